Context: an optimization exercise on an open-source flow, tuned for small area, a short achievable clock period and few clock cycles per item. The choices shown serve that exercise and are no tape-out recipe.
At most, simulation tests tie the RTL to the original design; equivalence was not proved.
The runs stand in the order in which they began. Some may have run side by side, so a run need not build on the results above it, and the first need not be the original design.
The series may have gaps, and a smaller design here may also do less where the tests do not look.
The RTL of run 16 was laid out without a check of its function.
Power figures rest on the tool's default switching activity, not on a simulated workload.

`flow/run.sh`:
```
#!/bin/bash
# synth_recipe.tcl (not shown) runs the flow's synth.tcl, then flattens the netlist and writes it again
# the make line also repeats each setting of config.mk as NAME=value (left out here)
make -C /OpenROAD-flow-scripts/flow DESIGN_CONFIG=/design/flow/config.mk WORK_HOME=/design/flow/orfs CLKGATE_MAP_FILE= SYNTH_SCRIPT=/design/flow/synth_recipe.tcl finish
```
`flow/config.mk`:
```
export PLATFORM = sky130hd
export DESIGN_NAME = fir_wrapper
export DESIGN_NICKNAME = fir_wrapper
export VERILOG_FILES = /design/flow/design.v
export SDC_FILE = /design/flow/constraint.sdc
export NUM_CORES = 4
export LEC_CHECK = 0
export CAP_MARGIN = 20
export CORE_MARGIN = 2
export CORE_UTILIZATION = 40
export SLEW_MARGIN = 20
```
`flow/constraint.sdc`:
```
create_clock -name core_clock -period 10.0 [get_ports {wb_clk_i}]
set_input_delay 2.0000 -clock core_clock [delete_from_list [all_inputs] [get_ports {wb_clk_i}]]
set_output_delay 2.0000 -clock core_clock [all_outputs]
set_load 0.01 [all_outputs]
```
`flow/design.v`:
```
module bram11 (clk, we, re, waddr, raddr, wdi, rdo);
    parameter ADDR_WIDTH = 12;
    parameter SIZE = 11;
    parameter BIT_WIDTH = 32;
    input                          clk;
    input                          we, re;
    input [ADDR_WIDTH-1:0]         waddr, raddr;
    input [BIT_WIDTH-1:0]          wdi;
    output reg [BIT_WIDTH-1:0]     rdo;
    reg [BIT_WIDTH-1:0] RAM [SIZE-1:0];
    always @(posedge clk)begin
        if(re) rdo <= RAM[raddr >> 2];
    end
    always @(posedge clk)begin
        if(we) RAM[waddr >> 2] <= wdi;
    end
endmodule
module fir 
#(  parameter pADDR_WIDTH = 12,
    parameter pDATA_WIDTH = 32,
    parameter Tape_Num    = 10  
)
(
    output  wire                     awready,  
    output  wire                      wready,   
    input   wire                     awvalid,  
    input   wire [(pADDR_WIDTH-1):0] awaddr,   
    input   wire                     wvalid,  
    input   wire [(pDATA_WIDTH-1):0] wdata,   
    output  wire                     arready,  
    input   wire                     rready,  
    input   wire                     arvalid,  
    input   wire [(pADDR_WIDTH-1):0] araddr,  
    output  reg                      rvalid,  
    output  reg  [(pDATA_WIDTH-1):0] rdata,   
    input   wire                     ss_tvalid,  
    input   wire [(pDATA_WIDTH-1):0] ss_tdata,  
    input   wire                     ss_tlast,  
    output  reg                      ss_tready,  
    input   wire                     sm_tready,  
    output  reg                      sm_tvalid,  
    output  reg  [(pDATA_WIDTH-1):0] sm_tdata,  
    output  reg                      sm_tlast,  
    output  reg  [3:0]               tap_WE,
    output  wire                     tap_EN,
    output  reg  [(pDATA_WIDTH-1):0] tap_Di,
    output  wire   [(pADDR_WIDTH-1):0] tap_A,
    input   wire [(pDATA_WIDTH-1):0] tap_Do,
    output  reg  [3:0]               data_WE,
    output  wire                     data_EN,
    output  reg  [(pDATA_WIDTH-1):0] data_Di,
    output  wire [(pADDR_WIDTH-1):0] data_A,
    input   wire [(pDATA_WIDTH-1):0] data_Do,
    input   wire                     axis_clk,
    input   wire                     axis_rst_n
);
localparam S_RESET_RAM = 0;
localparam S_COMPUTE = 1;
localparam S_READY = 2;
localparam S_DONE = 3;
localparam S_FIN = 4;
localparam S_WAIT_START = 5;
reg ap_done_w, ap_done_r;
reg ap_idle_w, ap_idle_r;
reg ap_start_w, ap_start_r;
reg rvalid_w;
reg [(pDATA_WIDTH-1):0] rdata_w;
reg read_axil_wait_w, read_axil_wait_r;
reg tap_A_read, tap_A_write;
reg [(pDATA_WIDTH-1):0] data_len_w,data_len_r;
wire [31:0] addr_map_0_data;
reg [3:0] data_A_byte;
reg [3:0] state_w, state_r;
reg [3:0] data_addr_cnt_w, data_addr_cnt_r;
reg [3:0] data_addr_base_w, data_addr_base_r;
reg [(pDATA_WIDTH-1):0] res_w,res_r;
reg last_one_w, last_one_r;
wire [31:0] mac_result;
assign addr_map_0_data = {{29{1'b0}},ap_idle_r,ap_done_r,ap_start_r};
assign tap_EN = 1'b1;
assign data_EN = 1'b1;
assign tap_A =  tap_A_write ? awaddr-64 : 
                tap_A_read ? araddr-64 : data_addr_cnt_r<<2;
assign wready = awvalid && wvalid;
assign awready = awvalid && wvalid;
assign data_A = data_A_byte << 2;
assign arready = 1;
assign mac_result = $signed(res_r) + $signed($signed(data_Do) * $signed(tap_Do));
always @(*) begin
    state_w = state_r;
    case (state_r)
        S_RESET_RAM:begin
            if(data_addr_cnt_r == Tape_Num)begin
                state_w = S_WAIT_START;
            end
        end
        S_WAIT_START:begin
            if(ap_start_r)begin
                state_w = S_READY;
            end
        end
        S_READY:begin
            if(ss_tvalid)begin
                state_w = S_COMPUTE;
            end
        end
        S_COMPUTE:begin
            if(data_addr_cnt_r == Tape_Num + 1)begin
                state_w = S_DONE;
            end
        end
        S_DONE:begin
            if(sm_tready)begin
                if(last_one_r) 
                    state_w = S_FIN;
                else
                    state_w = S_READY;
            end
        end
    endcase
end
always @(*) begin
    data_addr_cnt_w = data_addr_cnt_r;
    data_WE = 4'b0000;
    data_Di = 0;
    data_A_byte = 0;
    ap_done_w = ap_done_r;
    ap_idle_w = ap_idle_r;
    data_addr_base_w = data_addr_base_r;
    last_one_w = last_one_r;
    ss_tready = 0;
    sm_tvalid = 0;
    sm_tdata = 0;
    res_w = res_r;
    case (state_r)
        S_RESET_RAM:begin
            data_WE = 4'b1111;
            data_Di = 0;
            data_A_byte = data_addr_cnt_r;
            if (data_addr_cnt_r == Tape_Num)begin
                data_addr_cnt_w = data_addr_cnt_r;
                ap_idle_w = 0;
            end
            else begin
                data_addr_cnt_w = data_addr_cnt_r + 1;
            end
        end
        S_WAIT_START:begin
            data_addr_cnt_w = 0;
        end
        S_READY:begin
            ss_tready = 1;
            res_w = 0;
            if(ss_tvalid)begin
                data_Di = ss_tdata;
                data_WE = 4'b1111;
                data_A_byte = data_addr_base_r;
            end
        end
        S_COMPUTE:begin
            if(data_addr_cnt_r != 0)begin
                res_w = mac_result;
            end
            data_A_byte = (data_addr_base_r + data_addr_cnt_r > Tape_Num) ? 
                        data_addr_base_r + data_addr_cnt_r - Tape_Num - 1 : 
                        data_addr_base_r + data_addr_cnt_r;
            if(data_addr_cnt_r == Tape_Num + 1)begin
                data_addr_cnt_w = 0;
                if(data_addr_base_r == 0)begin
                    data_addr_base_w = Tape_Num;
                end
                else begin
                    data_addr_base_w = data_addr_base_r - 1;
                end
                if(ss_tlast)begin
                    ap_done_w = 1;
                    ap_idle_w = 1;
                end
            end
            else begin
                data_addr_cnt_w = data_addr_cnt_r + 1;
            end
        end
        S_DONE:begin
            sm_tvalid = 1;
            sm_tdata = res_r;
            if(sm_tready)begin
                res_w = 0;
                last_one_w = ss_tlast;
            end
        end
        S_FIN:begin
        end
    endcase
end
always @(*) begin
    tap_A_write = 0;
    tap_Di = 0;
    tap_WE = 0;
    ap_start_w = 0;
    data_len_w = data_len_r;
    if(awvalid && wvalid)begin
        if(awaddr >= 64)begin
            tap_A_write = 1;
            tap_Di = wdata;
            tap_WE = 4'b1111;
        end
        else begin
            if (awaddr == 0)begin
                ap_start_w = 1;
            end
            else begin  
                data_len_w = wdata;
            end
        end
    end
end
always @(*) begin
    rvalid_w = 0;
    rdata_w = 0;
    read_axil_wait_w = 0;
    tap_A_read = 0;
    if(arvalid)begin
        if(araddr == 0)begin
            rdata_w = addr_map_0_data;
            rvalid_w = 1;
        end
        else begin
            if(read_axil_wait_r == 0) begin
                read_axil_wait_w = 1;
                tap_A_read = 1;
            end
            else begin
                rdata_w = tap_Do;
                rvalid_w = 1;
            end
        end
    end
end
always @(posedge axis_clk or negedge axis_rst_n) begin
    if(!axis_rst_n) begin
        ap_done_r <= 1'b0;
        ap_idle_r <= 1'b1;  
        ap_start_r <= 1'b0;
        rdata <= 0;
        rvalid <= 0;
        read_axil_wait_r <= 0;
        data_len_r <= 0;
        data_addr_cnt_r <= 0;
        state_r <= S_RESET_RAM;
        data_addr_base_r <= Tape_Num;
        res_r <= 0;
        last_one_r <= 0;
    end 
    else begin
        ap_done_r <= ap_done_w;
        ap_idle_r <= ap_idle_w;
        ap_start_r <= ap_start_w;
        rdata <= rdata_w;
        rvalid <= rvalid_w;
        read_axil_wait_r <= read_axil_wait_w;
        data_len_r <= data_len_w;
        data_addr_cnt_r <= data_addr_cnt_w;
        state_r <= state_w;
        data_addr_base_r <= data_addr_base_w;
        res_r <= res_w;
        last_one_r <= last_one_w;
    end
end
endmodule
`timescale 1ns / 1ps
module fir_wrapper (  
    input           wb_clk_i,
    input           wb_rst_i,
    input           wbs_stb_i,
    input           wbs_cyc_i,
    input           wbs_we_i,
    input   [3:0]   wbs_sel_i,
    input  [31:0]   wbs_dat_i,
    input  [31:0]   wbs_adr_i,
    output reg          wbs_ack_o,
    output reg [31:0]   wbs_dat_o
);
wire awready, wready;
reg awvalid, wvalid, awvalid_w, wvalid_w;
reg [11:0] awaddr,   awaddr_w;
reg [31:0] wdata,   wdata_w;
reg  rready, arvalid , rready_w, arvalid_w;
wire  arready, rvalid;
reg  [11:0] araddr,araddr_w;
wire [31:0] rdata;
wire  ss_tready;
reg ss_tvalid ,ss_tvalid_w;
reg [31:0] ss_tdata, ss_tdata_w;
reg sm_tready,sm_tready_w;
wire        sm_tvalid;
wire [31:0] sm_tdata;
wire [3:0]  tap_WE;
wire        tap_EN;
wire [11:0] tap_A;
wire [31:0] tap_Di, tap_Do;
wire axil_valid,axis_valid;
wire read;  
wire wb_valid;
reg wbs_ack_o_w;
reg [31:0] wbs_dat_o_w;
assign axil_valid = (wbs_adr_i[31:24] == 8'h30) && (wbs_adr_i[7:4] < 4'h8);
assign axis_valid = (wbs_adr_i[31:24] == 8'h30) && (wbs_adr_i[7:4] == 4'h8);
bram11 tap_ram(
    .clk(wb_clk_i),
    .we(|tap_WE),
    .re(tap_EN),
    .waddr(tap_A),
    .raddr(tap_A),
    .wdi(tap_Di),
    .rdo(tap_Do)
);
wire [3:0]  data_WE;
wire        data_EN;
wire [11:0] data_A;
wire [31:0] data_Di, data_Do;
bram11 data_ram(
    .clk(wb_clk_i),
    .we(|data_WE),
    .re(data_EN),
    .waddr(data_A),
    .raddr(data_A),
    .wdi(data_Di),
    .rdo(data_Do)
);
fir inst_fir(
    .awready(awready),
    .wready(wready),
    .awvalid(awvalid),
    .awaddr(awaddr),
    .wvalid(wvalid),
    .wdata(wdata),
    .arready(arready),
    .rready(rready),
    .arvalid(arvalid),
    .araddr(araddr),
    .rvalid(rvalid),
    .rdata(rdata),    
    .ss_tvalid(ss_tvalid), 
    .ss_tdata(ss_tdata), 
    .ss_tlast(1'b0), 
    .ss_tready(ss_tready), 
    .sm_tready(sm_tready), 
    .sm_tvalid(sm_tvalid), 
    .sm_tdata(sm_tdata), 
    .sm_tlast(), 
    .tap_WE(tap_WE),
    .tap_EN(tap_EN),
    .tap_Di(tap_Di),
    .tap_A(tap_A),
    .tap_Do(tap_Do),
    .data_WE(data_WE),
    .data_EN(data_EN),
    .data_Di(data_Di),
    .data_A(data_A),
    .data_Do(data_Do),
    .axis_clk(wb_clk_i),
    .axis_rst_n(~wb_rst_i)
);
reg [2:0] wb_state_w, wb_state_r;
reg [31:0] axilr_data_w, axilr_data_r;
reg [31:0] sm_data_buf_w, sm_data_buf_r;
localparam S_IDLE = 0;
localparam S_ACK = 1;
localparam S_AXILW = 2;
localparam S_AXILR_WAITREADY = 3;
localparam S_AXILR = 4;
localparam S_AXISW = 5;
localparam S_AXISR = 6;
always @(*) begin
    awvalid_w = 0;
    wvalid_w = 0;
    awaddr_w = awaddr;
    wdata_w = wdata;
    arvalid_w = 0;
    rready_w = 0;
    araddr_w = araddr;
    axilr_data_w = axilr_data_r;
    ss_tvalid_w = 0;
    ss_tdata_w = ss_tdata;
    sm_tready_w = 0;
    sm_data_buf_w = sm_data_buf_r;
    wb_state_w = wb_state_r;
    wbs_ack_o = 0;
    case (wb_state_r)
        S_IDLE:begin
            if (wbs_stb_i && wbs_cyc_i && (wbs_we_i) && axil_valid) begin
                awvalid_w = 1;
                wvalid_w = 1;
                awaddr_w = wbs_adr_i[11:0];
                wdata_w = wbs_dat_i[31:0];
                wb_state_w = S_AXILW;
            end
            if (wbs_stb_i && wbs_cyc_i && (~wbs_we_i) && axil_valid) begin
                arvalid_w = 1;
                araddr_w = wbs_adr_i[11:0];
                wb_state_w = S_AXILR_WAITREADY;
            end
            if (wbs_stb_i && wbs_cyc_i && (wbs_we_i) && axis_valid) begin
                ss_tvalid_w = 1;
                ss_tdata_w = wbs_dat_i[31:0];
                wb_state_w = S_AXISW;
            end
            if (wbs_stb_i && wbs_cyc_i && (~wbs_we_i) && axis_valid) begin
                sm_tready_w = 1;
                wb_state_w = S_AXISR;
            end
        end 
        S_AXILW:begin
            if (awready && wready) begin
                awvalid_w = 0;
                wvalid_w = 0;
                wb_state_w = S_ACK;
            end
        end
        S_AXILR_WAITREADY:begin
            arvalid_w = 1;
            if (arready) begin
                arvalid_w = 0;
                wb_state_w = S_AXILR;
                rready_w = 1;
            end
        end
        S_AXILR:begin
            if (rvalid) begin
                axilr_data_w = rdata;
                wb_state_w = S_ACK;
            end
        end
        S_AXISW:begin
            if (ss_tready) begin
                ss_tvalid_w = 0;
                wb_state_w = S_ACK;
            end
        end
        S_AXISR:begin
            sm_tready_w = 1;
            if (sm_tvalid) begin
                sm_data_buf_w = sm_tdata;
                wb_state_w = S_ACK;
            end
        end
        S_ACK:begin
            wb_state_w = S_IDLE;
            wbs_ack_o = 1;
        end
    endcase
end
always @(posedge wb_clk_i or posedge wb_rst_i) begin
    if (wb_rst_i)begin
        wbs_dat_o <= 0;
        awvalid <= 0;
        wvalid <= 0;
        awaddr <= 0;
        wdata <= 0;
        arvalid <= 0;
        rready <= 0;
        araddr <= 0;
        ss_tvalid <= 0;
        ss_tdata <= 0;
        sm_tready <= 0;
        sm_data_buf_r <= 0;
        wb_state_r <= 0;
    end
    else begin
        wbs_dat_o <= axis_valid ? sm_data_buf_w : axilr_data_w;
        awvalid <= awvalid_w;
        wvalid <= wvalid_w;
        awaddr <= awaddr_w;
        wdata <= wdata_w;
        arvalid <= arvalid_w;
        rready <= rready_w;
        araddr <= araddr_w;
        ss_tvalid <= ss_tvalid_w;
        ss_tdata <= ss_tdata_w;
        sm_tready <= sm_tready_w;
        axilr_data_r <= axilr_data_w;
        sm_data_buf_r <= sm_data_buf_w;
        wb_state_r <= wb_state_w;
    end
end
endmodule
```
==> summary.txt, run 1 <==
Outcome
  • Status: no timing/DRC/antenna violations

Drt
  • DR WL/cell: approximately 22 um
  • Drt first pass iters: 5
  • ANT nets after route: 0
  • Post-detailed-routing wire length: approximately 140000 um
  • Via count: between 30k and 40k
  • DRT iter0 DRCs: 2386
  • Drt via density: slightly above 5
  • # DRC: 0

Clock network
  • H-Tree Depth: 3
  • Clock transition at path regs: around 0.06 ns
  • Hold_buf cts: 0
  • Clock Sinks: between 1k and 1.5k
  • Clock Path Buffers: 3
  • Clk latency of the worst-skew pair: 0.74 ns
  • CTS tree: built
  • Setup bufs post-CTS: 0
  • Post-CTS Resized: 0
  • Number of buffers created by CTS: 110
  • CTS Root Cell: clkbuf_16

Global routing
  • Grt total ovfl: 0
  • Largest net degree at the start of global routing: approximately 120
  • First-pass GRT wire length: roughly 220000 um
  • Vias in the first global route: between 30k and 40k
  • Initial antenna violation count: 12
  • Global Route Usage Sum: 0.199

Timing
  • Fin crit period: around 8.1 ns
  • Slew HR: 0.265
  • Worst-margin pin slew: between 1 and 1.5 ns
  • Hold WS: 0.453 ns
  • Tcrit/Tclk final: 0.808
  • Setup total negative slack: 0 ns
  • Max Fclk: between 0.1 and 0.15 GHz
  • Final Max Slew Viols: 0
  • Clk_skew: roughly 0.093 ns
  • Setup violators final: 0
  • Fin. Hold Viols: 0
  • Unrepaired setup endpoints after global routing: false

Synth
  • Main synth FF type: edfxtp_1
  • FFs w/ async S/R, synth: 0.229
  • Area leader, netlist: edfxtp_1
  • Sequential fraction of the synthesis area: 0.516
  • Netlist Area Pre-Place: roughly 57000 um^2
  • Yosys cell types: 60
  • Synth top area cells: edfxtp_1, fa_1, dfrtp_1
  • Post-Synthesis Cells: ~4.4k
  • Post-synth EDFFs: 736
  • Syn_nets: 5044
  • Yosys reg bits: around 1.0k
  • Syn_area_per_cell: about 13 um^2
  • Synth Warn #: 3
  • Synth top area share: 0.388

Layout
  • Final net count: between 5k and 6k
  • Most frequent cells in the layout: edfxtp_1, inv_1, fa_1
  • Area grow syn2layout: 12.2%
  • Most common cell after layout, fill and taps aside: edfxtp_1
  • Design area: between 60000 and 70000 um^2
  • Non-filler cells, final: about 6.4k
  • Layout cells sized above 1: 0.114

Critical path
  • Element type at the critical path start: flop
  • Critical path launch point: tap_ram.rdo[1]$_DFF_P_
  • CP max-delay cell: dfxtp_1
  • Delay of the slowest critical-path stage: around 0.93 ns
  • Crit path DAT: a little under 9 ns
  • Critical Path Most Common Cell: fa_1
  • CP Class: reg -> reg
  • CP required: 10.59 ns
  • RR Startpoint: tap_ram.rdo[1]$_DFF_P_
  • Worst-path fanout max: 17
  • CP Capture Type: flop
  • Reg2reg setup slack: just under 2 ns

Placed design
  • Placed cell count: 6217
  • GPL Wtd Cong: 0.845
  • DPL Wire Length: ~93000 um
  • # port buffers: 89
  • Placed cell area: 60200 um^2

Die
  • Starting Density: 0.402
  • DIE WIDTH: 381 um
  • Die Footprint: about 150000 um^2
  • I/O pin cnt: roughly 110
  • Core area: ~140000 um^2
  • Row Count: 138
  • Die Y: between 300 and 400 um

Min path
  • HP Class: reg -> reg
  • Hold Path Origin: inst_fir.ap_idle_r$_DFFE_PP1P_

Job
  • Max-cap violations: 0
-- per-layer routing --
layer	global-route usage	wire length (um)	vias up	part of all wire
met5	0	0	-	0
met4	0.0541	3680	0	0.026
met3	0.0328	8370	210	0.059
met2	0.326	68200	867	0.48
met1	0.273	62100	17300	0.44
li1	-	-	14800	-
-- final timing paths --
check                                                     endpoint  cells after the start
hold / removal                      inst_fir.ap_idle_r$_DFFE_PP1P_                      2
setup reg to reg                    inst_fir.res_r[31]$_DFFE_PP0P_                     25
setup / recovery                    inst_fir.res_r[31]$_DFFE_PP0P_                     25
max in group asynchronous  inst_fir.data_addr_cnt_r[2]$_DFFE_PP0P_                      3
hold reg to reg                     inst_fir.ap_idle_r$_DFFE_PP1P_                      2
min in group asynchronous                   wbs_dat_o[5]$_DFF_PP0_                      2
-- sequential cells by signal (all words and copies together) (netlist names), 3 cells and up --
signal / flops
data_ram.RAM: 352
tap_ram.RAM: 352
axilr_data_r: 32
data_ram.rdo: 32
inst_fir.rdata: 32
inst_fir.res_r: 32
sm_data_buf_r: 32
ss_tdata: 32
tap_ram.rdo: 32
wbs_dat_o: 32
wdata: 32
araddr: 12
awaddr: 12
inst_fir.data_addr_base_r: 4
inst_fir.data_addr_cnt_r: 4
inst_fir.state_r: 3
wb_state_r: 3
-- cell type report --
type / count / area (um^2)
fillers: 12700 / 77600
flip-flops and latches: 1038 / 29300
multi-input cells: 2567 / 24800
clock buffers: 151 / 3040
well taps: 1890 / 2360
inverters: 538 / 2030
repair buffers: 184 / 1630
clock inverters: 57 / 601
diodes: 2 / 5.00
-- cells in the mapped netlist, types with 12 or more instances --
cell,instances
dfxtp_1,64
buf_2,36
a22o_1,21
a211o_1,31
xnor2_1,75
dfrtp_1,235
ha_1,161
inv_1,537
nor2b_1,73
mux4_2,64
xor2_1,17
mux2i_1,170
o21ai_0,35
and3_1,38
edfxtp_1,736
nor2_1,149
clkbuf_1,162
mux2_2,139
nand2_1,390
fa_1,439
buf_4,12
a21oi_1,134
nor3_1,15
and2_1,381
a211oi_1,128
buf_1,12
-- kinds of logic (layout without fill, tap and decap cells) --
kind of cell,Yosys count,in the layout,synth area share
XOR/XNOR,92,92,0.0142
other,0,2,0
adder cells (fa/ha/maj),600,600,0.190
AND/OR/NAND/NOR,1094,1094,0.0965
multiplexers,373,373,0.0827
AO/OA/AOI/OAI,408,408,0.0482
buffers and inverters,766,930,0.0529
flip-flops,1038,1038,0.516
-- worst max-delay path, delay by kind of cell, from the launching register on --
family / cells / cell delay, ns
AO/OA/AOI/OAI: 7 / 2.02
XOR/XNOR: 1 / 0.17
adder cells (fa/ha/maj): 9 / 3.86
buffers and inverters: 5 / 0.38
flip-flops: 1 / 0.93
AND/OR/NAND/NOR: 3 / 0.54
-- through the flow --
step	util	setup WS (ns)
final	0.451	1.92
after global routing	0.451	1.50
after CTS	0.451	1.88
after detailed placement	0.426	1.87
after global placement	0.425	1.95
after floorplan	-	0.622
Testbench counts, summed over its fixed seeds: cycles 20,480, items 1,280.
Power of run 1 is not shown: the default activity estimate is doubtful for this run.
--- run 2: outline of the changes from run 1 ---
flow/design.v: 487 -> 2497 lines; modules unchanged: 0
  fir_wrapper: edited, 216 -> 2496 lines, shown in part
  removed: bram11, fir
==> module fir_wrapper as of run 2, first 56 of 2496 lines <==
module fir_wrapper (
    input           wb_clk_i,
    input           wb_rst_i,
    input           wbs_stb_i,
    input           wbs_cyc_i,
    input           wbs_we_i,
    input   [3:0]   wbs_sel_i,
    input  [31:0]   wbs_dat_i,
    input  [31:0]   wbs_adr_i,
    output          wbs_ack_o,
    output [31:0]   wbs_dat_o
);
  wire req = wbs_stb_i & wbs_cyc_i;
  reg ack_r, init_r, ik_r;
  reg sl0, sl1, sl2, sl3, sl4;
  assign wbs_ack_o = ack_r;
  always @(posedge wb_clk_i or posedge wb_rst_i) begin
    if (wb_rst_i) begin
      ack_r <= 1'b0; init_r <= 1'b1; ik_r <= 1'b1;
      sl0 <= 1'b0; sl1 <= 1'b0; sl2 <= 1'b0; sl3 <= 1'b0; sl4 <= 1'b0;
    end else begin
      ack_r <= req & ~ack_r & ~init_r;
      ik_r <= 1'b0;
      sl0 <= ik_r | (req & wbs_we_i & wbs_adr_i[7] & ~ack_r & ~init_r);
      sl1 <= sl0; sl2 <= sl1; sl3 <= sl2; sl4 <= sl3;
      if (sl4) init_r <= 1'b0;
    end
  end
  reg mask_r;
  always @(posedge wb_clk_i) mask_r <= wbs_adr_i[7];
  reg [10:0] cwe;
  reg [31:0] h [0:10];
  integer i;
  always @(posedge wb_clk_i) begin
    for (i = 0; i < 11; i = i + 1)
      cwe[i] <= req & wbs_we_i & ~wbs_adr_i[7] & wbs_adr_i[6] & (wbs_adr_i[5:2] == i) & ~ack_r;
  end
  always @(posedge wb_clk_i) begin
    for (i = 0; i < 11; i = i + 1)
      if (cwe[i]) h[i] <= wbs_dat_i;
  end
  wire hold = sl0 | sl1 | sl2;
  wire [32:0] xe = {wbs_dat_i, 1'b0};
  reg [15:0] bone, btwo, bneg;
  integer d;
  always @(posedge wb_clk_i) begin
    if (!hold) begin
      for (d = 0; d < 16; d = d + 1) begin
        bone[d] <= ~init_r & (xe[2*d+1] ^ xe[2*d]);
        btwo[d] <= ~init_r & ((xe[2*d+2] & ~xe[2*d+1] & ~xe[2*d]) | (~xe[2*d+2] & xe[2*d+1] & xe[2*d]));
        bneg[d] <= ~init_r & xe[2*d+2];
      end
    end
  end
  reg [31:0] s [0:10];
  wire [31:0] s11 = 32'd0;
==> run 2 against run 1 <==
Effect of this change: global-route usage is 5.0 points higher; critical path depth fell by 7; clock skew fell by 0.017 ns; utilization fell by 0.98 points; synthesized cell count is 36% higher; sequential share of layout area fell by 9.0 points; critical endpoint is now pr0[90]$_DFF_P_; maximum frequency grew 25%; worst hold slack improved by 0.16 ns; count of clock-buffer cells in the layout is 6 lower.
==> summary.txt, run 2 <==
Synth
  • Post-synth EDFFs: about 750
  • Synth Area in Compound Gates: 0.148
  • Syn_area_per_cell: 11.8 um^2
  • Commonest cells in the netlist: edfxtp_1, a22oi_1, fa_1
  • Post-synthesis xor/xnor area fraction: 0.122
  • Yosys cell types: approximately 70
  • Largest family of logic cells by synthesized area: adder cells
  • Sequential fraction of the synthesis area: 0.406
  • Top-count cell post-synth: edfxtp_1
  • Yosys reg bits: 1042
  • Post-Synthesis Cells: around 5.9k
  • Syn_nets: 6852
  • Main synth FF type: edfxtp_1
  • Synth top area share: 0.322
  • Multiplexer share of the synthesized area: 0.00402
  • FFs w/ async S/R, synth: 0.00768
  • Simple-Gate Fraction of Synth Area: 0.0401
  • Netlist Area Pre-Place: 70100 um^2
  • Synth Warn #: 3
  • Synth top area cells: edfxtp_1, fa_1, dfxtp_1
  • Area leader, netlist: edfxtp_1
  • Adder-cell share of the synthesized area: 0.219

Clock network
  • Setup bufs post-CTS: 0
  • Clock Path Buffers: 3
  • Number of buffers created by CTS: 114
  • CTS tree: built
  • Hold_buf cts: 0
  • CTS Root Cell: clkbuf_16
  • Clk latency of the worst-skew pair: roughly 0.79 ns
  • H-Tree Depth: 3
  • Clock transition at path regs: 0.06 ns
  • Post-CTS Resized: 0
  • Clock Sinks: 1042

Layout
  • Most frequent cells in the layout: edfxtp_1, a22oi_1, fa_1
  • Biggest regs: h: 352 flops, s: 352 flops, pr0: 92 flops
  • Layout cells sized above 1: 0.0722
  • Fillers: 15.9k
  • Area grow syn2layout: 9.60%
  • Non-filler cells, final: approximately 8.2k
  • Final net count: roughly 6.7k
  • Most common cell after layout, fill and taps aside: edfxtp_1

Die
  • DIE WIDTH: 423 um
  • Die Footprint: around 180000 um^2
  • Die Y: 423 um
  • I/O pin cnt: 106
  • Starting Density: 0.403
  • Row Count: between 150 and 200
  • Core area: approximately 170000 um^2

Global routing
  • Grt total ovfl: 0
  • First-pass GRT wire length: roughly 330000 um
  • Vias in the first global route: around 50k
  • Largest net degree at the start of global routing: 96
  • Global Route Usage Sum: 0.248
  • Initial antenna violation count: 4

Drt
  • Via count: ~48k
  • DR WL/cell: between 20 and 30 um
  • Post-detailed-routing wire length: about 220000 um
  • DRT iter0 DRCs: 4917
  • Drt via density: about 5.8
  • ANT nets after route: 0
  • Top layer in use: met5
  • # DRC: 0
  • WL met1: between 90000 and 100000 um
  • DR WL met2: approximately 100000 um
  • Drt first pass iters: 6
  • Met3 WL: 22500 um

Critical path
  • Worst-path fanout max: between 50 and 60
  • CP required: between 10 and 15 ns
  • Element type at the critical path start: flop
  • CP Capture Type: flop
  • CP Class: reg -> reg
  • Reg2reg setup slack: between 3 and 4 ns
  • Crit path DAT: 7.09 ns

Timing
  • Setup total negative slack: 0 ns
  • Fin. Hold Viols: 0
  • Final Max Slew Viols: 0
  • Tcrit/Tclk final: 0.646
  • Setup violators final: 0
  • Worst-margin pin slew: 1.19 ns
  • Clk_skew: about 0.077 ns
  • Fin crit period: 6.46 ns
  • Max Fclk: approximately 0.15 GHz
  • Unrepaired setup endpoints after global routing: false
  • Slew HR: 0.207

Placed design
  • # port buffers: 75
  • Placed cell count: 8007
  • DPL Wire Length: ~140000 um
  • GPL Wtd Cong: about 0.9

Outcome
  • Status: no timing/DRC/antenna violations

Job
  • Max-cap violations: 0

Min path
  • HP Class: reg -> reg
-- run 2: cell types whose count changed after synthesis, sizes merged, moves of 169 or more --
cell | previous run | this run
and2 | 381 | 37
a22oi | 4 | 773
dfxtp | 64 | 282
dfrtp | 235 | 6
fa | 439 | 651
clkbuf | 162 | 331
xnor2 | 75 | 608
xor2 | 17 | 364
a22o | 21 | 279
-- run 2: final cells by class --
class | instances | area, um^2 | area share
Sequential cell | 1042 | 28400 | 0.370
Multi-Input combinational cell | 3811 | 37400 | 0.487
Timing Repair Buffer | 208 | 1820 | 0.0237
Clock inverter | 70 | 785 | 0.0102
Tap cell | 2325 | 2910 | 0.0379
Antenna cell | 2 | 5.00 | 0.0000651
Clock buffer | 145 | 3100 | 0.0404
Inverter | 622 | 2330 | 0.0304
-- run 2: metal layers --
layer  vias to the layer above  track usage
li1                      20200            -
met1                     24400        0.335
met2                      2664        0.381
met3                       571       0.0575
met4                         4        0.110
met5                         -            0
-- run 2: path summary, 6_finish.rpt --
| path | from | to | cells past startpoint |
|---|---|---|---|
| worst max-delay path | sl1$_DFF_PP0_ | pr0[90]$_DFF_P_ | 18 |
| worst min-delay path | ik_r$_DFF_PP1_ | sl0$_DFF_PP0_ | 1 |
| worst max register to register | sl1$_DFF_PP0_ | pr0[90]$_DFF_P_ | 18 |
| worst min register to register | ik_r$_DFF_PP1_ | sl0$_DFF_PP0_ | 1 |
| max in group asynchronous | wb_rst_i | sl1$_DFF_PP0_ | 2 |
| min in group asynchronous | wb_rst_i | sl2$_DFF_PP0_ | 2 |
-- run 2: logic make-up after synthesis --
kind of cell,count (synthesis)
adders and majority gates,837
and+or+nand+nor,618
muxes,27
other,1
xor gates and xnor gates,972
buffers and inverters,1089
AOI/OAI and AO/OA,1356
DFF,1042
-- run 2: worst max-delay path: stages, from the launching register on --
cell and delay, ns:
dfrtp_4 0.82, buf_4 0.75, a22oi_1 0.15, nand2_1 0.85, a22oi_1 0.24, xnor2_1 0.21
fa_1 0.52, inv_1 0.06, fa_1 0.54, inv_1 0.05, fa_1 0.45, fa_1 0.44
xor2_1 0.17, xnor2_1 0.18, xnor2_1 0.16, xnor2_1 0.15, xnor2_1 0.10, xnor2_1 0.16
xnor2_1 0.27
-- run 2: stage by stage --
step	area (um^2)	utilization	setup slack, ns	hold WS (ns)
after CTS	76800	0.441	3.64	0.618
after detailed placement	72900	0.419	3.65	0.610
after global placement	72900	0.419	3.73	0.607
after floorplan	70100	-	3.16	0.343
after global routing	76800	0.441	3.42	0.620
final	76800	0.442	3.54	0.615
Testbench counts for the RTL of run 2, summed over its fixed seeds: cycles 5,120, items 1,280.
Power of run 2 is not shown: the default activity estimate is doubtful for this run.
--- run 3: outline of the changes from run 2 ---
flow/design.v: 2497 -> 3220 lines; modules unchanged: 0
  fir_wrapper: edited, 2496 -> 3219 lines, shown in part
==> module fir_wrapper as of run 3, first 56 of 3219 lines <==
module fir_wrapper (
    input           wb_clk_i,
    input           wb_rst_i,
    input           wbs_stb_i,
    input           wbs_cyc_i,
    input           wbs_we_i,
    input   [3:0]   wbs_sel_i,
    input  [31:0]   wbs_dat_i,
    input  [31:0]   wbs_adr_i,
    output          wbs_ack_o,
    output [31:0]   wbs_dat_o
);
  wire req = wbs_stb_i & wbs_cyc_i;
  reg ack_r, init_r, ik_r;
  reg sl0, sl1, sl2, sl3, sl4;
  assign wbs_ack_o = ack_r;
  always @(posedge wb_clk_i or posedge wb_rst_i) begin
    if (wb_rst_i) begin
      ack_r <= 1'b0; init_r <= 1'b1; ik_r <= 1'b1;
      sl0 <= 1'b0; sl1 <= 1'b0; sl2 <= 1'b0; sl3 <= 1'b0; sl4 <= 1'b0;
    end else begin
      ack_r <= req & ~ack_r & ~init_r;
      ik_r <= 1'b0;
      sl0 <= ik_r | (req & wbs_we_i & wbs_adr_i[7] & ~ack_r & ~init_r);
      sl1 <= sl0; sl2 <= sl1; sl3 <= sl2; sl4 <= sl3;
      if (sl4) init_r <= 1'b0;
    end
  end
  reg mask_r;
  always @(posedge wb_clk_i) mask_r <= wbs_adr_i[7];
  reg [10:0] cwe;
  reg [31:0] h [0:10];
  integer i;
  always @(posedge wb_clk_i) begin
    for (i = 0; i < 11; i = i + 1)
      cwe[i] <= req & wbs_we_i & ~wbs_adr_i[7] & wbs_adr_i[6] & (wbs_adr_i[5:2] == i) & ~ack_r;
  end
  always @(posedge wb_clk_i) begin
    for (i = 0; i < 11; i = i + 1)
      if (cwe[i]) h[i] <= wbs_dat_i;
  end
  wire hold = sl0 | sl1 | sl2;
  wire [32:0] xe = {wbs_dat_i, 1'b0};
  reg [15:0] bone, btwo, bneg;
  integer d;
  always @(posedge wb_clk_i) begin
    if (!hold) begin
      for (d = 0; d < 16; d = d + 1) begin
        bone[d] <= ~init_r & (xe[2*d+1] ^ xe[2*d]);
        btwo[d] <= ~init_r & ((xe[2*d+2] & ~xe[2*d+1] & ~xe[2*d]) | (~xe[2*d+2] & xe[2*d+1] & xe[2*d]));
        bneg[d] <= ~init_r & xe[2*d+2];
      end
    end
  end
  reg [31:0] s [0:10];
  wire [31:0] s11 = 32'd0;
--- a/flow/config.mk
+++ b/flow/config.mk
@@ -9,3 +9,4 @@
 export CORE_MARGIN = 2
-export CORE_UTILIZATION = 40
+export CORE_UTILIZATION = 50
+export SETUP_SLACK_MARGIN = 5
 export SLEW_MARGIN = 20
==> run 3 against run 2 <==
Effect of this change: global-route usage increased by 6.0 points; count of clock-buffer cells in the layout increased by 41; final cell count increased by 0.11%; utilization increased by 11 points; wire length increased by 3.4%; register-to-register slack improved by 1.6 ns; first-iteration DRC count increased by 17%; setup slack improved by 1.6 ns; critical path depth decreased by 7; highest routed layer unchanged.
==> summary.txt, run 3 <==
Synth
  • Syn_area_per_cell: around 12 um^2
  • Top-count cell post-synth: a22oi_1
  • Commonest cells in the netlist: a22oi_1, inv_1, edfxtp_1
  • Post-Synthesis Cells: 6331
  • Netlist Area Pre-Place: between 70000 and 80000 um^2
  • Synth Warn #: 3
  • Syn_nets: about 7.2k
  • Yosys cell types: 73
  • Main synth FF type: edfxtp_1
  • Sequential fraction of the synthesis area: 0.437
  • FFs w/ async S/R, synth: 0.00648
  • Yosys reg bits: 1234
  • Post-synth EDFFs: roughly 750
  • Synth top area share: 0.306
  • Area leader, netlist: edfxtp_1
  • Synth top area cells: edfxtp_1, fa_1, dfxtp_1

Timing
  • Max Fclk: roughly 0.21 GHz
  • Slew HR: 0.179
  • Clk_skew: 0.0509 ns
  • Tcrit/Tclk final: 0.484
  • Setup violators final: 0
  • Fin. Hold Viols: 0
  • Hold WS: ~0.43 ns
  • Setup total negative slack: 0 ns
  • Fin crit period: approximately 4.8 ns
  • Worst-margin pin slew: ~1.2 ns
  • Unrepaired setup endpoints after global routing: false
  • Final Max Slew Viols: 0

Critical path
  • Worst-path fanout max: 64
  • CP Cell Sequence: nor2b_4 > buf_4 > buf_4 > a22o_1 > a21oi_1 > fa_1 > inv_1 > fa_1 > inv_1 > fa_1 > inv_1
  • CP Capture Type: flop
  • RR Startpoint: sl1$_DFF_PP0_
  • CP Class: reg -> reg
  • R2r endpoint: pr1[112]$_DFF_P_
  • Crit path DAT: between 5 and 6 ns
  • Cells on worst reg2reg path: 11
  • CP required: around 11 ns
  • Element type at the critical path start: flop
  • Reg2reg setup slack: ~5.2 ns
  • Delay of the slowest critical-path stage: 1.00 ns
  • CP max-delay cell: dfrtp_4

Min path
  • HP Class: reg -> reg
  • Hold Path Origin: s[3][1]$_DFFE_PP_
  • Hold Crit Depth: 2
  • Min-Delay Endpoint: pr2[4]$_DFF_P_

Layout
  • Final net count: roughly 7.1k
  • Util after Layout: 0.550
  • Biggest regs: h: 352 flops, s: 352 flops, pr0: 124 flops
  • Layout cells sized above 1: 0.0663
  • Most frequent cells in the layout: a22oi_1, inv_1, edfxtp_1
  • Fillers: 12.5k
  • Most common cell after layout, fill and taps aside: a22oi_1
  • Footprint of the multi-input gates: approximately 37000 um^2
  • Seq. cell area: 32300 um^2
  • Area grow syn2layout: 9.65%

Drt
  • Post-detailed-routing wire length: between 200000 and 250000 um
  • Via count: approximately 50k
  • DR WL/cell: 28.1 um
  • ANT nets after route: 0
  • Drt via density: just over 6
  • Drt first pass iters: 6
  • DRT iter0 DRCs: ~5.7k
  • # DRC: 0

Die
  • Starting Density: 0.502
  • Row Count: 141
  • DIE WIDTH: 388 um
  • Core area: between 100000 and 150000 um^2
  • Die Y: a little under 400 um
  • Die Footprint: 151000 um^2
  • I/O pin cnt: 106

Placed design
  • DPL Wire Length: roughly 140000 um
  • GPL Wtd Cong: about 0.9
  • # port buffers: 75

Clock network
  • H-Tree Depth: 4
  • Number of buffers created by CTS: about 140
  • Post-CTS Resized: 0
  • Setup bufs post-CTS: 0
  • Clk latency of the worst-skew pair: 0.79 ns
  • Clock transition at path regs: around 0.06 ns
  • CTS Root Cell: clkbuf_16
  • Hold_buf cts: 0
  • Clock Sinks: 1234
  • Clock Path Buffers: 3
  • CTS tree: built

Global routing
  • Largest net degree at the start of global routing: between 80 and 90
  • Vias in the first global route: approximately 52k
  • Initial antenna violation count: 3
  • Global Route Usage Sum: 0.308
  • Grt total ovfl: 0
  • First-pass GRT wire length: between 300000 and 400000 um

Outcome
  • Status: no timing/DRC/antenna violations

Job
  • Max-cap violations: 0
==> run 3: cell types whose count changed after synthesis, moves of 63 or more <==
| cell | previous run | this run |
|---|---|---|
| a22o_1 | 279 | 35 |
| inv_1 | 621 | 828 |
| dfxtp_1 | 282 | 474 |
| xor2_1 | 364 | 556 |
| xnor2_1 | 607 | 418 |
| a22oi_1 | 719 | 883 |
| nand2_1 | 299 | 363 |
| a222oi_1 | 1 | 64 |
==> run 3: kinds of logic (layout without fill, tap and decap cells) <==
kind of cell / Yosys count / after routing / share of synthesized area
buffers and inverters: 1328 / 1297 / 0.0675
XOR/XNOR: 974 / 974 / 0.116
other: 1 / 5 / 0.0000508
adder cells (fa/ha/maj): 839 / 839 / 0.209
AND/OR/NAND/NOR: 618 / 618 / 0.0359
AO/OA/AOI/OAI: 1317 / 1317 / 0.132
multiplexers: 20 / 20 / 0.00297
flip-flops: 1234 / 1234 / 0.437
==> run 3: worst max path at each step <==
stage                         start                  to  slack (ns)  cells past startpoint
finish                sl1$_DFF_PP0_    pr1[112]$_DFF_P_        5.16                     11
global route        pr0[13]$_DFF_P_  s[9][25]$_DFFE_PP_        5.02                     15
CTS                 pr0[13]$_DFF_P_  s[0][31]$_DFFE_PP_        5.05                     15
detailed placement  pr0[13]$_DFF_P_  s[0][31]$_DFFE_PP_        5.09                     15
global placement    pr0[13]$_DFF_P_  s[0][31]$_DFFE_PP_        5.10                     15
floorplan             sl3$_DFF_PP0_    pr0[112]$_DFF_P_        5.09                     10
==> run 3: per-stage QoR <==
stage | cells | setup WS (ns) | instance area (um^2)
floorplan | 6331 | 5.09 | 73800
global placement | 7971 | 5.10 | 76300
detailed placement | 7972 | 5.09 | 76300
CTS | 8229 | 5.05 | 80900
global route | 8231 | 5.02 | 81000
finish | 8234 | 5.16 | 81000
==> run 3: layout make-up <==
cell class                      count  share of cell area
Tap cell                         1930              0.0298
Sequential cell                  1234               0.399
Clock inverter                     71              0.0101
Timing Repair Buffer              212              0.0225
Clock buffer                      186              0.0477
Multi-Input combinational cell   3769               0.452
Inverter                          828              0.0384
Antenna cell                        4            0.000124
==> run 3: worst max-delay path: cells and delay by family (launching register included) <==
kind	cells	cell delay, ns
buffers and inverters	5	1.45
AO/OA/AOI/OAI	2	0.32
flip-flops	1	1.00
AND/OR/NAND/NOR	1	0.27
adder cells (fa/ha/maj)	3	1.61
==> run 3: per-layer routing <==
| layer | routed length, um | vias up | track usage | part of all wire |
|---|---|---|---|---|
| met2 | 106000 | 2781 | 0.489 | 0.46 |
| met5 | 27 | - | 0 | 0.00012 |
| met3 | 22200 | 624 | 0.0715 | 0.096 |
| li1 | - | 21100 | - | - |
| met4 | 12700 | 4 | 0.151 | 0.055 |
| met1 | 90500 | 25200 | 0.400 | 0.39 |
Testbench counts for the RTL of run 3, summed over its fixed seeds: cycles 5,120, items 1,280.
Power of run 3 is not shown: the default activity estimate is doubtful for this run.
==> run 4: changes to the inputs <==
==> flow/flow/run.sh (new file) <==
#!/bin/bash
set -e
cp standard.sh standard.sh.log
cp config.mk config.mk.orig.log
echo "export SETUP_SLACK_MARGIN = 6.5" >> config.mk
bash standard.sh > standard.log 2>&1
==> flow/standard.sh (new file) <==
#!/bin/bash
# synth_recipe.tcl (not shown) runs the flow's synth.tcl, then flattens the netlist and writes it again
# the make line also repeats each setting of config.mk as NAME=value (left out here)
make -C /OpenROAD-flow-scripts/flow DESIGN_CONFIG=/design/flow/config.mk WORK_HOME=/design/flow/orfs CLKGATE_MAP_FILE= SYNTH_SCRIPT=/design/flow/synth_recipe.tcl "${@:-finish}"
--- a/flow/config.mk
+++ b/flow/config.mk
@@ -10,3 +10,3 @@
 export CORE_UTILIZATION = 50
-export SETUP_SLACK_MARGIN = 5
 export SLEW_MARGIN = 20
+export SETUP_SLACK_MARGIN = 6.5
removed: flow/run.sh
==> run 4 against run 3 <==
Effect of this change: critical path type unchanged; synthesized area stayed put; non-clock buffer count grew 220; worst hold slack got worse by 0.0054 ns; first-iteration DRC count is 16% higher; final cell count increased by 2.6%.
==> summary.txt, run 4 <==
Global routing
  • Initial antenna violation count: 6
  • Vias in the first global route: 52.3k
  • Grt total ovfl: 0
  • First-pass GRT wire length: approximately 360000 um
  • Global Route Usage Sum: 0.325
  • Largest net degree at the start of global routing: 106

Layout
  • Biggest regs: h: 352 flops, s: 352 flops, pr0: 124 flops
  • Non-filler cells, final: ~8.5k
  • Design area: slightly below 90000 um^2
  • Most common cell after layout, fill and taps aside: a22oi_1
  • Area grow syn2layout: 17.1%
  • Layout cells sized above 1: 0.158
  • Final net count: 7315
  • Most frequent cells in the layout: a22oi_1, inv_1, edfxtp_1

Critical path
  • R2r endpoint: s[8][30]$_DFFE_PP_
  • CP Class: reg -> reg
  • Worst Path Buf+Inv: 4
  • Critical path launch point: pr2[16]$_DFF_P_
  • Crit path DAT: 4.68 ns
  • CP max-delay cell: fa_1
  • CP Cell Sequence: fa_1 > inv_1 > fa_1 > inv_2 > ha_4 > nand4_1 > a211o_1 > a31oi_4 > a31oi_4 > nor3b_4 > a211oi_4 > a41oi_4 > buf_12 > a21oi_4 > xor2_2 > buf_6
  • Worst-path fanout max: 3
  • Delay of the slowest critical-path stage: about 0.54 ns
  • Reg2reg setup slack: approximately 5.9 ns
  • Top Family by Delay on Critical Path: compound AO/OA/AOI/OAI gates
  • CP Capture Point: s[8][30]$_DFFE_PP_
  • Cells on worst reg2reg path: 16
  • CP Capture Type: flop
  • RR Startpoint: pr2[16]$_DFF_P_
  • Crit path depth: 16
  • CP required: roughly 11 ns
  • Element type at the critical path start: flop

Synth
  • Simple-Gate Fraction of Synth Area: 0.0359
  • Yosys reg bits: ~1.2k
  • Area leader, netlist: edfxtp_1
  • Post-synthesis xor/xnor area fraction: 0.116
  • Netlist Area Pre-Place: roughly 74000 um^2
  • Synth top area cells: edfxtp_1, fa_1, dfxtp_1
  • Synth Area in Compound Gates: 0.132
  • Main synth FF type: edfxtp_1
  • Yosys cell types: 73
  • Synth Warn #: 3
  • Post-Synthesis Cells: between 6k and 7k
  • Top-count cell post-synth: a22oi_1
  • Commonest cells in the netlist: a22oi_1, inv_1, edfxtp_1
  • Syn_nets: between 7k and 8k
  • FFs w/ async S/R, synth: 0.00648
  • Adder-cell share of the synthesized area: 0.209
  • Sequential fraction of the synthesis area: 0.437
  • Multiplexer share of the synthesized area: 0.00297
  • Post-synth EDFFs: approximately 750
  • Synth top area share: 0.306
  • Largest family of logic cells by synthesized area: adder cells
  • Syn_area_per_cell: roughly 12 um^2

Drt
  • Post-detailed-routing wire length: between 200000 and 300000 um
  • DR WL/cell: a little under 30 um
  • ANT nets after route: 0
  • # DRC: 0
  • Via count: around 50k
  • Drt first pass iters: 9
  • Drt via density: slightly above 6
  • DRT iter0 DRCs: 6652

Die
  • Core area: around 150000 um^2
  • Die Y: slightly below 400 um
  • Starting Density: 0.502
  • Row Count: about 140
  • Die Footprint: around 150000 um^2
  • DIE WIDTH: slightly below 400 um
  • I/O pin cnt: around 110

Timing
  • Fin. Hold Viols: 0
  • Clk_skew: around 0.048 ns
  • Setup violators final: 0
  • Fin crit period: 4.12 ns
  • Worst-margin pin slew: roughly 1.0 ns
  • Unrepaired setup endpoints after global routing: true
  • Slew HR: 0.304
  • Tcrit/Tclk final: 0.412
  • Final Max Slew Viols: 0
  • Setup total negative slack: 0 ns
  • Max Fclk: ~0.24 GHz

Placed design
  • DPL Wire Length: 147000 um
  • Placed cell count: ~8k
  • GPL Wtd Cong: a little under 0.9
  • # port buffers: 75
  • Placed cell area: approximately 77000 um^2

Clock network
  • CTS tree: built
  • Clock Sinks: between 1k and 1.5k
  • Hold_buf cts: 0
  • Number of buffers created by CTS: between 100 and 150
  • CTS Root Cell: clkbuf_16
  • Clock transition at path regs: ~0.06 ns
  • Clk latency of the worst-skew pair: 0.82 ns
  • H-Tree Depth: 4
  • Clock Path Buffers: 3

Job
  • Max-cap violations: 0

Min path
  • HP Class: reg -> reg

Outcome
  • Status: no timing/DRC/antenna violations
-- run 4: cell counts after synthesis --
No cell type changed its count.
-- run 4: worst min path at each step --
stage	start	endpoint	slack (ns)	cells past startpoint
after floorplan	bneg[2]$_DFFE_PN_	pr0[13]$_DFF_P_	0.35	0
after global placement	s[2][5]$_DFFE_PP_	pr1[17]$_DFF_P_	0.41	2
after detailed placement	s[2][5]$_DFFE_PP_	pr1[17]$_DFF_P_	0.42	2
after CTS	h[1][8]$_DFFE_PP_	hs1[8]$_DFF_P_	0.42	2
after global routing	s[3][2]$_DFFE_PP_	pr2[8]$_DFF_P_	0.44	2
final	s[3][3]$_DFFE_PP_	pr2[11]$_DFF_P_	0.43	2
-- run 4: per-stage QoR --
step           utilization  worst slack [ns]  hold slack [ns]
2_1_floorplan            -              6.23            0.346
3_3_place_gp         0.520              5.03            0.409
3_5_place_dp         0.520              5.03            0.419
4_1_cts              0.573              5.92            0.422
5_1_grt              0.587              5.72            0.443
6_report             0.588              5.88            0.427
-- run 4: cell type report --
cell class | instances | area, um^2
Inverter | 828 | 3110
Clock inverter | 71 | 1010
Sequential cell | 1234 | 32400
Antenna cell | 4 | 10.0
Clock buffer | 183 | 3720
Fill cell | 11900 | 60700
Tap cell | 1930 | 2410
Multi-Input combinational cell | 3770 | 39000
Timing Repair Buffer | 432 | 4830
-- run 4: kinds of logic (layout without fill, tap and decap cells) --
kind of cell               count (synthesis)  count (layout)
muxes                                     20              20
buffers and inverters                   1328            1514
and+or+nand+nor                          618             619
xor gates and xnor gates                 974             974
adders and majority gates                839             839
other                                      1               5
AOI/OAI and AO/OA                       1317            1317
DFF                                     1234            1234
-- run 4: per-layer routing --
layer  global-route usage  wire, um  up-vias
li1                     -         -    21500
met1                0.442     99300    26100
met2                0.485    110000     3142
met3               0.0914     28100      666
met4                0.145     13600        0
met5                    0         0        -
-- run 4: worst register-to-register path, cell delays in order (launching register included) --
cell	delay, ns
dfxtp_2	0.32
fa_1	0.54
inv_1	0.05
fa_1	0.50
inv_2	0.06
ha_4	0.27
nand4_1	0.11
a211o_1	0.37
a31oi_4	0.30
a31oi_4	0.14
nor3b_4	0.18
a211oi_4	0.27
a41oi_4	0.16
buf_12	0.19
a21oi_4	0.16
xor2_2	0.09
buf_6	0.14
-- run 4: repair_timing --
item	4_1_cts	5_1_grt
resized for setup	556	276
buffers inserted	103	74
endpoints found under the setup margin	414	291
pin swaps	110	139
cloned	10	11
Power of run 4 is not shown: the default activity estimate is doubtful for this run.
==> run 5: too many edits to list; what changed since run 4 <==
flow/design.v: 3220 -> 2540 lines; modules unchanged: 0
  fir_wrapper: edited, 3219 -> 2539 lines, shown in part
==> module fir_wrapper, changes in run 5, first 49 of 5670 lines <==
@@ -13,15 +13,26 @@
   wire req = wbs_stb_i & wbs_cyc_i;
-  reg ack_r, init_r, ik_r;
-  reg sl0, sl1, sl2, sl3, sl4;
+  reg        ack_r, init_r, act;
+  reg  [1:0] ph;
+  reg  [3:0] icnt;
   assign wbs_ack_o = ack_r;
+  wire p0 = (ph == 2'd0);
+  wire p1 = (ph == 2'd1);
+  wire p3 = (ph == 2'd3);
+  wire a_x   =  wbs_we_i &  wbs_adr_i[7];                   
+  wire a_y   = ~wbs_we_i &  wbs_adr_i[7];                   
+  wire a_ctl =  wbs_we_i & ~wbs_adr_i[7] & ~wbs_adr_i[6];   
+  wire a_any = ~wbs_adr_i[7] & (wbs_adr_i[6] | ~wbs_we_i);  
+  wire a_go  = (a_x & p3) | ((a_y | a_ctl) & p1) | a_any;
   always @(posedge wb_clk_i or posedge wb_rst_i) begin
     if (wb_rst_i) begin
-      ack_r <= 1'b0; init_r <= 1'b1; ik_r <= 1'b1;
-      sl0 <= 1'b0; sl1 <= 1'b0; sl2 <= 1'b0; sl3 <= 1'b0; sl4 <= 1'b0;
+      ack_r <= 1'b0; init_r <= 1'b1; act <= 1'b0;
+      ph <= 2'd0; icnt <= 4'd0;
     end else begin
-      ack_r <= req & ~ack_r & ~init_r;
-      ik_r <= 1'b0;
-      sl0 <= ik_r | (req & wbs_we_i & wbs_adr_i[7] & ~ack_r & ~init_r);
-      sl1 <= sl0; sl2 <= sl1; sl3 <= sl2; sl4 <= sl3;
-      if (sl4) init_r <= 1'b0;
+      ph <= ph + 2'd1;
+      ack_r <= req & ~ack_r & ~init_r & a_go;
+      if (p3) begin
+        act  <= init_r | (req & ~ack_r & a_x);
+        if (init_r) icnt <= icnt + 4'd1;
+        if (icnt == 4'd12) init_r <= 1'b0;
+      end
     end
@@ -31,13 +42,8 @@
   reg [10:0] cwe;
-  reg [31:0] h [0:10];
   integer i;
-  always @(posedge wb_clk_i) begin
+  always @(posedge wb_clk_i)
     for (i = 0; i < 11; i = i + 1)
       cwe[i] <= req & wbs_we_i & ~wbs_adr_i[7] & wbs_adr_i[6] & (wbs_adr_i[5:2] == i) & ~ack_r;
-  end
-  always @(posedge wb_clk_i) begin
-    for (i = 0; i < 11; i = i + 1)
-      if (cwe[i]) h[i] <= wbs_dat_i;
-  end
removed: flow/flow/run.sh
removed: flow/standard.sh
==> flow/run.sh (new file) <==
#!/bin/bash
# synth_recipe.tcl (not shown) runs the flow's synth.tcl, then flattens the netlist and writes it again
# the make line also repeats each setting of config.mk as NAME=value (left out here)
make -C /OpenROAD-flow-scripts/flow DESIGN_CONFIG=/design/flow/config.mk WORK_HOME=/design/flow/orfs CLKGATE_MAP_FILE= SYNTH_SCRIPT=/design/flow/synth_recipe.tcl finish
--- a/flow/config.mk
+++ b/flow/config.mk
@@ -10,3 +10,3 @@
 export CORE_UTILIZATION = 50
+export SETUP_SLACK_MARGIN = 5
 export SLEW_MARGIN = 20
-export SETUP_SLACK_MARGIN = 6.5
==> run 5 against run 4 <==
Effect of this change: worst hold slack lost 0.12 ns; count of clock-buffer cells in the layout shrank 8; maximum frequency shrank 15%; setup slack lost 0.73 ns; critical path depth shrank 2; wire length shrank 13%; synthesized area shrank 9.5%; still clean; via count shrank 8.6%; global-route usage shrank 0.36 points; non-clock buffer count shrank 235; utilization shrank 4.0 points; critical path type unchanged.
==> summary.txt, run 5 <==
Critical path
  • RR Startpoint: pr0[13]$_DFF_P_
  • CP Cell Sequence: inv_1 > fa_1 > inv_1 > fa_1 > ha_1 > nor3_1 > nor2_1 > a31oi_1 > a31oi_1 > a221oi_2 > o21ai_1 > nand3_1 > a21o_1 > a211oi_1
  • Element type at the critical path start: flop
  • Reg2reg setup slack: approximately 5.1 ns
  • CP required: roughly 11 ns
  • CP Class: reg -> reg
  • Cells on worst reg2reg path: 14
  • Worst-path fanout max: 5
  • CP Capture Type: flop
  • CP max-delay cell: a31oi_1
  • Crit path DAT: ~5.5 ns
  • R2r endpoint: S0_0[31]$_DFF_P_
  • Worst Path Buf+Inv: 2
  • Critical path launch point: pr0[13]$_DFF_P_
  • Delay of the slowest critical-path stage: about 0.81 ns
  • Top Family by Delay on Critical Path: compound AO/OA/AOI/OAI gates

Drt
  • Drt first pass iters: 6
  • Post-detailed-routing wire length: ~220000 um
  • DR WL/cell: roughly 28 um
  • ANT nets after route: 0
  • DRT iter0 DRCs: between 4k and 5k
  • # DRC: 0
  • Via count: ~47k
  • Drt via density: approximately 5.9

Clock network
  • CTS Root Cell: clkbuf_16
  • Clock Sinks: 1107
  • Number of buffers created by CTS: roughly 120
  • CTS tree: built
  • Clock Path Buffers: 3
  • Clk latency of the worst-skew pair: between 0.7 and 0.8 ns
  • H-Tree Depth: 3
  • Hold_buf cts: 0
  • Setup bufs post-CTS: 0
  • Post-CTS Resized: 0
  • Clock transition at path regs: around 0.07 ns

Pwr
  • Flop pwr share: 0.363
  • Pwr dens: ~230 nW/um^2
  • LEAKAGE: roughly 30 nW
  • Clock network power share: 0.267
  • Overall power: between 15 and 20 mW
  • Switching Share: 0.357
  • Combinational Power Share: 0.370
  • Int Pwr: between 10 and 15 mW
  • Maximum vdd drop: roughly 0.18 mV
  • Sw power: around 6.1 mW

Timing
  • Fin. Hold Viols: 0
  • Tcrit/Tclk final: 0.486
  • Worst-margin pin slew: 1.27 ns
  • Max Fclk: a little over 0.2 GHz
  • Final Max Slew Viols: 0
  • Setup violators final: 0
  • Clk_skew: approximately 0.048 ns
  • Fin crit period: roughly 4.9 ns
  • Slew HR: 0.151
  • Unrepaired setup endpoints after global routing: false
  • Setup total negative slack: 0 ns

Synth
  • FFs w/ async S/R, synth: 0.00813
  • Post-synth EDFFs: between 40 and 50
  • Multiplexer share of the synthesized area: 0.0766
  • Netlist Area Pre-Place: approximately 67000 um^2
  • Synth Area in Compound Gates: 0.117
  • Post-synthesis xor/xnor area fraction: 0.128
  • Sequential fraction of the synthesis area: 0.340
  • Simple-Gate Fraction of Synth Area: 0.0300
  • Post-Synthesis Cells: approximately 6.3k
  • Commonest cells in the netlist: dfxtp_1, inv_1, a22oi_1
  • Synth top area share: 0.315
  • Yosys reg bits: around 1.1k
  • Synth top area cells: dfxtp_1, fa_1, a22oi_1
  • Syn_area_per_cell: between 10 and 15 um^2
  • Yosys cell types: 70
  • Area leader, netlist: dfxtp_1
  • Top-count cell post-synth: dfxtp_1
  • Synth Warn #: 1
  • Syn_nets: 7184
  • Adder-cell share of the synthesized area: 0.232
  • Main synth FF type: dfxtp_1
  • Largest family of logic cells by synthesized area: adder cells

Die
  • Starting Density: 0.502
  • DIE WIDTH: roughly 370 um
  • Die Footprint: 137000 um^2
  • Core area: roughly 130000 um^2
  • Row Count: around 130
  • I/O pin cnt: ~110
  • Die Y: 370 um

Layout
  • Most common cell after layout, fill and taps aside: dfxtp_1
  • Most frequent cells in the layout: dfxtp_1, inv_1, a22oi_1
  • Final net count: roughly 7k
  • Largest register FFs: between 100 and 150
  • Layout cells sized above 1: 0.128
  • Biggest regs: pr0: 124 flops, pr1: 121 flops, pr2: 121 flops
  • Area grow syn2layout: 9.02%
  • Design area: roughly 73000 um^2
  • Util after Layout: 0.547
  • Biggest register: pr0

Min path
  • Hold Crit Depth: 0
  • HP Class: reg -> reg
  • Min-Delay Endpoint: S1_1[27]$_DFF_P_
  • Hold Path Origin: S1_0[27]$_DFF_P_

Global routing
  • Initial antenna violation count: 6
  • Global Route Usage Sum: 0.321
  • Largest net degree at the start of global routing: 90
  • First-pass GRT wire length: 321000 um
  • Vias in the first global route: 48.8k
  • Grt total ovfl: 0

Placed design
  • DPL Wire Length: ~140000 um
  • Placed cell area: 68800 um^2
  • # port buffers: 75
  • GPL Wtd Cong: between 0.9 and 1

Outcome
  • Status: no timing/DRC/antenna violations

Job
  • Max-cap violations: 0
## run 5: cell types whose count changed in the layout (fill, tap and decap cells not counted), sizes merged, moves of 163 or more
cell / change
edfxtp: -704
xnor2: +163
nand2: -242
buf: -248
dfxtp: +576
mux2: +413
## run 5: how the worst max path moves through the flow
stage	to	slack, ns	cells after the start
2_1_floorplan	pr1[96]$_DFF_P_	5.80	10
3_3_place_gp	S2_0[31]$_DFF_P_	5.21	14
3_5_place_dp	S2_0[31]$_DFF_P_	5.21	14
4_1_cts	S2_0[31]$_DFF_P_	5.16	14
5_1_grt	S2_0[31]$_DFF_P_	5.00	14
6_report	S0_0[31]$_DFF_P_	5.14	14
## run 5: through the flow
step / setup slack (ns) / hold slack [ns] / instances
2_1_floorplan: 5.80 / 0.310 / 6268
5_1_grt: 5.00 / 0.311 / 7924
4_1_cts: 5.16 / 0.311 / 7922
3_3_place_gp: 5.21 / 0.310 / 7700
3_5_place_dp: 5.21 / 0.312 / 7700
6_report: 5.14 / 0.307 / 7926
## run 5: per-layer routing
metal  wire length (um)  vias to the layer above  share of wire  global-route usage
met5                 13                        -       0.000059             0.00142
met4              13100                        2          0.060               0.169
met3              23700                      647           0.11              0.0926
met2              95400                     2789           0.44               0.488
met1              86600                    23600           0.40               0.414
li1                   -                    20000              -                   -
## run 5: cell type report
class	instances	area [um^2]
Clock inverter	47	547
Multi-Input combinational cell	3782	39000
Inverter	846	3180
Sequential cell	1107	22700
Tap cell	1768	2210
Clock buffer	175	3510
Fill cell	11600	60300
Antenna cell	4	10.0
Timing Repair Buffer	197	1690
## run 5: power groups by stage
stage,logic (mW),clock network [mW],registers (mW)
detailed placement,6.23,0,6.24
global placement,6.12,0,6.23
CTS,6.28,4.60,6.16
floorplan,4.63,0,5.88
global route,7.13,4.78,6.25
finish,6.28,4.52,6.17
## run 5: cells by family after synthesis
group           count (synthesis)
buf+inv                      1379
flops                        1107
compound gates               1086
xor+xnor                      975
fa+ha+maj                     843
mux                           458
simple gates                  420
Testbench counts for the RTL of run 5, summed over its fixed seeds: cycles 5,120, items 1,280.
==> run 6: changes to the inputs <==
==> flow/flow/run.sh (new file) <==
#!/bin/bash
set -e
cp standard.sh standard.sh.log
cp config.mk config.mk.orig.log
echo "export SETUP_SLACK_MARGIN = 6.3" >> config.mk
bash standard.sh > standard.log 2>&1
==> flow/standard.sh (new file) <==
#!/bin/bash
# synth_recipe.tcl (not shown) runs the flow's synth.tcl, then flattens the netlist and writes it again
# the make line also repeats each setting of config.mk as NAME=value (left out here)
make -C /OpenROAD-flow-scripts/flow DESIGN_CONFIG=/design/flow/config.mk WORK_HOME=/design/flow/orfs CLKGATE_MAP_FILE= SYNTH_SCRIPT=/design/flow/synth_recipe.tcl "${@:-finish}"
--- a/flow/config.mk
+++ b/flow/config.mk
@@ -10,3 +10,3 @@
 export CORE_UTILIZATION = 50
-export SETUP_SLACK_MARGIN = 5
 export SLEW_MARGIN = 20
+export SETUP_SLACK_MARGIN = 6.3
removed: flow/run.sh
==> run 6 against run 5 <==
Effect of this change: still clean; sequential cell count unchanged; setup slack gained 0.88 ns; synthesized cell count stayed put; via count increased by 1.7%; final cell count rose by 1.1%; sequential power about the same; design area rose by 3.9%; utilization up 2.1 points; first-iteration DRC count rose by 11%; count of clock-buffer cells in the layout is 8 lower; maximum frequency is 22% higher; clock skew grew 0.015 ns; critical path type unchanged; critical endpoint is now S2_0[29]$_DFF_P_; largest cell class unchanged; highest routed layer unchanged.
==> summary.txt, run 6 <==
Clock network
  • Number of buffers created by CTS: 118
  • Clock Sinks: 1107
  • Clock transition at path regs: 0.07 ns
  • CTS Root Cell: clkbuf_16
  • Clk latency of the worst-skew pair: ~0.8 ns
  • Clock Path Buffers: 3
  • Hold_buf cts: 0
  • H-Tree Depth: 3
  • CTS tree: built

Critical path
  • Top Family by Delay on Critical Path: adder cells
  • CP Class: reg -> reg
  • CP Cell Sequence: inv_2 > fa_1 > fa_1 > inv_2 > ha_4 > nand2_4 > o21ai_2 > o211ai_1 > buf_4 > o221a_4 > nor3_4 > buf_12 > o211ai_1 > buf_4 > buf_6 > o211a_4 > o211ai_1 > nand4b_1
  • Delay of the slowest critical-path stage: approximately 0.58 ns
  • Critical Path Most Common Cell: o211ai_1
  • Element type at the critical path start: flop
  • Worst-path fanout max: 4
  • Crit path DAT: approximately 4.6 ns
  • CP Capture Type: flop
  • CP max-delay cell: fa_1
  • CP required: approximately 11 ns
  • Worst Path Buf+Inv: 6

Global routing
  • Initial antenna violation count: 6
  • Vias in the first global route: 49.9k
  • First-pass GRT wire length: about 330000 um
  • Global Route Usage Sum: 0.327
  • Grt total ovfl: 0
  • Largest net degree at the start of global routing: 77

Die
  • Core area: about 130000 um^2
  • DIE WIDTH: approximately 370 um
  • Die Y: between 300 and 400 um
  • Starting Density: 0.502
  • Die Footprint: between 100000 and 150000 um^2
  • I/O pin cnt: between 100 and 150
  • Row Count: between 100 and 150

Synth
  • Synth Warn #: 1
  • FFs w/ async S/R, synth: 0.00813
  • Synth top area cells: dfxtp_1, fa_1, a22oi_1
  • Syn_area_per_cell: between 10 and 15 um^2
  • Netlist Area Pre-Place: 66800 um^2
  • Top-count cell post-synth: dfxtp_1
  • Sequential fraction of the synthesis area: 0.340
  • Yosys cell types: 70
  • Post-Synthesis Cells: between 6k and 7k
  • Syn_nets: 7184
  • Area leader, netlist: dfxtp_1
  • Synth top area share: 0.315
  • Main synth FF type: dfxtp_1
  • Post-synth EDFFs: 48
  • Commonest cells in the netlist: dfxtp_1, inv_1, a22oi_1
  • Yosys reg bits: 1107

Timing
  • Clk_skew: 0.0629 ns
  • Setup violators final: 0
  • Crit path setup slack, layout: approximately 6 ns
  • Worst-margin pin slew: between 1 and 1.5 ns
  • Fin crit period: approximately 4 ns
  • Fin. Hold Viols: 0
  • Slew HR: 0.252
  • Max Fclk: 0.252 GHz
  • Final Max Slew Viols: 0
  • Tcrit/Tclk final: 0.397
  • Setup total negative slack: 0 ns
  • Unrepaired setup endpoints after global routing: true

Drt
  • Via count: around 48k
  • DR WL/cell: 28.3 um
  • Drt first pass iters: 8
  • Drt via density: 5.97
  • # DRC: 0
  • Post-detailed-routing wire length: 227000 um
  • DRT iter0 DRCs: approximately 5.3k
  • ANT nets after route: 0

Pwr
  • Flop pwr share: 0.349
  • Sw power: 6.35 mW
  • Combinational Power Share: 0.387
  • Switching Share: 0.360
  • Int Pwr: ~11 mW
  • Clock network power share: 0.263
  • Pwr dens: between 200 and 250 nW/um^2
  • Maximum vdd drop: 0.183 mV
  • LEAKAGE: 30.7 nW

Placed design
  • GPL Wtd Cong: ~0.89
  • # port buffers: between 70 and 80
  • DPL Wire Length: roughly 140000 um
  • Worst slack at placement: just over 5 ns

Layout
  • Biggest register: pr0
  • Layout cells sized above 1: 0.174
  • Final net count: 7057
  • Most common cell after layout, fill and taps aside: dfxtp_1
  • Most frequent cells in the layout: dfxtp_1, inv_1, a22oi_1
  • Fillers: ~11k
  • Largest register FFs: roughly 120
  • Biggest regs: pr0: 124 flops, pr1: 121 flops, pr2: 121 flops
  • Area grow syn2layout: 13.3%

Min path
  • HP Class: reg -> reg

Outcome
  • Status: no timing/DRC/antenna violations

Job
  • Max-cap violations: 0
-- run 6: metrics by stage --
step,cell area [um^2],hold WS (ns),cells,utilization,power [mW]
3_3_place_gp,68800,0.310,7709,0.517,12.3
3_5_place_dp,68800,0.312,7709,0.517,12.4
4_1_cts,74800,0.321,7978,0.562,17.5
6_report,75700,0.320,8014,0.569,17.6
2_1_floorplan,66800,0.310,6268,-,10.5
5_1_grt,75700,0.327,8012,0.569,18.8
-- run 6: what timing repair did --
| item | in CTS | in global routing |
|---|---|---|
| pin swaps | 51 | 49 |
| buffers inserted | 42 | 24 |
| cloned | 5 | 9 |
| setup endpoints to repair | 258 | 111 |
| resized for setup | 446 | 111 |
-- run 6: power by group through the flow --
stage	Clock [mW]	Sequential (mW)	Combinational [mW]
floorplan	0	5.88	4.63
detailed placement	0	6.23	6.21
global placement	0	6.22	6.12
global route	4.90	6.24	7.67
finish	4.65	6.17	6.83
CTS	4.71	6.15	6.62
-- run 6: area by class of cell --
type	instances	area, um^2	share of cell area
clock buffers	167	3500	0.0463
multi-input cells	3782	40000	0.528
well taps	1768	2210	0.0292
repair buffers	286	3380	0.0446
clock inverters	55	691	0.00912
inverters	846	3190	0.0422
diodes	3	7.51	0.0000992
flip-flops and latches	1107	22700	0.300
-- run 6: path summary, 6_finish.rpt --
path / endpoint / cells past startpoint / slack, ns / start
setup / recovery: S2_0[29]$_DFF_P_ / 18 / 6.03 / pr2[20]$_DFF_P_
min in group asynchronous: act$_DFFE_PP0P_ / 2 / 1.50 / wb_rst_i
max in group asynchronous: init_r$_DFFE_PP1P_ / 2 / 8.19 / wb_rst_i
setup reg to reg: S2_0[29]$_DFF_P_ / 18 / 6.03 / pr2[20]$_DFF_P_
hold / removal: S2_1[26]$_DFF_P_ / 0 / 0.32 / S2_0[26]$_DFF_P_
hold reg to reg: S2_1[26]$_DFF_P_ / 0 / 0.32 / S2_0[26]$_DFF_P_
-- run 6: cell families after synthesis --
kind of cell	Yosys count	synth area share
muxes	458	0.0766
adders and majority gates	843	0.232
and+or+nand+nor	420	0.0300
xor gates and xnor gates	975	0.128
AOI/OAI and AO/OA	1086	0.117
DFF	1107	0.340
buffers and inverters	1379	0.0775
-- run 6: per-layer routing --
metal  GRT usage  vias up  part of all wire
met3      0.0972      723              0.11
met2       0.484     2967              0.42
met1       0.422    24000              0.39
met4       0.198        4             0.074
met5           0        -           0.00012
li1            -    20200                 -
## Run 7: large edit since run 6, in outline
flow/design.v: 2540 -> 2599 lines; modules unchanged: 0
  fir_wrapper: edited, 2539 -> 2598 lines, shown in part
==> module fir_wrapper, changes in run 7, first 32 of 3337 lines <==
@@ -23,4 +23,11 @@
   wire a_ctl =  wbs_we_i & ~wbs_adr_i[7] & ~wbs_adr_i[6];   
-  wire a_any = ~wbs_adr_i[7] & (wbs_adr_i[6] | ~wbs_we_i);  
-  wire a_go  = (a_x & p3) | ((a_y | a_ctl) & p1) | a_any;
+  wire a_st  = ~wbs_we_i & ~wbs_adr_i[7];                   
+  wire a_h   =  wbs_we_i & ~wbs_adr_i[7] &  wbs_adr_i[6];   
+  wire [3:0] kt;    
+  assign kt[0] = (wbs_adr_i[5:2] <= 4'd2);
+  assign kt[1] = (wbs_adr_i[5:2] >= 4'd3) & (wbs_adr_i[5:2] <= 4'd5);
+  assign kt[2] = (wbs_adr_i[5:2] >= 4'd6) & (wbs_adr_i[5:2] <= 4'd8);
+  assign kt[3] = (wbs_adr_i[5:2] >= 4'd9);
+  wire h_ok  = (kt[0] & p3) | (kt[1] & p0) | (kt[2] & p1) | (kt[3] & (ph == 2'd2));
+  wire a_go  = (a_x & p3) | ((a_y | a_ctl) & p1) | a_st | (a_h & h_ok);
   always @(posedge wb_clk_i or posedge wb_rst_i) begin
@@ -41,7 +48,9 @@
   always @(posedge wb_clk_i) mask_r <= wbs_adr_i[7];
-  reg [10:0] cwe;
-  integer i;
+  wire [2:0] kj;    
+  assign kj[0] = (wbs_adr_i[5:2] == 4'd0) | (wbs_adr_i[5:2] == 4'd3) | (wbs_adr_i[5:2] == 4'd6) | (wbs_adr_i[5:2] == 4'd9);
+  assign kj[1] = (wbs_adr_i[5:2] == 4'd1) | (wbs_adr_i[5:2] == 4'd4) | (wbs_adr_i[5:2] == 4'd7) | (wbs_adr_i[5:2] == 4'd10);
+  assign kj[2] = (wbs_adr_i[5:2] == 4'd2) | (wbs_adr_i[5:2] == 4'd5) | (wbs_adr_i[5:2] == 4'd8);
+  reg [2:0] hw;
   always @(posedge wb_clk_i)
-    for (i = 0; i < 11; i = i + 1)
-      cwe[i] <= req & wbs_we_i & ~wbs_adr_i[7] & wbs_adr_i[6] & (wbs_adr_i[5:2] == i) & ~ack_r;
+    hw <= {3{req & ~ack_r & ~init_r & a_h & h_ok}} & kj;
   wire take = p3 & ~init_r & req & ~ack_r & a_x;
@@ -71,32 +80,19 @@
   assign wbs_dat_o = S0_0 & {32{mask_r}};
-  wire [3:0] phv = {p3, ph == 2'd2, p1, p0};
-  wire hw0_0 = (cwe[0] & phv[3]) | (cwe[3] & phv[0]) | (cwe[6] & phv[1]) | (cwe[9] & phv[2]);
==> run 7 against run 6 <==
Effect of this change: sequential power is 13% lower; count of clock-buffer cells in the layout is 26 lower; synthesized cell count is 11% lower; worst hold slack worse by 0.0024 ns; clock power is 15% lower; non-clock buffer count is 41 lower; utilization is 0.62 points lower; critical path type is now reg -> out; setup slack better by 0.10 ns; wire length is 12% lower; combinational power is 43% lower; critical endpoint is now wbs_dat_o[31]; design area is 12% lower; global-route usage is 0.87 points lower.
==> summary.txt, run 7 <==
Die
  • DIE WIDTH: about 350 um
  • Core area: about 120000 um^2
  • Row Count: around 130
  • I/O pin cnt: ~110
  • Die Y: about 350 um
  • Die Footprint: 122000 um^2
  • Starting Density: 0.505

Critical path
  • Crit path DAT: 1.87 ns
  • CP Capture Type: primary output
  • Element type at the critical path start: flop
  • Top Family by Delay on Critical Path: buffers and inverters
  • CP Cell Sequence: buf_6 > buf_16 > buf_12 > and2_4 > buf_6
  • CP max-delay cell: dfxtp_4
  • Delay of the slowest critical-path stage: between 0.4 and 0.5 ns
  • CP required: 8.00 ns
  • Worst Path Buf+Inv: 4
  • Critical Path Most Common Cell: buf_6
  • Worst-path fanout max: 7
  • CP Class: reg -> out

Timing
  • Max Fclk: ~0.26 GHz
  • Unrepaired setup endpoints after global routing: true
  • Fin. Hold Viols: 0
  • Worst-margin pin slew: roughly 1.1 ns
  • Slew HR: 0.261
  • Setup violators final: 0
  • Clk_skew: roughly 0.045 ns
  • Setup total negative slack: 0 ns
  • Tcrit/Tclk final: 0.387
  • Fin crit period: 3.87 ns
  • Final Max Slew Viols: 0

Drt
  • Drt via density: ~5.9
  • Via count: 42.1k
  • DRT iter0 DRCs: roughly 5.3k
  • Top layer in use: met5
  • DR WL met2: 84500 um
  • Post-detailed-routing wire length: 200000 um
  • DR WL/cell: about 28 um
  • WL met1: just over 80000 um
  • Met3 WL: 23600 um
  • # DRC: 0
  • Drt first pass iters: 9
  • ANT nets after route: 0

Job
  • Max-cap violations: 0

Min path
  • HP Class: reg -> reg

Layout
  • Final net count: between 6k and 7k
  • Most common cell after layout, fill and taps aside: dfxtp_1
  • Util after Layout: 0.562
  • Biggest regs: pr0: 80 flops, pr1: 80 flops, pr2: 80 flops
  • Non-filler cells, final: about 7.1k
  • Most frequent cells in the layout: dfxtp_1, a22oi_1, inv_1
  • Layout cells sized above 1: 0.107
  • Area grow syn2layout: 11.4%

Clock network
  • Clock Path Buffers: 3
  • CTS Root Cell: clkbuf_16
  • Hold_buf cts: 0
  • Clock Sinks: 973
  • Number of buffers created by CTS: a little over 100
  • CTS tree: built
  • H-Tree Depth: 3
  • Clock transition at path regs: approximately 0.070 ns
  • Clk latency of the worst-skew pair: 0.76 ns

Synth
  • Adder-cell share of the synthesized area: 0.260
  • Syn_area_per_cell: 10.7 um^2
  • Syn_nets: 6486
  • Synth Area in Compound Gates: 0.126
  • Synth top area cells: dfxtp_1, fa_1, a22oi_1
  • Multiplexer share of the synthesized area: 0.0331
  • Synth top area share: 0.307
  • Largest family of logic cells by synthesized area: adder cells
  • Post-synth EDFFs: between 40 and 50
  • Top-count cell post-synth: dfxtp_1
  • Main synth FF type: dfxtp_1
  • Yosys cell types: 72
  • Simple-Gate Fraction of Synth Area: 0.0317
  • Netlist Area Pre-Place: roughly 60000 um^2
  • Post-Synthesis Cells: about 5.6k
  • Commonest cells in the netlist: dfxtp_1, a22oi_1, inv_1
  • Synth Warn #: 1
  • Area leader, netlist: dfxtp_1
  • Sequential fraction of the synthesis area: 0.335
  • Post-synthesis xor/xnor area fraction: 0.143
  • Yosys reg bits: 973
  • FFs w/ async S/R, synth: 0.00925

Pwr
  • Pwr dens: a little under 200 nW/um^2
  • LEAKAGE: 26.2 nW
  • Maximum vdd drop: roughly 0.16 mV

Global routing
  • Initial antenna violation count: 3
  • First-pass GRT wire length: roughly 290000 um
  • Vias in the first global route: between 40k and 50k
  • Global Route Usage Sum: 0.319
  • Grt total ovfl: 0
  • Largest net degree at the start of global routing: between 90 and 100

Outcome
  • Status: no timing/DRC/antenna violations

Placed design
  • DPL Wire Length: ~120000 um
  • Placed cell count: 6882
  • # port buffers: 75
  • GPL Wtd Cong: around 0.90
-- run 7: worst paths after layout --
path | end | start | slack, ns | cells past startpoint
min in group asynchronous | ph[0]$_DFF_PP0_ | wb_rst_i | 1.54 | 2
max | wbs_dat_o[31] | mask_r$_DFF_P_ | 6.13 | 5
max in group asynchronous | init_r$_DFFE_PP1P_ | wb_rst_i | 8.14 | 2
min reg2reg | S1_1[28]$_DFF_P_ | S1_0[28]$_DFF_P_ | 0.32 | 0
min | S1_1[28]$_DFF_P_ | S1_0[28]$_DFF_P_ | 0.32 | 0
max reg2reg | pr1[67]$_DFF_P_ | bone[9]$_DFFE_PP_ | 6.32 | 9
-- run 7: layout make-up --
type	instances	area, um^2
Fill cell	10100	51800
Multi-Input combinational cell	3449	35600
Sequential cell	973	20000
Timing Repair Buffer	245	2950
Clock buffer	141	2900
Inverter	662	2480
Tap cell	1600	2000
Clock inverter	50	626
Antenna cell	1	2.50
-- run 7: per-layer routing --
metal  vias up  track usage
met5         -      0.00118
met4         2        0.152
met3       562       0.0877
met2      2743        0.473
met1     20900        0.431
li1      17900            -
-- run 7: kinds of logic (layout without fill, tap and decap cells) --
kind of cell,Yosys count,after routing
AO/OA/AOI/OAI,1047,1047
XOR/XNOR,973,973
adder cells (fa/ha/maj),846,846
buffers and inverters,1145,1098
AND/OR/NAND/NOR,403,403
multiplexers,180,180
flip-flops,973,973
other,0,1
-- run 7: metrics by stage --
stage / total power, mW / hold WS, ns / area (um^2) / worst slack, ns
after CTS: 13.3 / 0.321 / 65900 / 6.10
after global placement: 9.18 / 0.310 / 61700 / 5.64
after global routing: 14.1 / 0.325 / 66600 / 6.11
after floorplan: 7.93 / 0.310 / 59800 / 6.31
after detailed placement: 9.26 / 0.312 / 61700 / 5.61
final: 13.2 / 0.318 / 66600 / 6.13
-- run 7: timing repair --
| item | CTS | global route |
|---|---|---|
| endpoints found under the setup margin | 228 | 86 |
| setup buffers | 16 | 15 |
| endpoints found under the hold margin | 0 | 0 |
| resized for setup | 278 | 75 |
| gates cloned | 3 | 13 |
| pin swaps | 10 | 1 |
-- run 7: where the power goes --
group	internal, mW	leakage [nW]	switching [mW]
clock	2.25	1.72	1.70
sequential	4.86	8.10	0.504
combinational	1.70	16.4	2.22
Testbench counts for the RTL of run 7, summed over its fixed seeds: cycles 5,120, items 1,280.
==> run 8: changes to the inputs <==
==> flow/flow/run.sh (replaced) <==
#!/bin/bash
set -e
cp standard.sh standard.sh.log
cp config.mk config.mk.orig.log
echo "export SETUP_SLACK_MARGIN = 6.7" >> config.mk
bash standard.sh > standard.log 2>&1
--- a/flow/config.mk
+++ b/flow/config.mk
@@ -11,2 +11,2 @@
 export SLEW_MARGIN = 20
-export SETUP_SLACK_MARGIN = 6.3
+export SETUP_SLACK_MARGIN = 6.7
==> run 8 against run 7 <==
Effect of this change: worst hold slack worse by 0.0080 ns; setup slack better by 0.054 ns; non-clock buffer count up 241; clock power about the same; via count up 8.9%; synthesized area unchanged; clock skew about the same; critical path depth unchanged.
==> summary.txt, run 8 <==
Layout
  • Most frequent cells in the layout: dfxtp_1, inv_1, a22oi_1
  • Non-filler cells, final: 7357
  • Fillers: approximately 9.1k
  • Most common cell after layout, fill and taps aside: dfxtp_1
  • Design area: approximately 74000 um^2
  • Final net count: between 6k and 7k
  • Biggest regs: pr0: 80 flops, pr1: 80 flops, pr2: 80 flops
  • Area grow syn2layout: 24.4%
  • Layout cells sized above 1: 0.283

Critical path
  • CP Cell Sequence: buf_6 > buf_12 > buf_16 > and2_4 > buf_6
  • Crit path DAT: about 1.8 ns
  • CP Class: reg -> out
  • Reg2reg setup slack: between 6 and 7 ns
  • Critical Path Most Common Cell: buf_6
  • Element type at the critical path start: flop
  • Delay of the slowest critical-path stage: between 0.4 and 0.5 ns
  • CP max-delay cell: dfxtp_4
  • Worst-path fanout max: 8
  • CP required: 8.00 ns
  • CP Capture Type: primary output

Clock network
  • Clk latency of the worst-skew pair: slightly above 0.7 ns
  • Clock transition at path regs: approximately 0.06 ns
  • CTS Root Cell: clkbuf_16
  • Number of buffers created by CTS: 102
  • Clock Path Buffers: 3
  • Hold_buf cts: 0
  • H-Tree Depth: 3
  • Clock Sinks: a little under 1k
  • CTS tree: built

Synth
  • Syn_nets: between 6k and 7k
  • Sequential fraction of the synthesis area: 0.335
  • Main synth FF type: dfxtp_1
  • Yosys reg bits: just under 1k
  • Area leader, netlist: dfxtp_1
  • Commonest cells in the netlist: dfxtp_1, a22oi_1, inv_1
  • Netlist Area Pre-Place: around 60000 um^2
  • FFs w/ async S/R, synth: 0.00925
  • Post-synth EDFFs: 48
  • Syn_area_per_cell: approximately 11 um^2
  • Synth top area share: 0.307
  • Synth Warn #: 1
  • Post-Synthesis Cells: 5567
  • Yosys cell types: 72
  • Synth top area cells: dfxtp_1, fa_1, a22oi_1
  • Top-count cell post-synth: dfxtp_1

Timing
  • Worst-margin pin slew: about 1 ns
  • Crit path setup slack, layout: just over 6 ns
  • Unrepaired setup endpoints after global routing: true
  • Clk_skew: around 0.046 ns
  • Slew HR: 0.344
  • Final Max Slew Viols: 0
  • Setup total negative slack: 0 ns
  • Fin crit period: between 3 and 4 ns
  • Max Fclk: 0.262 GHz
  • Fin. Hold Viols: 0
  • Tcrit/Tclk final: 0.382
  • Setup violators final: 0

Job
  • Max-cap violations: 0

Global routing
  • Largest net degree at the start of global routing: 52
  • Grt total ovfl: 0
  • Initial antenna violation count: 4
  • Vias in the first global route: between 40k and 50k
  • First-pass GRT wire length: approximately 330000 um
  • Global Route Usage Sum: 0.385

Outcome
  • Status: no timing/DRC/antenna violations

Placed design
  • Placed cell area: a little over 60000 um^2
  • Worst slack at placement: 5.52 ns
  • Placed cell count: 6870
  • # port buffers: 75
  • GPL Wtd Cong: 0.884
  • DPL Wire Length: ~120000 um

Drt
  • DR WL/cell: 32.5 um
  • Via count: around 46k
  • Drt via density: between 6 and 7
  • Drt first pass iters: 10
  • DRT iter0 DRCs: 6456
  • ANT nets after route: 0
  • Post-detailed-routing wire length: approximately 240000 um
  • # DRC: 0

Die
  • Core area: between 100000 and 150000 um^2
  • Row Count: 126
  • Die Y: approximately 350 um
  • DIE WIDTH: 350 um
  • Die Footprint: between 100000 and 150000 um^2
  • I/O pin cnt: 106
  • Starting Density: 0.505

Pwr
  • LEAKAGE: approximately 29 nW
  • Maximum vdd drop: roughly 0.16 mV
  • Pwr dens: 183 nW/um^2

Min path
  • HP Class: reg -> reg
-- run 8: cells by family (layout without fill, tap and decap cells) --
group / count (synthesis) / count (layout) / synth area share
buf+inv: 1145 / 1333 / 0.0721
compound gates: 1047 / 1047 / 0.126
xor+xnor: 973 / 973 / 0.143
flops: 973 / 973 / 0.335
fa+ha+maj: 846 / 846 / 0.260
simple gates: 403 / 403 / 0.0317
mux: 180 / 180 / 0.0331
other cells: 0 / 2 / 0
-- run 8: cell type report --
| class | instances | area [um^2] | area share |
|---|---|---|---|
| diodes | 2 | 5.00 | 0.0000673 |
| clock buffers | 134 | 2860 | 0.0384 |
| clock inverters | 51 | 627 | 0.00843 |
| inverters | 662 | 2490 | 0.0335 |
| multi-input cells | 3449 | 38500 | 0.518 |
| flip-flops and latches | 973 | 20100 | 0.270 |
| well taps | 1600 | 2000 | 0.0269 |
| repair buffers | 486 | 7750 | 0.104 |
-- run 8: where the power goes --
part,switching (mW),internal [mW]
sequential,0.503,4.86
clock,1.65,2.30
combinational,2.42,1.88
total,4.58,9.04
-- run 8: critical path: cells and delay by family, from the launching register on --
family,cells,cell delay (ns)
AND/OR/NAND/NOR,1,0.16
flip-flops,1,0.41
buffers and inverters,4,0.53
-- run 8: timing repair --
item | 4_1_cts | 5_1_grt
setup buffers | 159 | 53
resized for setup | 883 | 495
endpoints found under the setup margin | 266 | 203
pin swaps | 314 | 335
cloned | 78 | 10
-- run 8: layer usage --
layer / track usage / wire, um
met4: 0.271 / 22000
met2: 0.543 / 95100
met5: 0.00667 / 319
met1: 0.484 / 86400
met3: 0.147 / 35000
-- run 8: per-stage QoR --
step           hold slack [ns]  utilization  power, mW
3_3_place_gp             0.310        0.521       9.22
3_5_place_dp             0.312        0.521       9.27
5_1_grt                  0.320        0.628       14.4
2_1_floorplan            0.310            -       7.95
4_1_cts                  0.319        0.607       13.4
6_report                 0.310        0.628       13.6
-- run 8: final timing paths --
path | cells past startpoint | start | to
max | 5 | mask_r$_DFF_P_ | wbs_dat_o[9]
min | 0 | H0_2[25]$_DFF_P_ | H0_1[25]$_DFF_P_
max reg2reg | 13 | btwo[0]$_DFFE_PP_ | pr2[67]$_DFF_P_
min reg2reg | 0 | H0_2[25]$_DFF_P_ | H0_1[25]$_DFF_P_
max in group asynchronous | 2 | wb_rst_i | init_r$_DFFE_PP1P_
min in group asynchronous | 2 | wb_rst_i | icnt[3]$_DFFE_PP0P_
==> run 9: too many edits to list; what changed since run 8 <==
flow/design.v: 2599 -> 2607 lines; modules unchanged: 0
  fir_fa: new, 4 lines
  fir_ha: new, 4 lines
  fir_wrapper: edited, 2598 -> 2598 lines, shown in part
==> module fir_fa as of run 9 <==
module fir_fa (input a, input b, input c, output s, output co);
  assign s  = a ^ b ^ c;
  assign co = (a & b) | (a & c) | (b & c);
endmodule
==> module fir_ha as of run 9 <==
module fir_ha (input a, input b, output s, output co);
  assign s  = a ^ b;
  assign co = a & b;
endmodule
==> module fir_wrapper as of run 9, first 49 of 2598 lines <==
module fir_wrapper (
    input           wb_clk_i,
    input           wb_rst_i,
    input           wbs_stb_i,
    input           wbs_cyc_i,
    input           wbs_we_i,
    input   [3:0]   wbs_sel_i,
    input  [31:0]   wbs_dat_i,
    input  [31:0]   wbs_adr_i,
    output          wbs_ack_o,
    output [31:0]   wbs_dat_o
);
  wire req = wbs_stb_i & wbs_cyc_i;
  reg        ack_r, init_r, act;
  reg  [1:0] ph;
  reg  [3:0] icnt;
  assign wbs_ack_o = ack_r;
  wire p0 = (ph == 2'd0);
  wire p1 = (ph == 2'd1);
  wire p3 = (ph == 2'd3);
  wire a_x   =  wbs_we_i &  wbs_adr_i[7];                   
  wire a_y   = ~wbs_we_i &  wbs_adr_i[7];                   
  wire a_ctl =  wbs_we_i & ~wbs_adr_i[7] & ~wbs_adr_i[6];   
  wire a_st  = ~wbs_we_i & ~wbs_adr_i[7];                   
  wire a_h   =  wbs_we_i & ~wbs_adr_i[7] &  wbs_adr_i[6];   
  wire [3:0] kt;    
  assign kt[0] = (wbs_adr_i[5:2] <= 4'd2);
  assign kt[1] = (wbs_adr_i[5:2] >= 4'd3) & (wbs_adr_i[5:2] <= 4'd5);
  assign kt[2] = (wbs_adr_i[5:2] >= 4'd6) & (wbs_adr_i[5:2] <= 4'd8);
  assign kt[3] = (wbs_adr_i[5:2] >= 4'd9);
  wire h_ok  = (kt[0] & p3) | (kt[1] & p0) | (kt[2] & p1) | (kt[3] & (ph == 2'd2));
  wire a_go  = (a_x & p3) | ((a_y | a_ctl) & p1) | a_st | (a_h & h_ok);
  always @(posedge wb_clk_i or posedge wb_rst_i) begin
    if (wb_rst_i) begin
      ack_r <= 1'b0; init_r <= 1'b1; act <= 1'b0;
      ph <= 2'd0; icnt <= 4'd0;
    end else begin
      ph <= ph + 2'd1;
      ack_r <= req & ~ack_r & ~init_r & a_go;
      if (p3) begin
        act  <= init_r | (req & ~ack_r & a_x);
        if (init_r) icnt <= icnt + 4'd1;
        if (icnt == 4'd12) init_r <= 1'b0;
      end
    end
  end
  reg mask_r;
  always @(posedge wb_clk_i) mask_r <= wbs_adr_i[7];
  wire [2:0] kj;    
==> flow/flow/run.sh (replaced) <==
#!/bin/bash
set -e
cp standard.sh standard.sh.log
cp config.mk config.mk.orig.log
echo "export SETUP_SLACK_MARGIN = 6.3" >> config.mk
bash standard.sh > standard.log 2>&1
--- a/flow/config.mk
+++ b/flow/config.mk
@@ -11,2 +11,4 @@
 export SLEW_MARGIN = 20
-export SETUP_SLACK_MARGIN = 6.7
+export SYNTH_HIERARCHICAL = 1
+export SYNTH_MINIMUM_KEEP_SIZE = 0
+export SETUP_SLACK_MARGIN = 6.3
==> run 9 against run 8 <==
Effect of this change: sequential share of layout area rose by 4.6 points; final cell count fell by 14%; setup slack got worse by 0.10 ns; maximum frequency fell by 2.6%; non-clock buffer count fell by 297; first-iteration DRC count fell by 28%; utilization fell by 7.3 points.
==> summary.txt, run 9 <==
Outcome
  • Status: no timing/DRC/antenna violations

Pwr
  • Flop pwr share: 0.415
  • Overall power: approximately 13 mW
  • Sw power: between 4 and 5 mW
  • Int Pwr: 8.99 mW
  • Switching Share: 0.324
  • Pwr dens: roughly 210 nW/um^2
  • Maximum vdd drop: 0.183 mV
  • Combinational Power Share: 0.289
  • LEAKAGE: approximately 21 nW
  • Clock network power share: 0.296

Drt
  • DR WL/cell: 29.5 um
  • # DRC: 0
  • DRT iter0 DRCs: approximately 4.7k
  • Drt via density: roughly 6.2
  • Post-detailed-routing wire length: between 150000 and 200000 um
  • Via count: about 40k
  • Drt first pass iters: 7
  • ANT nets after route: 0

Timing
  • Max Fclk: ~0.26 GHz
  • Tcrit/Tclk final: 0.392
  • Fin crit period: 3.92 ns
  • Slew HR: 0.257
  • Clk_skew: around 0.062 ns
  • Unrepaired setup endpoints after global routing: true
  • Setup total negative slack: 0 ns
  • Final Max Slew Viols: 0
  • Crit path setup slack, layout: just over 6 ns
  • Worst-margin pin slew: approximately 1.1 ns
  • Setup violators final: 0
  • Fin. Hold Viols: 0

Synth
  • Synth Warn #: 7
  • Yosys reg bits: slightly below 1k
  • Area leader, netlist: dfxtp_1
  • Syn_area_per_cell: about 12 um^2
  • Commonest cells in the netlist: xnor2_1, dfxtp_1, a22oi_1
  • Synth top area share: 0.319
  • Post-synth EDFFs: 48
  • Top-count cell post-synth: xnor2_1
  • Synth top area cells: dfxtp_1, fa_1, xnor2_1
  • Main synth FF type: dfxtp_1
  • Sequential fraction of the synthesis area: 0.348
  • Post-Synthesis Cells: between 4k and 5k
  • FFs w/ async S/R, synth: 0.00925
  • Yosys cell types: 60
  • Syn_nets: 5839
  • Netlist Area Pre-Place: 57500 um^2

Critical path
  • CP max-delay cell: dfxtp_4
  • Worst-path fanout max: 8
  • RR Startpoint: H2_0[2]$_DFF_P_
  • Delay of the slowest critical-path stage: around 0.36 ns
  • CP Class: reg -> out
  • R2r endpoint: pr2[12]$_DFF_P_
  • Worst Path Buf+Inv: 5
  • Element type at the critical path start: flop
  • Crit path DAT: 1.92 ns
  • CP required: ~8.0 ns
  • CP Capture Type: primary output
  • Reg2reg setup slack: roughly 6.3 ns
  • Top Family by Delay on Critical Path: buffers and inverters
  • CP Cell Sequence: buf_12 > buf_16 > buf_12 > buf_6 > and2_4 > buf_6
  • Cells on worst reg2reg path: 6

Layout
  • Layout cells sized above 1: 0.112
  • Final net count: roughly 5.7k
  • Most common cell after layout, fill and taps aside: xnor2_1
  • Most frequent cells in the layout: xnor2_1, dfxtp_1, a22oi_1
  • Area grow syn2layout: 10.3%
  • Util after Layout: 0.555
  • Biggest regs: pr0: 80 flops, pr1: 80 flops, pr2: 80 flops
  • Fillers: about 9.7k
  • Design area: between 60000 and 70000 um^2

Job
  • Max-cap violations: 0

Placed design
  • Worst slack at placement: between 5 and 6 ns
  • GPL Wtd Cong: 0.870
  • DPL Wire Length: roughly 110000 um
  • # port buffers: between 70 and 80
  • Placed cell area: between 50000 and 60000 um^2

Clock network
  • Clk latency of the worst-skew pair: between 0.7 and 0.8 ns
  • H-Tree Depth: 3
  • CTS Root Cell: clkbuf_16
  • Hold_buf cts: 0
  • Number of buffers created by CTS: slightly above 100
  • Clock Path Buffers: 3
  • Clock Sinks: between 900 and 1k
  • Clock transition at path regs: 0.06 ns
  • CTS tree: built

Min path
  • HP Class: reg -> reg
  • Hold Path Origin: S1_1[13]$_DFF_P_
  • Hold Crit Depth: 0
  • Min-Delay Endpoint: S1_2[13]$_DFF_P_

Die
  • Die Footprint: 118000 um^2
  • DIE WIDTH: around 340 um
  • I/O pin cnt: roughly 110
  • Starting Density: 0.503
  • Core area: 114000 um^2
  • Row Count: 124
  • Die Y: between 300 and 400 um

Global routing
  • Initial antenna violation count: 5
  • Global Route Usage Sum: 0.315
  • Vias in the first global route: ~42k
  • Largest net degree at the start of global routing: 98
  • Grt total ovfl: 0
  • First-pass GRT wire length: around 270000 um
==> run 9: how the worst max path moves through the flow <==
stage,startpoint,endpoint,slack (ns),cells past startpoint
finish,mask_r$_DFF_P_,wbs_dat_o[0],6.08,6
global placement,bone[3]$_DFFE_PN_,pr2[75]$_DFF_P_,5.43,7
detailed placement,bone[3]$_DFFE_PN_,pr2[75]$_DFF_P_,5.38,7
floorplan,bneg[9]$_DFFE_PN_,pr1[67]$_DFF_P_,6.28,8
global route,mask_r$_DFF_P_,wbs_dat_o[0],6.04,6
CTS,mask_r$_DFF_P_,wbs_dat_o[0],6.01,6
==> run 9: area by class of cell <==
type,count,area [um^2],area share
clock buffers,135,2830,0.0446
multi-input cells,3378,35500,0.561
diodes,2,5.00,0.0000790
repair buffers,189,2130,0.0337
clock inverters,54,712,0.0112
well taps,1512,1890,0.0299
inverters,57,214,0.00338
flip-flops and latches,973,20000,0.316
==> run 9: kinds of logic (layout without fill, tap and decap cells) <==
| kind of cell | Yosys count | after routing | share of synthesized area |
|---|---|---|---|
| other | 0 | 2 | 0 |
| flip-flops | 973 | 973 | 0.348 |
| XOR/XNOR | 979 | 979 | 0.149 |
| AO/OA/AOI/OAI | 998 | 998 | 0.125 |
| AND/OR/NAND/NOR | 361 | 361 | 0.0290 |
| buffers and inverters | 536 | 435 | 0.0351 |
| multiplexers | 161 | 161 | 0.0315 |
| adder cells (fa/ha/maj) | 879 | 879 | 0.282 |
==> run 9: stage by stage <==
stage | hold WS, ns | cells
finish | 0.292 | 6300
global route | 0.306 | 6298
CTS | 0.290 | 6289
detailed placement | 0.312 | 6078
global placement | 0.310 | 6078
floorplan | 0.310 | 4887
==> run 9: Yosys stat by module, one instance, submodules excluded <==
module	copies in the design	flops+latches
fir_wrapper	1	973
fir_fa	693	0
fir_ha	105	0
==> run 9: timing repair <==
action / 4_1_cts / 5_1_grt
gates resized for setup: 226 / 37
setup buffers: 20 / 7
gates cloned: 2 / 2
pin swaps: 1 / 0
endpoints found under the setup margin: 246 / 143
==> run 9: power by group through the flow <==
stage	combinational [mW]	sequential [mW]	clock, mW
after global placement	3.74	5.59	0
after floorplan	2.77	5.21	0
final	3.84	5.52	3.94
after detailed placement	3.78	5.59	0
after global routing	4.35	5.58	4.17
after CTS	3.85	5.53	4.01
==> run 9: layer usage <==
metal	track usage	up-vias	wire, um
li1	-	16200	-
met1	0.395	19900	70800
met2	0.493	2535	83000
met3	0.0752	652	18200
met4	0.198	2	13800
met5	0	-	13
==> run 9: worst reg2reg max path: stages (launching register included) <==
cell	delay (ns)
dfxtp_2	0.97
a22oi_1	0.35
xnor2_1	0.21
fa_1	0.45
fa_1	0.50
fa_1	0.53
fa_1	0.49
Testbench counts for the RTL of run 9, summed over its fixed seeds: cycles 5,120, items 1,280.
==> run 10: changes to the inputs <==
--- a/flow/design.v
+++ b/flow/design.v
@@ -55,4 +55,9 @@
   end
-  reg mask_r;
-  always @(posedge wb_clk_i) mask_r <= wbs_adr_i[7];
+  reg [3:0] mask_r;
+  always @(posedge wb_clk_i) begin
+    mask_r[0] <= wbs_adr_i[7];
+    mask_r[1] <= wbs_adr_i[2];
+    mask_r[2] <= wbs_adr_i[7] & wbs_adr_i[2];
+    mask_r[3] <= wbs_adr_i[7] | wbs_adr_i[2];
+  end
   wire [2:0] kj;    
@@ -88,3 +93,3 @@
   reg [31:0] H2_3, S2_3;
-  assign wbs_dat_o = S0_0 & {32{mask_r}};
+  assign wbs_dat_o = S0_0 & {{8{mask_r[3]}}, {8{mask_r[2]}}, {8{mask_r[1]}}, {8{mask_r[0]}}};
   always @(posedge wb_clk_i) begin
==> flow/flow/run.sh (replaced) <==
#!/bin/bash
set -e
cp standard.sh standard.sh.log
cp config.mk config.mk.orig.log
echo "export SETUP_SLACK_MARGIN = 6.0" >> config.mk
bash standard.sh > standard.log 2>&1
--- a/flow/config.mk
+++ b/flow/config.mk
@@ -13,2 +13,2 @@
 export SYNTH_MINIMUM_KEEP_SIZE = 0
-export SETUP_SLACK_MARGIN = 6.3
+export SETUP_SLACK_MARGIN = 6.0
==> run 10 against run 9 <==
Effect of this change: first-iteration DRC count decreased by 3.6%; critical path type is now reg -> reg; count of clock-buffer cells in the layout fell by 1; maximum frequency down 0.95%; power up 2.2%; combinational power up 4%; via count decreased by 0.31%; utilization fell by 0.19 points; sequential share of layout area increased by 0.10 points; still clean on timing, DRC and antenna.
==> summary.txt, run 10 <==
Synth
  • Syn_nets: between 5k and 6k
  • Main synth FF type: dfxtp_1
  • Synth Warn #: 7
  • Yosys cell types: roughly 70
  • Top-count cell post-synth: xnor2_1
  • Yosys reg bits: between 900 and 1k
  • Sequential fraction of the synthesis area: 0.347
  • Syn_area_per_cell: roughly 12 um^2
  • Synth top area share: 0.318
  • Post-Synthesis Cells: between 4k and 5k
  • Commonest cells in the netlist: xnor2_1, dfxtp_1, a22oi_1
  • Area leader, netlist: dfxtp_1
  • Synth top area cells: dfxtp_1, fa_1, xnor2_1
  • Post-synth EDFFs: 48
  • FFs w/ async S/R, synth: 0.00922
  • Netlist Area Pre-Place: 57800 um^2

Clock network
  • Number of buffers created by CTS: around 100
  • Clock Sinks: between 900 and 1k
  • Clock Path Buffers: 3
  • Hold_buf cts: 0
  • Clock transition at path regs: approximately 0.070 ns
  • CTS tree: built
  • Clk latency of the worst-skew pair: roughly 0.7 ns
  • CTS Root Cell: clkbuf_16
  • H-Tree Depth: 3

Layout
  • Layout cells sized above 1: 0.0961
  • Biggest regs: pr0: 80 flops, pr1: 80 flops, pr2: 80 flops
  • Non-filler cells, final: 6333
  • Final net count: between 5k and 6k
  • Fillers: 9726
  • Most common cell after layout, fill and taps aside: xnor2_1
  • Design area: about 63000 um^2
  • Area grow syn2layout: 9.51%
  • Most frequent cells in the layout: xnor2_1, dfxtp_1, a22oi_1

Die
  • DIE WIDTH: about 340 um
  • Starting Density: 0.505
  • Row Count: 124
  • Core area: ~110000 um^2
  • Die Y: around 340 um
  • Die Footprint: ~120000 um^2
  • I/O pin cnt: 106

Critical path
  • Worst-path fanout max: between 40 and 50
  • CP Cell Sequence: buf_6 > clkbuf_8 > xnor2_1 > fa_1 > fa_1 > fa_1 > fa_1
  • CP required: between 10 and 15 ns
  • CP max-delay cell: clkbuf_8
  • Delay of the slowest critical-path stage: 0.68 ns
  • Element type at the critical path start: flop
  • RR Startpoint: bneg[2]$_DFFE_PN_
  • Reg2reg setup slack: 6.05 ns
  • CP Class: reg -> reg
  • CP Capture Type: flop
  • R2r endpoint: pr0[30]$_DFF_P_
  • Crit path DAT: 4.52 ns
  • Cells on worst reg2reg path: 7
  • Critical Path Most Common Cell: fa_1

Timing
  • Fin crit period: between 3 and 4 ns
  • Hold WS: just over 0.3 ns
  • Slew HR: 0.172
  • Setup total negative slack: 0 ns
  • Setup violators final: 0
  • Final Max Slew Viols: 0
  • Unrepaired setup endpoints after global routing: true
  • Fin. Hold Viols: 0
  • Max Fclk: 0.253 GHz
  • Clk_skew: 0.0394 ns
  • Tcrit/Tclk final: 0.395
  • Worst-margin pin slew: 1.24 ns

Min path
  • Min-Delay Endpoint: H1_1[7]$_DFF_P_
  • Hold Crit Depth: 0
  • Hold Path Origin: H1_2[7]$_DFF_P_
  • HP Class: reg -> reg

Global routing
  • Vias in the first global route: approximately 42k
  • Largest net degree at the start of global routing: slightly above 90
  • Global Route Usage Sum: 0.313
  • First-pass GRT wire length: 273000 um
  • Initial antenna violation count: 8
  • Grt total ovfl: 0

Placed design
  • # port buffers: 75
  • DPL Wire Length: 118000 um
  • Placed cell area: slightly below 60000 um^2
  • GPL Wtd Cong: between 0.9 and 1
  • Placed cell count: around 6k

Pwr
  • Overall power: between 10 and 15 mW
  • Pwr dens: approximately 210 nW/um^2
  • LEAKAGE: 20.7 nW
  • Maximum vdd drop: about 0.19 mV

Drt
  • Drt via density: slightly above 6
  • DRT iter0 DRCs: ~4.5k
  • # DRC: 0
  • Drt first pass iters: 7
  • Via count: approximately 40k
  • DR WL/cell: roughly 29 um
  • Post-detailed-routing wire length: about 180000 um
  • ANT nets after route: 0

Outcome
  • Status: no timing/DRC/antenna violations

Job
  • Max-cap violations: 0
run 10: cell types whose count changed after synthesis, sizes merged, moves of 7 or more:
| cell | before | now |
|---|---|---|
| nor2 | 107 | 115 |
| clkbuf | 356 | 371 |
| o21ai | 60 | 69 |
| xor2 | 44 | 37 |
| buf | 123 | 110 |
| nor3 | 7 | 14 |
run 10: worst max-delay path: cells and delay by family (launching register included):
family	cells	cell delay [ns]
xor gates and xnor gates	1	0.20
adders and majority gates	4	1.95
buffers and inverters	2	1.21
DFF	1	0.34
run 10: cell type report:
class | instances | area, um^2 | area share
Multi-Input combinational cell | 3424 | 35700 | 0.565
Sequential cell | 976 | 20100 | 0.317
Clock buffer | 134 | 2850 | 0.0451
Tap cell | 1512 | 1890 | 0.0299
Timing Repair Buffer | 172 | 1680 | 0.0266
Clock inverter | 57 | 833 | 0.0132
Inverter | 55 | 206 | 0.00326
Antenna cell | 3 | 7.51 | 0.000119
run 10: metrics by stage:
stage | setup WS, ns | utilization
global placement | 5.40 | 0.519
CTS | 5.98 | 0.552
global route | 5.89 | 0.553
floorplan | 6.12 | -
finish | 6.05 | 0.553
detailed placement | 5.38 | 0.519
run 10: what timing repair did:
| action | CTS | global route |
|---|---|---|
| resized for setup | 28 | 23 |
| endpoints found under the setup margin | 215 | 75 |
| buffers inserted | 4 | 1 |
run 10: logic make-up (layout without fill, tap and decap cells):
family / after synthesis / count (layout) / share of synthesized area
AO/OA/AOI/OAI: 1029 / 1029 / 0.128
other: 0 / 3 / 0
multiplexers: 162 / 162 / 0.0315
buffers and inverters: 536 / 418 / 0.0349
flip-flops: 976 / 976 / 0.347
adder cells (fa/ha/maj): 879 / 879 / 0.280
AND/OR/NAND/NOR: 381 / 381 / 0.0306
XOR/XNOR: 973 / 973 / 0.147
run 10: how the worst max path moves through the flow:
stage,startpoint,to,cells after the start
finish,bneg[2]$_DFFE_PN_,pr0[30]$_DFF_P_,7
global route,bone[2]$_DFFE_PN_,pr2[79]$_DFF_P_,12
CTS,bneg[0]$_DFFE_PN_,pr2[79]$_DFF_P_,11
detailed placement,btwo[3]$_DFFE_PN_,pr2[79]$_DFF_P_,11
global placement,bneg[0]$_DFFE_PN_,pr2[79]$_DFF_P_,11
floorplan,ph[0]$_DFF_PP0_,pr1[67]$_DFF_P_,11
run 10: where the power goes:
group / leakage, nW / switching, mW / internal, mW
clock network: 1.81 / 1.68 / 2.43
registers: 8.12 / 0.574 / 4.92
logic: 10.7 / 2.14 / 1.86
run 10: metal layers:
layer  track usage  part of all wire  vias to the layer above  wire length (um)
li1              -                 -                    16400                 -
met1         0.397              0.39                    19600             71700
met2         0.497              0.45                     2514             83500
met3        0.0786             0.099                      579             18300
met4         0.163             0.060                        8             11200
met5             0           0.00027                        -                50
run 10: per-module statistics from Yosys, one instance, submodules excluded:
module,area [um^2],cells inside,flops+latches
fir_wrapper,42600,4138,976
fir_ha,12.5,1,0
fir_fa,20.0,1,0
Testbench counts for the RTL of run 10, summed over its fixed seeds: cycles 5,120, items 1,280.
==> run 11: changes to the inputs <==
==> flow/flow/run.sh (replaced) <==
#!/bin/bash
set -e
cp standard.sh standard.sh.log
cp config.mk config.mk.orig.log
echo "export SETUP_SLACK_MARGIN = 6.5" >> config.mk
bash standard.sh > standard.log 2>&1
--- a/flow/config.mk
+++ b/flow/config.mk
@@ -13,2 +13,2 @@
 export SYNTH_MINIMUM_KEEP_SIZE = 0
-export SETUP_SLACK_MARGIN = 6.0
+export SETUP_SLACK_MARGIN = 6.5
==> run 11 against run 10 <==
Effect of this change: sequential cell count unchanged; synthesized area unchanged; clock power decreased by 1%; die area unchanged; register-to-register slack improved by 0.34 ns; utilization increased by 1.6 points; design area increased by 2.9%; synthesized cell count unchanged; largest cell class unchanged; largest power group unchanged; highest routed layer unchanged.
==> summary.txt, run 11 <==
Outcome
  • Status: no timing/DRC/antenna violations

Synth
  • Main synth FF type: dfxtp_1
  • Post-synth EDFFs: 48
  • Sequential fraction of the synthesis area: 0.347
  • Synth top area cells: dfxtp_1, fa_1, xnor2_1
  • Area leader, netlist: dfxtp_1
  • Commonest cells in the netlist: xnor2_1, dfxtp_1, a22oi_1
  • Syn_nets: 5888
  • Yosys reg bits: slightly below 1k
  • Post-Synthesis Cells: approximately 5k
  • Synth Warn #: 7
  • FFs w/ async S/R, synth: 0.00922
  • Synth top area share: 0.318
  • Top-count cell post-synth: xnor2_1
  • Netlist Area Pre-Place: approximately 58000 um^2
  • Yosys cell types: between 60 and 70
  • Syn_area_per_cell: 11.7 um^2

Pwr
  • Pwr dens: between 200 and 250 nW/um^2
  • Overall power: between 10 and 15 mW
  • Maximum vdd drop: approximately 0.18 mV
  • LEAKAGE: approximately 22 nW

Die
  • Row Count: 124
  • Core area: ~110000 um^2
  • Starting Density: 0.505
  • DIE WIDTH: approximately 340 um
  • Die Footprint: about 120000 um^2
  • I/O pin cnt: roughly 110
  • Die Y: approximately 340 um

Timing
  • Final Max Slew Viols: 0
  • Tcrit/Tclk final: 0.362
  • Max Fclk: roughly 0.28 GHz
  • Setup violators final: 0
  • Worst-margin pin slew: 1.14 ns
  • Unrepaired setup endpoints after global routing: true
  • Fin. Hold Viols: 0
  • Clk_skew: 0.0568 ns
  • Setup total negative slack: 0 ns
  • Fin crit period: ~3.6 ns
  • Slew HR: 0.241
  • Crit path setup slack, layout: 6.38 ns

Critical path
  • Critical Path Most Common Cell: fa_1
  • Element type at the critical path start: flop
  • CP Capture Type: flop
  • CP required: 10.56 ns
  • CP Class: reg -> reg
  • Worst-path fanout max: 91
  • Delay of the slowest critical-path stage: 0.57 ns
  • Crit path DAT: between 4 and 5 ns
  • CP Cell Sequence: clkbuf_16 > xnor2_1 > fa_1 > fa_1 > fa_1 > fa_1
  • CP max-delay cell: fa_1

Placed design
  • # port buffers: 75
  • Worst slack at placement: between 5 and 6 ns
  • DPL Wire Length: around 120000 um
  • Placed cell count: between 6k and 7k
  • GPL Wtd Cong: between 0.8 and 0.9

Drt
  • DRT iter0 DRCs: approximately 5.3k
  • # DRC: 0
  • DR WL/cell: 32.2 um
  • Post-detailed-routing wire length: a little over 200000 um
  • Via count: about 41k
  • Drt first pass iters: 9
  • ANT nets after route: 0
  • Drt via density: roughly 6.4

Global routing
  • Global Route Usage Sum: 0.332
  • First-pass GRT wire length: around 280000 um
  • Initial antenna violation count: 4
  • Vias in the first global route: about 43k
  • Largest net degree at the start of global routing: 92
  • Grt total ovfl: 0

Layout
  • Util after Layout: 0.569
  • Area grow syn2layout: 12.7%
  • Most frequent cells in the layout: xnor2_1, dfxtp_1, a22oi_1
  • Non-filler cells, final: roughly 6.4k
  • Biggest regs: pr0: 80 flops, pr1: 80 flops, pr2: 80 flops
  • Layout cells sized above 1: 0.129
  • Most common cell after layout, fill and taps aside: xnor2_1
  • Final net count: about 5.7k

Clock network
  • CTS Root Cell: clkbuf_16
  • CTS tree: built
  • Number of buffers created by CTS: 102
  • Clock Sinks: about 980
  • Clock Path Buffers: 3
  • Clk latency of the worst-skew pair: between 0.7 and 0.8 ns
  • H-Tree Depth: 3
  • Clock transition at path regs: ~0.060 ns

Min path
  • HP Class: reg -> reg

Job
  • Max-cap violations: 0
## run 11: cells by family after synthesis
| kind of cell | count (synthesis) | synth area share |
|---|---|---|
| simple gates | 381 | 0.0306 |
| buf+inv | 536 | 0.0349 |
| compound gates | 1029 | 0.128 |
| xor+xnor | 973 | 0.147 |
| mux | 162 | 0.0315 |
| flops | 976 | 0.347 |
| fa+ha+maj | 879 | 0.280 |
## run 11: worst paths after layout
kind	startpoint	endpoint	slack [ns]	cells after the start
worst max-delay path	bneg[1]$_DFFE_PN_	pr2[16]$_DFF_P_	6.38	6
worst min-delay path	S1_0[14]$_DFF_P_	S1_1[14]$_DFF_P_	0.29	0
worst max register to register	bneg[1]$_DFFE_PN_	pr2[16]$_DFF_P_	6.38	6
worst min register to register	S1_0[14]$_DFF_P_	S1_1[14]$_DFF_P_	0.29	0
max in group asynchronous	wb_rst_i	init_r$_DFFE_PP1P_	8.17	2
min in group asynchronous	wb_rst_i	ph[0]$_DFF_PP0_	1.52	2
## run 11: cell type report
type / instances / area (um^2)
fill: 9495 / 49400
inverter: 55 / 206
antenna: 2 / 5.00
clock inverter: 49 / 657
multi-input combinational: 3424 / 35900
sequential: 976 / 20200
tap: 1512 / 1890
clock buffer: 143 / 3010
timing repair buffer: 235 / 3240
## run 11: critical path, delay by kind of cell, from the launching register on
kind / cells / cell delay (ns)
xor+xnor: 1 / 0.48
fa+ha+maj: 4 / 1.91
flops: 1 / 0.41
buf+inv: 1 / 0.34
## run 11: report_power, final
part           internal, mW  switching [mW]
Combinational          1.87            2.20
Clock                  2.36            1.68
Sequential             4.94           0.569
## run 11: stage by stage
stage               cell area [um^2]  hold WS, ns
floorplan                      57900        0.310
global placement               59400        0.310
detailed placement             59400        0.312
CTS                            64200        0.294
global route                   65100        0.305
finish                         65100        0.293
## run 11: per-layer routing
layer	global-route usage	share of wire
met1	0.411	0.37
met2	0.511	0.43
met5	0.00160	0.00043
met4	0.206	0.082
met3	0.0955	0.12
## run 11: timing repair
| item | 4_1_cts | 5_1_grt |
|---|---|---|
| setup buffers | 19 | 15 |
| setup endpoints to repair | 268 | 129 |
| hold buffers | 0 | 0 |
| pin swaps | 2 | 8 |
| cloned | 10 | 19 |
| gates resized for setup | 292 | 101 |
## run 11: per-module statistics from Yosys (local to each module, per instance)
module,cells,flops+latches,times used
fir_fa,1,0,693
fir_ha,1,0,105
fir_wrapper,4138,976,1
==> run 12: changes to the inputs <==
--- a/flow/config.mk
+++ b/flow/config.mk
@@ -9,3 +9,4 @@
 export CORE_MARGIN = 2
-export CORE_UTILIZATION = 50
+export CORE_UTILIZATION = 60
+export CTS_CLUSTER_SIZE = 30
 export SLEW_MARGIN = 20
==> run 12 against run 11 <==
Effect of this change: still clean on timing, DRC and antenna; largest cell class unchanged; critical endpoint is now pr1[52]$_DFF_P_; clock skew shrank 0.028 ns; clock power shrank 2%; wire length grew 1.1%.
==> summary.txt, run 12 <==
Drt
  • # DRC: 0
  • DRT iter0 DRCs: around 5.5k
  • DR WL/cell: roughly 34 um
  • Drt via density: about 6.7
  • Via count: between 40k and 50k
  • Drt first pass iters: 11
  • Post-detailed-routing wire length: approximately 210000 um
  • ANT nets after route: 0

Timing
  • Unrepaired setup endpoints after global routing: true
  • Slew HR: 0.335
  • Clk_skew: approximately 0.029 ns
  • Worst-margin pin slew: 0.994 ns
  • Setup violators final: 0
  • Tcrit/Tclk final: 0.354
  • Final Max Slew Viols: 0
  • Setup total negative slack: 0 ns
  • Max Fclk: between 0.2 and 0.3 GHz
  • Fin. Hold Viols: 0
  • Fin crit period: 3.54 ns

Synth
  • Yosys cell types: between 60 and 70
  • Yosys reg bits: 976
  • Main synth FF type: dfxtp_1
  • Post-synth EDFFs: between 40 and 50
  • Syn_area_per_cell: around 12 um^2
  • Post-Synthesis Cells: a little under 5k
  • Top-count cell post-synth: xnor2_1
  • Syn_nets: a little under 6k
  • Commonest cells in the netlist: xnor2_1, dfxtp_1, a22oi_1
  • FFs w/ async S/R, synth: 0.00922
  • Synth top area cells: dfxtp_1, fa_1, xnor2_1
  • Sequential fraction of the synthesis area: 0.347
  • Synth top area share: 0.318
  • Netlist Area Pre-Place: slightly below 60000 um^2
  • Synth Warn #: 7
  • Area leader, netlist: dfxtp_1

Clock network
  • Clock Path Buffers: 3
  • CTS Root Cell: clkbuf_16
  • Clk latency of the worst-skew pair: between 0.7 and 0.8 ns
  • H-Tree Depth: 3
  • Clock Sinks: about 1000
  • Number of buffers created by CTS: 100
  • Clock transition at path regs: ~0.07 ns
  • CTS tree: built

Layout
  • Most common cell after layout, fill and taps aside: xnor2_1
  • Design area: ~65000 um^2
  • Most frequent cells in the layout: xnor2_1, dfxtp_1, a22oi_1
  • Layout cells sized above 1: 0.134
  • Final net count: about 5.8k
  • Biggest regs: pr0: 80 flops, pr1: 80 flops, pr2: 80 flops
  • Area grow syn2layout: 12.2%

Pwr
  • Sw power: 4.54 mW
  • LEAKAGE: around 22 nW
  • Maximum vdd drop: about 0.22 mV
  • Pwr dens: between 200 and 250 nW/um^2
  • Clock network power share: 0.292
  • Switching Share: 0.333
  • Flop pwr share: 0.405
  • Int Pwr: 9.10 mW
  • Combinational Power Share: 0.303

Global routing
  • Largest net degree at the start of global routing: 70
  • Initial antenna violation count: 3
  • GR Util met2: 0.594
  • GRT Max-Usage Layer: met2
  • Grt total ovfl: 0
  • Vias in the first global route: 42.9k
  • Met1 usage: 0.491
  • Global Route Usage Sum: 0.395
  • First-pass GRT wire length: 284000 um
  • GRT met3 Usage: 0.121

Placed design
  • GPL Wtd Cong: roughly 0.95
  • DPL Wire Length: between 100000 and 150000 um
  • # port buffers: 75
  • Placed cell area: a little under 60000 um^2

Critical path
  • Cells on worst reg2reg path: 8
  • Crit path DAT: between 4 and 5 ns
  • CP required: around 11 ns
  • Worst-path fanout max: 20
  • Element type at the critical path start: flop
  • CP Class: reg -> reg
  • CP Capture Type: flop
  • Reg2reg setup slack: 6.46 ns

Die
  • Core area: ~95000 um^2
  • Starting Density: 0.607
  • I/O pin cnt: 106
  • DIE WIDTH: around 310 um
  • Die Footprint: about 100000 um^2
  • Row Count: about 110
  • Die Y: approximately 310 um

Outcome
  • Status: no timing/DRC/antenna violations

Min path
  • HP Class: reg -> reg
  • Hold Crit Depth: 0

Job
  • Max-cap violations: 0
==> run 12: changes by cell type in the layout (fill, tap and decap cells not counted), sizes merged, moves of 4 or more <==
| cell | previous run | this run |
|---|---|---|
| clkdlybuf4s15 | 11 | 7 |
| buf | 152 | 168 |
| diode | 2 | 7 |
| clkbuf | 169 | 162 |
| clkinvlp | 4 | 12 |
| clkinv | 28 | 32 |
==> run 12: logic make-up after synthesis <==
| logic type | share of synthesized area |
|---|---|
| compound gates | 0.128 |
| xor+xnor | 0.147 |
| simple gates | 0.0306 |
| mux | 0.0315 |
| buf+inv | 0.0349 |
| flops | 0.347 |
| fa+ha+maj | 0.280 |
==> run 12: worst paths after layout <==
check,from,endpoint
min in group asynchronous,wb_rst_i,ph[1]$_DFF_PP0_
worst max register to register,bone[1]$_DFFE_PN_,pr1[52]$_DFF_P_
worst min register to register,H1_1[5]$_DFF_P_,H1_0[5]$_DFF_P_
worst max-delay path,bone[1]$_DFFE_PN_,pr1[52]$_DFF_P_
worst min-delay path,H1_1[5]$_DFF_P_,H1_0[5]$_DFF_P_
max in group asynchronous,wb_rst_i,init_r$_DFFE_PP1P_
==> run 12: layout make-up <==
class	count	area (um^2)
Multi-Input combinational cell	3424	35900
Antenna cell	7	17.5
Clock inverter	67	815
Fill cell	7198	30400
Timing Repair Buffer	262	3410
Clock buffer	122	2750
Tap cell	1265	1580
Sequential cell	976	20200
Inverter	55	206
==> run 12: critical path: stages, from the launching register on <==
cell	delay [ns]
edfxtp_1	0.44
buf_12	0.30
buf_16	0.23
a22oi_1	0.12
xnor2_1	0.31
fa_1	0.51
fa_1	0.50
fa_1	0.53
fa_1	0.42
==> run 12: power groups by stage <==
stage               Combinational (mW)  Clock [mW]  Sequential, mW
global placement                  3.98           0            5.57
finish                            4.13        3.98            5.53
CTS                               4.07        4.03            5.52
global route                      4.59        4.20            5.58
detailed placement                4.03           0            5.58
floorplan                         2.91           0            5.23
==> run 12: through the flow <==
step,utilization,std cells,hold WS [ns],setup slack [ns],power [mW]
floorplan,-,4936,0.310,6.46,8.14
global placement,0.621,5898,0.310,5.49,9.55
detailed placement,0.621,5898,0.312,5.45,9.61
CTS,0.669,6115,0.318,6.37,13.6
global route,0.681,6172,0.319,6.42,14.4
finish,0.681,6178,0.317,6.46,13.6
==> run 12: per-module statistics from Yosys (local to each module, per instance) <==
module | cell area (um^2) | cells inside | flip-flops and latches
fir_fa | 20.0 | 1 | 0
fir_wrapper | 42600 | 4138 | 976
fir_ha | 12.5 | 1 | 0
==> run 12: timing repair <==
item                                    in CTS  in global routing
resized for setup                          248                143
setup buffers                               18                 31
endpoints found under the setup margin     271                129
pin swaps                                    1                 15
cloned                                      10                 24
hold buffers                                 0                  0
==> run 12: layer usage <==
| metal | vias up | wire [um] |
|---|---|---|
| met1 | 20700 | 74100 |
| met3 | 943 | 26500 |
| li1 | 16600 | - |
| met2 | 3252 | 89400 |
| met4 | 4 | 18000 |
| met5 | - | 134 |
==> run 13: changes to the inputs <==
--- a/flow/design.v
+++ b/flow/design.v
@@ -49,3 +49,3 @@
       if (p3) begin
-        act  <= init_r | (req & ~ack_r & a_x);
+        act  <= init_r | take;
         if (init_r) icnt <= icnt + 4'd1;
@@ -69,3 +69,3 @@
     hw <= {3{req & ~ack_r & ~init_r & a_h & h_ok}} & kj;
-  wire take = p3 & ~init_r & req & ~ack_r & a_x;
+  wire take = p3 & req & a_x;
   wire hold = ~p3;
@@ -79,3 +79,3 @@
         btwo[d] <= take & ((xe[2*d+2] & ~xe[2*d+1] & ~xe[2*d]) | (~xe[2*d+2] & xe[2*d+1] & xe[2*d]));
-        bneg[d] <= take & xe[2*d+2];
+        bneg[d] <= xe[2*d+2];    
       end
==> run 13 against run 12 <==
Effect of this change: still clean on timing, DRC and antenna; clock skew down 0.0056 ns; largest power group is now combinational cells; worst hold slack worse by 0.010 ns; power up 38%; sequential share of layout area up 0.26 points; count of clock-buffer cells in the layout up 20; combinational power up 110%; wire length down 3.6%.
==> summary.txt, run 13 <==
Outcome
  • Status: no timing/DRC/antenna violations

Critical path
  • CP Capture Type: flop
  • RR Startpoint: bneg[5]$_DFFE_PN_
  • Element type at the critical path start: flop
  • Crit path DAT: slightly above 4 ns
  • Reg2reg setup slack: 6.49 ns
  • Critical path launch point: bneg[5]$_DFFE_PN_
  • CP Class: reg -> reg
  • Cells on worst reg2reg path: 7
  • Worst-path fanout max: 35
  • CP required: approximately 11 ns
  • R2r endpoint: pr2[67]$_DFF_P_

Drt
  • Drt via density: 6.68
  • DR WL/cell: roughly 33 um
  • DRT iter0 DRCs: about 5.6k
  • Drt first pass iters: 11
  • # DRC: 0
  • ANT nets after route: 0
  • Via count: 40.7k
  • Post-detailed-routing wire length: 201000 um

Layout
  • Area grow syn2layout: 11.9%
  • Footprint of the multi-input gates: approximately 36000 um^2
  • Most frequent cells in the layout: xnor2_1, dfxtp_1, a22oi_1
  • Most common cell after layout, fill and taps aside: xnor2_1
  • Seq. cell area: 20200 um^2
  • Biggest regs: pr0: 80 flops, pr1: 80 flops, pr2: 80 flops
  • Final net count: 5692
  • Fillers: 7144
  • Non-filler cells, final: between 6k and 7k
  • Layout cells sized above 1: 0.131

Min path
  • Min-Delay Endpoint: H1_0[21]$_DFF_P_
  • Hold Path Origin: H1_1[21]$_DFF_P_
  • HP Class: reg -> reg
  • Hold Crit Depth: 0

Timing
  • Slew HR: 0.385
  • Clk_skew: ~0.023 ns
  • Fin. Hold Viols: 0
  • Hold WS: roughly 0.31 ns
  • Tcrit/Tclk final: 0.351
  • Setup total negative slack: 0 ns
  • Fin crit period: ~3.5 ns
  • Setup violators final: 0
  • Max Fclk: between 0.2 and 0.3 GHz
  • Worst-margin pin slew: around 0.92 ns
  • Final Max Slew Viols: 0
  • Unrepaired setup endpoints after global routing: true

Placed design
  • GPL Wtd Cong: between 0.8 and 0.9
  • Placed cell count: about 5.8k
  • DPL Wire Length: roughly 120000 um
  • # port buffers: 75

Clock network
  • Clock Path Buffers: 3
  • Clock transition at path regs: approximately 0.070 ns
  • CTS Root Cell: clkbuf_16
  • Clk latency of the worst-skew pair: 0.71 ns
  • Number of buffers created by CTS: between 100 and 150
  • CTS tree: built
  • H-Tree Depth: 3
  • Clock Sinks: roughly 980

Global routing
  • Grt total ovfl: 0
  • First-pass GRT wire length: 279000 um
  • Initial antenna violation count: 8
  • Vias in the first global route: between 40k and 50k
  • Global Route Usage Sum: 0.393
  • Largest net degree at the start of global routing: 86

Die
  • Die Y: roughly 310 um
  • I/O pin cnt: roughly 110
  • DIE WIDTH: 314 um
  • Row Count: 113
  • Starting Density: 0.605
  • Die Footprint: approximately 100000 um^2
  • Core area: about 95000 um^2

Synth
  • Syn_area_per_cell: between 10 and 15 um^2
  • Syn_nets: ~5.8k
  • FFs w/ async S/R, synth: 0.00922
  • Sequential fraction of the synthesis area: 0.349
  • Largest family of logic cells by synthesized area: adder cells
  • Post-synthesis xor/xnor area fraction: 0.149
  • Top-count cell post-synth: xnor2_1
  • Synth top area share: 0.320
  • Netlist Area Pre-Place: about 57000 um^2
  • Yosys cell types: 69
  • Multiplexer share of the synthesized area: 0.0315
  • Post-synth EDFFs: 48
  • Yosys reg bits: ~980
  • Simple-Gate Fraction of Synth Area: 0.0290
  • Post-Synthesis Cells: approximately 5k
  • Area leader, netlist: dfxtp_1
  • Synth Warn #: 7
  • Adder-cell share of the synthesized area: 0.282
  • Commonest cells in the netlist: xnor2_1, dfxtp_1, a22oi_1
  • Synth Area in Compound Gates: 0.125
  • Main synth FF type: dfxtp_1
  • Synth top area cells: dfxtp_1, fa_1, xnor2_1

Pwr
  • Maximum vdd drop: between 0.2 and 0.3 mV
  • Pwr dens: around 290 nW/um^2
  • LEAKAGE: about 24 nW
  • Overall power: ~19 mW

Job
  • Max-cap violations: 0
[run 13: changes by cell type in the layout (fill, tap and decap cells not counted), moves of 8 or more]
cell      delta
nor2_1      -15
clkbuf_1     +8
clkbuf_2     -8
and2_1      -17
buf_16       -8
buf_4       -18
[run 13: critical path: stages, from the launching register on]
cell,delay (ns)
edfxtp_1,0.39
buf_12,0.32
buf_12,0.37
xnor2_1,0.18
fa_1,0.47
fa_1,0.59
fa_1,0.45
fa_1,0.52
[run 13: modules after synthesis (local to each module, per instance)]
module	flops+latches	times used	area, um^2
fir_wrapper	976	1	42300
fir_fa	0	693	20.0
fir_ha	0	105	12.5
[run 13: what timing repair did]
item / 4_1_cts / 5_1_grt
setup buffers: 23 / 12
pin swaps: 2 / 14
cloned: 8 / 19
resized for setup: 244 / 133
hold buffers: 0 / 0
setup endpoints to repair: 271 / 131
[run 13: how the worst max path moves through the flow]
stage,slack [ns],to,cells past startpoint
after floorplan,6.48,pr1[67]$_DFF_P_,8
after detailed placement,5.61,pr0[79]$_DFF_P_,11
final,6.49,pr2[67]$_DFF_P_,7
after global routing,6.39,pr0[79]$_DFF_P_,11
after global placement,5.64,pr2[67]$_DFF_P_,7
after CTS,6.45,pr0[79]$_DFF_P_,11
[run 13: layer usage]
metal | vias to the layer above | wire (um) | global-route usage | part of all wire
met1 | 20300 | 73000 | 0.492 | 0.36
met4 | 6 | 16700 | 0.262 | 0.083
met2 | 3206 | 85700 | 0.589 | 0.43
met3 | 908 | 25100 | 0.121 | 0.13
met5 | - | 36 | 0 | 0.00018
li1 | 16300 | - | - | -
[run 13: logic make-up after synthesis]
| family | count (synthesis) |
|---|---|
| AO/OA/AOI/OAI | 994 |
| XOR/XNOR | 976 |
| flip-flops | 976 |
| adder cells (fa/ha/maj) | 879 |
| buffers and inverters | 527 |
| AND/OR/NAND/NOR | 361 |
| multiplexers | 161 |
[run 13: area by class of cell]
class / instances / share of cell area
inverter: 53 / 0.00309
sequential: 976 / 0.314
clock inverter: 48 / 0.0101
multi-input combinational: 3371 / 0.554
timing repair buffer: 236 / 0.0476
clock buffer: 142 / 0.0466
antenna: 9 / 0.000350
tap: 1265 / 0.0246
[run 13: through the flow]
stage	setup WS, ns	util	instance area (um^2)
CTS	6.45	0.668	63400
global placement	5.64	0.619	58800
detailed placement	5.61	0.619	58800
global route	6.39	0.677	64300
finish	6.49	0.677	64300
floorplan	6.48	-	57500
[run 13: power breakdown]
group | switching [mW] | total, mW | internal [mW]
clock network | 1.66 | 4.10 | 2.44
registers | 0.695 | 5.97 | 5.27
logic | 4.84 | 8.76 | 3.92
total | 7.20 | 18.8 | 11.6
Testbench counts for the RTL of run 13, summed over its fixed seeds: cycles 5,120, items 1,280.
==> run 14: changes to the inputs <==
==> flow/flow/run.sh (replaced) <==
#!/bin/bash
set -e
cp standard.sh standard.sh.log
cp config.mk config.mk.orig.log
echo "export SETUP_SLACK_MARGIN = 6.5" >> config.mk
bash standard.sh MATCH_CELL_FOOTPRINT=0 finish > standard.log 2>&1
==> run 14 against run 13 <==
Effect of this change: still clean on timing, DRC and antenna; via count shrank 1.5%; die area did not move; combinational power fell by 0.7%; sequential share of layout area hardly changed; design area hardly changed; critical endpoint is now wbs_dat_o[12]; largest cell class unchanged; largest power group unchanged.
==> summary.txt, run 14 <==
Outcome
  • Status: no timing/DRC/antenna violations

Layout
  • Biggest regs: pr0: 80 flops, pr1: 80 flops, pr2: 80 flops
  • Layout cells sized above 1: 0.128
  • Seq. cell area: between 20000 and 25000 um^2
  • Final net count: 5686
  • Most frequent cells in the layout: xnor2_1, dfxtp_1, a22oi_1
  • Area grow syn2layout: 11.9%
  • Fillers: about 7.2k
  • Design area: between 60000 and 70000 um^2
  • Footprint of the multi-input gates: approximately 36000 um^2
  • Most common cell after layout, fill and taps aside: xnor2_1

Timing
  • Final Max Slew Viols: 0
  • Hold WS: around 0.31 ns
  • Unrepaired setup endpoints after global routing: true
  • Setup violators final: 0
  • Fin. Hold Viols: 0
  • Slew HR: 0.395
  • Tcrit/Tclk final: 0.360
  • Clk_skew: 0.0278 ns
  • Fin crit period: 3.60 ns
  • Max Fclk: 0.278 GHz
  • Setup total negative slack: 0 ns
  • Crit path setup slack, layout: ~6.4 ns
  • Worst-margin pin slew: slightly above 0.9 ns

Synth
  • Main synth FF type: dfxtp_1
  • Multiplexer share of the synthesized area: 0.0315
  • Synth top area share: 0.320
  • Netlist Area Pre-Place: 57500 um^2
  • Yosys reg bits: ~1000
  • FFs w/ async S/R, synth: 0.00922
  • Syn_area_per_cell: between 10 and 15 um^2
  • Top-count cell post-synth: xnor2_1
  • Syn_nets: 5826
  • Area leader, netlist: dfxtp_1
  • Synth top area cells: dfxtp_1, fa_1, xnor2_1
  • Yosys cell types: between 60 and 70
  • Synth Warn #: 7
  • Post-synth EDFFs: 48
  • Commonest cells in the netlist: xnor2_1, dfxtp_1, a22oi_1
  • Sequential fraction of the synthesis area: 0.349
  • Simple-Gate Fraction of Synth Area: 0.0290
  • Synth Area in Compound Gates: 0.125
  • Post-Synthesis Cells: a little under 5k
  • Post-synthesis xor/xnor area fraction: 0.149
  • Adder-cell share of the synthesized area: 0.282
  • Largest family of logic cells by synthesized area: adder cells

Critical path
  • CP Capture Type: primary output
  • CP Class: reg -> out
  • Critical path launch point: mask_r[1]$_DFF_P_
  • Critical Path Most Common Cell: buf_6
  • CP required: 8.00 ns
  • Reg2reg setup slack: 6.45 ns
  • CP Cell Sequence: buf_6 > buf_6 > and2_4 > buf_6
  • Delay of the slowest critical-path stage: 0.37 ns
  • Worst-path fanout max: 5
  • CP max-delay cell: dfxtp_4
  • R2r endpoint: pr2[67]$_DFF_P_
  • RR Startpoint: bneg[1]$_DFFE_PN_
  • Element type at the critical path start: flop
  • Cells on worst reg2reg path: 6
  • CP Capture Point: wbs_dat_o[12]
  • Crit path DAT: 1.60 ns

Pwr
  • LEAKAGE: about 24 nW
  • Pwr dens: 291 nW/um^2
  • Overall power: around 19 mW
  • Maximum vdd drop: between 0.3 and 0.4 mV

Global routing
  • Grt total ovfl: 0
  • Global Route Usage Sum: 0.387
  • First-pass GRT wire length: approximately 280000 um
  • Vias in the first global route: ~41k
  • Initial antenna violation count: 3
  • Largest net degree at the start of global routing: 92

Drt
  • # DRC: 0
  • ANT nets after route: 0
  • Post-detailed-routing wire length: 198000 um
  • Drt via density: approximately 6.6
  • DR WL/cell: between 30 and 40 um
  • Via count: about 40k
  • DRT iter0 DRCs: between 5k and 6k
  • Drt first pass iters: 9

Die
  • DIE WIDTH: approximately 310 um
  • Row Count: roughly 110
  • Core area: between 90000 and 100000 um^2
  • Starting Density: 0.605
  • Die Y: 314 um
  • Die Footprint: between 90000 and 100000 um^2
  • I/O pin cnt: between 100 and 150

Job
  • Max-cap violations: 0

Clock network
  • Clock Path Buffers: 3
  • H-Tree Depth: 3
  • Hold_buf cts: 0
  • CTS tree: built
  • Clock transition at path regs: 0.06 ns
  • CTS Root Cell: clkbuf_16
  • Clk latency of the worst-skew pair: 0.71 ns
  • Number of buffers created by CTS: about 100
  • Clock Sinks: slightly below 1k

Placed design
  • Worst slack at placement: ~5.5 ns
  • # port buffers: 75
  • DPL Wire Length: ~110000 um
  • GPL Wtd Cong: roughly 0.89
  • Placed cell area: about 59000 um^2

Min path
  • HP Class: reg -> reg
  • Hold Crit Depth: 0
-- run 14: cell counts after synthesis --
Identical to the previous run, type by type.
-- run 14: critical path: cells and delay by family, from the launching register on --
family                 cells  cell delay [ns]
buffers and inverters      3             0.37
AND/OR/NAND/NOR            1             0.14
flip-flops                 1             0.37
-- run 14: through the flow --
stage / utilization / std cells
final: 0.677 / 6086
after global routing: 0.677 / 6085
after CTS: 0.668 / 6052
after detailed placement: 0.618 / 5831
after global placement: 0.618 / 5831
after floorplan: - / 4874
-- run 14: per-module statistics from Yosys, one instance, submodules excluded --
| module | flops+latches | area (um^2) | cells inside | copies in the design |
|---|---|---|---|---|
| fir_ha | 0 | 12.5 | 1 | 105 |
| fir_fa | 0 | 20.0 | 1 | 693 |
| fir_wrapper | 976 | 42300 | 4076 | 1 |
-- run 14: layout make-up --
cell class | instances | share of cell area
Inverter | 53 | 0.00309
Sequential cell | 976 | 0.314
Antenna cell | 3 | 0.000117
Multi-Input combinational cell | 3371 | 0.555
Timing Repair Buffer | 230 | 0.0472
Clock buffer | 138 | 0.0455
Tap cell | 1265 | 0.0246
Clock inverter | 50 | 0.0107
-- run 14: power by group --
| group | leakage (nW) | internal [mW] | total, mW | switching, mW |
|---|---|---|---|---|
| clock network | 1.75 | 2.42 | 4.07 | 1.65 |
| registers | 8.12 | 5.27 | 5.94 | 0.673 |
| logic | 13.7 | 3.92 | 8.70 | 4.78 |
-- run 14: how the worst min path moves through the flow --
stage               slack [ns]                to              from
detailed placement        0.31   H0_0[4]$_DFF_P_   H0_1[4]$_DFF_P_
CTS                       0.31  H2_1[13]$_DFF_P_  H2_2[13]$_DFF_P_
floorplan                 0.31   H0_0[0]$_DFF_P_   H0_1[0]$_DFF_P_
global route              0.32  H0_0[13]$_DFF_P_  H0_1[13]$_DFF_P_
global placement          0.31   S1_0[0]$_DFF_P_    pr1[0]$_DFF_P_
finish                    0.31  H2_1[13]$_DFF_P_  H2_2[13]$_DFF_P_
-- run 14: routing by layer --
| layer | track usage | vias to the layer above | wire length [um] | part of all wire |
|---|---|---|---|---|
| li1 | - | 16300 | - | - |
| met1 | 0.499 | 20100 | 73100 | 0.37 |
| met2 | 0.587 | 2942 | 86600 | 0.44 |
| met3 | 0.103 | 778 | 23700 | 0.12 |
| met4 | 0.236 | 4 | 14300 | 0.072 |
| met5 | 0.00193 | - | 22 | 0.00011 |
-- run 14: logic make-up after synthesis --
group                      count (synthesis)
adders and majority gates                879
AOI/OAI and AO/OA                        994
buffers and inverters                    527
muxes                                    161
xor gates and xnor gates                 976
DFF                                      976
and+or+nand+nor                          361
-- run 14: repair_timing --
action | 4_1_cts | 5_1_grt
setup endpoints to repair | 278 | 98
cloned | 7 | 15
pin swaps | 2 | 14
buffers inserted | 26 | 16
gates resized for setup | 213 | 151
==> run 15: changes to the inputs <==
==> flow/flow/run.sh (replaced) <==
#!/bin/bash
set -e
cp standard.sh standard.sh.log
cp config.mk config.mk.orig.log
echo "export SETUP_SLACK_MARGIN = 6.65" >> config.mk
bash standard.sh > standard.log 2>&1
--- a/flow/config.mk
+++ b/flow/config.mk
@@ -9,3 +9,3 @@
 export CORE_MARGIN = 2
-export CORE_UTILIZATION = 60
+export CORE_UTILIZATION = 70
 export CTS_CLUSTER_SIZE = 30
@@ -14,2 +14,2 @@
 export SYNTH_MINIMUM_KEEP_SIZE = 0
-export SETUP_SLACK_MARGIN = 6.5
+export SETUP_SLACK_MARGIN = 6.65
==> run 15 against run 14 <==
Effect of this change: still clean on timing, DRC and antenna; combinational power is 6.6% higher; critical path depth up 5; clock skew rose by 0.0032 ns; first-iteration DRC count rose by 26%; count of clock-buffer cells in the layout fell by 10; sequential power about the same; synthesized area unchanged; highest routed layer unchanged.
==> summary.txt, run 15 <==
Synth
  • Main synth FF type: dfxtp_1
  • Synth top area cells: dfxtp_1, fa_1, xnor2_1
  • Synth Warn #: 7
  • Syn_area_per_cell: between 10 and 15 um^2
  • Yosys cell types: slightly below 70
  • Top-count cell post-synth: xnor2_1
  • Post-Synthesis Cells: 4874
  • FFs w/ async S/R, synth: 0.00922
  • Sequential fraction of the synthesis area: 0.349
  • Commonest cells in the netlist: xnor2_1, dfxtp_1, a22oi_1
  • Yosys reg bits: between 900 and 1k
  • Post-synth EDFFs: 48
  • Area leader, netlist: dfxtp_1
  • Syn_nets: between 5k and 6k
  • Synth top area share: 0.320
  • Netlist Area Pre-Place: around 57000 um^2

Die
  • Die Y: between 200 and 300 um
  • Core area: about 82000 um^2
  • DIE WIDTH: approximately 290 um
  • Row Count: between 100 and 150
  • Starting Density: 0.703
  • I/O pin cnt: 106
  • Die Footprint: approximately 84000 um^2

Min path
  • Min-Delay Endpoint: H2_0[15]$_DFF_P_
  • HP Class: reg -> reg
  • Hold Crit Depth: 0
  • Hold Path Origin: H2_1[15]$_DFF_P_

Critical path
  • Cells on worst reg2reg path: 9
  • Critical Path Most Common Cell: fa_2
  • Delay of the slowest critical-path stage: 0.63 ns
  • Critical path launch point: bone[1]$_DFFE_PN_
  • CP required: between 10 and 15 ns
  • Crit path depth: 9
  • R2r endpoint: pr2[67]$_DFF_P_
  • Reg2reg setup slack: between 6 and 7 ns
  • Worst-path fanout max: 10
  • CP Cell Sequence: buf_4 > buf_6 > buf_16 > a22oi_2 > xnor2_2 > fa_2 > fa_2 > fa_2 > fa_2
  • CP Capture Type: flop
  • Top Family by Delay on Critical Path: adder cells
  • RR Startpoint: bone[1]$_DFFE_PN_
  • Element type at the critical path start: flop
  • CP Class: reg -> reg
  • Worst Path Buf+Inv: 3
  • CP max-delay cell: fa_2
  • Crit path DAT: between 4 and 5 ns

Timing
  • Worst-margin pin slew: 1.04 ns
  • Tcrit/Tclk final: 0.353
  • Hold WS: between 0.3 and 0.4 ns
  • Fin crit period: approximately 3.5 ns
  • Slew HR: 0.296
  • Setup violators final: 0
  • Unrepaired setup endpoints after global routing: true
  • Clk_skew: 0.0309 ns
  • Final Max Slew Viols: 0
  • Fin. Hold Viols: 0
  • Max Fclk: 0.283 GHz
  • Setup total negative slack: 0 ns

Clock network
  • Clock transition at path regs: ~0.070 ns
  • H-Tree Depth: 3
  • Clk latency of the worst-skew pair: 0.71 ns
  • Number of buffers created by CTS: between 90 and 100
  • CTS Root Cell: clkbuf_16
  • CTS tree: built
  • Clock Path Buffers: 3
  • Clock Sinks: a little under 1k

Drt
  • ANT nets after route: 0
  • # DRC: 0
  • DR WL/cell: 35.2 um
  • Drt first pass iters: 11
  • Drt via density: between 7 and 8
  • Post-detailed-routing wire length: 209000 um
  • DRT iter0 DRCs: about 6.6k
  • Via count: 42.6k

Pwr
  • Maximum vdd drop: roughly 0.33 mV
  • Switching Share: 0.390
  • Flop pwr share: 0.312
  • Pwr dens: between 200 and 300 nW/um^2
  • Combinational Power Share: 0.488
  • LEAKAGE: between 20 and 25 nW
  • Int Pwr: around 12 mW
  • Sw power: roughly 7.4 mW
  • Clock network power share: 0.200

Placed design
  • # port buffers: 75
  • Placed cell count: approximately 5.6k
  • GPL Wtd Cong: roughly 0.91
  • DPL Wire Length: 110000 um

Outcome
  • Status: no timing/DRC/antenna violations

Layout
  • Most frequent cells in the layout: xnor2_1, dfxtp_1, a22oi_1
  • Final net count: roughly 5.7k
  • Layout cells sized above 1: 0.214
  • Seq. cell area: between 20000 and 25000 um^2
  • Most common cell after layout, fill and taps aside: xnor2_1
  • Non-filler cells, final: about 5.9k
  • Fillers: around 4.7k
  • Util after Layout: 0.812
  • Biggest regs: pr0: 80 flops, pr1: 80 flops, pr2: 80 flops
  • Area grow syn2layout: 15.5%
  • Footprint of the multi-input gates: ~37000 um^2

Global routing
  • Initial antenna violation count: 5
  • Global Route Usage Sum: 0.456
  • First-pass GRT wire length: about 280000 um
  • Largest net degree at the start of global routing: 67
  • Grt total ovfl: 0
  • Vias in the first global route: roughly 43k

Job
  • Max-cap violations: 0
run 15: changes by cell type in the layout (fill, tap and decap cells not counted), moves of 14 or more:
cell,previous run,this run
buf_6,28,46
xnor2_1,930,886
fa_1,683,558
and2_4,6,20
a22oi_2,22,178
and2_1,33,19
xnor2_2,2,46
buf_16,14,29
buf_4,65,82
o21ai_0,59,45
a22oi_1,746,590
fa_2,10,135
dlymetal6s2s_1,20,1
run 15: metrics by stage:
step | setup WS (ns) | cell area (um^2) | total power, mW
floorplan | 6.62 | 57600 | 12.0
global placement | 5.48 | 58500 | 14.2
detailed placement | 5.42 | 58500 | 14.4
CTS | 6.49 | 63700 | 18.4
global route | 6.46 | 66300 | 20.1
finish | 6.47 | 66400 | 19.0
run 15: modules after synthesis (local to each module, per instance):
module       copies in the design  flops+latches  area, um^2
fir_wrapper                     1            976       42300
fir_fa                        693              0        20.0
fir_ha                        105              0        12.5
run 15: what timing repair did:
item	CTS	global route
cloned	21	27
buffers inserted	41	30
gates resized for setup	399	464
hold buffers	0	0
pin swaps	27	190
setup endpoints to repair	280	176
run 15: layout make-up:
class	instances	share of cell area
inverters	53	0.00300
repair buffers	290	0.0617
multi-input cells	3371	0.561
diodes	4	0.000151
well taps	1070	0.0202
flip-flops and latches	976	0.304
clock buffers	128	0.0400
clock inverters	49	0.00941
run 15: cells by family (layout without fill, tap and decap cells):
| family | Yosys count | after routing | synth area share |
|---|---|---|---|
| AO/OA/AOI/OAI | 994 | 994 | 0.125 |
| XOR/XNOR | 976 | 976 | 0.149 |
| adder cells (fa/ha/maj) | 879 | 879 | 0.282 |
| buffers and inverters | 527 | 520 | 0.0345 |
| flip-flops | 976 | 976 | 0.349 |
| multiplexers | 161 | 161 | 0.0315 |
| other | 0 | 4 | 0 |
| AND/OR/NAND/NOR | 361 | 361 | 0.0290 |
run 15: power groups by stage:
stage	clock network [mW]	logic [mW]	registers (mW)
6_report	3.80	9.27	5.92
5_1_grt	3.96	10.1	6.00
4_1_cts	3.79	8.75	5.90
3_5_place_dp	0	8.45	5.95
3_3_place_gp	0	8.25	5.93
2_1_floorplan	0	6.29	5.66
run 15: how the worst max path moves through the flow:
stage                      end  slack, ns
2_1_floorplan  pr1[67]$_DFF_P_       6.62
3_3_place_gp     hw[0]$_DFF_P_       5.48
3_5_place_dp   ack_r$_DFF_PP0_       5.42
4_1_cts           wbs_dat_o[9]       6.49
5_1_grt        pr2[67]$_DFF_P_       6.46
6_report       pr2[67]$_DFF_P_       6.47
run 15: metal layers:
layer,track usage,wire (um),up-vias,part of all wire
li1,-,-,16400,-
met1,0.559,69700,20900,0.33
met2,0.669,85900,3924,0.41
met3,0.166,31800,1377,0.15
met4,0.324,21800,6,0.10
met5,0.00567,124,-,0.00059
run 15: worst reg2reg max path: stages (launching register included):
cell and delay [ns]:
edfxtp_1 0.47, buf_4 0.19, buf_6 0.13, buf_16 0.19
a22oi_2 0.24, xnor2_2 0.12, fa_2 0.63, fa_2 0.46
fa_2 0.55, fa_2 0.45
==> run 16: changes to the inputs <==
--- a/flow/design.v
+++ b/flow/design.v
@@ -30,16 +30,21 @@
   wire a_x   =  wbs_we_i &  wbs_adr_i[7];                   
-  wire a_y   = ~wbs_we_i &  wbs_adr_i[7];                   
-  wire a_ctl =  wbs_we_i & ~wbs_adr_i[7] & ~wbs_adr_i[6];   
-  wire a_st  = ~wbs_we_i & ~wbs_adr_i[7];                   
-  wire a_h   =  wbs_we_i & ~wbs_adr_i[7] &  wbs_adr_i[6];   
-  wire [3:0] kt;    
-  assign kt[0] = (wbs_adr_i[5:2] <= 4'd2);
-  assign kt[1] = (wbs_adr_i[5:2] >= 4'd3) & (wbs_adr_i[5:2] <= 4'd5);
-  assign kt[2] = (wbs_adr_i[5:2] >= 4'd6) & (wbs_adr_i[5:2] <= 4'd8);
-  assign kt[3] = (wbs_adr_i[5:2] >= 4'd9);
-  wire h_ok  = (kt[0] & p3) | (kt[1] & p0) | (kt[2] & p1) | (kt[3] & (ph == 2'd2));
-  wire a_go  = (a_x & p3) | ((a_y | a_ctl) & p1) | a_st | (a_h & h_ok);
+  reg        pend_r, ctl_r, st_r, h_r;
+  reg  [3:0] kt_r;    
+  reg  [2:0] kj_r;    
+  wire [3:0] ka = wbs_adr_i[5:2];
+  always @(posedge wb_clk_i) begin
+    ctl_r <=  wbs_we_i & ~wbs_adr_i[7] & ~wbs_adr_i[6];      
+    st_r  <= ~wbs_we_i & ~wbs_adr_i[7];                      
+    h_r   <=  wbs_we_i & ~wbs_adr_i[7] &  wbs_adr_i[6];      
+    kt_r  <= {ka >= 4'd9, (ka >= 4'd6) & (ka <= 4'd8), (ka >= 4'd3) & (ka <= 4'd5), ka <= 4'd2};
+    kj_r  <= {(ka == 4'd2) | (ka == 4'd5) | (ka == 4'd8),
+              (ka == 4'd1) | (ka == 4'd4) | (ka == 4'd7) | (ka == 4'd10),
+              (ka == 4'd0) | (ka == 4'd3) | (ka == 4'd6) | (ka == 4'd9)};
+  end
+  wire h_ok  = (kt_r[0] & p3) | (kt_r[1] & p0) | (kt_r[2] & p1) | (kt_r[3] & (ph == 2'd2));
+  wire a_go  = (wbs_adr_i[7] & (wbs_we_i ? p3 : p1))
+             | (pend_r & ((ctl_r & p1) | st_r | (h_r & h_ok)));
   always @(posedge wb_clk_i or posedge wb_rst_i) begin
     if (wb_rst_i) begin
-      ack_r <= 1'b0; init_r <= 1'b1; act <= 1'b0;
+      ack_r <= 1'b0; init_r <= 1'b1; act <= 1'b0; pend_r <= 1'b0;
       ph <= 2'd0; icnt <= 4'd0;
@@ -48,2 +53,3 @@
       ack_r <= req & ~ack_r & ~init_r & a_go;
+      pend_r <= req & ~ack_r;
       if (p3) begin
@@ -62,9 +68,5 @@
   end
-  wire [2:0] kj;    
-  assign kj[0] = (wbs_adr_i[5:2] == 4'd0) | (wbs_adr_i[5:2] == 4'd3) | (wbs_adr_i[5:2] == 4'd6) | (wbs_adr_i[5:2] == 4'd9);
-  assign kj[1] = (wbs_adr_i[5:2] == 4'd1) | (wbs_adr_i[5:2] == 4'd4) | (wbs_adr_i[5:2] == 4'd7) | (wbs_adr_i[5:2] == 4'd10);
-  assign kj[2] = (wbs_adr_i[5:2] == 4'd2) | (wbs_adr_i[5:2] == 4'd5) | (wbs_adr_i[5:2] == 4'd8);
   reg [2:0] hw;
   always @(posedge wb_clk_i)
-    hw <= {3{req & ~ack_r & ~init_r & a_h & h_ok}} & kj;
+    hw <= {3{req & ~ack_r & ~init_r & pend_r & h_r & h_ok}} & kj_r;
   wire take = p3 & req & a_x;
==> flow/flow/run.sh (replaced) <==
#!/bin/bash
set -e
cp standard.sh standard.sh.log
cp config.mk config.mk.orig.log
echo "export SETUP_SLACK_MARGIN = 6.5" >> config.mk
bash standard.sh > standard.log 2>&1
--- a/flow/config.mk
+++ b/flow/config.mk
@@ -14,2 +14,2 @@
 export SYNTH_MINIMUM_KEEP_SIZE = 0
-export SETUP_SLACK_MARGIN = 6.65
+export SETUP_SLACK_MARGIN = 6.5
==> run 16 against run 15 <==
Effect of this change: still clean; final cell count about the same; sequential share of layout area is 1.4 points higher; synthesized area up 1.3%.
==> summary.txt, run 16 <==
Pwr
  • Int Pwr: 11.3 mW
  • Switching Share: 0.386
  • Sw power: between 7 and 8 mW
  • Flop pwr share: 0.321
  • Clock network power share: 0.219
  • Combinational Power Share: 0.460
  • Maximum vdd drop: between 0.3 and 0.4 mV
  • Pwr dens: approximately 290 nW/um^2
  • LEAKAGE: around 23 nW

Placed design
  • DPL Wire Length: approximately 110000 um
  • # port buffers: 75
  • GPL Wtd Cong: 0.969
  • Placed cell count: 5697

Outcome
  • Status: no timing/DRC/antenna violations

Critical path
  • Crit path depth: 8
  • CP max-delay cell: fa_1
  • Top Family by Delay on Critical Path: adder cells
  • Worst-path fanout max: 25
  • Delay of the slowest critical-path stage: 0.58 ns
  • Crit path DAT: 4.12 ns
  • CP Cell Sequence: buf_12 > buf_16 > a22oi_2 > xnor2_1 > fa_1 > fa_1 > fa_1 > fa_1
  • Cells on worst reg2reg path: 8
  • CP required: about 11 ns
  • Worst Path Buf+Inv: 2
  • Critical Path Most Common Cell: fa_1
  • Element type at the critical path start: flop
  • CP Capture Type: flop
  • CP Class: reg -> reg

Synth
  • Commonest cells in the netlist: dfxtp_1, xnor2_1, a22oi_1
  • Synth Area in Compound Gates: 0.131
  • Sequential fraction of the synthesis area: 0.348
  • Top-count cell post-synth: dfxtp_1
  • Post-synth EDFFs: 48
  • Main synth FF type: dfxtp_1
  • Syn_nets: 5905
  • Yosys reg bits: ~990
  • Synth Warn #: 7
  • Multiplexer share of the synthesized area: 0.0318
  • Synth top area cells: dfxtp_1, fa_1, xnor2_1
  • Largest family of logic cells by synthesized area: adder cells
  • Post-Synthesis Cells: 4953
  • Simple-Gate Fraction of Synth Area: 0.0283
  • Post-synthesis xor/xnor area fraction: 0.146
  • Yosys cell types: just over 80
  • Netlist Area Pre-Place: 58200 um^2
  • Area leader, netlist: dfxtp_1
  • Adder-cell share of the synthesized area: 0.278
  • Synth top area share: 0.319
  • Syn_area_per_cell: about 12 um^2
  • FFs w/ async S/R, synth: 0.0101

Job
  • Max-cap violations: 0

Die
  • Core area: between 80000 and 90000 um^2
  • Die Y: 292 um
  • Row Count: about 110
  • Starting Density: 0.708
  • DIE WIDTH: 292 um
  • I/O pin cnt: 106
  • Die Footprint: 85500 um^2

Drt
  • Post-detailed-routing wire length: roughly 190000 um
  • Drt first pass iters: 9
  • Via count: between 40k and 50k
  • Drt via density: about 7.0
  • DRT iter0 DRCs: about 5.9k
  • DR WL/cell: ~32 um
  • # DRC: 0
  • ANT nets after route: 0

Layout
  • Most common cell after layout, fill and taps aside: xnor2_1
  • Non-filler cells, final: 5944
  • Fillers: between 5k and 6k
  • Layout cells sized above 1: 0.119
  • Most frequent cells in the layout: xnor2_1, dfxtp_1, a22oi_1
  • Biggest regs: pr0: 80 flops, pr1: 80 flops, pr2: 80 flops
  • Area grow syn2layout: 10.2%
  • Final net count: roughly 5.7k

Global routing
  • Global Route Usage Sum: 0.430
  • First-pass GRT wire length: 270000 um
  • Largest net degree at the start of global routing: approximately 90
  • Grt total ovfl: 0
  • Initial antenna violation count: 11
  • Vias in the first global route: 42.8k

Timing
  • Setup violators final: 0
  • Fin. Hold Viols: 0
  • Tcrit/Tclk final: 0.355
  • Setup total negative slack: 0 ns
  • Clk_skew: approximately 0.027 ns
  • Fin crit period: between 3 and 4 ns
  • Unrepaired setup endpoints after global routing: true
  • Max Fclk: between 0.2 and 0.3 GHz
  • Final Max Slew Viols: 0
  • Slew HR: 0.244
  • Worst-margin pin slew: ~1.1 ns

Clock network
  • Clock Sinks: roughly 990
  • CTS tree: built
  • Clock Path Buffers: 3
  • H-Tree Depth: 3
  • Number of buffers created by CTS: 100
  • Hold_buf cts: 0
  • Clock transition at path regs: approximately 0.060 ns
  • Clk latency of the worst-skew pair: approximately 0.70 ns
  • CTS Root Cell: clkbuf_16

Min path
  • Hold Crit Depth: 0
  • HP Class: reg -> reg
## run 16: changes by cell type after synthesis, moves of 10 or more
| cell | before | now |
|---|---|---|
| a21oi_1 | 72 | 84 |
| o22ai_1 | 1 | 34 |
| o21ai_0 | 60 | 28 |
| dfxtp_1 | 919 | 929 |
| xnor2_1 | 932 | 922 |
## run 16: per-stage QoR
stage | area, um^2 | utilization | worst slack, ns | hold WS, ns | power, mW
2_1_floorplan | 58300 | - | 6.48 | 0.310 | 11.8
3_3_place_gp | 59200 | 0.719 | 5.65 | 0.310 | 13.9
3_5_place_dp | 59200 | 0.719 | 5.55 | 0.312 | 14.2
4_1_cts | 63300 | 0.770 | 6.49 | 0.312 | 18.2
5_1_grt | 64200 | 0.780 | 6.43 | 0.323 | 19.5
6_report | 64200 | 0.780 | 6.45 | 0.316 | 18.5
## run 16: kinds of logic (layout without fill, tap and decap cells)
logic type,after synthesis,in the layout
other,0,7
AO/OA/AOI/OAI,1050,1050
buffers and inverters,547,461
AND/OR/NAND/NOR,354,354
flip-flops,987,987
multiplexers,165,165
adder cells (fa/ha/maj),879,879
XOR/XNOR,971,971
## run 16: metal layers
metal / vias to the layer above / global-route usage / wire length, um
met5: - / 0 / 161
met4: 6 / 0.243 / 13500
met3: 964 / 0.152 / 29300
met2: 3653 / 0.639 / 81100
met1: 20600 / 0.550 / 68200
li1: 16600 / - / -
## run 16: final timing paths
kind	startpoint	endpoint	slack [ns]
worst min register to register	H0_3[2]$_DFF_P_	H0_2[2]$_DFF_P_	0.32
worst max-delay path	bone[0]$_DFFE_PP_	pr0[67]$_DFF_P_	6.45
max in group asynchronous	wb_rst_i	act$_DFFE_PP0P_	8.07
worst min-delay path	H0_3[2]$_DFF_P_	H0_2[2]$_DFF_P_	0.32
min in group asynchronous	wb_rst_i	icnt[0]$_DFFE_PP0P_	1.61
worst max register to register	bone[0]$_DFFE_PP_	pr0[67]$_DFF_P_	6.45
## run 16: what timing repair did
| item | CTS | global route |
|---|---|---|
| gates resized for setup | 198 | 96 |
| setup endpoints to repair | 263 | 146 |
| buffers inserted | 17 | 22 |
| pin swaps | 0 | 3 |
| endpoints found under the hold margin | 0 | 0 |
| cloned | 2 | 15 |
## run 16: modules after synthesis, one instance, submodules excluded
module       area [um^2]  flip-flops and latches
fir_wrapper        43100                     987
fir_ha              12.5                       0
fir_fa              20.0                       0
## run 16: power groups by stage
| stage | registers (mW) | logic, mW | clock network, mW |
|---|---|---|---|
| 2_1_floorplan | 5.64 | 6.18 | 0 |
| 3_3_place_gp | 5.94 | 7.97 | 0 |
| 3_5_place_dp | 5.98 | 8.18 | 0 |
| 4_1_cts | 5.91 | 8.26 | 4.05 |
| 5_1_grt | 6.01 | 9.32 | 4.21 |
| 6_report | 5.93 | 8.50 | 4.04 |
## run 16: final cells by class
type                       count  area (um^2)  area share
clock inverter                59          830      0.0129
sequential                   987        20400       0.318
antenna                        7         17.5    0.000273
multi-input combinational   3419        36000       0.560
clock buffer                 125         2730      0.0425
tap                         1070         1340      0.0209
inverter                      62          233     0.00363
timing repair buffer         215         2670      0.0416
==> run 17: changes to the inputs <==
==> flow/design.v: back to that of run 13 <==
==> run 17 against run 16 <==
Effect of this change: register-to-register slack improved by 0.05 ns; design area fell by 1.1%; synthesized cell count fell by 1.6%; still clean on timing, DRC and antenna; combinational power rose by 4.1%; count of clock-buffer cells in the layout rose by 10; wire length fell by 3.0%; sequential share of layout area barely moved; die area fell by 1.3%; setup slack got worse by 0.035 ns; maximum frequency fell by 0.97%; clock power fell by 5.0%; critical endpoint is now wbs_dat_o[8]; synthesized area fell by 1.3%; critical path type is now reg -> out.
==> summary.txt, run 17 <==
Pwr
  • Sw power: about 7.2 mW
  • Switching Share: 0.387
  • Overall power: around 19 mW
  • Int Pwr: 11.4 mW
  • Flop pwr share: 0.317
  • Clock network power share: 0.207
  • Combinational Power Share: 0.476
  • Maximum vdd drop: 0.282 mV
  • LEAKAGE: 23.2 nW
  • Pwr dens: between 200 and 300 nW/um^2

Drt
  • Drt first pass iters: 7
  • Drt via density: around 6.9
  • ANT nets after route: 0
  • Via count: 40.7k
  • # DRC: 0
  • Post-detailed-routing wire length: around 190000 um
  • DRT iter0 DRCs: around 5.6k
  • DR WL/cell: ~32 um

Synth
  • Syn_area_per_cell: 11.8 um^2
  • FFs w/ async S/R, synth: 0.00922
  • Synth top area cells: dfxtp_1, fa_1, xnor2_1
  • Top-count cell post-synth: xnor2_1
  • Main synth FF type: dfxtp_1
  • Yosys cell types: 69
  • Commonest cells in the netlist: xnor2_1, dfxtp_1, a22oi_1
  • Synth top area share: 0.320
  • Post-synth EDFFs: 48
  • Synth Warn #: 7
  • Area leader, netlist: dfxtp_1
  • Yosys reg bits: 976
  • Netlist Area Pre-Place: roughly 57000 um^2
  • Sequential fraction of the synthesis area: 0.349
  • Syn_nets: about 5.8k
  • Post-Synthesis Cells: ~5k

Timing
  • Worst-margin pin slew: roughly 1.2 ns
  • Slew HR: 0.195
  • Unrepaired setup endpoints after global routing: true
  • Fin crit period: 3.58 ns
  • Setup total negative slack: 0 ns
  • Clk_skew: ~0.030 ns
  • Tcrit/Tclk final: 0.358
  • Final Max Slew Viols: 0
  • Setup violators final: 0
  • Max Fclk: ~0.28 GHz
  • Fin. Hold Viols: 0

Placed design
  • # port buffers: 75
  • GPL Wtd Cong: slightly above 0.9
  • DPL Wire Length: between 100000 and 150000 um
  • Placed cell count: about 5.6k

Critical path
  • Crit path DAT: roughly 1.6 ns
  • CP Class: reg -> out
  • CP required: ~8.0 ns
  • CP Capture Type: primary output
  • Top Family by Delay on Critical Path: flip-flops
  • Element type at the critical path start: flop
  • CP Cell Sequence: buf_6 > buf_6 > and2_4 > buf_6
  • Delay of the slowest critical-path stage: approximately 0.40 ns
  • Critical Path Most Common Cell: buf_6
  • Worst Path Buf+Inv: 3
  • CP max-delay cell: dfxtp_4
  • Worst-path fanout max: 4

Die
  • Die Y: just under 300 um
  • Starting Density: 0.703
  • DIE WIDTH: ~290 um
  • Die Footprint: 84400 um^2
  • I/O pin cnt: 106
  • Core area: 81700 um^2
  • Row Count: between 100 and 150

Clock network
  • Clock Sinks: ~980
  • Clock Path Buffers: 3
  • Clk latency of the worst-skew pair: 0.71 ns
  • Clock transition at path regs: ~0.060 ns
  • H-Tree Depth: 3
  • Number of buffers created by CTS: 96
  • CTS Root Cell: clkbuf_16
  • CTS tree: built

Global routing
  • GRT Max-Usage Layer: met2
  • Grt total ovfl: 0
  • GRT met3 Usage: 0.131
  • Global Route Usage Sum: 0.429
  • GR Util met2: 0.644
  • First-pass GRT wire length: around 270000 um
  • Vias in the first global route: around 43k
  • Largest net degree at the start of global routing: 92
  • Initial antenna violation count: 4
  • Met1 usage: 0.535

Layout
  • Most frequent cells in the layout: xnor2_1, dfxtp_1, a22oi_1
  • Area grow syn2layout: 10.4%
  • Biggest regs: pr0: 80 flops, pr1: 80 flops, pr2: 80 flops
  • Final net count: around 5.7k
  • Layout cells sized above 1: 0.120
  • Non-filler cells, final: about 5.9k
  • Most common cell after layout, fill and taps aside: xnor2_1

Job
  • Max-cap violations: 0

Min path
  • HP Class: reg -> reg

Outcome
  • Status: no timing/DRC/antenna violations
run 17: changes by cell type after synthesis, sizes merged, moves of 9 or more:
| cell | change |
|---|---|
| a211oi | -9 |
| o22ai | -33 |
| dfxtp | -10 |
| clkbuf | -10 |
| o21bai | -9 |
| o21ai | +34 |
| inv | -9 |
| a21oi | -9 |
| xnor2 | +10 |
run 17: per-module statistics from Yosys (local to each module, per instance):
module	cell area [um^2]	cells	flops+latches
fir_fa	20.0	1	0
fir_wrapper	42300	4076	976
fir_ha	12.5	1	0
run 17: logic make-up (layout without fill, tap and decap cells):
group,count (synthesis),count (layout),synth area share
compound gates,994,994,0.125
xor+xnor,976,976,0.149
fa+ha+maj,879,879,0.282
buf+inv,527,448,0.0345
flops,976,976,0.349
mux,161,161,0.0315
other cells,0,5,0
simple gates,361,361,0.0290
run 17: metal layers:
metal	vias to the layer above	wire, um
met3	996	25700
met2	3514	79500
li1	16300	-
met5	-	230
met1	19900	65200
met4	6	15900
run 17: path summary, 6_finish.rpt:
| check | startpoint | end | slack, ns | cells after the start |
|---|---|---|---|---|
| worst max-delay path | mask_r[1]$_DFF_P_ | wbs_dat_o[8] | 6.42 | 4 |
| worst min-delay path | H1_1[23]$_DFF_P_ | H1_0[23]$_DFF_P_ | 0.31 | 0 |
| worst max register to register | bneg[1]$_DFFE_PN_ | pr0[45]$_DFF_P_ | 6.50 | 6 |
| min in group asynchronous | wb_rst_i | ack_r$_DFF_PP0_ | 1.57 | 2 |
| max in group asynchronous | wb_rst_i | init_r$_DFFE_PP1P_ | 8.12 | 2 |
| worst min register to register | H1_1[23]$_DFF_P_ | H1_0[23]$_DFF_P_ | 0.31 | 0 |
run 17: repair_timing:
action                     CTS  global route
buffers inserted            15             7
pin swaps                    1             5
hold endpoints to repair     0             0
hold buffers                 0             0
setup endpoints to repair  273           146
gates resized for setup    241           106
gates cloned                 5            14
run 17: metrics by stage:
stage               utilization  hold slack (ns)  setup slack, ns  instance area, um^2
floorplan                     -            0.310             6.48                57500
global placement          0.717            0.310             5.48                58600
detailed placement        0.717            0.312             5.46                58600
CTS                       0.768            0.308             6.40                62700
global route              0.777            0.310             6.39                63500
finish                    0.777            0.310             6.42                63500
run 17: layout make-up:
type,instances,area (um^2)
sequential,976,20200
inverter,53,199
clock inverter,44,662
fill,5229,18200
timing repair buffer,216,2750
tap,1070,1340
antenna,5,12.5
multi-input combinational,3371,35600
clock buffer,135,2730
run 17: power groups by stage:
stage | Sequential, mW | Combinational (mW) | Clock [mW]
global placement | 5.92 | 8.27 | 0
detailed placement | 5.94 | 8.44 | 0
global route | 5.99 | 9.78 | 4.03
finish | 5.89 | 8.85 | 3.84
floorplan | 5.66 | 6.29 | 0
CTS | 5.89 | 8.61 | 3.87
Testbench counts for the RTL of run 17, summed over its fixed seeds: cycles 5,120, items 1,280.
==> run 18: changes to the inputs <==
--- a/flow/config.mk
+++ b/flow/config.mk
@@ -10,3 +10,4 @@
 export CORE_UTILIZATION = 70
-export CTS_CLUSTER_SIZE = 30
+export CTS_CLUSTER_DIAMETER = 60
+export CTS_CLUSTER_SIZE = 40
 export SLEW_MARGIN = 20
==> run 18 against run 17 <==
Effect of this change: still clean; maximum frequency is 0.26% lower; count of clock-buffer cells in the layout is 53 lower; via count is 0.29% higher; utilization is 0.43 points lower; global-route usage is 0.20 points lower; critical endpoint is now wbs_dat_o[11].
==> summary.txt, run 18 <==
Outcome
  • Status: no timing/DRC/antenna violations

Drt
  • WL met1: approximately 65000 um
  • Via count: around 40k
  • DR WL/cell: 32.2 um
  • Post-detailed-routing wire length: 188000 um
  • Drt first pass iters: 10
  • Top layer in use: met5
  • Drt via density: between 6 and 7
  • ANT nets after route: 0
  • Met3 WL: 25900 um
  • DR WL met2: 79600 um
  • DRT iter0 DRCs: slightly above 6k
  • # DRC: 0

Timing
  • Final Max Slew Viols: 0
  • Hold WS: just over 0.3 ns
  • Setup violators final: 0
  • Clk_skew: approximately 0.050 ns
  • Worst-margin pin slew: 1.14 ns
  • Unrepaired setup endpoints after global routing: true
  • Max Fclk: approximately 0.28 GHz
  • Fin crit period: ~3.6 ns
  • Fin. Hold Viols: 0
  • Slew HR: 0.237
  • Tcrit/Tclk final: 0.359
  • Setup total negative slack: 0 ns

Global routing
  • Largest net degree at the start of global routing: between 90 and 100
  • Vias in the first global route: between 40k and 50k
  • First-pass GRT wire length: ~270000 um
  • Initial antenna violation count: 3
  • Grt total ovfl: 0
  • Global Route Usage Sum: 0.427

Critical path
  • CP Cell Sequence: buf_6 > buf_6 > and2_4 > buf_6
  • Critical Path Most Common Cell: buf_6
  • RR Startpoint: bone[6]$_DFFE_PN_
  • CP Class: reg -> out
  • Delay of the slowest critical-path stage: ~0.4 ns
  • Element type at the critical path start: flop
  • Crit path DAT: approximately 1.6 ns
  • Critical path launch point: mask_r[1]$_DFF_P_
  • CP Capture Type: primary output
  • Worst Path Buf+Inv: 3
  • Top Family by Delay on Critical Path: flip-flops
  • Worst-path fanout max: 4
  • CP required: 8.00 ns
  • CP max-delay cell: dfxtp_4

Die
  • DIE WIDTH: 291 um
  • I/O pin cnt: 106
  • Starting Density: 0.703
  • Die Y: 291 um
  • Core area: 81700 um^2
  • Die Footprint: roughly 84000 um^2
  • Row Count: 105

Synth
  • Sequential fraction of the synthesis area: 0.349
  • Adder-cell share of the synthesized area: 0.282
  • Main synth FF type: dfxtp_1
  • Post-synth EDFFs: between 40 and 50
  • Synth top area cells: dfxtp_1, fa_1, xnor2_1
  • Synth Area in Compound Gates: 0.125
  • FFs w/ async S/R, synth: 0.00922
  • Commonest cells in the netlist: xnor2_1, dfxtp_1, a22oi_1
  • Synth top area share: 0.320
  • Post-synthesis xor/xnor area fraction: 0.149
  • Area leader, netlist: dfxtp_1
  • Multiplexer share of the synthesized area: 0.0315
  • Syn_nets: between 5k and 6k
  • Largest family of logic cells by synthesized area: adder cells
  • Top-count cell post-synth: xnor2_1
  • Syn_area_per_cell: 11.8 um^2
  • Simple-Gate Fraction of Synth Area: 0.0290
  • Post-Synthesis Cells: 4874
  • Synth Warn #: 7
  • Yosys reg bits: between 900 and 1k
  • Yosys cell types: 69
  • Netlist Area Pre-Place: around 57000 um^2

Clock network
  • CTS Root Cell: clkbuf_16
  • Hold_buf cts: 0
  • Clock Sinks: 976
  • CTS tree: built
  • H-Tree Depth: 3
  • Clock transition at path regs: roughly 0.09 ns
  • Clk latency of the worst-skew pair: roughly 0.70 ns
  • Number of buffers created by CTS: 73
  • Clock Path Buffers: 3

Placed design
  • GPL Wtd Cong: slightly above 0.9
  • # port buffers: 75
  • Placed cell area: between 50000 and 60000 um^2
  • DPL Wire Length: ~110000 um

Layout
  • Design area: ~63000 um^2
  • Area grow syn2layout: 9.83%
  • Layout cells sized above 1: 0.121
  • Final net count: about 5.7k
  • Footprint of the multi-input gates: approximately 36000 um^2
  • Fillers: ~5.3k
  • Seq. cell area: 20200 um^2
  • Biggest regs: pr0: 80 flops, pr1: 80 flops, pr2: 80 flops
  • Most frequent cells in the layout: xnor2_1, dfxtp_1, a22oi_1
  • Most common cell after layout, fill and taps aside: xnor2_1
  • Util after Layout: 0.772

Pwr
  • Maximum vdd drop: approximately 0.3 mV
  • Pwr dens: approximately 290 nW/um^2
  • LEAKAGE: ~23 nW

Min path
  • HP Class: reg -> reg
  • Hold Path Origin: H2_1[13]$_DFF_P_

Job
  • Max-cap violations: 0
run 18: power breakdown:
part / switching (mW) / internal (mW) / leakage [nW]
Sequential: 0.622 / 5.27 / 8.12
Combinational: 4.93 / 3.93 / 13.6
Clock: 1.72 / 1.59 / 1.33
Total: 7.27 / 10.8 / 23.0
run 18: cell type report:
| cell class | count | area share |
|---|---|---|
| antenna | 4 | 0.000159 |
| inverter | 53 | 0.00315 |
| clock buffer | 82 | 0.0313 |
| timing repair buffer | 229 | 0.0468 |
| tap | 1070 | 0.0212 |
| sequential | 976 | 0.319 |
| clock inverter | 51 | 0.0128 |
| multi-input combinational | 3371 | 0.565 |
run 18: repair_timing:
action	in CTS	in global routing
gates resized for setup	242	137
cloned	5	19
pin swaps	2	8
endpoints found under the setup margin	273	157
setup buffers	20	10
hold endpoints to repair	0	0
run 18: cells by family (layout without fill, tap and decap cells):
| logic type | Yosys count | count (layout) |
|---|---|---|
| multiplexers | 161 | 161 |
| adder cells (fa/ha/maj) | 879 | 879 |
| XOR/XNOR | 976 | 976 |
| buffers and inverters | 527 | 415 |
| AND/OR/NAND/NOR | 361 | 361 |
| flip-flops | 976 | 976 |
| AO/OA/AOI/OAI | 994 | 994 |
| other | 0 | 4 |
run 18: path summary, 6_finish.rpt:
kind	to	slack [ns]	depth (start not counted)
worst min-delay path	H2_0[13]$_DFF_P_	0.31	0
max in group asynchronous	init_r$_DFFE_PP1P_	8.11	2
worst max register to register	pr1[42]$_DFF_P_	6.48	8
worst min register to register	H2_0[13]$_DFF_P_	0.31	0
worst max-delay path	wbs_dat_o[11]	6.41	4
min in group asynchronous	ph[1]$_DFF_PP0_	1.58	2
run 18: worst register-to-register path, cell delays in order (launching register included):
cell and delay [ns]:
edfxtp_1 0.42, buf_12 0.14, buf_6 0.46, a22oi_1 0.21
xnor2_1 0.18, fa_1 0.60, fa_1 0.47, fa_1 0.42
fa_1 0.48
run 18: metrics by stage:
stage          worst slack (ns)  cells  power [mW]
2_1_floorplan              6.48   4874        12.0
3_3_place_gp               5.48   5645        14.2
3_5_place_dp               5.46   5645        14.4
4_1_cts                    6.36   5803        17.8
5_1_grt                    6.39   5832        19.2
6_report                   6.41   5836        18.1
run 18: modules after synthesis, one instance, submodules excluded:
module | times used | flops+latches | cells | area, um^2
fir_ha | 105 | 0 | 1 | 12.5
fir_wrapper | 1 | 976 | 4076 | 42300
fir_fa | 693 | 0 | 1 | 20.0
run 18: routing by layer:
layer  track usage  vias to the layer above
met2         0.637                     3517
met1         0.534                    20000
met3         0.137                     1045
met4         0.290                        6
li1              -                    16200
met5             0                        -
==> run 19: changes to the inputs <==
==> flow/flow/run.sh (replaced) <==
#!/bin/bash
set -e
cp standard.sh standard.sh.log
cp config.mk config.mk.orig.log
echo "export SETUP_SLACK_MARGIN = 6.55" >> config.mk
bash standard.sh > standard.log 2>&1
--- a/flow/config.mk
+++ b/flow/config.mk
@@ -9,5 +9,4 @@
 export CORE_MARGIN = 2
-export CORE_UTILIZATION = 70
-export CTS_CLUSTER_DIAMETER = 60
-export CTS_CLUSTER_SIZE = 40
+export CORE_UTILIZATION = 65
+export CTS_CLUSTER_SIZE = 30
 export SLEW_MARGIN = 20
@@ -15,2 +14,2 @@
 export SYNTH_MINIMUM_KEEP_SIZE = 0
-export SETUP_SLACK_MARGIN = 6.5
+export SETUP_SLACK_MARGIN = 6.55
==> run 19 against run 18 <==
Effect of this change: non-clock buffer count up 29; register-to-register slack gained 0.04 ns; via count fell by 0.22%; critical path depth is 1 lower; critical path type unchanged; largest cell class unchanged; largest power group unchanged; highest routed layer unchanged.
==> summary.txt, run 19 <==
Critical path
  • Worst Path Buf+Inv: 2
  • Worst-path fanout max: 5
  • CP Class: reg -> out
  • CP Capture Type: primary output
  • Delay of the slowest critical-path stage: between 0.4 and 0.5 ns
  • Reg2reg setup slack: around 6.5 ns
  • CP Cell Sequence: buf_6 > and2_1 > buf_2
  • R2r endpoint: pr1[54]$_DFF_P_
  • Top Family by Delay on Critical Path: flip-flops
  • Crit path DAT: about 1.5 ns
  • CP max-delay cell: dfxtp_4
  • Cells on worst reg2reg path: 9
  • Element type at the critical path start: flop
  • RR Startpoint: bone[1]$_DFFE_PN_
  • CP required: roughly 8.0 ns

Synth
  • Synth top area share: 0.320
  • Simple-Gate Fraction of Synth Area: 0.0290
  • Adder-cell share of the synthesized area: 0.282
  • FFs w/ async S/R, synth: 0.00922
  • Yosys reg bits: just under 1k
  • Synth top area cells: dfxtp_1, fa_1, xnor2_1
  • Top-count cell post-synth: xnor2_1
  • Synth Area in Compound Gates: 0.125
  • Multiplexer share of the synthesized area: 0.0315
  • Commonest cells in the netlist: xnor2_1, dfxtp_1, a22oi_1
  • Syn_area_per_cell: approximately 12 um^2
  • Area leader, netlist: dfxtp_1
  • Sequential fraction of the synthesis area: 0.349
  • Post-Synthesis Cells: between 4k and 5k
  • Largest family of logic cells by synthesized area: adder cells
  • Post-synth EDFFs: 48
  • Post-synthesis xor/xnor area fraction: 0.149
  • Syn_nets: just under 6k
  • Yosys cell types: 69
  • Netlist Area Pre-Place: 57500 um^2
  • Main synth FF type: dfxtp_1
  • Synth Warn #: 7

Timing
  • Slew HR: 0.300
  • Setup total negative slack: 0 ns
  • Fin. Hold Viols: 0
  • Fin crit period: 3.54 ns
  • Max Fclk: roughly 0.28 GHz
  • Unrepaired setup endpoints after global routing: true
  • Worst-margin pin slew: 1.04 ns
  • Clk_skew: between 0.02 and 0.03 ns
  • Tcrit/Tclk final: 0.354
  • Final Max Slew Viols: 0
  • Setup violators final: 0

Pwr
  • Maximum vdd drop: 0.480 mV
  • Overall power: about 19 mW
  • Pwr dens: 289 nW/um^2
  • LEAKAGE: approximately 24 nW

Drt
  • WL met1: around 70000 um
  • DR WL/cell: around 33 um
  • Met3 WL: approximately 26000 um
  • Drt first pass iters: 10
  • Post-detailed-routing wire length: ~200000 um
  • Via count: slightly above 40k
  • Drt via density: 6.78
  • # DRC: 0
  • DRT iter0 DRCs: roughly 5.7k
  • Top layer in use: met5
  • ANT nets after route: 0
  • DR WL met2: ~84000 um

Layout
  • Biggest regs: pr0: 80 flops, pr1: 80 flops, pr2: 80 flops
  • Most frequent cells in the layout: xnor2_1, dfxtp_1, a22oi_1
  • Fillers: 6093
  • Area grow syn2layout: 12.7%
  • Util after Layout: 0.737
  • Final net count: 5711
  • Most common cell after layout, fill and taps aside: xnor2_1
  • Layout cells sized above 1: 0.157

Clock network
  • Hold_buf cts: 0
  • Clock transition at path regs: around 0.060 ns
  • Clock Sinks: approximately 980
  • H-Tree Depth: 3
  • CTS Root Cell: clkbuf_16
  • Number of buffers created by CTS: around 100
  • CTS tree: built
  • Clock Path Buffers: 3
  • Clk latency of the worst-skew pair: approximately 0.7 ns

Die
  • Die Footprint: just over 90000 um^2
  • DIE WIDTH: approximately 300 um
  • Die Y: 301 um
  • Row Count: between 100 and 150
  • Starting Density: 0.653
  • I/O pin cnt: between 100 and 150
  • Core area: 88000 um^2

Outcome
  • Status: no timing/DRC/antenna violations

Min path
  • Hold Crit Depth: 0
  • Min-Delay Endpoint: S1_2[14]$_DFF_P_
  • Hold Path Origin: S1_1[14]$_DFF_P_
  • HP Class: reg -> reg

Placed design
  • GPL Wtd Cong: 0.912
  • # port buffers: between 70 and 80
  • DPL Wire Length: around 110000 um

Job
  • Max-cap violations: 0

Global routing
  • Vias in the first global route: between 40k and 50k
  • Largest net degree at the start of global routing: between 80 and 90
  • Initial antenna violation count: 4
  • First-pass GRT wire length: 271000 um
  • Global Route Usage Sum: 0.412
  • Grt total ovfl: 0
run 19: logic make-up (layout without fill, tap and decap cells):
family                   after synthesis  after routing
other                                  0              1
AO/OA/AOI/OAI                        994            994
flip-flops                           976            976
multiplexers                         161            161
adder cells (fa/ha/maj)              879            879
XOR/XNOR                             976            976
AND/OR/NAND/NOR                      361            361
buffers and inverters                527            497
run 19: Yosys stat by module, one instance, submodules excluded:
module	cells	area, um^2	times used
fir_wrapper	4076	42300	1
fir_fa	1	20.0	693
fir_ha	1	12.5	105
run 19: layer usage:
metal  GRT usage  vias to the layer above
met5           0                        -
met4       0.266                       16
met3       0.121                      928
met2       0.616                     3307
met1       0.523                    20200
li1            -                    16300
run 19: repair_timing:
action	CTS	global route
pin swaps	5	51
setup endpoints to repair	273	144
resized for setup	333	208
cloned	9	18
setup buffers	25	32
endpoints found under the hold margin	0	0
run 19: cell type report:
class | count | area [um^2] | area share
Antenna cell | 1 | 2.50 | 0.0000386
Timing Repair Buffer | 258 | 3320 | 0.0512
Clock buffer | 118 | 2660 | 0.0410
Inverter | 53 | 199 | 0.00307
Clock inverter | 68 | 925 | 0.0143
Tap cell | 1165 | 1460 | 0.0225
Sequential cell | 976 | 20200 | 0.311
Multi-Input combinational cell | 3371 | 36100 | 0.557
run 19: worst max path at each step:
stage,start,endpoint,depth (start not counted)
floorplan,act$_DFFE_PP0N_,pr0[16]$_DFF_P_,8
global placement,ph[0]$_DFF_PP0_,pr1[27]$_DFF_P_,9
detailed placement,ph[0]$_DFF_PP0_,pr1[27]$_DFF_P_,9
CTS,mask_r[1]$_DFF_P_,wbs_dat_o[9],3
global route,mask_r[1]$_DFF_P_,wbs_dat_o[9],3
finish,mask_r[1]$_DFF_P_,wbs_dat_o[9],3
run 19: per-stage QoR:
stage | setup WS (ns) | instances | hold WS (ns) | cell area [um^2]
after floorplan | 6.54 | 4874 | 0.310 | 57500
after global placement | 5.46 | 5739 | 0.309 | 58700
after detailed placement | 5.45 | 5739 | 0.312 | 58700
after CTS | 6.42 | 5959 | 0.307 | 63400
after global routing | 6.44 | 6009 | 0.312 | 64800
final | 6.46 | 6010 | 0.310 | 64800
run 19: power by group:
part           internal (mW)  leakage (nW)  total [mW]  switching [mW]
clock network           2.33          1.74        4.04            1.71
logic                   3.93          13.9        8.76            4.83
registers               5.27          8.12        5.92           0.646

separate check: timing with driven ports:
Ports are ideal in the flow. The routed layouts listed here were re-timed in OpenROAD. Step 1 assumes that a clkbuf_16 drives the clock port and a buf_2 every other input. Step 2 adds t to the input delays and takes it off the output delays; t is the mean of the earliest and latest rising clock arrival at the registers after step 1. Input paths then give back, and output paths get back, about the clock's delay inside the block. Three values: ideal, step 1, step 2; two values: the first two.
run | t, ns | setup WS [ns] | worst setup path after step 2
run 1 | 0.774 | 1.922 / 1.922 / 1.922 | register to register
run 2 | 0.835 | 3.542 / 3.542 / 3.542 | register to register
run 3 | 0.855 | 5.164 / 5.164 / 5.164 | register to register
run 4 | 0.881 | 5.875 / 5.875 / 5.875 | register to register
run 5 | 0.845 | 5.145 / 5.145 / 5.145 | register to register
run 6 | 0.844 | 6.030 / 6.030 / 5.848 | input to register
run 7 | 0.816 | 6.131 / 6.050 / 5.975 | input to register
run 8 | 0.770 | 6.185 / 6.106 / 6.218 | input to register
run 9 | 0.786 | 6.084 / 6.007 / 5.925 | input to register
run 10 | 0.776 | 6.047 / 6.028 / 5.729 | input to register
run 11 | 0.786 | 6.383 / 6.334 / 5.878 | input to register
run 12 | 0.790 | 6.465 / 6.439 / 5.831 | input to register
run 13 | 0.774 | 6.493 / 6.456 / 5.921 | input to register
run 14 | 0.777 | 6.405 / 6.328 / 5.974 | input to register
run 15 | 0.771 | 6.470 / 6.417 / 6.187 | input to register
run 16 | 0.760 | 6.452 / 6.452 / 6.139 | input to register
run 17 | 0.770 | 6.418 / 6.345 / 6.000 | input to register
run 18 | 0.742 | 6.408 / 6.341 / 5.996 | input to register
run 19 | 0.779 | 6.459 / 6.385 / 6.030 | input to register
After both steps every run listed still meets setup and hold. For run 12, which loses most, drivers alone change the setup slack by -0.026 ns; drivers and shift together by -0.634 ns.
